Context: an optimization exercise on an open-source flow, tuned for small area. The choices shown serve that exercise and are no tape-out recipe.
Where RTL was checked, it was by simulation tests only, not by an equivalence proof against the original.
Runs are listed by start time; runs that overlapped did not see each other's results, and the first one shown may already differ from the original design.
Some runs may be left out. An edit can pass the tests and still lose a function that they never use.
Function not checked in run 5: the RTL went through the layout flow alone.
No driver is modelled on the clock port, so clocking that relies on it looks cheaper here than on a real chip.
No activity file was given, so power comes from the tool's default toggle rates.

File: flow/run.sh
#!/bin/bash
# synth_recipe.tcl (not shown) runs the flow's synth.tcl, then flattens the netlist and writes it again
# the make line also repeats each setting of config.mk as NAME=value (left out here)
make -C /OpenROAD-flow-scripts/flow DESIGN_CONFIG=/design/flow/config.mk WORK_HOME=/design/flow/orfs CLKGATE_MAP_FILE= SYNTH_SCRIPT=/design/flow/synth_recipe.tcl finish
File: flow/config.mk
export PLATFORM = sky130hd
export DESIGN_NAME = main_proj
export DESIGN_NICKNAME = main_proj
export VERILOG_FILES = /design/flow/design.v
export SDC_FILE = /design/flow/constraint.sdc
export NUM_CORES = 4
export LEC_CHECK = 0
export CAP_MARGIN = 20
export CORE_MARGIN = 2
export CORE_UTILIZATION = 40
export SLEW_MARGIN = 20
File: flow/constraint.sdc
create_clock -name core_clock -period 8.0 [get_ports {clk}]
set_input_delay 1.6000 -clock core_clock [delete_from_list [all_inputs] [get_ports {clk}]]
set_output_delay 1.6000 -clock core_clock [all_outputs]
set_load 0.01 [all_outputs]
File: flow/design.v
`timescale 1ns / 1ps
module mode(clk_05hz,clk_2hz,sw0, sw1, outyl1, outyl2, train1, train2);
    input clk_05hz,clk_2hz,sw0, sw1;
    output reg outyl1, outyl2, train1, train2;
    always @ (clk_05hz,clk_2hz,sw0,sw1) begin
        if (sw0 == 1) begin
            if (sw1 == 1) begin
                outyl1 <= clk_05hz;
                outyl2 <= clk_05hz;
                train1 <= clk_2hz;
                train2 <= ~clk_2hz;
            end
            else begin
                outyl1 <= clk_05hz;
                outyl2 <= clk_05hz;
                train1 <= 1'b0;
                train2 <= 1'b0;
            end
        end
        else begin
            if (sw1 == 1) begin
                outyl1 <= 1'b0;
                outyl2 <= 1'b0;
                train1 <= clk_2hz;
                train2 <= ~clk_2hz;
            end
            else begin
                outyl1 <= 1'b0;
                outyl2 <= 1'b0;
                train1 <= 1'b0;
                train2 <= 1'b0;
            end
        end
    end
endmodule    
module count_time1(clk,en,G1,Y1,sw0,set,rst,seg,run);
input clk,en,sw0,set,rst,run;
input [7:0] G1,Y1;
output [7:0] seg;
reg [7:0] pre_count,count;
assign seg[7:0] =        count == 8'd100 ? 8'b1010_1010 :
                         count == 8'd88 ?  9'b1000_1000 :
                         count == 8'd30 ?  8'b0011_0000 :
                         count == 8'd29 ?  8'b0010_1001 :
                         count == 8'd28 ?  8'b0010_1000 :
                         count == 8'd27 ?  8'b0010_0111 :
                         count == 8'd26 ?  8'b0010_0110 :
                         count == 8'd25 ?  8'b0010_0101 :
                         count == 8'd24 ?  8'b0010_0100 :
                         count == 8'd23 ?  8'b0010_0011 :
                         count == 8'd22 ?   8'b0010_0010 :
                         count == 8'd21 ?   8'b0010_0001 :
                         count == 8'd20 ?  8'b0010_0000 :
                         count == 8'd19 ?  8'b0001_1001 :
                         count == 8'd18 ?  8'b0001_1000 :
                         count == 8'd17 ?  8'b0001_0111 :
                         count == 8'd16 ?  8'b0001_0110 :
                         count == 8'd15 ?  8'b0001_0101 :
                         count == 8'd14 ?  8'b0001_0100 :
                         count == 8'd13 ?  8'b0001_0011 :
                         count == 8'd12 ?  8'b0001_0010 :
                         count == 8'd11 ? 8'b0001_0001 :
                         count == 8'd10 ? 8'b0001_0000 :
                         count == 8'd9 ?  8'b0000_1001 :
                         count == 8'd8 ?  8'b0000_1000 :
                         count == 8'd7 ?  8'b0000_0111 :
                         count == 8'd6 ?  8'b0000_0110 :
                         count == 8'd5 ?  8'b0000_0101 :
                         count == 8'd4 ?  8'b0000_0100 :
                         count == 8'd3 ?  8'b0000_0011 :
                         count == 8'd2 ?  8'b0000_0010 :
                                         8'b0000_0001 ;
    always @(posedge clk) if (en) begin
    if(rst) begin
    pre_count<= 8'd7;
    count<= 8'd88;
    end
    else if(run) begin
    pre_count<= G1;
    count<=8'd88;
    end
    else if (sw0) begin
    pre_count <= G1;
      count <= 8'd100;
    end
    else if (set) begin
    pre_count <= G1;
      count <= G1;
    end
    else if (count > 1) begin
      if(count==8'd100|| count==8'd88) count<=G1;
      else
      count <= count - 1;
    end
    else begin
        case (pre_count)
        G1+Y1: begin
        count <= G1;
        pre_count<=G1;end
        G1: begin
        count <= Y1;
        pre_count <=Y1;end
        Y1: begin
        count <= G1+Y1;
        pre_count <=G1+Y1;
        end
        default:begin
        pre_count<= G1;
        count<= G1+1;
        end
      endcase
end
end
endmodule
module count_time2(clk,en,G1,Y1,sw0,set,rst,seg,run);
input clk,en,sw0,set,rst,run;
input [7:0] G1,Y1;
output [7:0] seg;
reg [7:0] pre_count,count;
assign seg[7:0] =        count == 8'd100 ? 8'b1010_1010 :
                         count == 8'd88 ?  9'b1000_1000 :
                         count == 8'd30 ?  8'b0011_0000 :
                         count == 8'd29 ?  8'b0010_1001 :
                         count == 8'd28 ?  8'b0010_1000 :
                         count == 8'd27 ?  8'b0010_0111 :
                         count == 8'd26 ?  8'b0010_0110 :
                         count == 8'd25 ?  8'b0010_0101 :
                         count == 8'd24 ?  8'b0010_0100 :
                         count == 8'd23 ?  8'b0010_0011 :
                         count == 8'd22 ?   8'b0010_0010 :
                         count == 8'd21 ?   8'b0010_0001 :
                         count == 8'd20 ?  8'b0010_0000 :
                         count == 8'd19 ?  8'b0001_1001 :
                         count == 8'd18 ?  8'b0001_1000 :
                         count == 8'd17 ?  8'b0001_0111 :
                         count == 8'd16 ?  8'b0001_0110 :
                         count == 8'd15 ?  8'b0001_0101 :
                         count == 8'd14 ?  8'b0001_0100 :
                         count == 8'd13 ?  8'b0001_0011 :
                         count == 8'd12 ?  8'b0001_0010 :
                         count == 8'd11 ? 8'b0001_0001 :
                         count == 8'd10 ? 8'b0001_0000 :
                         count == 8'd9 ?  8'b0000_1001 :
                         count == 8'd8 ?  8'b0000_1000 :
                         count == 8'd7 ?  8'b0000_0111 :
                         count == 8'd6 ?  8'b0000_0110 :
                         count == 8'd5 ?  8'b0000_0101 :
                         count == 8'd4 ?  8'b0000_0100 :
                         count == 8'd3 ?  8'b0000_0011 :
                         count == 8'd2 ?  8'b0000_0010 :
                                         8'b0000_0001 ;
  always @(posedge clk) if (en) begin
    if(rst) begin
    pre_count <= 8'd10;
        count <= 8'd88;
        end
    else if(run) begin
        pre_count <= G1+Y1;
        count <= 8'd88;
    end
    else if (sw0) begin
    pre_count <= G1+Y1;
      count <= 8'd100;
    end
    else if(set) begin
    pre_count <= G1+Y1;
    count <= G1+Y1;
    end
    else if (count > 1) begin
    if(count==8'd100|| count==8'd88) count<=G1+Y1;
    else
      count <= count - 1;
    end
    else begin
        case (pre_count)
        G1+Y1: begin
        count <= G1;
        pre_count<=G1;end
        G1: begin
        count <= Y1;
        pre_count <=Y1;end
        Y1: begin
        count <= G1+Y1;
        pre_count <=G1+Y1;
        end
        default:begin
        pre_count<= G1+Y1;
        count<= G1+Y1+1;
        end
      endcase
    end
  end
  endmodule
module FSM(traffic1,traffic2,clk,en,rst,set,run,sw0,G1,Y1);
input clk,en,set,sw0,rst,run;
input [7:0] G1,Y1;
output reg [2:0] traffic1,traffic2;
reg [2:0] state, next_state;
reg [7:0] counter;
  parameter 
        RED		= 3'b001,
        YELLOW	= 3'b101,
        GREEN	= 3'b100;
    parameter		 
        S0 = 3'd0,	 
        S1 = 3'd1,	 
        S2 = 3'd2,	 
        S3 = 3'd3,	 
        OFF =3'd4;
   always @(state) begin
        case (state)
            S0: begin
                    traffic1 = GREEN;
                    traffic2 = RED;
                end
            S1: begin
                    traffic1 = YELLOW;
                    traffic2 = RED;
                end
            S2: begin
                    traffic1 = RED;
                    traffic2 = GREEN;
                end
            S3: begin
                    traffic1 = RED;
                    traffic2 = YELLOW;
                end
            OFF:begin
                    traffic1 = 3'b000;
                    traffic2 = 3'b000;
                end
            default: begin 
                    traffic1 = 3'b000;
                    traffic2 = 3'b000;
                    end
        endcase
    end
    always @(posedge clk) if (en) begin
          if(rst) begin
                state<=OFF;
                counter<=8'd2;
                  end
          else if(run) begin
                state<=OFF;
                  end
          else if(set) begin
                state<=OFF;
                  end
          else if(sw0) begin
                state<=OFF;
                end
          else begin
                state <= next_state;
                end
    case (state)
        S0:if (counter < G1) begin
                    counter <= counter + 8'd1;
                end else begin
                    next_state <= S1;
                    counter <= 8'd1;
                    end
        S1:if (counter < Y1) begin
                    counter <= counter + 8'd1;
                end else begin
                    next_state <= S2;
                    counter <= 8'd1;
                end
        S2:   if (counter < G1) begin
                    counter <= counter + 8'd1;
                end else begin
                    next_state <= S3;
                    counter <= 8'd1;
                end
        S3:  if (counter < Y1) begin
                    counter <= counter + 8'd1;
                end else begin
                    next_state <= S0;
                    counter <= 8'd1;
                end
        OFF: begin
                    next_state<=S0;
                    counter<=8'd2;
                    end
    endcase
end
endmodule
module clk_divider_1hz(
   input clock_in,
   input rst,
output reg clock_out,
output tick);
reg[7:0] counter;
parameter DIVISOR = 8'd100;
assign tick = ~clock_out & (counter<DIVISOR/2);
always @(posedge clock_in)
begin
 if (rst) begin
  counter <= 8'd0;
  clock_out <= 1'b0;
 end else begin
 counter <= counter + 8'd1;
 if(counter>=(DIVISOR-1))
  counter <= 8'd0;
 clock_out <= (counter<DIVISOR/2)?1'b1:1'b0;
 end
end
endmodule
module clk_divider_05hz(
     input clock_in,
     input rst,
output reg clock_out);
reg[7:0] counter;
parameter DIVISOR = 8'd200;
always @(posedge clock_in)
begin
 if (rst) begin
  counter <= 8'd0;
  clock_out <= 1'b0;
 end else begin
 counter <= counter + 8'd1;
 if(counter>=(DIVISOR-1))
  counter <= 8'd0;
 clock_out <= (counter<DIVISOR/2)?1'b1:1'b0;
 end
end
endmodule
module clk_divider_2hz(
     input clock_in,
     input rst,
output reg clock_out);
reg[7:0] counter;
parameter DIVISOR = 8'd50;
always @(posedge clock_in)
begin
 if (rst) begin
  counter <= 8'd0;
  clock_out <= 1'b0;
 end else begin
 counter <= counter + 8'd1;
 if(counter>=(DIVISOR-1))
  counter <= 8'd0;
 clock_out <= (counter<DIVISOR/2)?1'b1:1'b0;
 end
end
endmodule  
module main_proj ( 
input clk,sw0,sw1,bgreen1,bgreen2,byellow1,byellow2,set,rst,run,
output [7:0] seg1,
output [7:0] seg2,
output [2:0] traffic1,traffic2,
output outyl1,outyl2,
output train1,train2);
wire clk_1hz,clk_2hz,clk_05hz,tick_1hz;
wire en_1hz = rst | tick_1hz;
reg [7:0] Y_to_R_delay;
reg [7:0] G_to_Y_delay;
    clk_divider_05hz divider05(clk,rst,clk_05hz);
    clk_divider_1hz divider1(clk,rst,clk_1hz,tick_1hz);
    clk_divider_2hz divider2(clk,rst,clk_2hz);
    count_time1 c2(.clk(clk),.en(en_1hz),.G1(G_to_Y_delay),.Y1(Y_to_R_delay),.sw0(sw0),.set(set),.seg(seg1),.rst(rst),.run(run));
    count_time2 c1(.clk(clk),.en(en_1hz),.G1(G_to_Y_delay),.Y1(Y_to_R_delay),.sw0(sw0),.set(set),.seg(seg2),.rst(rst),.run(run));
    mode m1(.clk_2hz(clk_2hz),.clk_05hz(clk_05hz),.sw0(sw0), .sw1(sw1), .outyl1(outyl1), .outyl2(outyl2), .train1(train1), .train2(train2));
    FSM f1(.traffic1(traffic1),.traffic2(traffic2),.clk(clk),.en(en_1hz),.rst(rst),.run(run),.set(set),.sw0(sw0),.G1(G_to_Y_delay),.Y1(Y_to_R_delay));
    always @(posedge clk)
    if (en_1hz) begin
    if(rst) begin 
    Y_to_R_delay<=8'd3;
    G_to_Y_delay<=8'd7;
    end
    else if(set) begin
    if(byellow1) Y_to_R_delay<=Y_to_R_delay+8'd1;
    else if(byellow2) Y_to_R_delay<=Y_to_R_delay-8'd1;
    else if(bgreen1) G_to_Y_delay<=G_to_Y_delay+8'd1;
    else if(bgreen2) G_to_Y_delay<=G_to_Y_delay-8'd1;
    end
    end
endmodule
==> flow_summary.ini, run 1 <==
[worst_setup_path]
crit_fanout = 10
cp-start-kind = register
r2r_setup_slack_ps = 3230
critPathKind = reg -> out
arrival_ps = 3280
end_kind = output pin
required_ps = 6400

[synth]
synth_warnings = 8
synth.area.top_cells = edfxtp_1 24%, ha_1 7.4%, dfxtp_1 7.0%
synth_top_area_share_pct = 23.7
synthFlopType = edfxtp_1
synth_edf_count = 61
synth_cell_types = 79
synth-seq-cells = 88
syn_inst = 902
syn_area_um2 = 7730
synth.avg_cell_area_um2 = 8.57
synth_area_leader_cell = edfxtp_1
synthArstFlopShare_pct = 0
ys_seq_area_share_pct = 30.7

[die]
dieArea_um2 = 20500
core_area_um2 = 18800
rows = 50
die_x_um = 143
start_util_pct = 41.0
ios = 36
fp.dieH_um = 143

[clocking]
cts_hold_buffers = 0
htreeDepth = 3
tritoncts = built
cts_made_buffers = 9
clk_pin_slew_ps = 60
worstSkewPairLatency_ps = 350
cts.sinks = 88
clockBufferDepth = 2
root_buffer = clkbuf_16
cts_setup_buffers = 0
cts_resized = 0

[outcome]
outcome = finished clean

[layout]
fill_cells = 1848
fin_cells = 1163
final_area_um2 = 8510
area_growth_pct = 10.1
final_nets = 957
layout-drive-gt1-share_pct = 4.98
n_antenna_cell = 0

[detailed_routing]
drtPass1Iterations = 6
drt_iter0_markers = 693
wire_per_inst_um = 18.6
remaining_drc_errors = 0
ant_nets = 0
vias = 6800
viasPerCell = 5.85
drt-total-wl_um = 21600

[grt]
grt_usage_pct = 21.7
grt_overflow = 0
grt_max_degree = 47
grt_pass1_vias = 6372
grt_pass1_wl_um = 34400
antenna_found_initial = 0

[sta]
period_minus_slack_ps = 4880
slew_headroom_pct = 33.9
period_share_pct = 61.1
rsz0062_at_grt = false
hold_viol_final = 0
drv_slew = 0
fmaxAchievable_ghz = 0.205
max_slew.worst_pin.slew_ps = 990
finClkSkew_ps = 11.0
tns_ps = 0
finalSetupViolCount = 0

[power]
p_total_mw = 1.68
power_density_nw_per_um2 = 197
ir_drop_v = 0.000112
p_leak_nw = 3.26

[placement]
dp_hpwl_um = 15600
post-place-cells = 1147
io_buffers = 31
dpl_cell_area_um2 = 8180
gp_congestion = 0.918

[flow_run]
maxCapViolations = 0

[hold_path]
hold_class = reg -> reg
## cell families after synthesis
kind of cell    count (synthesis)  share of synthesized area [%]
xor+xnor                      116                           14.9
flops                          88                           30.7
other cells                     1                         0.0485
mux                             5                          0.680
buf+inv                       112                           5.94
simple gates                  288                           18.2
compound gates                243                           21.3
fa+ha+maj                      49                           8.22
## synthesized netlist by cell type, drive strengths merged, types with 4 or more instances
| cell type | count |
|---|---|
| nand3 | 30 |
| nand2b | 11 |
| nor3 | 32 |
| a31oi | 14 |
| or3 | 15 |
| nor2b | 6 |
| o21ai | 52 |
| xor2 | 59 |
| nand2 | 44 |
| inv | 51 |
| a221oi | 17 |
| and2 | 7 |
| buf | 13 |
| xnor2 | 48 |
| and3 | 9 |
| a211oi | 7 |
| or2 | 4 |
| o21a | 7 |
| o32ai | 6 |
| edfxtp | 61 |
| a2111oi | 4 |
| ha | 46 |
| o21bai | 6 |
| nor2 | 100 |
| a22oi | 5 |
| o22ai | 18 |
| nor4 | 13 |
| clkbuf | 48 |
| dfxtp | 27 |
| a221o | 7 |
| xnor3 | 8 |
| or4 | 4 |
| o311ai | 5 |
| a21oi | 50 |
| a21o | 8 |
| o211ai | 10 |
## final cells by class
cell class                 count  area [µm²]  area share (%)
tap                          260         325            3.82
clock inverter                 3        23.8           0.279
timing repair buffer          40         373            4.38
multi-input combinational    708        4920            57.8
inverter                      51         191            2.25
clock buffer                  13         304            3.57
sequential                    88        2370            27.9
## power by group
group	leakage, nW	internal, mW	total (mW)	switching (mW)
clock network	0.163	0.270	0.453	0.183
registers	0.829	0.536	0.610	0.0740
logic	2.27	0.267	0.612	0.346
## final timing paths
| path | startpoint | to | cells past startpoint |
|---|---|---|---|
| setup / recovery | c2.count[0] | seg1[1] | 11 |
| hold / removal | divider1.counter[0] | divider1.counter[0] | 1 |
| setup reg to reg | Y_to_R_delay[0] | c1.pre_count[3] | 9 |
| hold reg to reg | divider1.counter[0] | divider1.counter[0] | 1 |
## flip-flops by register name, indices dropped and copies added (netlist names)
signal and flops:
G_to_Y_delay 8, Y_to_R_delay 8, c1.count 8, c1.pre_count 8
c2.count 8, c2.pre_count 8, divider05.clock_out 1, divider05.counter 8
divider1.clock_out 1, divider1.counter 8, divider2.clock_out 1, divider2.counter 8
f1.counter 8, f1.next_state 2, f1.state 3
## layer usage
layer | global-route usage (%) | vias up | part of all wire [%]
met5 | 0 | - | 0
met4 | 9.74 | 0 | 3.4
met3 | 3.02 | 53 | 5.9
met2 | 33.6 | 250 | 45
met1 | 30.0 | 3223 | 46
li1 | - | 3274 | -
## per-stage QoR
step / util, % / setup WS [ps] / hold WS [ps]
3_3_place_gp: 43.5 / 3340 / 434
2_1_floorplan: - / 4210 / 405
3_5_place_dp: 43.5 / 3310 / 437
4_1_cts: 45.2 / 3130 / 452
6_report: 45.2 / 3120 / 446
5_1_grt: 45.2 / 2870 / 474
## critical path: stages (launching register included)
cell	delay (ps)
edfxtp_1	400
inv_1	130
ha_1	320
nor2_1	480
o21ai_0	230
nor2_1	160
a22oi_1	110
nor2_1	180
mux2_2	170
nor2_1	40
a31oi_1	160
clkdlybuf4s50_1	550
## placed cells by master (no fill, tap or decap), drive strengths merged, types with 4 or more instances in the layout
cell type / n
nor2b: 6
a21oi: 50
nand3: 30
a221oi: 17
clkdlybuf4s50: 30
edfxtp: 61
nor3: 32
or3: 15
xnor2: 48
and3: 9
nor4: 13
o22ai: 18
xor2: 59
a21o: 8
o21bai: 6
nand2b: 11
xnor3: 8
ha: 46
a2111oi: 4
or4: 4
or2: 4
o211ai: 10
nand2: 44
and2: 7
o21ai: 52
a221o: 7
buf: 10
a22oi: 5
nor2: 100
o311ai: 5
conb: 7
o32ai: 6
a31oi: 14
clkbuf: 13
dfxtp: 27
o21a: 7
a211oi: 7
inv: 54
==> run 2: changes to the inputs <==
==> flow/design.v (replaced) <==
`timescale 1ns / 1ps
module main_proj (
input clk,sw0,sw1,bgreen1,bgreen2,byellow1,byellow2,set,rst,run,
output [7:0] seg1,
output [7:0] seg2,
output [2:0] traffic1,traffic2,
output outyl1,outyl2,
output train1,train2);
reg [4:0] m25;
reg [2:0] ph;
wire m_nz = |m25;
wire m_last = m25[4] & m25[3];           
always @(posedge clk) begin
  if (rst) begin
    m25 <= 5'd0;
    ph  <= 3'd0;
  end else begin
    m25 <= m_last ? 5'd0 : m25 + 5'd1;
    if (m_last) ph <= ph + 3'd1;
  end
end
wire tick    = ~m_nz & ~ph[1] & ~ph[0];         
wire clk_2hz = ph[0] ^ m_nz;                    
wire clk_05hz = ph[2] ^ (ph[1] | ph[0] | m_nz);  
wire en = rst | tick;
assign outyl1 = sw0 & clk_05hz;
assign outyl2 = sw0 & clk_05hz;
assign train1 = sw1 & clk_2hz;
assign train2 = sw1 & ~clk_2hz;
reg [7:0] G, Y;
wire yinc = byellow1;
wire ydec = ~byellow1 & byellow2;
wire ginc = ~byellow1 & ~byellow2 & bgreen1;
wire gdec = ~byellow1 & ~byellow2 & ~bgreen1 & bgreen2;
always @(posedge clk) if (en) begin
  if (rst) begin
    Y <= 8'd3;
    G <= 8'd7;
  end else if (set) begin
    if (yinc) Y <= Y + 8'd1;
    else if (ydec) Y <= Y - 8'd1;
    else if (ginc) G <= G + 8'd1;
    else if (gdec) G <= G - 8'd1;
  end
end
wire [7:0] S  = G + Y;
wire [7:0] G1 = G + 8'd1;
wire [7:0] S1 = S + 8'd1;
wire g0 = (G == 8'd0), g1 = (G == 8'd1), g255 = (G == 8'd255);
wire y0 = (Y == 8'd0), y1 = (Y == 8'd1), y255 = (Y == 8'd255);
wire [7:0] D = G - Y;
wire geqy  = (D == 8'd0);
wire geqy1 = (D == 8'd1);       
wire yeqg1 = (D == 8'd255);     
localparam TG = 3'd0, TY = 3'd1, TS = 3'd2, TM = 3'd3, TP = 3'd4;
reg [7:0] c1, c2;
reg [2:0] t1, t2;
wire c1_big = |c1[7:1];
wire c2_big = |c2[7:1];
wire c1_100 = (c1 == 8'd100), c1_88 = (c1 == 8'd88);
wire c2_100 = (c2 == 8'd100), c2_88 = (c2 == 8'd88);
wire set_step = set;
wire [2:0] t1_set = (set_step & ginc) ? TM : (set_step & gdec) ? TP : TG;
wire [2:0] t2_set = (set_step & (yinc | ginc)) ? TM : (set_step & (ydec | gdec)) ? TP : TS;
reg [1:0] r1, r2;
always @* begin
  case (t1)
    TG: r1 = y0 ? 2'd0 : 2'd1;
    TY: r1 = g0 ? 2'd0 : geqy ? 2'd1 : 2'd2;
    TS: r1 = 2'd0;
    TM: r1 = y255 ? 2'd0 : geqy1 ? 2'd2 : 2'd3;
    default: r1 = y1 ? 2'd0 : yeqg1 ? 2'd2 : 2'd3;
  endcase
  case (t2)
    TS: r2 = 2'd0;
    TG: r2 = y0 ? 2'd0 : 2'd1;
    TY: r2 = g0 ? 2'd0 : geqy ? 2'd1 : 2'd2;
    TM: r2 = y1 ? 2'd1 : g1 ? 2'd2 : 2'd3;
    default: r2 = y255 ? 2'd1 : g255 ? 2'd2 : 2'd3;
  endcase
end
always @(posedge clk) if (en) begin
  if (rst) begin
    t1 <= TG; c1 <= 8'd88;
  end else if (run) begin
    t1 <= t1_set; c1 <= 8'd88;
  end else if (sw0) begin
    t1 <= t1_set; c1 <= 8'd100;
  end else if (set) begin
    t1 <= t1_set; c1 <= G;
  end else if (c1_big) begin
    if (c1_100 | c1_88) c1 <= G;
    else c1 <= c1 - 8'd1;
  end else begin
    case (r1)
      2'd0: begin t1 <= TG; c1 <= G; end
      2'd1: begin t1 <= TY; c1 <= Y; end
      2'd2: begin t1 <= TS; c1 <= S; end
      default: begin t1 <= TG; c1 <= G1; end
    endcase
  end
end
always @(posedge clk) if (en) begin
  if (rst) begin
    t2 <= TS; c2 <= 8'd88;
  end else if (run) begin
    t2 <= t2_set; c2 <= 8'd88;
  end else if (sw0) begin
    t2 <= t2_set; c2 <= 8'd100;
  end else if (set) begin
    t2 <= t2_set; c2 <= S;
  end else if (c2_big) begin
    if (c2_100 | c2_88) c2 <= S;
    else c2 <= c2 - 8'd1;
  end else begin
    case (r2)
      2'd0: begin t2 <= TG; c2 <= G; end
      2'd1: begin t2 <= TY; c2 <= Y; end
      2'd2: begin t2 <= TS; c2 <= S; end
      default: begin t2 <= TS; c2 <= S1; end
    endcase
  end
end
function [7:0] disp(input [7:0] c);
  reg [4:0] v;
  begin
    v = c[4:0];
    if (c == 8'd100) disp = 8'hAA;
    else if (c == 8'd88) disp = 8'h88;
    else if (c[7:5] != 3'd0 || v == 5'd31 || v < 5'd2) disp = 8'h01;
    else if (v >= 5'd30) disp = {4'd3, 4'd0};
    else if (v >= 5'd20) disp = {4'd2, v[3:0] - 4'd4};
    else if (v >= 5'd10) disp = {4'd1, v[3:0] - 4'd10};
    else disp = {4'd0, v[3:0]};
  end
endfunction
assign seg1 = disp(c1);
assign seg2 = disp(c2);
reg st_on;
reg [1:0] st, ns;
reg [7:0] fc;
wire [7:0] tgt = st[0] ? Y : G;
wire lt = fc < tgt;
always @(posedge clk) if (en) begin
  st_on <= ~(rst | run | set | sw0);
  st <= ns;
  if (~st_on) begin
    ns <= 2'd0;
    fc <= 8'd2;
  end else if (lt) begin
    fc <= fc + 8'd1;
  end else begin
    ns <= st + 2'd1;
    fc <= 8'd1;
  end
end
assign traffic1 = {st_on & ~st[1], 1'b0, st_on & (st[1] | st[0])};
assign traffic2 = {st_on & st[1], 1'b0, st_on & (~st[1] | st[0])};
endmodule
==> run 2 against run 1 <==
Effect of this change: still clean; via count shrank 16%; non-clock buffer count shrank 4; critical path depth shrank 7; combinational power shrank 14%; critical path type is now in -> out; largest cell class unchanged.
==> flow_summary.ini, run 2 <==
[synth]
synth_compound_area_share_pct = 21.3
synthFlopType = edfxtp_1
synth_most_common_cell = nor2_1
synth.avg_cell_area_um2 = 8.40
synth_top_area_share_pct = 24.5
synthTopCellsByCount = 80 x nor2_1, 62 x ha_1, 61 x nand2_1, 51 x edfxtp_1, 42 x a21oi_1
ys_seq_area_share_pct = 27.0
synth-seq-cells = 59
synth_warnings = 1
synth_edf_count = 51
syn_inst = 745
synthArstFlopShare_pct = 0
synth_top_family_by_area = simple AND/OR/NAND/NOR gates
synth_cell_types = 86
synth_xor_area_share_pct = 7.27
syn_area_um2 = 6260
synthMuxAreaShare_pct = 3.08
synth.area.top_cells = edfxtp_1 24%, ha_1 12%, nor2_1 4.8%
synth-simple-area-share_pct = 22.1
synth_area_leader_cell = edfxtp_1
synth_adder_area_share_pct = 13.0

[detailed_routing]
drtPass1Iterations = 5
vias = 5743
wire_per_inst_um = 18.3
ant_nets = 0
remaining_drc_errors = 0
viasPerCell = 5.90
drt_iter0_markers = 587
drt-total-wl_um = 17800

[clocking]
clockBufferDepth = 2
cts_made_buffers = 9
htreeDepth = 3
tritoncts = built
cts_resized = 0
cts_setup_buffers = 0
clk_pin_slew_ps = 50
cts.sinks = 59
cts_hold_buffers = 0
worstSkewPairLatency_ps = 350
root_buffer = clkbuf_16

[grt]
grt_pass1_vias = 5455
grt_max_degree = 30
antenna_found_initial = 0
grt_overflow = 0
grt_pass1_wl_um = 28700
grt_usage_pct = 21.9

[layout]
final_cell_mix = 80 x nor2_1, 62 x ha_1, 61 x nand2_1
area_growth_pct = 11.9
n_antenna_cell = 0
final_nets = 831
layout-drive-gt1-share_pct = 6.56
utilization_pct = 45.9
final_common_cell = nor2_1

[sta]
rsz0062_at_grt = false
finClkSkew_ps = 6.59
drv_slew = 0
max_slew.worst_pin.slew_ps = 1020
finalSetupViolCount = 0
slew_headroom_pct = 31.3
period_minus_slack_ps = 4930
tns_ps = 0
hold_viol_final = 0
period_share_pct = 61.6
fmaxAchievable_ghz = 0.203

[power]
power_density_nw_per_um2 = 200
ir_drop_v = 0.000114
p_leak_nw = 2.70

[die]
fp.dieH_um = 129
dieArea_um2 = 16700
core_area_um2 = 15300
die_x_um = 129
start_util_pct = 41.0
rows = 45
ios = 36

[placement]
dp_hpwl_um = 13500
io_buffers = 31
gp_congestion = 0.970

[worst_setup_path]
critPathKind = in -> out
r2r-start = Y[3]
end_kind = output pin
r2r_setup_slack_ps = 3910
r2r_cells = 10
crit_fanout = 10
arrival_ps = 3330
cp-startpoint = sw0
timing.rr.end = c2[0]
cp-start-kind = input pin
crit_path_end = outyl2
required_ps = 6400

[flow_run]
maxCapViolations = 0

[outcome]
outcome = finished clean

[hold_path]
hold_class = reg -> reg
## run 2: cell count changes after synthesis, moves of 14 or more
cell,change
clkbuf_1,-31
dfxtp_1,-19
ha_1,+16
mux2i_1,+14
nand2_1,+18
nor2_1,-19
xnor2_1,-15
xor2_1,-39
## run 2: critical path, cell delays in order
cell	delay [ps]
clkdlybuf4s50_1	670
inv_1	220
nor2_1	250
clkdlybuf4s50_1	580
## run 2: how the worst min path moves through the flow
stage,end,startpoint,depth (start not counted)
after floorplan,st[0],ns[0],0
after global placement,st[1],ns[1],0
after detailed placement,st[0],ns[0],0
after CTS,st[0],ns[0],0
after global routing,st[0],ns[0],0
final,st[0],ns[0],0
## run 2: area by class of cell
type,instances,area (µm²)
clock buffers,11,253
clock inverters,5,85.1
fillers,1488,8250
inverters,44,165
multi-input cells,607,4200
flip-flops and latches,59,1690
well taps,211,264
repair buffers,36,348
## run 2: through the flow
stage	setup WS (ps)	hold slack [ps]	instance area (µm²)	cells	power (mW)
global placement	3120	401	6670	957	0.952
global route	3050	434	7000	973	1.48
detailed placement	3090	410	6670	957	0.962
floorplan	4010	400	6270	748	0.824
CTS	3090	424	7000	973	1.40
finish	3070	420	7000	973	1.40
## run 2: power by group
| part | leakage [nW] | internal (mW) | switching [mW] |
|---|---|---|---|
| Clock | 0.162 | 0.290 | 0.144 |
| Combinational | 1.95 | 0.209 | 0.319 |
| Sequential | 0.586 | 0.378 | 0.0620 |
| Total | 2.70 | 0.877 | 0.525 |
## run 2: logic make-up (layout without fill, tap and decap cells)
| logic type | after synthesis | count (layout) |
|---|---|---|
| muxes | 19 | 19 |
| adders and majority gates | 64 | 64 |
| DFF | 59 | 59 |
| and+or+nand+nor | 276 | 276 |
| AOI/OAI and AO/OA | 192 | 192 |
| other | 1 | 4 |
| xor gates and xnor gates | 52 | 52 |
| buffers and inverters | 82 | 96 |
## run 2: per-layer routing
metal	vias to the layer above	track usage, %	share of wire, %
met5	-	0	0
met4	0	9.72	2.7
met3	39	4.09	6.2
met2	212	34.3	46
met1	2751	29.4	46
li1	2741	-	-
==> run 3: changes to the inputs <==
--- a/flow/config.mk
+++ b/flow/config.mk
@@ -8,4 +8,5 @@
 export CAP_MARGIN = 20
 export CORE_MARGIN = 2
 export CORE_UTILIZATION = 40
+export CTS_BUF_LIST = sky130_fd_sc_hd__clkbuf_4
 export SLEW_MARGIN = 20
==> run 3 against run 2 <==
Effect of this change: sequential power about the same; utilization decreased by 1.1 points; global-route usage shrank 0.063 points; power decreased by 13%; sequential share of layout area is 0.57 points higher; clock power is 43% lower; clock-buffer cell count fell by 2; die area unchanged; critical path type unchanged; largest power group unchanged; highest routed layer unchanged.
==> flow_summary.ini, run 3 <==
[synth]
synth.area.top_cells = edfxtp_1 24%, ha_1 12%, nor2_1 4.8%
synth_cell_types = 86
synth_most_common_cell = nor2_1
synthArstFlopShare_pct = 0
synth_warnings = 1
synth_top_area_share_pct = 24.5
synthFlopType = edfxtp_1
syn_inst = 745
syn_area_um2 = 6260
ys_seq_area_share_pct = 27.0
synth-seq-cells = 59
synth_area_leader_cell = edfxtp_1
synth_edf_count = 51
synthTopCellsByCount = 80 x nor2_1, 62 x ha_1, 61 x nand2_1, 51 x edfxtp_1, 42 x a21oi_1
synth.avg_cell_area_um2 = 8.40

[grt]
grt_pass1_vias = 5437
antenna_found_initial = 0
grt_pass1_wl_um = 28500
grt_max_degree = 30
grt_overflow = 0
grt_usage_pct = 21.8

[worst_setup_path]
path_delay_family = buffers and inverters
required_ps = 6400
crit_top_cell = clkdlybuf4s50_1
slowest_stage = clkdlybuf4s50_1
critPathBufInv = 3
critPathKind = in -> out
crit_fanout = 10
end_kind = output pin
cp-start-kind = input pin
path_cells = clkdlybuf4s50_1, inv_1, nor2_1, clkdlybuf4s50_1
arrival_ps = 3330
crit_path_max_incr_delay_ps = 670

[sta]
layout_setup_ws_ps = 3070
drv_slew = 0
hold_viol_final = 0
finClkSkew_ps = 16.5
slew_headroom_pct = 40.3
period_minus_slack_ps = 4930
finalSetupViolCount = 0
tns_ps = 0
fmaxAchievable_ghz = 0.203
max_slew.worst_pin.slew_ps = 893
rsz0062_at_grt = false
period_share_pct = 61.6

[clocking]
cts_setup_buffers = 0
clockBufferDepth = 2
root_buffer = clkbuf_4
cts_made_buffers = 9
htreeDepth = 3
cts_hold_buffers = 0
cts.sinks = 59
clk_pin_slew_ps = 110
cts_resized = 0
worstSkewPairLatency_ps = 450
tritoncts = built

[layout]
layout-drive-gt1-share_pct = 6.42
area_growth_pct = 9.27
final_common_cell = nor2_1
n_antenna_cell = 0
final_nets = 832
final_cell_mix = 80 x nor2_1, 62 x ha_1, 61 x nand2_1

[power]
ir_drop_v = 0.000123
p_leak_nw = 2.63
p_total_mw = 1.22
power_density_nw_per_um2 = 178

[die]
core_area_um2 = 15300
start_util_pct = 41.0
dieArea_um2 = 16700
fp.dieH_um = 129
rows = 45
die_x_um = 129
ios = 36

[detailed_routing]
viasPerCell = 5.88
wire_per_inst_um = 18.3
vias = 5728
ant_nets = 0
drtPass1Iterations = 6
drt-total-wl_um = 17800
remaining_drc_errors = 0
drt_iter0_markers = 572

[hold_path]
hold_class = reg -> reg

[placement]
gp_congestion = 0.970
dp_hpwl_um = 13500
dp_worst_setup_slack_ps = 3090
io_buffers = 31

[flow_run]
maxCapViolations = 0

[outcome]
outcome = finished clean
run 3: kinds of logic (layout without fill, tap and decap cells):
kind of cell               Yosys count  count (layout)  share of synthesized area (%)
muxes                               19              19                           3.08
and+or+nand+nor                    276             276                           22.1
adders and majority gates           64              64                           13.0
buffers and inverters               82              97                           6.11
DFF                                 59              59                           27.0
xor gates and xnor gates            52              52                           7.27
AOI/OAI and AO/OA                  192             192                           21.3
other                                1               4                         0.0599
run 3: worst register-to-register path, delay by kind of cell, from the launching register on:
family                   cells  cell delay [ps]
flip-flops                   1              540
buffers and inverters        2              600
adder cells (fa/ha/maj)      1              630
AO/OA/AOI/OAI                7             1470
AND/OR/NAND/NOR              2              620
run 3: final cells by class:
cell class / count / area (µm²)
fill: 1515 / 8420
multi-input combinational: 607 / 4200
sequential: 59 / 1690
timing repair buffer: 37 / 363
tap: 211 / 264
inverter: 44 / 165
clock inverter: 7 / 92.6
clock buffer: 9 / 67.6
run 3: per-layer routing:
metal  global-route usage, %  vias to the layer above  part of all wire, %
li1                        -                     2742                    -
met1                    29.4                     2757                   46
met2                    34.5                      194                   46
met3                    4.71                       35                  5.9
met4                    7.86                        0                  2.7
met5                       0                        -                    0
run 3: through the flow:
step / hold WS (ps) / std cells / cell area, µm² / util [%]
detailed placement: 410 / 957 / 6670 / 43.7
CTS: 437 / 973 / 6830 / 44.7
finish: 438 / 974 / 6840 / 44.8
global placement: 401 / 957 / 6670 / 43.7
floorplan: 400 / 748 / 6270 / -
global route: 449 / 974 / 6840 / 44.8
run 3: final timing paths:
path,cells after the start,start,slack (ps),to
worst max register to register,12,Y[3],3880,c2[2]
worst max-delay path,4,sw0,3070,outyl2
worst min register to register,0,ns[0],440,st[0]
worst min-delay path,0,ns[0],440,st[0]
run 3: where the power goes:
part	switching, mW	internal, mW	leakage [nW]	total, mW
Sequential	0.0618	0.377	0.586	0.438
Clock	0.123	0.125	0.0812	0.248
Combinational	0.319	0.210	1.96	0.529
Total	0.503	0.712	2.63	1.22
==> run 4: changes to the inputs <==
--- a/flow/config.mk
+++ b/flow/config.mk
@@ -8,5 +8,6 @@
 export CAP_MARGIN = 20
 export CORE_MARGIN = 2
 export CORE_UTILIZATION = 40
-export CTS_BUF_LIST = sky130_fd_sc_hd__clkbuf_4
+export CTS_BUF_LIST = sky130_fd_sc_hd__clkbuf_2 sky130_fd_sc_hd__clkbuf_4
+export CTS_CLUSTER_SIZE = 30
 export SLEW_MARGIN = 20
==> run 4 against run 3 <==
Effect of this change: via count unchanged; non-clock buffer count unchanged; sequential power about the same; routed wire length unchanged; critical path type unchanged; critical endpoint unchanged; largest power group unchanged.
==> flow_summary.ini, run 4 <==
[synth]
syn_inst = 745
synth_warnings = 1
synth_area_leader_cell = edfxtp_1
synth.area.top_cells = edfxtp_1 24%, ha_1 12%, nor2_1 4.8%
syn_area_um2 = 6260
synth.avg_cell_area_um2 = 8.40
synth-seq-cells = 59
synthTopCellsByCount = 80 x nor2_1, 62 x ha_1, 61 x nand2_1, 51 x edfxtp_1, 42 x a21oi_1
ys_seq_area_share_pct = 27.0
synth_top_area_share_pct = 24.5
synth_most_common_cell = nor2_1
synth_edf_count = 51
synth_cell_types = 86
synthFlopType = edfxtp_1
synthArstFlopShare_pct = 0

[sta]
tns_ps = 0
max_slew.worst_pin.slew_ps = 893
finalSetupViolCount = 0
period_minus_slack_ps = 4930
rsz0062_at_grt = false
period_share_pct = 61.6
drv_slew = 0
fin_hold_ws_ps = 438
fmaxAchievable_ghz = 0.203
hold_viol_final = 0
slew_headroom_pct = 40.3
finClkSkew_ps = 16.5

[clocking]
clockBufferDepth = 2
cts_made_buffers = 9
tritoncts = built
cts_hold_buffers = 0
root_buffer = clkbuf_4
htreeDepth = 3
cts_resized = 0
clk_pin_slew_ps = 110
cts.sinks = 59
worstSkewPairLatency_ps = 450
cts_setup_buffers = 0

[detailed_routing]
wire_per_inst_um = 18.3
remaining_drc_errors = 0
ant_nets = 0
drt_iter0_markers = 572
viasPerCell = 5.88
vias = 5728
drtPass1Iterations = 6
drt-total-wl_um = 17800

[layout]
final_cell_mix = 80 x nor2_1, 62 x ha_1, 61 x nand2_1
fin_cells = 974
final_nets = 832
area_growth_pct = 9.27
final_common_cell = nor2_1
layout-drive-gt1-share_pct = 6.42
n_antenna_cell = 0
final_area_um2 = 6840

[worst_setup_path]
crit_fanout = 10
end_kind = output pin
arrival_ps = 3330
critPathKind = in -> out
required_ps = 6400
cp-start-kind = input pin

[die]
fp.dieH_um = 129
ios = 36
dieArea_um2 = 16700
start_util_pct = 41.0
rows = 45
die_x_um = 129
core_area_um2 = 15300

[placement]
dpl_cell_area_um2 = 6670
gp_congestion = 0.970
io_buffers = 31
dp_hpwl_um = 13500
post-place-cells = 957

[power]
p_leak_nw = 2.63
p_switching_mw = 0.503
clkPwrFrac_pct = 20.4
p_int_mw = 0.712
share_comb_of_total_power_pct = 43.5
p_total_mw = 1.22
ir_drop_v = 0.000123
switching_share_pct = 41.4
power_density_nw_per_um2 = 178
pwr-share-seq_pct = 36.1

[hold_path]
hold_class = reg -> reg

[grt]
grt_max_degree = 30
grt_usage_pct = 21.8
use_met3_pct = 4.71
grt_pass1_vias = 5437
grtUsageMet2_pct = 34.5
grt_pass1_wl_um = 28500
busiest_layer = met2
grt_overflow = 0
antenna_found_initial = 0
met1_usage_pct = 29.4

[flow_run]
maxCapViolations = 0

[outcome]
outcome = finished clean
==> run 4: cell counts in the layout (fill, tap and decap cells not counted) <==
No cell type changed its count.
==> run 4: logic make-up (layout without fill, tap and decap cells) <==
| logic type | count (synthesis) | after routing | synth area share (%) |
|---|---|---|---|
| AOI/OAI and AO/OA | 192 | 192 | 21.3 |
| and+or+nand+nor | 276 | 276 | 22.1 |
| adders and majority gates | 64 | 64 | 13.0 |
| muxes | 19 | 19 | 3.08 |
| other | 1 | 4 | 0.0599 |
| buffers and inverters | 82 | 97 | 6.11 |
| DFF | 59 | 59 | 27.0 |
| xor gates and xnor gates | 52 | 52 | 7.27 |
==> run 4: routing by layer <==
metal | up-vias | part of all wire [%]
met5 | - | 0
met4 | 0 | 2.7
li1 | 2742 | -
met2 | 194 | 46
met3 | 35 | 5.9
met1 | 2757 | 46
==> run 4: power by group through the flow <==
| stage | combinational [mW] | clock, mW | sequential [mW] |
|---|---|---|---|
| after floorplan | 0.411 | 0 | 0.413 |
| after global placement | 0.508 | 0 | 0.444 |
| after detailed placement | 0.515 | 0 | 0.446 |
| after CTS | 0.519 | 0.255 | 0.439 |
| after global routing | 0.581 | 0.265 | 0.446 |
| final | 0.529 | 0.248 | 0.438 |
==> run 4: path summary, 6_finish.rpt <==
check             slack (ps)      to  cells after the start   from
setup / recovery        3070  outyl2                      4    sw0
hold / removal           440   st[0]                      0  ns[0]
setup reg to reg        3880   c2[2]                     12   Y[3]
hold reg to reg          440   st[0]                      0  ns[0]
==> run 4: worst max-delay path: stages <==
cell and delay, ps:
clkdlybuf4s50_1 670, inv_1 220, nor2_1 250, clkdlybuf4s50_1 580
==> run 4: layout make-up <==
cell class                      count  area [µm²]
Fill cell                        1515        8420
Multi-Input combinational cell    607        4200
Sequential cell                    59        1690
Timing Repair Buffer               37         363
Tap cell                          211         264
Inverter                           44         165
Clock inverter                      7        92.6
Clock buffer                        9        67.6
==> run 4: per-stage QoR <==
step	setup slack, ps	util, %
global placement	3120	43.7
CTS	3100	44.7
global route	3040	44.8
finish	3070	44.8
floorplan	4010	-
detailed placement	3090	43.7
==> run 5: changes to the inputs <==
--- a/flow/design.v
+++ b/flow/design.v
@@ -32,19 +32,20 @@
 wire ydec = ~byellow1 & byellow2;
 wire ginc = ~byellow1 & ~byellow2 & bgreen1;
 wire gdec = ~byellow1 & ~byellow2 & ~bgreen1 & bgreen2;
+wire ysel = set & (byellow1 | byellow2);
+wire dn = set & ~byellow1 & (byellow2 | ~bgreen1);
+wire [7:0] op = ysel ? Y : G;
+wire [7:0] G1 = op + {{7{dn}}, 1'b1};
 always @(posedge clk) if (en) begin
   if (rst) begin
     Y <= 8'd3;
     G <= 8'd7;
   end else if (set) begin
-    if (yinc) Y <= Y + 8'd1;
-    else if (ydec) Y <= Y - 8'd1;
-    else if (ginc) G <= G + 8'd1;
-    else if (gdec) G <= G - 8'd1;
+    if (ysel) Y <= G1;
+    else if (bgreen1 | bgreen2) G <= G1;
   end
 end
 wire [7:0] S  = G + Y;
-wire [7:0] G1 = G + 8'd1;
 wire [7:0] S1 = S + 8'd1;
 wire g0 = (G == 8'd0), g1 = (G == 8'd1), g255 = (G == 8'd255);
 wire y0 = (Y == 8'd0), y1 = (Y == 8'd1), y255 = (Y == 8'd255);
==> flow/flow/run.sh (new file) <==
#!/bin/bash
# Own layout flow: the standard synthesis, then its combinational logic re-mapped by ABC with
# an area script (registers untouched, proven equal), then the standard layout steps with
# small port buffers and a clock tree without dummy loads.
set -euo pipefail
here=$(pwd)
YOSYS=$(command -v yosys || echo "$FLOW_HOME/../tools/install/yosys/bin/yosys")
R=$here/orfs/results/$FLOW_PLATFORM/main_proj/base
LIB=$FLOW_HOME/platforms/$FLOW_PLATFORM/lib/sky130_fd_sc_hd__tt_025C_1v80.lib

bash standard.sh synth > $here/1_standard_synth.log 2>&1

cp $R/1_2_yosys.v $here/1_2_yosys_standard.v
export RESYN_LIB=$LIB RESYN_IN=$here/1_2_yosys_standard.v RESYN_OUT=$here/1_2_yosys_resyn.v RESYN_ABC=$here/flow/abc.scr
if "$YOSYS" -c $here/flow/resyn.tcl > $here/2_resyn.log 2>&1 && \
   "$YOSYS" -c $here/flow/eqv.tcl > $here/3_resyn_equiv.log 2>&1; then
  cp $here/1_2_yosys_resyn.v $R/1_2_yosys.v
  echo "using re-mapped netlist" > $here/resyn_choice.txt
else
  echo "using standard netlist" > $here/resyn_choice.txt
fi
rm -f $R/1_synth.odb $R/1_synth.sdc
touch $R/1_2_yosys.v

bash standard.sh finish \
  "BUFFER_PORTS_ARGS=-buffer_cell sky130_fd_sc_hd__buf_1" \
  "CTS_ARGS=-sink_clustering_enable -repair_clock_nets -dont_use_dummy_load -buf_list sky130_fd_sc_hd__clkbuf_4" \
  > $here/4_standard_finish.log 2>&1
==> flow/flow/abc.scr (new file) <==
strash
balance -l; resub -K 6 -l; rewrite -l; resub -K 6 -N 2 -l; refactor -l; resub -K 8 -l; balance -l; resub -K 8 -N 2 -l; rewrite -l; resub -K 10 -l; rewrite -z -l; resub -K 10 -N 2 -l; balance -l; resub -K 12 -l; refactor -z -l; resub -K 12 -N 2 -l; rewrite -z -l; balance -l
dch -f
amap
strash
balance -l; resub -K 6 -l; rewrite -l; resub -K 6 -N 2 -l; refactor -l; resub -K 8 -l; balance -l; resub -K 8 -N 2 -l; rewrite -l; resub -K 10 -l; rewrite -z -l; resub -K 10 -N 2 -l; balance -l; resub -K 12 -l; refactor -z -l; resub -K 12 -N 2 -l; rewrite -z -l; balance -l
dch -f
amap
strash
dch -f
amap
topo
==> flow/flow/eqv.tcl (new file) <==
# Prove the re-mapped netlist equal to the standard one (registers paired by name).
yosys -import
set lib $::env(RESYN_LIB)
read_liberty -ignore_miss_func $lib
read_verilog $::env(RESYN_IN)
yosys rename main_proj gold
read_verilog $::env(RESYN_OUT)
yosys rename main_proj gate
flatten gold gate
yosys rename -hide gold/w:_* gate/w:_* gold/c:_* gate/c:_*
opt_clean
equiv_make gold gate eq
hierarchy -top eq
equiv_simple -seq 2
equiv_induct
equiv_status -assert
==> flow/flow/resyn.tcl (new file) <==
# Re-map the combinational logic of the standard synthesis netlist with an area-oriented ABC
# script. Every register instance (name, cell type, connections) is kept as it is.
yosys -import
set lib $::env(RESYN_LIB)
set in $::env(RESYN_IN)
set out $::env(RESYN_OUT)
set scr $::env(RESYN_ABC)
read_liberty -ignore_miss_func $lib
read_verilog $in
hierarchy -top main_proj
set ffs [exec grep -oE {sky130_fd_sc_hd__(e?dfxtp|dfxbp|dfrtp|dfstp|dfrbp|dfsbp|dfbbp|sdf|sedf|dl)\w*} $in]
foreach f [lsort -unique $ffs] {
  setattr -mod -set keep_hierarchy 1 $f
}
flatten
opt_clean -purge
abc -liberty $lib -dont_use sky130_fd_sc_hd__probe_p_8 -dont_use sky130_fd_sc_hd__probec_p_8 -dont_use *lpflow* -script $scr main_proj
opt_clean -purge
hilomap -singleton -hicell sky130_fd_sc_hd__conb_1 HI -locell sky130_fd_sc_hd__conb_1 LO main_proj
splitnets main_proj
opt_clean -purge
select main_proj
write_verilog -noattr -nohex -nodec -selected $out
==> flow/standard.sh (new file) <==
#!/bin/bash
# synth_recipe.tcl (not shown) runs the flow's synth.tcl, then flattens the netlist and writes it again
# the make line also repeats each setting of config.mk as NAME=value (left out here)
make -C /OpenROAD-flow-scripts/flow DESIGN_CONFIG=/design/flow/config.mk WORK_HOME=/design/flow/orfs CLKGATE_MAP_FILE= SYNTH_SCRIPT=/design/flow/synth_recipe.tcl "${@:-finish}"
--- a/flow/config.mk
+++ b/flow/config.mk
@@ -8,6 +8,4 @@
 export CAP_MARGIN = 20
 export CORE_MARGIN = 2
 export CORE_UTILIZATION = 40
-export CTS_BUF_LIST = sky130_fd_sc_hd__clkbuf_2 sky130_fd_sc_hd__clkbuf_4
-export CTS_CLUSTER_SIZE = 30
 export SLEW_MARGIN = 20
removed: flow/run.sh
==> run 5 against run 4 <==
Effect of this change: non-clock buffer count fell by 1; sequential power shrank 4.8%; clock-buffer cell count stayed put; utilization shrank 0.12 points; power shrank 21%; area after synthesis is 29% lower; final cell count shrank 19%.
==> flow_summary.ini, run 5 <==
[outcome]
outcome = finished clean

[detailed_routing]
wl_met1_um = 6470
vias = 4750
drtPass1Iterations = 5
wire_per_inst_um = 18.1
wl_met3_um = 856
viasPerCell = 6.03
drt_iter0_markers = 533
remaining_drc_errors = 0
routed.top_layer = met4
drt-total-wl_um = 14300
ant_nets = 0
wl_met2_um = 6490

[placement]
post-place-cells = 779
dpl_cell_area_um2 = 4760
gp_congestion = 1.05
dp_worst_setup_slack_ps = 1900
dp_hpwl_um = 11100
io_buffers = 31

[sta]
period_share_pct = 73.5
rsz0062_at_grt = false
max_slew.worst_pin.slew_ps = 970
hold_viol_final = 0
slew_headroom_pct = 35.0
fmaxAchievable_ghz = 0.170
tns_ps = 0
drv_slew = 0
finClkSkew_ps = 42.4
period_minus_slack_ps = 5880
layout_setup_ws_ps = 2120
finalSetupViolCount = 0

[die]
start_util_pct = 40.9
dieArea_um2 = 11900
ios = 36
core_area_um2 = 10800
fp.dieH_um = 109
die_x_um = 109
rows = 38

[hold_path]
hp-start = ns[1]
hold_class = reg -> reg
hold_path_end = st[1]
min_delay_path_depth = 0

[worst_setup_path]
r2r_setup_slack_ps = 2190
r2r_cells = 28
cp-start-kind = input pin
critPathKind = in -> reg
r2r-start = G[2]
timing.rr.end = c2[5]
required_ps = 8250
end_kind = register
arrival_ps = 6130
crit_fanout = 13

[clocking]
cts.sinks = 59
root_buffer = clkbuf_4
worstSkewPairLatency_ps = 440
cts_setup_buffers = 0
cts_resized = 0
cts_hold_buffers = 0
clk_pin_slew_ps = 120
htreeDepth = 3
clockBufferDepth = 2
cts_made_buffers = 9
tritoncts = built

[grt]
grt_usage_pct = 25.5
grt_max_degree = 28
grt_pass1_vias = 4417
grt_pass1_wl_um = 23100
grt_overflow = 0
antenna_found_initial = 0

[flow_run]
maxCapViolations = 0

[layout]
fin_cells = 788
fill_cells = 1131
final_area_um2 = 4830
layout-drive-gt1-share_pct = 2.16
area_growth_pct = 9.23
final_common_cell = nor2_1
final_cell_mix = 124 x nor2_1, 83 x clkinv_1, 66 x nand2_1
n_antenna_cell = 0
final_nets = 660

[synth]
synth_warnings = 1
synth.avg_cell_area_um2 = 7.36
syn_inst = 600
syn_area_um2 = 4420

[power]
ir_drop_v = 0.0000801
power_density_nw_per_um2 = 199
p_leak_nw = 1.56
==> run 5: cell count changes in the layout (fill, tap and decap cells not counted), moves of 31 or more <==
cell | previous run | this run
buf_1 | 0 | 31
nor2_1 | 80 | 124
clkdlybuf4s50_1 | 31 | 0
xnor2_1 | 32 | 0
ha_1 | 62 | 0
inv_1 | 38 | 0
clkinv_1 | 5 | 83
==> run 5: per-stage QoR <==
stage               hold slack (ps)  util, %  power, mW
detailed placement              417     44.1      0.803
finish                          429     44.7      0.959
CTS                             426     44.7      0.951
global route                    430     44.7       1.02
global placement                402     44.1      0.800
floorplan                       400        -      0.682
==> run 5: per-layer routing <==
metal,GRT usage [%],vias to the layer above
met5,0,-
met4,12.2,0
met3,3.53,37
met2,40.3,187
met1,34.5,2188
li1,-,2338
==> run 5: where the power goes <==
part	internal, mW	switching [mW]	leakage, nW	total, mW
combinational	0.123	0.269	0.930	0.393
clock	0.0520	0.0973	0.0414	0.149
sequential	0.377	0.0403	0.586	0.417
total	0.552	0.407	1.56	0.959
==> run 5: area by class of cell <==
type                    count  area [µm²]  share of cell area [%]
multi-input cells         461        2430                    50.3
flip-flops and latches     59        1690                    35.1
inverters                  83         312                    6.46
well taps                 140         175                    3.63
repair buffers             36         154                    3.19
clock buffers               9        67.6                    1.40
==> run 5: critical path: stages <==
cell and delay [ps]:
buf_1 490, clkinv_1 490, nor2_1 540, clkinv_1 360, o22ai_1 350, nor2_1 70, a21oi_1 150, nand2_1 80
o21ai_0 130, o21ai_0 140, nand2_1 100, nand2_1 70, nand2_1 80, nand2_1 60, nand2_1 80, nand2_1 70
nor2_1 160, nand2_1 60, o21ai_0 120, a21oi_1 120, or2_0 240, a32oi_1 240, a21oi_1 60, a211oi_1 250
==> run 5: worst max path at each step <==
stage               startpoint  endpoint  slack [ps]  cells after the start
floorplan                  set     c1[7]        3260                     23
global placement           set     c1[7]        2100                     24
detailed placement         set     c1[7]        1900                     24
CTS                        set     c1[7]        2330                     24
global route               set     c1[7]        1570                     24
finish                     set     c1[7]        2120                     24
==> run 6: changes to the inputs <==
--- a/flow/design.v
+++ b/flow/design.v
@@ -80,6 +80,18 @@
     default: r2 = y255 ? 2'd1 : g255 ? 2'd2 : 2'd3;
   endcase
 end
+wire c1_case = ~run & ~sw0 & ~set & ~c1_big;
+wire c2_case = ~run & ~sw0 & ~set & ~c2_big;
+wire a1g = ~c1_case | (r1 != 2'd1);
+wire a1y = c1_case & (r1 == 2'd1 || r1 == 2'd2);
+wire a1c = c1_case & (r1 == 2'd3);
+wire d1 = ~run & ~sw0 & ~set & c1_big & ~(c1_100 | c1_88);
+wire [7:0] L1 = (d1 ? c1 : a1g ? G : 8'd0) + (d1 ? 8'hFF : a1y ? Y : 8'd0) + {7'd0, a1c};
+wire a2g = ~c2_case | (r2 != 2'd1);
+wire a2y = ~c2_case | (r2 != 2'd0);
+wire a2c = c2_case & (r2 == 2'd3);
+wire d2 = ~run & ~sw0 & ~set & c2_big & ~(c2_100 | c2_88);
+wire [7:0] L2 = (d2 ? c2 : a2g ? G : 8'd0) + (d2 ? 8'hFF : a2y ? Y : 8'd0) + {7'd0, a2c};
 always @(posedge clk) if (en) begin
   if (rst) begin
     t1 <= TG; c1 <= 8'd88;
@@ -88,16 +100,17 @@
   end else if (sw0) begin
     t1 <= t1_set; c1 <= 8'd100;
   end else if (set) begin
-    t1 <= t1_set; c1 <= G;
+    t1 <= t1_set; c1 <= L1;
   end else if (c1_big) begin
-    if (c1_100 | c1_88) c1 <= G;
-    else c1 <= c1 - 8'd1;
+    if (c1_100 | c1_88) c1 <= L1;
+    else c1 <= L1;
   end else begin
+    c1 <= L1;
     case (r1)
-      2'd0: begin t1 <= TG; c1 <= G; end
-      2'd1: begin t1 <= TY; c1 <= Y; end
-      2'd2: begin t1 <= TS; c1 <= S; end
-      default: begin t1 <= TG; c1 <= G1; end
+      2'd0: t1 <= TG;
+      2'd1: t1 <= TY;
+      2'd2: t1 <= TS;
+      default: t1 <= TG;
     endcase
   end
 end
@@ -109,16 +122,17 @@
   end else if (sw0) begin
     t2 <= t2_set; c2 <= 8'd100;
   end else if (set) begin
-    t2 <= t2_set; c2 <= S;
+    t2 <= t2_set; c2 <= L2;
   end else if (c2_big) begin
-    if (c2_100 | c2_88) c2 <= S;
-    else c2 <= c2 - 8'd1;
+    if (c2_100 | c2_88) c2 <= L2;
+    else c2 <= L2;
   end else begin
+    c2 <= L2;
     case (r2)
-      2'd0: begin t2 <= TG; c2 <= G; end
-      2'd1: begin t2 <= TY; c2 <= Y; end
-      2'd2: begin t2 <= TS; c2 <= S; end
-      default: begin t2 <= TS; c2 <= S1; end
+      2'd0: t2 <= TG;
+      2'd1: t2 <= TY;
+      2'd2: t2 <= TS;
+      default: t2 <= TS;
     endcase
   end
 end
==> run 6 against run 5 <==
Effect of this change: sequential share of layout area up 1.9 points; synthesized cell count decreased by 6.3%; routed wire length shrank 14%; clock skew decreased by 10 ps; register-to-register slack worse by 820 ps; clock-buffer cell count unchanged.
==> flow_summary.ini, run 6 <==
[die]
ios = 36
start_util_pct = 40.8
die_x_um = 106
core_area_um2 = 10200
rows = 37
dieArea_um2 = 11300
fp.dieH_um = 106

[synth]
synth.avg_cell_area_um2 = 7.43
synth_warnings = 1
syn_area_um2 = 4180
syn_inst = 562

[grt]
grt_max_degree = 28
grt_usage_pct = 23.0
grt_pass1_vias = 3970
antenna_found_initial = 0
grt_pass1_wl_um = 20200
grt_overflow = 0

[power]
switching_share_pct = 38.5
power_density_nw_per_um2 = 185
clkPwrFrac_pct = 18.4
share_comb_of_total_power_pct = 32.9
p_total_mw = 0.846
p_int_mw = 0.521
pwr-share-seq_pct = 48.7
p_switching_mw = 0.325
p_leak_nw = 1.50
ir_drop_v = 0.0000789

[clocking]
root_buffer = clkbuf_4
cts_resized = 0
cts_hold_buffers = 0
htreeDepth = 3
worstSkewPairLatency_ps = 430
clockBufferDepth = 2
tritoncts = built
clk_pin_slew_ps = 110
cts_setup_buffers = 0
cts.sinks = 59
cts_made_buffers = 9

[layout]
final_cell_mix = 118 x nor2_1, 70 x clkinv_1, 51 x edfxtp_1
layout-drive-gt1-share_pct = 1.97
area_growth_pct = 9.70
n_antenna_cell = 0
utilization_pct = 44.8
final_nets = 620
final_common_cell = nor2_1

[placement]
gp_congestion = 0.928
dp_hpwl_um = 9560
io_buffers = 31

[sta]
max_slew.worst_pin.slew_ps = 942
finClkSkew_ps = 32.3
fmaxAchievable_ghz = 0.151
drv_slew = 0
period_share_pct = 82.9
tns_ps = 0
slew_headroom_pct = 36.5
rsz0062_at_grt = false
finalSetupViolCount = 0
period_minus_slack_ps = 6630
hold_viol_final = 0

[worst_setup_path]
end_kind = register
slowest_stage = o21ai_0
crit_path_max_incr_delay_ps = 770
crit_top_cell = nand2_1
cp-start-kind = register
r2r_setup_slack_ps = 1370
cp-startpoint = G[1]
required_ps = 8140
arrival_ps = 6770
crit_path_end = c2[7]
critPathKind = reg -> reg
timing.rr.end = c2[7]
r2r-start = G[1]
crit_fanout = 10
r2r_cells = 36

[detailed_routing]
vias = 4293
drtPass1Iterations = 5
ant_nets = 0
drt_iter0_markers = 500
drt-total-wl_um = 12400
remaining_drc_errors = 0
wire_per_inst_um = 16.6
viasPerCell = 5.77

[outcome]
outcome = finished clean

[hold_path]
hold_class = reg -> reg

[flow_run]
maxCapViolations = 0
run 6: worst max-delay path, delay by kind of cell (launching register included):
kind | cells | cell delay, ps
flops | 1 | 460
simple gates | 20 | 2320
compound gates | 15 | 3400
buf+inv | 1 | 180
run 6: through the flow:
step	cell area [µm²]	setup slack [ps]	std cells	hold WS, ps
2_1_floorplan	4190	2550	565	400
3_3_place_gp	4490	1380	734	404
3_5_place_dp	4490	1470	734	417
4_1_cts	4560	1550	743	400
5_1_grt	4580	733	744	418
6_report	4580	1370	744	395
run 6: layout make-up:
cell class,instances,area (µm²)
clock buffers,9,67.6
fillers,1062,5650
inverters,70,263
multi-input cells,436,2230
flip-flops and latches,59,1690
well taps,136,170
repair buffers,34,156
run 6: how the worst min path moves through the flow:
stage,startpoint,end,slack [ps],cells past startpoint
final,ns[1],st[1],400,0
after global routing,ns[1],st[1],420,0
after detailed placement,ns[1],st[1],420,0
after CTS,ns[1],st[1],400,0
after floorplan,ns[0],st[0],400,0
after global placement,ns[1],st[1],400,0
run 6: power by group through the flow:
stage               Combinational, mW  Clock (mW)  Sequential, mW
finish                          0.278       0.156           0.412
CTS                             0.273       0.158           0.411
global placement                0.268           0           0.417
global route                    0.315       0.169           0.417
floorplan                       0.205           0           0.403
detailed placement              0.272           0           0.418
run 6: per-layer routing:
metal | vias up | track usage (%) | routed length, µm
li1 | 2133 | - | -
met1 | 1966 | 32.5 | 5900
met2 | 159 | 34.6 | 5370
met3 | 35 | 4.41 | 712
met4 | 0 | 9.40 | 368
met5 | - | 0 | 0
==> run 7: changes to the inputs <==
==> flow/design.v (replaced) <==
`timescale 1ns / 1ps
module main_proj (
input clk,sw0,sw1,bgreen1,bgreen2,byellow1,byellow2,set,rst,run,
output [7:0] seg1,
output [7:0] seg2,
output [2:0] traffic1,traffic2,
output outyl1,outyl2,
output train1,train2);
reg [4:0] m25;
reg [2:0] ph;
wire m_nz = |m25;
wire m_last = m25[4] & m25[3];           
always @(posedge clk) begin
  if (rst) begin
    m25 <= 5'd0;
    ph  <= 3'd0;
  end else begin
    m25 <= m_last ? 5'd0 : m25 + 5'd1;
    if (m_last) ph <= ph + 3'd1;
  end
end
wire tick     = ~m_nz & ~ph[1] & ~ph[0];          
wire clk_2hz  = ph[0] ^ m_nz;                     
wire clk_05hz = ph[2] ^ (ph[1] | ph[0] | m_nz);   
wire en = rst | tick;
assign outyl1 = sw0 & clk_05hz;
assign outyl2 = sw0 & clk_05hz;
assign train1 = sw1 & clk_2hz;
assign train2 = sw1 & ~clk_2hz;
reg [7:0] G, Y;
wire yinc = byellow1;
wire ydec = ~byellow1 & byellow2;
wire ginc = ~byellow1 & ~byellow2 & bgreen1;
wire gdec = ~byellow1 & ~byellow2 & ~bgreen1 & bgreen2;
wire step = en & ~rst & set;
wire yi = step & (yinc | ydec), yd = step & ydec;
wire gi = step & (ginc | gdec), gd = step & gdec;
always @(posedge clk) begin
  if (rst) begin
    Y <= 8'd3;
    G <= 8'd7;
  end else begin
    Y <= Y + {{7{yd}}, yi};
    G <= G + {{7{gd}}, gi};
  end
end
wire gz = ~|G[7:1], yz = ~|Y[7:1];
wire g0 = gz & ~G[0], g1 = gz & G[0], g255 = &G;
wire y0 = yz & ~Y[0], y1 = yz & Y[0], y255 = &Y;
wire geqy = (G == Y);
localparam TG = 2'd0, TY = 2'd1, TS = 2'd2, TD = 2'd3;
reg [7:0] c1, c2;
reg [1:0] t1, t2;
wire c1_big = |c1[7:1];
wire c2_big = |c2[7:1];
wire c1_100 = (c1 == 8'd100), c1_88 = (c1 == 8'd88);
wire c2_100 = (c2 == 8'd100), c2_88 = (c2 == 8'd88);
wire [1:0] t1_set = ~set ? TG :
                    ginc ? (y255 ? TS : geqy ? TY : TD) :
                    gdec ? (y1   ? TS : geqy ? TY : TD) : TG;
wire [1:0] t2_set = ~set ? TS :
                    yinc ? (y0 ? TG : g1   ? TY : TD) :
                    ydec ? (y0 ? TG : g255 ? TY : TD) :
                    ginc ? (y1   ? TG : g0 ? TY : TD) :
                    gdec ? (y255 ? TG : g0 ? TY : TD) : TS;
function [1:0] res(input [1:0] t, input y0, input g0, input geqy);
  case (t)
    TG: res = y0 ? 2'd0 : 2'd1;
    TY: res = g0 ? 2'd0 : geqy ? 2'd1 : 2'd2;
    TS: res = 2'd0;
    default: res = 2'd3;
  endcase
endfunction
wire [1:0] r1 = res(t1, y0, g0, geqy);
wire [1:0] r2 = res(t2, y0, g0, geqy);
wire ctl  = ~rst & ~run & ~sw0 & ~set;
wire k1   = en & (rst | run);                  
wire h1   = en & ~rst & ~run & sw0;            
wire dec1 = en & ctl & c1_big & ~(c1_100 | c1_88);
wire cs1  = en & ctl & ~c1_big;                
wire dec2 = en & ctl & c2_big & ~(c2_100 | c2_88);
wire cs2  = en & ctl & ~c2_big;
wire ld1  = en & ~rst & ~run & ~sw0 & (set | c1_big);
wire ld2  = en & ~rst & ~run & ~sw0 & (set | c2_big);
wire a1c  = ~en | dec1;                        
wire a1g  = (ld1 & ~dec1) | (cs1 & (r1 != 2'd1));
wire a1y  = cs1 & (r1 == 2'd1 || r1 == 2'd2);
wire a1i  = cs1 & (r1 == 2'd3);
wire [7:0] L1 = (a1c ? c1 : a1g ? G : 8'd0) + (dec1 ? 8'hFF : a1y ? Y : 8'd0) + {7'd0, a1i};
wire a2c  = ~en | dec2;
wire a2g  = (ld2 & ~dec2) | (cs2 & (r2 != 2'd1));
wire a2y  = (ld2 & ~dec2) | (cs2 & (r2 != 2'd0));
wire a2i  = cs2 & (r2 == 2'd3);
wire [7:0] L2 = (a2c ? c2 : a2g ? G : 8'd0) + (dec2 ? 8'hFF : a2y ? Y : 8'd0) + {7'd0, a2i};
always @(posedge clk) begin
  c1 <= k1 ? 8'd88 : h1 ? 8'd100 : L1;
  c2 <= k1 ? 8'd88 : h1 ? 8'd100 : L2;
end
always @(posedge clk) if (en) begin
  if (rst) begin
    t1 <= TG; t2 <= TS;
  end else if (run | sw0 | set) begin
    t1 <= t1_set; t2 <= t2_set;
  end else begin
    if (~c1_big)
      case (r1)
        2'd1: t1 <= TY;
        2'd2: t1 <= TS;
        default: t1 <= TG;
      endcase
    if (~c2_big)
      case (r2)
        2'd0: t2 <= TG;
        2'd1: t2 <= TY;
        default: t2 <= TS;
      endcase
  end
end
function [7:0] disp(input [7:0] c);
  reg [4:0] v;
  begin
    v = c[4:0];
    if (c == 8'd100) disp = 8'hAA;
    else if (c == 8'd88) disp = 8'h88;
    else if (c[7:5] != 3'd0 || v == 5'd31 || v < 5'd2) disp = 8'h01;
    else if (v >= 5'd30) disp = {4'd3, 4'd0};
    else if (v >= 5'd20) disp = {4'd2, v[3:0] - 4'd4};
    else if (v >= 5'd10) disp = {4'd1, v[3:0] - 4'd10};
    else disp = {4'd0, v[3:0]};
  end
endfunction
assign seg1 = disp(c1);
assign seg2 = disp(c2);
reg st_on;
reg [1:0] st, ns;
reg [7:0] fc;
wire [7:0] tgt = st[0] ? Y : G;
wire lt = fc < tgt;
always @(posedge clk) if (en) begin
  st_on <= ~(rst | run | set | sw0);
  st <= ns;
  if (~st_on) ns <= 2'd0;
  else if (~lt) ns <= st + 2'd1;
end
wire f_ld = en & ~(st_on & lt);
always @(posedge clk)
  fc <= f_ld ? {~st_on, st_on} : fc + {7'd0, en & st_on & lt};
assign traffic1 = {st_on & ~st[1], 1'b0, st_on & (st[1] | st[0])};
assign traffic2 = {st_on & st[1], 1'b0, st_on & (~st[1] | st[0])};
endmodule
==> run 7 against run 6 <==
Effect of this change: synthesized cell count down 1.1%; utilization down 0.19 points; sequential power down 18%; largest power group unchanged; setup slack better by 880 ps; power down 18%.
==> flow_summary.ini, run 7 <==
[clocking]
clockBufferDepth = 2
cts_made_buffers = 9
worstSkewPairLatency_ps = 410
tritoncts = built
cts.sinks = 57
cts_resized = 0
cts_hold_buffers = 0
cts_setup_buffers = 0
htreeDepth = 3
root_buffer = clkbuf_4
clk_pin_slew_ps = 110

[die]
dieArea_um2 = 10100
ios = 36
core_area_um2 = 9150
rows = 35
die_x_um = 101
fp.dieH_um = 101
start_util_pct = 40.7

[sta]
slew_headroom_pct = 43.8
rsz0062_at_grt = false
period_minus_slack_ps = 5750
drv_slew = 0
hold_viol_final = 0
tns_ps = 0
period_share_pct = 71.9
finClkSkew_ps = 33.9
fmaxAchievable_ghz = 0.174
finalSetupViolCount = 0
max_slew.worst_pin.slew_ps = 837

[worst_setup_path]
cp-start-kind = input pin
end_kind = register
required_ps = 8280
crit_fanout = 13
critPathKind = in -> reg
arrival_ps = 6040

[detailed_routing]
drt_iter0_markers = 230
vias = 4120
wire_per_inst_um = 15.1
drtPass1Iterations = 6
viasPerCell = 5.78
ant_nets = 0
remaining_drc_errors = 0
drt-total-wl_um = 10800

[flow_run]
maxCapViolations = 0

[layout]
layout-drive-gt1-share_pct = 1.99
final_nets = 614
area_growth_pct = 9.57
final_cell_mix = 112 x nor2_1, 77 x clkinv_1, 61 x o21ai_0
final_common_cell = nor2_1
n_antenna_cell = 0
utilization_pct = 44.6

[synth]
synth_warnings = 1
syn_area_um2 = 3730
syn_inst = 556
synth.avg_cell_area_um2 = 6.70

[placement]
gp_congestion = 0.938
dp_hpwl_um = 8100
io_buffers = 31

[grt]
grt_max_degree = 15
grt_pass1_vias = 3620
grt_pass1_wl_um = 17200
grt_usage_pct = 21.7
grt_overflow = 0
antenna_found_initial = 0

[power]
power_density_nw_per_um2 = 169
ir_drop_v = 0.000108
p_leak_nw = 1.43

[outcome]
outcome = finished clean

[hold_path]
hold_class = reg -> reg
==> run 7: final cells by class <==
class / instances / area (µm²)
fill: 950 / 5070
clock buffer: 9 / 67.6
sequential: 57 / 1230
timing repair buffer: 34 / 139
multi-input combinational: 425 / 2220
tap: 111 / 139
inverter: 77 / 289
==> run 7: through the flow <==
stage / instances / area (µm²) / total power, mW / hold slack, ps / setup WS (ps)
2_1_floorplan: 559 / 3740 / 0.484 / 400 / 2780
3_3_place_gp: 704 / 4020 / 0.539 / 406 / 2140
3_5_place_dp: 704 / 4020 / 0.541 / 412 / 1940
4_1_cts: 713 / 4080 / 0.695 / 434 / 2310
5_1_grt: 713 / 4080 / 0.734 / 461 / 1840
6_report: 713 / 4080 / 0.690 / 428 / 2250
==> run 7: power breakdown <==
| group | total (mW) | internal, mW | leakage [nW] | switching (mW) |
|---|---|---|---|---|
| clock network | 0.152 | 0.0522 | 0.0414 | 0.0996 |
| registers | 0.339 | 0.316 | 0.486 | 0.0229 |
| logic | 0.200 | 0.0694 | 0.902 | 0.130 |
==> run 7: path summary, 6_finish.rpt <==
path,from,endpoint,slack (ps),cells after the start
setup / recovery,rst,c1[7],2250,20
hold / removal,ns[0],st[0],430,0
setup reg to reg,Y[5],c1[7],3460,19
hold reg to reg,ns[0],st[0],430,0
==> run 7: metal layers <==
| layer | global-route usage (%) | vias up | wire length, µm |
|---|---|---|---|
| met2 | 34.7 | 139 | 4970 |
| met5 | 0 | - | 0 |
| met4 | 8.96 | 0 | 303 |
| li1 | - | 2098 | - |
| met3 | 4.85 | 29 | 599 |
| met1 | 28.4 | 1854 | 4920 |
==> run 7: critical path, stage by stage <==
cell and delay (ps):
buf_1 70, buf_4 180, or2_0 270, nor2_1 260
clkinv_1 180, nor2_1 330, clkinv_1 240, nor4_1 710
nor2_1 280, o22a_1 250, nor2_1 140, a21oi_1 70
and2_0 160, nor2_1 180, o22ai_1 130, a21o_1 230
a21oi_1 180, nor2_1 90, o21a_1 210, o31a_1 280
==> run 8: changes to the inputs <==
==> flow/flow/run.sh (replaced) <==
#!/bin/bash
# Own layout flow: the standard synthesis; then its combinational logic re-mapped by ABC with
# a few area scripts (registers untouched), each proven equal to the standard netlist, and the
# smallest kept; then the standard layout steps, with small port buffers and a clock tree
# without dummy loads.
set -euo pipefail
here=$(pwd)
YOSYS=$(command -v yosys || echo "$FLOW_HOME/../tools/install/yosys/bin/yosys")
R=$here/orfs/results/$FLOW_PLATFORM/main_proj/base
LIB=$FLOW_HOME/platforms/$FLOW_PLATFORM/lib/sky130_fd_sc_hd__tt_025C_1v80.lib

bash standard.sh synth > $here/1_standard_synth.log 2>&1
cp $R/1_2_yosys.v $here/1_2_yosys_standard.v
export RESYN_LIB=$LIB RESYN_IN=$here/1_2_yosys_standard.v

for c in a b c; do
  ( export RESYN_OUT=$here/1_2_yosys_resyn_$c.v RESYN_ABC=$here/flow/abc_$c.scr RESYN_AREA=$here/area_$c.txt
    if "$YOSYS" -c $here/flow/resyn.tcl > $here/2_resyn_$c.log 2>&1 && \
       "$YOSYS" -c $here/flow/eqv.tcl > $here/3_resyn_equiv_$c.log 2>&1 && \
       "$YOSYS" -c $here/flow/area.tcl > $here/3_area_$c.log 2>&1; then
      echo ok > $here/resyn_ok_$c
    fi ) &
done
wait

best=""; bestarea=""
for c in a b c; do
  [[ -f $here/resyn_ok_$c ]] || continue
  a=$(grep -oE "Chip area for module '.main_proj': [0-9.]+" $here/area_$c.txt | awk '{print $NF}')
  [[ -n "$a" ]] || continue
  if [[ -z "$bestarea" ]] || awk -v x="$a" -v y="$bestarea" 'BEGIN{exit !(x<y)}'; then best=$c; bestarea=$a; fi
done
if [[ -n "$best" ]]; then
  cp $here/1_2_yosys_resyn_$best.v $R/1_2_yosys.v
  echo "using re-mapped netlist $best ($bestarea um2)" > $here/resyn_choice.txt
else
  echo "using standard netlist" > $here/resyn_choice.txt
fi
rm -f $R/1_synth.odb $R/1_synth.sdc
touch $R/1_2_yosys.v

bash standard.sh finish \
  "BUFFER_PORTS_ARGS=-buffer_cell sky130_fd_sc_hd__buf_1" \
  "CTS_ARGS=-sink_clustering_enable -repair_clock_nets -dont_use_dummy_load -buf_list sky130_fd_sc_hd__clkbuf_4" \
  > $here/4_standard_finish.log 2>&1
==> flow/flow/abc_a.scr (new file) <==
strash
balance -l; resub -K 6 -l; rewrite -l; resub -K 6 -N 2 -l; refactor -l; resub -K 8 -l; balance -l; resub -K 8 -N 2 -l; rewrite -l; resub -K 10 -l; rewrite -z -l; resub -K 10 -N 2 -l; balance -l; resub -K 12 -l; refactor -z -l; resub -K 12 -N 2 -l; rewrite -z -l; balance -l
dch -f
amap
strash
balance -l; resub -K 6 -l; rewrite -l; resub -K 6 -N 2 -l; refactor -l; resub -K 8 -l; balance -l; resub -K 8 -N 2 -l; rewrite -l; resub -K 10 -l; rewrite -z -l; resub -K 10 -N 2 -l; balance -l; resub -K 12 -l; refactor -z -l; resub -K 12 -N 2 -l; rewrite -z -l; balance -l
dch -f
amap
strash
dch -f
amap
topo
==> flow/flow/abc_b.scr (new file) <==
strash; &get -n; &deepsyn -T 60; &put; dch -f; amap; strash; dch -f; amap; topo
==> flow/flow/abc_c.scr (new file) <==
strash; &get -n; &deepsyn -T 60 -S 7; &put; dch -f; amap; strash; dch -f; amap; topo
==> flow/flow/area.tcl (new file) <==
# Standard-cell area of a netlist.
yosys -import
read_liberty -lib $::env(RESYN_LIB)
read_verilog $::env(RESYN_OUT)
hierarchy -top main_proj
tee -o $::env(RESYN_AREA) stat -liberty $::env(RESYN_LIB)
--- a/flow/config.mk
+++ b/flow/config.mk
@@ -5,7 +5,8 @@
 export SDC_FILE = /design/flow/constraint.sdc
 export NUM_CORES = 4
 export LEC_CHECK = 0
-export CAP_MARGIN = 20
+export CAP_MARGIN = 0
 export CORE_MARGIN = 2
 export CORE_UTILIZATION = 40
-export SLEW_MARGIN = 20
+export GPL_TIMING_DRIVEN = 0
+export SLEW_MARGIN = 0
removed: flow/flow/abc.scr
==> run 8 against run 7 <==
Effect of this change: worst hold slack got worse by 6.5 ps; non-clock buffer count decreased by 3; register-to-register slack worse by 340 ps; final cell count fell by 4.2%; cell area decreased by 4.0%; utilization increased by 0.31 points; combinational power fell by 5%; global-route usage is 0.13 points higher; area after synthesis is 3.7% lower; die area fell by 3.6%; flip-flop and latch count did not move; sequential share of layout area up 1.3 points; critical endpoint is now c2[7]; largest power group unchanged.
==> flow_summary.ini, run 8 <==
[clocking]
cts_resized = 0
cts_setup_buffers = 0
cts_made_buffers = 9
clk_pin_slew_ps = 110
cts.sinks = 57
htreeDepth = 3
root_buffer = clkbuf_4
worstSkewPairLatency_ps = 410
cts_hold_buffers = 0
tritoncts = built
clockBufferDepth = 2

[placement]
dp_hpwl_um = 7960
io_buffers = 31
gp_congestion = 0.956
post-place-cells = 674

[die]
dieArea_um2 = 9740
start_util_pct = 41.1
fp.dieH_um = 98.7
die_x_um = 98.7
ios = 36
core_area_um2 = 8720
rows = 34

[worst_setup_path]
cp-start-kind = input pin
critPathKind = in -> reg
crit_top_cell = nor2_1
end_kind = register
crit_path_max_incr_delay_ps = 430
r2r_setup_slack_ps = 3120
r2r_cells = 25
required_ps = 8330
r2r-start = m25[0]
crit_fanout = 19
slowest_stage = nor4_1
cp-startpoint = rst
arrival_ps = 6340

[layout]
final_nets = 587
fill_cells = 922
final_common_cell = nor2_1
fin_cells = 683
layout-drive-gt1-share_pct = 1.57
area_growth_pct = 9.21
final_cell_mix = 112 x nor2_1, 66 x clkinv_1, 60 x o21ai_0
n_antenna_cell = 0

[synth]
synth_warnings = 1
syn_inst = 532
syn_area_um2 = 3590
synth.avg_cell_area_um2 = 6.74

[sta]
drv_slew = 0
slew_headroom_pct = 25.7
tns_ps = 0
period_minus_slack_ps = 6020
fmaxAchievable_ghz = 0.166
finalSetupViolCount = 0
fin_hold_ws_ps = 421
finClkSkew_ps = 34.1
rsz0062_at_grt = false
hold_viol_final = 0
max_slew.worst_pin.slew_ps = 1100
period_share_pct = 75.2

[grt]
busiest_layer = met2
grtUsageMet2_pct = 32.2
grt_overflow = 0
grt_pass1_wl_um = 17100
grt_max_degree = 20
grt_usage_pct = 21.9
grt_pass1_vias = 3580
antenna_found_initial = 0
use_met3_pct = 3.90
met1_usage_pct = 31.5

[power]
pwr-share-seq_pct = 50.8
share_comb_of_total_power_pct = 27.7
p_switching_mw = 0.249
ir_drop_v = 0.0000642
switching_share_pct = 36.4
power_density_nw_per_um2 = 175
p_int_mw = 0.435
p_leak_nw = 1.32
clkPwrFrac_pct = 21.5

[hold_path]
min_delay_path_depth = 0
hp-start = ns[0]
hold_class = reg -> reg

[flow_run]
maxCapViolations = 0

[detailed_routing]
ant_nets = 0
vias = 3975
drt-total-wl_um = 10400
wire_per_inst_um = 15.2
drtPass1Iterations = 6
drt_iter0_markers = 309
viasPerCell = 5.82
remaining_drc_errors = 0

[outcome]
outcome = finished clean
## run 8: final cells by class
class | instances | area, µm² | share of cell area (%)
multi-input cells | 412 | 2120 | 54.1
flip-flops and latches | 57 | 1230 | 31.4
inverters | 66 | 248 | 6.32
well taps | 108 | 135 | 3.45
repair buffers | 31 | 116 | 2.97
clock buffers | 9 | 67.6 | 1.72
## run 8: final timing paths
kind	end
max	c2[7]
min	st[0]
max reg2reg	c2[7]
min reg2reg	st[0]
## run 8: worst max-delay path, delay by kind of cell
kind | cells | cell delay, ps
buf+inv | 4 | 1040
simple gates | 15 | 2440
compound gates | 7 | 1260
## run 8: power groups by stage
stage          clock [mW]  combinational (mW)  sequential (mW)
6_report            0.147               0.190            0.347
5_1_grt             0.165               0.214            0.351
4_1_cts             0.152               0.187            0.346
3_5_place_dp            0               0.187            0.353
3_3_place_gp            0               0.184            0.352
2_1_floorplan           0               0.139            0.343
## run 8: routing by layer
layer	routed length, µm	share of wire [%]
met3	783	7.5
met2	4390	42
met1	4970	48
met5	0	0
met4	266	2.6
## run 8: stage by stage
stage          total power [mW]  cell area (µm²)  setup WS (ps)  utilization (%)
3_5_place_dp              0.539             3850           1770             44.1
2_1_floorplan             0.482             3600           3200                -
3_3_place_gp              0.536             3850           1820             44.1
4_1_cts                   0.686             3920           2160             44.9
6_report                  0.684             3920           1980             44.9
5_1_grt                   0.729             3920           1520             44.9
==> run 9: changes to the inputs <==
==> flow/config.mk (replaced) <==
export PLATFORM = sky130hd
export DESIGN_NAME = main_proj
export DESIGN_NICKNAME = main_proj
export VERILOG_FILES = /design/flow/design.v
export SDC_FILE = /design/flow/constraint.sdc
export NUM_CORES = 4
export LEC_CHECK = 0
export CAP_MARGIN = 20
export CORE_MARGIN = 2
export CORE_UTILIZATION = 40
export SLEW_MARGIN = 20
==> run 9 against run 8 <==
Effect of this change: still clean on timing, DRC and antenna; die area unchanged; flip-flop and latch count is the same; sequential share of layout area decreased by 0.11 points; largest power group unchanged.
==> flow_summary.ini, run 9 <==
[worst_setup_path]
critPathBufInv = 4
crit_fanout = 19
path_delay_family = simple AND/OR/NAND/NOR gates
slowest_stage = nor2_1
critPathKind = in -> reg
arrival_ps = 6010
crit_path_max_incr_delay_ps = 380
cp-start-kind = input pin
end_kind = register
crit_top_cell = nor2_1
required_ps = 8330

[sta]
period_minus_slack_ps = 5670
tns_ps = 0
rsz0062_at_grt = false
max_slew.worst_pin.slew_ps = 921
layout_setup_ws_ps = 2330
fmaxAchievable_ghz = 0.176
finClkSkew_ps = 14.9
finalSetupViolCount = 0
fin_hold_ws_ps = 411
hold_viol_final = 0
period_share_pct = 70.9
drv_slew = 0
slew_headroom_pct = 37.8

[layout]
final_area_um2 = 3930
fin_cells = 684
layout-drive-gt1-share_pct = 1.91
area_growth_pct = 9.59
final_nets = 588
final_cell_mix = 112 x nor2_1, 66 x clkinv_1, 60 x o21ai_0
n_antenna_cell = 0
regArea_um2 = 1230
utilization_pct = 45.1
fill_cells = 912
multi_input_area_um2 = 2130
final_common_cell = nor2_1

[synth]
syn_inst = 532
synth_warnings = 1
synth.avg_cell_area_um2 = 6.74
syn_area_um2 = 3590

[power]
p_leak_nw = 1.33
power_density_nw_per_um2 = 176
p_total_mw = 0.691
ir_drop_v = 0.0000923

[detailed_routing]
drt_iter0_markers = 305
vias = 3976
wire_per_inst_um = 15.6
remaining_drc_errors = 0
viasPerCell = 5.81
drtPass1Iterations = 6
ant_nets = 0
drt-total-wl_um = 10600

[die]
dieArea_um2 = 9740
core_area_um2 = 8720
ios = 36
fp.dieH_um = 98.7
die_x_um = 98.7
rows = 34
start_util_pct = 41.1

[grt]
use_met3_pct = 4.54
grtUsageMet2_pct = 35.1
antenna_found_initial = 0
met1_usage_pct = 31.7
grt_pass1_vias = 3531
grt_pass1_wl_um = 17600
grt_usage_pct = 22.6
grt_overflow = 0
busiest_layer = met2
grt_max_degree = 20

[clocking]
cts.sinks = 57
clockBufferDepth = 2
worstSkewPairLatency_ps = 400
htreeDepth = 3
cts_made_buffers = 9
cts_resized = 0
cts_setup_buffers = 0
root_buffer = clkbuf_4
clk_pin_slew_ps = 100
cts_hold_buffers = 0
tritoncts = built

[outcome]
outcome = finished clean

[placement]
post-place-cells = 675
io_buffers = 31
gp_congestion = 0.936
dp_hpwl_um = 8140
dp_worst_setup_slack_ps = 2050
dpl_cell_area_um2 = 3860

[flow_run]
maxCapViolations = 0

[hold_path]
hold_class = reg -> reg
run 9: changes by cell type in the layout (fill, tap and decap cells not counted), sizes merged:
cell and delta:
buf +1
run 9: worst paths after layout:
path	slack (ps)	from	to	depth (start not counted)
hold / removal	410	ns[1]	st[1]	0
setup reg to reg	3240	m25[0]	c2[7]	25
setup / recovery	2330	rst	c2[7]	26
hold reg to reg	410	ns[1]	st[1]	0
run 9: power by group:
| part | switching (mW) | internal, mW |
|---|---|---|
| Clock | 0.102 | 0.0523 |
| Sequential | 0.0281 | 0.318 |
| Combinational | 0.126 | 0.0651 |
run 9: worst register-to-register path, cell delays in order (launching register included):
cell and delay, ps:
dfxtp_1 330, nor2_1 150, nand4_1 170, nor3_1 560, clkinv_1 430, nor2_1 350, o41ai_1 240, o21ai_0 400
nand2_1 80, o21ai_0 120, nor2_1 100, a21oi_1 180, nand2_1 90, o21ai_0 140, nor2_1 80, nor2_1 130
nor2_1 70, a21oi_1 150, nor2_1 80, a21oi_1 230, clkinv_1 110, o22ai_1 200, nor2_1 70, nor2_1 120
nor2_1 50, a21oi_1 100
run 9: final cells by class:
type                       count  area share (%)
inverter                      66            6.30
timing repair buffer          32            3.15
tap                          108            3.44
clock buffer                   9            1.72
sequential                    57            31.3
multi-input combinational    412            54.1
run 9: metal layers:
| metal | wire length (µm) | part of all wire [%] |
|---|---|---|
| met1 | 5060 | 48 |
| met2 | 4770 | 45 |
| met3 | 659 | 6.2 |
| met4 | 144 | 1.4 |
| met5 | 0 | 0 |
==> run 10: changes to the inputs <==
--- a/flow/flow/run.sh
+++ b/flow/flow/run.sh
@@ -1,6 +1,6 @@
 #!/bin/bash
 # Own layout flow: the standard synthesis; then its combinational logic re-mapped by ABC with
-# a few area scripts (registers untouched), each proven equal to the standard netlist, and the
+# a few area scripts (one plain, four deepsyn seeds) (registers untouched), each proven equal to the standard netlist, and the
 # smallest kept; then the standard layout steps, with small port buffers and a clock tree
 # without dummy loads.
 set -euo pipefail
@@ -13,7 +13,7 @@
 cp $R/1_2_yosys.v $here/1_2_yosys_standard.v
 export RESYN_LIB=$LIB RESYN_IN=$here/1_2_yosys_standard.v
 
-for c in a b c; do
+for c in a s1 s2 s3 s4; do
   ( export RESYN_OUT=$here/1_2_yosys_resyn_$c.v RESYN_ABC=$here/flow/abc_$c.scr RESYN_AREA=$here/area_$c.txt
     if "$YOSYS" -c $here/flow/resyn.tcl > $here/2_resyn_$c.log 2>&1 && \
        "$YOSYS" -c $here/flow/eqv.tcl > $here/3_resyn_equiv_$c.log 2>&1 && \
@@ -24,7 +24,7 @@
 wait
 
 best=""; bestarea=""
-for c in a b c; do
+for c in a s1 s2 s3 s4; do
   [[ -f $here/resyn_ok_$c ]] || continue
   a=$(grep -oE "Chip area for module '.main_proj': [0-9.]+" $here/area_$c.txt | awk '{print $NF}')
   [[ -n "$a" ]] || continue
==> flow/flow/abc_s1.scr (new file) <==
strash; &get -n; &deepsyn -T 90 -S 1; &put; dch -f; amap; strash; dch -f; amap; topo
==> flow/flow/abc_s2.scr (new file) <==
strash; &get -n; &deepsyn -T 90 -S 2; &put; dch -f; amap; strash; dch -f; amap; topo
==> flow/flow/abc_s3.scr (new file) <==
strash; &get -n; &deepsyn -T 90 -S 3; &put; dch -f; amap; strash; dch -f; amap; topo
==> flow/flow/abc_s4.scr (new file) <==
strash; &get -n; &deepsyn -T 90 -S 4; &put; dch -f; amap; strash; dch -f; amap; topo
--- a/flow/config.mk
+++ b/flow/config.mk
@@ -5,7 +5,8 @@
 export SDC_FILE = /design/flow/constraint.sdc
 export NUM_CORES = 4
 export LEC_CHECK = 0
-export CAP_MARGIN = 20
+export CAP_MARGIN = 0
 export CORE_MARGIN = 2
 export CORE_UTILIZATION = 40
-export SLEW_MARGIN = 20
+export GPL_TIMING_DRIVEN = 0
+export SLEW_MARGIN = 0
removed: flow/flow/abc_b.scr
removed: flow/flow/abc_c.scr
==> run 10 against run 9 <==
Effect of this change: sequential share of layout area increased by 0.44 points; still clean on timing, DRC and antenna; fmax shrank 19%; cell area down 1.4%; synthesized cell count is 1.3% lower; flip-flop and latch count unchanged; critical endpoint is now c1[7].
==> flow_summary.ini, run 10 <==
[worst_setup_path]
critPathKind = in -> reg
r2r_setup_slack_ps = 2430
required_ps = 8270
slowest_stage = nor3_1
crit_path_max_incr_delay_ps = 950
end_kind = register
cp-start-kind = input pin
crit_fanout = 19
arrival_ps = 7300
crit_top_cell = nor2_1

[layout]
final_cell_mix = 129 x nor2_1, 69 x clkinv_1, 51 x o21ai_0
area_growth_pct = 9.32
layout-drive-gt1-share_pct = 1.58
fin_cells = 676
final_common_cell = nor2_1
final_area_um2 = 3880
n_antenna_cell = 0
final_nets = 580

[clocking]
cts.sinks = 57
clockBufferDepth = 2
cts_resized = 0
clk_pin_slew_ps = 80
root_buffer = clkbuf_4
tritoncts = built
htreeDepth = 3
worstSkewPairLatency_ps = 420
cts_hold_buffers = 0
cts_made_buffers = 9
cts_setup_buffers = 0

[grt]
antenna_found_initial = 0
grt_pass1_vias = 3579
grt_max_degree = 20
grt_usage_pct = 22.1
grt_overflow = 0
grtUsageMet2_pct = 36.2
grt_pass1_wl_um = 17200
use_met3_pct = 4.51
met1_usage_pct = 28.7
busiest_layer = met2

[detailed_routing]
drt_iter0_markers = 209
ant_nets = 0
vias = 3891
viasPerCell = 5.76
drt-total-wl_um = 10400
wire_per_inst_um = 15.4
remaining_drc_errors = 0
drtPass1Iterations = 6

[placement]
gp_congestion = 0.916
post-place-cells = 667
io_buffers = 31
dp_hpwl_um = 7970
dpl_cell_area_um2 = 3810

[sta]
fmaxAchievable_ghz = 0.142
hold_viol_final = 0
max_slew.worst_pin.slew_ps = 1260
period_minus_slack_ps = 7030
finClkSkew_ps = 29.1
finalSetupViolCount = 0
period_share_pct = 87.8
slew_headroom_pct = 15.4
rsz0062_at_grt = false
tns_ps = 0
drv_slew = 0

[power]
pwr-share-seq_pct = 46.9
p_int_mw = 0.469
switching_share_pct = 40.0
share_comb_of_total_power_pct = 34.2
ir_drop_v = 0.0000894
p_leak_nw = 1.32
clkPwrFrac_pct = 18.9
p_switching_mw = 0.313
power_density_nw_per_um2 = 202

[die]
ios = 36
rows = 34
die_x_um = 98.2
fp.dieH_um = 98.2
core_area_um2 = 8680
start_util_pct = 40.9
dieArea_um2 = 9630

[synth]
syn_area_um2 = 3550
synth_warnings = 1
synth.avg_cell_area_um2 = 6.75
syn_inst = 525

[hold_path]
hold_class = reg -> reg

[outcome]
outcome = finished clean

[flow_run]
maxCapViolations = 0
## run 10: cell count changes in the layout (fill, tap and decap cells not counted), sizes merged, moves of 4 or more
cell / delta
a21oi: +4
nand2: -19
nor2: +17
o21ai: -9
o22ai: +4
or2: -4
## run 10: final timing paths
| kind | startpoint | end | cells past startpoint |
|---|---|---|---|
| worst max-delay path | rst | c1[7] | 26 |
| worst min-delay path | ns[1] | st[1] | 0 |
| worst max register to register | c1[2] | c1[7] | 26 |
| worst min register to register | ns[1] | st[1] | 0 |
## run 10: power groups by stage
stage / clock (mW) / sequential (mW) / combinational, mW
6_report: 0.148 / 0.366 / 0.267
5_1_grt: 0.161 / 0.372 / 0.302
4_1_cts: 0.151 / 0.366 / 0.266
3_5_place_dp: 0 / 0.372 / 0.264
3_3_place_gp: 0 / 0.372 / 0.262
2_1_floorplan: 0 / 0.358 / 0.195
## run 10: layer usage
layer,wire (µm),up-vias
met1,4640,1740
met2,4750,148
met5,0,-
met3,746,29
li1,-,1974
met4,263,0
## run 10: area by class of cell
class | count | area [µm²]
clock buffers | 9 | 67.6
fillers | 940 | 4800
inverters | 69 | 259
multi-input cells | 402 | 2070
flip-flops and latches | 57 | 1230
well taps | 108 | 135
repair buffers | 31 | 116
## run 10: critical path, delay by kind of cell
kind            cells  cell delay [ps]
compound gates      8             1250
buf+inv             3              670
simple gates       15             3760
## run 10: stage by stage
step	power [mW]	hold WS, ps	util (%)	setup slack, ps
floorplan	0.554	400	-	2310
global placement	0.634	403	43.9	632
detailed placement	0.637	407	43.9	588
CTS	0.783	429	44.7	942
global route	0.835	438	44.7	51.9
finish	0.782	426	44.7	972
==> run 11: changes to the inputs <==
--- a/flow/design.v
+++ b/flow/design.v
@@ -48,7 +48,7 @@
 wire g0 = gz & ~G[0], g1 = gz & G[0], g255 = &G;
 wire y0 = yz & ~Y[0], y1 = yz & Y[0], y255 = &Y;
 wire geqy = (G == Y);
-localparam TG = 2'd0, TY = 2'd1, TS = 2'd2, TD = 2'd3;
+localparam TG = 2'd0, TY = 2'd2, TS = 2'd1, TD = 2'd3;
 reg [7:0] c1, c2;
 reg [1:0] t1, t2;
 wire c1_big = |c1[7:1];
==> run 11 against run 10 <==
Effect of this change: first-iteration DRC count rose by 1.9%; via count barely moved; fmax fell by 1.9%; cell area rose by 0.32%; combinational power fell by 26%; clock power rose by 4%; global-route usage fell by 0.15 points; area after synthesis rose by 0.28%; largest power group unchanged.
==> flow_summary.ini, run 11 <==
[sta]
hold_viol_final = 0
max_slew.worst_pin.slew_ps = 1220
drv_slew = 0
period_share_pct = 89.6
finalSetupViolCount = 0
fin_hold_ws_ps = 433
finClkSkew_ps = 20.6
tns_ps = 0
fmaxAchievable_ghz = 0.140
slew_headroom_pct = 18.1
period_minus_slack_ps = 7170
rsz0062_at_grt = false

[worst_setup_path]
cp-start-kind = input pin
slowest_stage = nor2_1
required_ps = 8300
critPathKind = in -> reg
r2r_setup_slack_ps = 1850
crit_path_max_incr_delay_ps = 530
r2r-start = m25[0]
crit_top_cell = nand2_1
crit_fanout = 18
r2r_cells = 31
end_kind = register
arrival_ps = 7470
timing.rr.end = c2[7]

[outcome]
outcome = finished clean

[clocking]
cts_setup_buffers = 0
root_buffer = clkbuf_4
cts.sinks = 57
cts_resized = 0
cts_hold_buffers = 0
clockBufferDepth = 2
cts_made_buffers = 9
worstSkewPairLatency_ps = 420
clk_pin_slew_ps = 80
htreeDepth = 3
tritoncts = built

[power]
p_int_mw = 0.436
pwr-share-seq_pct = 49.1
clkPwrFrac_pct = 22.3
ir_drop_v = 0.0000457
share_comb_of_total_power_pct = 28.5
switching_share_pct = 36.8
p_switching_mw = 0.254
p_total_mw = 0.690
p_leak_nw = 1.29
power_density_nw_per_um2 = 178

[die]
ios = 36
rows = 34
fp.dieH_um = 98.3
core_area_um2 = 8680
dieArea_um2 = 9660
die_x_um = 98.3
start_util_pct = 41.0

[layout]
fill_cells = 940
layout-drive-gt1-share_pct = 1.60
final_cell_mix = 99 x nor2_1, 75 x clkinv_1, 52 x nand2_1
final_common_cell = nor2_1
final_nets = 576
area_growth_pct = 9.36

[grt]
grt_overflow = 0
grt_pass1_vias = 3647
grt_max_degree = 19
grt_pass1_wl_um = 17100
antenna_found_initial = 0
grt_usage_pct = 21.9

[hold_path]
hold_class = reg -> reg
hold_path_end = st[0]
min_delay_path_depth = 0
hp-start = ns[0]

[detailed_routing]
vias = 3894
remaining_drc_errors = 0
ant_nets = 0
drtPass1Iterations = 5
wire_per_inst_um = 15.2
drt-total-wl_um = 10200
drt_iter0_markers = 213
viasPerCell = 5.79

[flow_run]
maxCapViolations = 0

[synth]
syn_inst = 521
synth_warnings = 1
synth.avg_cell_area_um2 = 6.83
syn_area_um2 = 3560

[placement]
dp_hpwl_um = 7740
gp_congestion = 0.930
io_buffers = 31
==> run 11: per-stage QoR <==
step	instance area, µm²	worst slack, ps	util (%)	std cells
floorplan	3570	2310	-	524
global placement	3820	670	44.0	663
detailed placement	3820	568	44.0	663
CTS	3890	952	44.8	672
global route	3890	122	44.8	672
finish	3890	834	44.8	673
==> run 11: power groups by stage <==
| stage | Clock [mW] | Sequential, mW | Combinational [mW] |
|---|---|---|---|
| detailed placement | 0 | 0.345 | 0.194 |
| global placement | 0 | 0.345 | 0.191 |
| global route | 0.171 | 0.343 | 0.225 |
| CTS | 0.155 | 0.339 | 0.195 |
| finish | 0.154 | 0.339 | 0.197 |
| floorplan | 0 | 0.339 | 0.146 |
==> run 11: worst max path at each step <==
stage / start / to / slack [ps] / depth (start not counted)
finish: rst / c2[7] / 830 / 32
floorplan: rst / c2[7] / 2310 / 31
CTS: rst / c2[7] / 950 / 32
global route: rst / c2[7] / 120 / 34
global placement: rst / c2[7] / 670 / 32
detailed placement: rst / c2[7] / 570 / 32
==> run 11: per-layer routing <==
layer  share of wire [%]  up-vias  GRT usage, %
met1                  46     1746          29.3
li1                    -     1967             -
met2                  43      147          33.4
met3                 6.8       34          5.30
met5                   0        -             0
met4                 3.4        0          10.3
==> run 11: layout make-up <==
| type | instances | area [µm²] | area share (%) |
|---|---|---|---|
| clock buffers | 9 | 67.6 | 1.74 |
| diodes | 1 | 2.50 | 0.0644 |
| repair buffers | 31 | 116 | 2.99 |
| flip-flops and latches | 57 | 1230 | 31.7 |
| multi-input cells | 392 | 2050 | 52.8 |
| inverters | 75 | 282 | 7.24 |
| well taps | 108 | 135 | 3.47 |
==> run 11: worst max-delay path, delay by kind of cell <==
kind            cells  cell delay [ps]
xor+xnor            1               90
buf+inv             4              890
simple gates       16             2800
compound gates     11             2080
==> run 12: changes to the inputs <==
--- a/flow/flow/run.sh
+++ b/flow/flow/run.sh
@@ -1,8 +1,8 @@
 #!/bin/bash
 # Own layout flow: the standard synthesis; then its combinational logic re-mapped by ABC with
 # a few area scripts (one plain, four deepsyn seeds) (registers untouched), each proven equal to the standard netlist, and the
-# smallest kept; then the standard layout steps, with small port buffers and a clock tree
-# without dummy loads.
+# smallest kept; then the standard layout steps, with small port buffers, one tie cell for the constant
+# outputs, and a clock tree without dummy loads whose buffers are downsized where slew allows.
 set -euo pipefail
 here=$(pwd)
 YOSYS=$(command -v yosys || echo "$FLOW_HOME/../tools/install/yosys/bin/yosys")
@@ -42,4 +42,6 @@
 bash standard.sh finish \
   "BUFFER_PORTS_ARGS=-buffer_cell sky130_fd_sc_hd__buf_1" \
   "CTS_ARGS=-sink_clustering_enable -repair_clock_nets -dont_use_dummy_load -buf_list sky130_fd_sc_hd__clkbuf_4" \
+  "POST_CTS_TCL=$here/flow/clkdown.tcl" \
+  "SKIP_REPAIR_TIE_FANOUT=1" \
   > $here/4_standard_finish.log 2>&1
==> flow/flow/clkdown.tcl (new file) <==
# Run after CTS: downsize clock-tree buffers one at a time (clkbuf_4 -> clkbuf_2 -> clkbuf_1)
# where the largest flip-flop clock-pin slew, as estimated from placement, stays at most 120 ps.
set_propagated_clock [all_clocks]
proc clk_max_slew {} {
  estimate_parasitics -placement
  set mx 0
  foreach p [get_pins -hierarchical */CLK] {
    set s [get_property $p slew_max]
    if {$s > $mx} { set mx $s }
  }
  return $mx
}
set limit 0.120
puts "clock slew before downsizing: [clk_max_slew]"
foreach inst [get_cells clkbuf_*] {
  set m [get_property $inst ref_name]
  foreach small {sky130_fd_sc_hd__clkbuf_2 sky130_fd_sc_hd__clkbuf_1} {
    replace_cell $inst $small
    if {[clk_max_slew] > $limit} {
      replace_cell $inst $m
      break
    }
    puts "[get_property $inst name]: $m -> $small"
    set m $small
  }
}
puts "clock slew after downsizing: [clk_max_slew]"
estimate_parasitics -placement
==> run 12 against run 11 <==
Effect of this change: still clean; power decreased by 0.11%; non-clock buffer count unchanged; flip-flop and latch count unchanged; critical path depth unchanged; global-route usage increased by 0.48 points; worst hold slack improved by 3.3 ps; routed wire length increased by 1.8%; cell area decreased by 0.23%; combinational power about the same; sequential share of layout area increased by 0.071 points; register-to-register slack got worse by 70 ps; first-iteration DRC count decreased by 14%.
==> flow_summary.ini, run 12 <==
[sta]
slew_headroom_pct = 15.8
finalSetupViolCount = 0
max_slew.worst_pin.slew_ps = 1260
finClkSkew_ps = 44.8
hold_viol_final = 0
rsz0062_at_grt = false
tns_ps = 0
drv_slew = 0
layout_setup_ws_ps = 1010
period_minus_slack_ps = 6990
fmaxAchievable_ghz = 0.143
period_share_pct = 87.4

[detailed_routing]
ant_nets = 0
vias = 3869
remaining_drc_errors = 0
drtPass1Iterations = 5
wire_per_inst_um = 15.5
drt-total-wl_um = 10400
drt_iter0_markers = 183
viasPerCell = 5.77

[die]
rows = 34
fp.dieH_um = 98.3
start_util_pct = 41.0
dieArea_um2 = 9660
ios = 36
core_area_um2 = 8680
die_x_um = 98.3

[synth]
synth.avg_cell_area_um2 = 6.83
synth_warnings = 1
syn_area_um2 = 3560
syn_inst = 521

[grt]
grt_pass1_wl_um = 17400
antenna_found_initial = 0
grt_max_degree = 19
grt_overflow = 0
grt_usage_pct = 22.4
grt_pass1_vias = 3641

[clocking]
clk_pin_slew_ps = 100
cts.sinks = 57
worstSkewPairLatency_ps = 440
tritoncts = built

[power]
p_total_mw = 0.690
ir_drop_v = 0.0000491
power_density_nw_per_um2 = 178
p_switching_mw = 0.253
pwr-share-seq_pct = 49.2
share_comb_of_total_power_pct = 28.7
switching_share_pct = 36.7
clkPwrFrac_pct = 22.1
p_int_mw = 0.436
p_leak_nw = 1.28

[layout]
area_growth_pct = 9.11
final_cell_mix = 98 x nor2_1, 75 x clkinv_1, 52 x nand2_1
final_area_um2 = 3880
final_common_cell = nor2_1
fin_cells = 670
final_nets = 573
layout-drive-gt1-share_pct = 1.78

[placement]
gp_congestion = 0.885
io_buffers = 31
dpl_cell_area_um2 = 3810
dp_hpwl_um = 7910
dp_worst_setup_slack_ps = 524
post-place-cells = 660

[worst_setup_path]
required_ps = 8320
slowest_stage = nor2_2
crit_top_cell = nand2_1
cp-start-kind = input pin
end_kind = register
crit_fanout = 18
critPathKind = in -> reg
arrival_ps = 7310
crit_path_max_incr_delay_ps = 420

[flow_run]
maxCapViolations = 0

[outcome]
outcome = finished clean

[hold_path]
hold_class = reg -> reg
[run 12: final cells by class]
class,count,area (µm²)
Inverter,75,282
Timing Repair Buffer,31,116
Tap cell,108,135
Fill cell,925,4800
Antenna cell,1,2.50
Clock buffer,9,67.6
Sequential cell,57,1230
Multi-Input combinational cell,389,2050
[run 12: final timing paths]
path / to / cells after the start / slack (ps) / from
hold reg to reg: st[0] / 0 / 440 / ns[0]
setup reg to reg: c2[7] / 31 / 1780 / m25[0]
setup / recovery: c2[7] / 32 / 1010 / rst
hold / removal: st[0] / 0 / 440 / ns[0]
[run 12: critical path: cells and delay by family]
family / cells / cell delay [ps]
xor gates and xnor gates: 1 / 90
AOI/OAI and AO/OA: 11 / 2090
and+or+nand+nor: 16 / 2660
buffers and inverters: 4 / 850
[run 12: power groups by stage]
stage	clock network, mW	registers (mW)	logic [mW]
floorplan	0	0.339	0.146
global placement	0	0.345	0.191
detailed placement	0	0.346	0.195
global route	0.166	0.344	0.228
finish	0.153	0.339	0.198
[run 12: through the flow]
step / hold slack, ps / util, %
after global placement: 401 / 43.9
after floorplan: 400 / -
after global routing: 466 / 44.7
after detailed placement: 419 / 43.9
final: 436 / 44.7
[run 12: metal layers]
| layer | wire length, µm | GRT usage, % | up-vias | share of wire, % |
|---|---|---|---|---|
| met5 | 0 | 0 | - | 0 |
| met4 | 326 | 10.9 | 0 | 3.1 |
| met3 | 582 | 4.87 | 26 | 5.6 |
| met2 | 4610 | 34.2 | 107 | 44 |
| met1 | 4870 | 30.2 | 1762 | 47 |
| li1 | - | - | 1974 | - |
==> run 13: changes to the inputs <==
--- a/flow/config.mk
+++ b/flow/config.mk
@@ -7,6 +7,6 @@
 export LEC_CHECK = 0
 export CAP_MARGIN = 0
 export CORE_MARGIN = 2
-export CORE_UTILIZATION = 40
+export CORE_UTILIZATION = 55
 export GPL_TIMING_DRIVEN = 0
 export SLEW_MARGIN = 0
==> run 13 against run 12 <==
Effect of this change: sequential share of layout area grew 0.41 points; still clean on timing, DRC and antenna; utilization is 16 points higher; setup slack gained 220 ps; critical path type unchanged; register-to-register slack better by 50 ps; largest power group unchanged.
==> flow_summary.ini, run 13 <==
[outcome]
outcome = finished clean

[placement]
io_buffers = 31
post-place-cells = 629
dp_worst_setup_slack_ps = 721
gp_congestion = 0.933
dp_hpwl_um = 7320
dpl_cell_area_um2 = 3770

[synth]
syn_area_um2 = 3560
synth.avg_cell_area_um2 = 6.83
syn_inst = 521
synth_warnings = 1

[detailed_routing]
wire_per_inst_um = 15.3
drtPass1Iterations = 5
remaining_drc_errors = 0
drt-total-wl_um = 9760
viasPerCell = 6.05
drt_iter0_markers = 387
vias = 3859
ant_nets = 0

[power]
power_density_nw_per_um2 = 177
p_leak_nw = 1.28
clkPwrFrac_pct = 21.0
p_int_mw = 0.429
p_total_mw = 0.678
share_comb_of_total_power_pct = 28.9
ir_drop_v = 0.0000988
p_switching_mw = 0.248
pwr-share-seq_pct = 50.0
switching_share_pct = 36.7

[die]
fp.dieH_um = 84.4
die_x_um = 84.4
start_util_pct = 56.3
core_area_um2 = 6310
dieArea_um2 = 7120
rows = 29
ios = 36

[grt]
grt_pass1_vias = 3376
grt_pass1_wl_um = 16100
grtUsageMet2_pct = 41.1
antenna_found_initial = 0
grt_overflow = 0
busiest_layer = met2
grt_usage_pct = 28.3
met1_usage_pct = 39.8
use_met3_pct = 6.98
grt_max_degree = 19

[worst_setup_path]
crit_path_max_incr_delay_ps = 510
crit_fanout = 18
crit_top_cell = nand2_1
cp-start-kind = input pin
critPathKind = in -> reg
arrival_ps = 7370
end_kind = register
required_ps = 8600
r2r_setup_slack_ps = 1830
r2r_cells = 33
slowest_stage = nor2_1

[layout]
final_nets = 573
layout-drive-gt1-share_pct = 1.43
n_antenna_cell = 0
fin_cells = 638
final_cell_mix = 99 x nor2_1, 75 x clkinv_1, 52 x nand2_1
final_common_cell = nor2_1
final_area_um2 = 3830
area_growth_pct = 7.71
utilization_pct = 60.7

[sta]
layout_setup_ws_ps = 1220
hold_viol_final = 0
fin_hold_ws_ps = 439
period_minus_slack_ps = 6780
slew_headroom_pct = 18.0
finalSetupViolCount = 0
rsz0062_at_grt = false
max_slew.worst_pin.slew_ps = 1230
finClkSkew_ps = 61.1
fmaxAchievable_ghz = 0.148
tns_ps = 0
period_share_pct = 84.7
drv_slew = 0

[clocking]
tritoncts = built
cts.sinks = 57
clk_pin_slew_ps = 100
worstSkewPairLatency_ps = 710

[flow_run]
maxCapViolations = 0

[hold_path]
min_delay_path_depth = 0
hold_class = reg -> reg
run 13: worst paths after layout:
kind                             start  endpoint
worst max register to register  m25[0]     c2[7]
worst max-delay path               rst     c2[7]
worst min register to register   ns[1]     st[1]
worst min-delay path             ns[1]     st[1]
run 13: routing by layer:
layer  share of wire, %  vias up  routed length, µm
met4                3.6        0                352
met3                7.1       26                697
met2                 42      145               4090
met5                  0        -                  0
met1                 47     1720               4620
li1                   -     1968                  -
run 13: critical path: cells and delay by family:
kind	cells	cell delay [ps]
AND/OR/NAND/NOR	18	2930
AO/OA/AOI/OAI	11	1890
buffers and inverters	4	850
XOR/XNOR	1	90
run 13: cell type report:
class | instances | area [µm²]
tap | 77 | 96.3
multi-input combinational | 389 | 2040
timing repair buffer | 31 | 116
inverter | 75 | 282
clock buffer | 9 | 61.3
fill | 612 | 2480
sequential | 57 | 1230
run 13: power by group through the flow:
stage	Clock (mW)	Combinational, mW	Sequential [mW]
floorplan	0	0.146	0.339
global placement	0	0.189	0.345
detailed placement	0	0.194	0.345
global route	0.156	0.221	0.343
finish	0.142	0.196	0.339
==> run 14: changes to the inputs <==
--- a/flow/design.v
+++ b/flow/design.v
@@ -48,7 +48,7 @@
 wire g0 = gz & ~G[0], g1 = gz & G[0], g255 = &G;
 wire y0 = yz & ~Y[0], y1 = yz & Y[0], y255 = &Y;
 wire geqy = (G == Y);
-localparam TG = 2'd0, TY = 2'd2, TS = 2'd1, TD = 2'd3;
+localparam TG = 2'd0, TY = 2'd1, TS = 2'd2, TD = 2'd3;
 reg [7:0] c1, c2;
 reg [1:0] t1, t2;
 wire c1_big = |c1[7:1];
--- a/flow/flow/run.sh
+++ b/flow/flow/run.sh
@@ -2,7 +2,7 @@
 # Own layout flow: the standard synthesis; then its combinational logic re-mapped by ABC with
 # a few area scripts (one plain, four deepsyn seeds) (registers untouched), each proven equal to the standard netlist, and the
 # smallest kept; then the standard layout steps, with small port buffers, one tie cell for the constant
-# outputs, and a clock tree without dummy loads whose buffers are downsized where slew allows.
+# outputs, and a clock tree without dummy loads.
 set -euo pipefail
 here=$(pwd)
 YOSYS=$(command -v yosys || echo "$FLOW_HOME/../tools/install/yosys/bin/yosys")
@@ -42,6 +42,5 @@
 bash standard.sh finish \
   "BUFFER_PORTS_ARGS=-buffer_cell sky130_fd_sc_hd__buf_1" \
   "CTS_ARGS=-sink_clustering_enable -repair_clock_nets -dont_use_dummy_load -buf_list sky130_fd_sc_hd__clkbuf_4" \
-  "POST_CTS_TCL=$here/flow/clkdown.tcl" \
   "SKIP_REPAIR_TIE_FANOUT=1" \
   > $here/4_standard_finish.log 2>&1
--- a/flow/config.mk
+++ b/flow/config.mk
@@ -7,6 +7,6 @@
 export LEC_CHECK = 0
 export CAP_MARGIN = 0
 export CORE_MARGIN = 2
-export CORE_UTILIZATION = 55
+export CORE_UTILIZATION = 40
 export GPL_TIMING_DRIVEN = 0
 export SLEW_MARGIN = 0
removed: flow/flow/clkdown.tcl
==> run 14 against run 13 <==
Effect of this change: non-clock buffer count stayed put; largest power group unchanged; routed wire length is 6.2% higher; critical path depth is 8 lower; global-route usage is 6.3 points lower; via count is 0.73% higher; final cell count is 5.5% higher; first-iteration DRC count is 28% lower; critical path type unchanged.
==> flow_summary.ini, run 14 <==
[placement]
dp_worst_setup_slack_ps = 581
dpl_cell_area_um2 = 3800
post-place-cells = 664
io_buffers = 31
gp_congestion = 0.935
dp_hpwl_um = 7970

[detailed_routing]
vias = 3887
drt-total-wl_um = 10400
drtPass1Iterations = 5
drt_iter0_markers = 279
wire_per_inst_um = 15.4
remaining_drc_errors = 0
viasPerCell = 5.78
ant_nets = 0

[grt]
grt_pass1_wl_um = 17100
grt_usage_pct = 22.0
grt_max_degree = 20
grt_pass1_vias = 3573
grt_overflow = 0
antenna_found_initial = 0

[layout]
area_growth_pct = 9.00
fill_cells = 941
fin_cells = 673
n_antenna_cell = 0
final_area_um2 = 3860
layout-drive-gt1-share_pct = 1.59
utilization_pct = 44.5
final_cell_mix = 129 x nor2_1, 69 x clkinv_1, 51 x o21ai_0
final_nets = 577
final_common_cell = nor2_1

[outcome]
outcome = finished clean

[sta]
drv_slew = 0
layout_setup_ws_ps = 900
fin_hold_ws_ps = 426
rsz0062_at_grt = false
hold_viol_final = 0
finalSetupViolCount = 0
fmaxAchievable_ghz = 0.141
finClkSkew_ps = 27.9
slew_headroom_pct = 14.7
period_minus_slack_ps = 7100
max_slew.worst_pin.slew_ps = 1280
tns_ps = 0
period_share_pct = 88.8

[synth]
syn_inst = 525
syn_area_um2 = 3550
synth_warnings = 1
synth.avg_cell_area_um2 = 6.75

[clocking]
cts_resized = 0
cts.sinks = 57
root_buffer = clkbuf_4
clockBufferDepth = 2
cts_setup_buffers = 0
clk_pin_slew_ps = 80
cts_hold_buffers = 0
cts_made_buffers = 9
htreeDepth = 3
worstSkewPairLatency_ps = 410
tritoncts = built

[die]
ios = 36
core_area_um2 = 8680
fp.dieH_um = 98.2
dieArea_um2 = 9630
die_x_um = 98.2
start_util_pct = 40.9
rows = 34

[worst_setup_path]
arrival_ps = 7380
required_ps = 8280
end_kind = register
critPathKind = in -> reg
crit_fanout = 19
cp-start-kind = input pin

[power]
p_total_mw = 0.785
p_leak_nw = 1.31
ir_drop_v = 0.0000925
power_density_nw_per_um2 = 203

[hold_path]
hold_class = reg -> reg

[flow_run]
maxCapViolations = 0
-- run 14: where the power goes --
group | switching, mW | internal [mW]
Sequential | 0.0402 | 0.326
Clock | 0.0980 | 0.0522
Combinational | 0.178 | 0.0903
Total | 0.316 | 0.469
-- run 14: final timing paths --
| path | start | end | slack [ps] | depth (start not counted) |
|---|---|---|---|---|
| max | rst | c1[7] | 900 | 26 |
| min | ns[1] | st[1] | 430 | 0 |
| max reg2reg | c1[4] | c1[7] | 2360 | 26 |
| min reg2reg | ns[1] | st[1] | 430 | 0 |
-- run 14: cell type report --
class | count | area (µm²) | share of cell area [%]
Tap cell | 108 | 135 | 3.50
Timing Repair Buffer | 31 | 116 | 3.01
Inverter | 69 | 259 | 6.70
Multi-Input combinational cell | 399 | 2060 | 53.2
Sequential cell | 57 | 1230 | 31.9
Clock buffer | 9 | 67.6 | 1.75
-- run 14: critical path, stage by stage --
cell and delay, ps:
buf_1 410, nor2_1 330, clkinv_1 110, nor2_1 230, clkinv_1 160, nor2_1 360, o21ai_0 250, nor3_1 1000
nor2_1 280, o22ai_1 310, and2_0 190, nor2_1 60, nor3_1 220, nor2_1 80, nor2b_1 150, nor2_1 90
nand2_1 70, o21ai_0 110, nor3_1 200, a21oi_1 80, and2_0 200, or3_1 400, a21oi_1 210, a21oi_1 80
o211ai_1 100, o21ai_0 100
-- run 14: routing by layer --
metal	vias up	routed length (µm)	track usage (%)
met5	-	0	0
met4	0	233	7.90
met3	23	676	3.58
met2	145	4740	36.2
met1	1750	4720	29.1
li1	1969	-	-
==> run 15: changes to the inputs <==
--- a/flow/flow/run.sh
+++ b/flow/flow/run.sh
@@ -42,5 +42,6 @@
 bash standard.sh finish \
   "BUFFER_PORTS_ARGS=-buffer_cell sky130_fd_sc_hd__buf_1" \
   "CTS_ARGS=-sink_clustering_enable -repair_clock_nets -dont_use_dummy_load -buf_list sky130_fd_sc_hd__clkbuf_4" \
+  "POST_CTS_TCL=$here/flow/clkdown.tcl" \
   "SKIP_REPAIR_TIE_FANOUT=1" \
   > $here/4_standard_finish.log 2>&1
==> flow/flow/clkdown.tcl (new file) <==
# Run after CTS: downsize leaf clock buffers (not the root) from clkbuf_4 to clkbuf_2 where the
# largest flip-flop clock-pin slew, as estimated from placement, stays at most 105 ps.
set_propagated_clock [all_clocks]
proc clk_max_slew {} {
  estimate_parasitics -placement
  set mx 0
  foreach p [get_pins -hierarchical */CLK] {
    set s [get_property $p slew_max]
    if {$s > $mx} { set mx $s }
  }
  return $mx
}
set limit 0.105
puts "clock slew before downsizing: [clk_max_slew]"
foreach inst [get_cells clkbuf_*_f_clk] {
  set m [get_property $inst ref_name]
  if {$m ne "sky130_fd_sc_hd__clkbuf_4"} continue
  replace_cell $inst sky130_fd_sc_hd__clkbuf_2
  if {[clk_max_slew] > $limit} {
    replace_cell $inst $m
  } else {
    puts "[get_property $inst name]: $m -> sky130_fd_sc_hd__clkbuf_2"
  }
}
puts "clock slew after downsizing: [clk_max_slew]"
estimate_parasitics -placement
==> run 15 against run 14 <==
Effect of this change: clock-buffer cell count unchanged; combinational power about the same; clock skew unchanged; die area unchanged; final cell count unchanged; sequential power about the same; critical path type unchanged; critical endpoint unchanged.
==> flow_summary.ini, run 15 <==
[die]
die_x_um = 98.2
ios = 36
start_util_pct = 40.9
fp.dieH_um = 98.2
core_area_um2 = 8680
dieArea_um2 = 9630
rows = 34

[power]
clkPwrFrac_pct = 19.1
pwr-share-seq_pct = 46.7
ir_drop_v = 0.0000925
p_leak_nw = 1.31
p_int_mw = 0.469
share_comb_of_total_power_pct = 34.1
switching_share_pct = 40.2
p_switching_mw = 0.316
power_density_nw_per_um2 = 203

[layout]
final_nets = 577
n_antenna_cell = 0
area_growth_pct = 9.00
final_common_cell = nor2_1
final_cell_mix = 129 x nor2_1, 69 x clkinv_1, 51 x o21ai_0
fill_cells = 941
layout-drive-gt1-share_pct = 1.59
regArea_um2 = 1230
multi_input_area_um2 = 2060

[worst_setup_path]
end_kind = register
critPathKind = in -> reg
r2r_cells = 26
r2r_setup_slack_ps = 2360
required_ps = 8280
crit_fanout = 19
cp-start-kind = input pin
arrival_ps = 7380

[sta]
slew_headroom_pct = 14.7
finClkSkew_ps = 27.9
period_minus_slack_ps = 7100
rsz0062_at_grt = false
finalSetupViolCount = 0
drv_slew = 0
fin_hold_ws_ps = 426
hold_viol_final = 0
fmaxAchievable_ghz = 0.141
layout_setup_ws_ps = 900
max_slew.worst_pin.slew_ps = 1280
period_share_pct = 88.8
tns_ps = 0

[clocking]
worstSkewPairLatency_ps = 410
cts.sinks = 57
tritoncts = built
clk_pin_slew_ps = 80

[detailed_routing]
viasPerCell = 5.78
vias = 3887
ant_nets = 0
drtPass1Iterations = 5
drt-total-wl_um = 10400
wire_per_inst_um = 15.4
drt_iter0_markers = 279
remaining_drc_errors = 0

[grt]
antenna_found_initial = 0
grt_max_degree = 20
grt_pass1_wl_um = 17100
grt_pass1_vias = 3573
grt_overflow = 0
grt_usage_pct = 22.0

[placement]
gp_congestion = 0.935
dp_hpwl_um = 7970
io_buffers = 31
dp_worst_setup_slack_ps = 581

[synth]
syn_area_um2 = 3550
synth.avg_cell_area_um2 = 6.75
syn_inst = 525
synth_warnings = 1

[hold_path]
hold_class = reg -> reg
min_delay_path_depth = 0

[flow_run]
maxCapViolations = 0

[outcome]
outcome = finished clean
-- run 15: routing by layer --
metal	wire length [µm]	track usage, %	up-vias	part of all wire, %
li1	-	-	1969	-
met1	4720	29.1	1750	46
met4	233	7.90	0	2.2
met5	0	0	-	0
met2	4740	36.2	145	46
met3	676	3.58	23	6.5
-- run 15: final cells by class --
class	count	share of cell area [%]
Timing Repair Buffer	31	3.01
Multi-Input combinational cell	399	53.2
Clock buffer	9	1.75
Inverter	69	6.70
Tap cell	108	3.50
Sequential cell	57	31.9
-- run 15: power by group through the flow --
stage	Combinational, mW	Clock [mW]	Sequential [mW]
global placement	0.263	0	0.372
finish	0.268	0.150	0.367
global route	0.302	0.163	0.370
detailed placement	0.266	0	0.371
floorplan	0.195	0	0.358
-- run 15: final timing paths --
kind | end | from
hold / removal | st[1] | ns[1]
setup / recovery | c1[7] | rst
setup reg to reg | c1[7] | c1[4]
hold reg to reg | st[1] | ns[1]
-- run 15: per-stage QoR --
| step | area (µm²) | util [%] | instances | power [mW] |
|---|---|---|---|---|
| finish | 3860 | 44.5 | 673 | 0.785 |
| global route | 3860 | 44.5 | 673 | 0.835 |
| detailed placement | 3800 | 43.8 | 664 | 0.637 |
| global placement | 3800 | 43.8 | 664 | 0.634 |
| floorplan | 3550 | - | 525 | 0.554 |
-- run 15: worst max-delay path, stage by stage --
cell and delay, ps:
buf_1 410, nor2_1 330, clkinv_1 110, nor2_1 230
clkinv_1 160, nor2_1 360, o21ai_0 250, nor3_1 1000
nor2_1 280, o22ai_1 310, and2_0 190, nor2_1 60
nor3_1 220, nor2_1 80, nor2b_1 150, nor2_1 90
nand2_1 70, o21ai_0 110, nor3_1 200, a21oi_1 80
and2_0 200, or3_1 400, a21oi_1 210, a21oi_1 80
o211ai_1 100, o21ai_0 100
==> run 16: changes to the inputs <==
--- a/flow/flow/run.sh
+++ b/flow/flow/run.sh
@@ -1,8 +1,13 @@
 #!/bin/bash
-# Own layout flow: the standard synthesis; then its combinational logic re-mapped by ABC with
-# a few area scripts (one plain, four deepsyn seeds) (registers untouched), each proven equal to the standard netlist, and the
-# smallest kept; then the standard layout steps, with small port buffers, one tie cell for the constant
-# outputs, and a clock tree without dummy loads.
+# Own layout flow.
+# 1. the standard synthesis (standard.sh synth), unchanged.
+# 2. Its combinational logic re-mapped by ABC with five area scripts (one plain, four deepsyn
+#    seeds); every register instance is kept as it is. Each result is proven equal to the
+#    standard netlist (Yosys equiv, registers paired by name) and the smallest is kept; if none
+#    passes, the standard netlist is used.
+# 3. The standard layout steps (standard.sh finish) with buf_1 port buffers, one tie cell for
+#    the constant outputs, and a clock tree without dummy loads.
+# Each tool's output goes to its own log file in this folder.
 set -euo pipefail
 here=$(pwd)
 YOSYS=$(command -v yosys || echo "$FLOW_HOME/../tools/install/yosys/bin/yosys")
@@ -42,6 +47,5 @@
 bash standard.sh finish \
   "BUFFER_PORTS_ARGS=-buffer_cell sky130_fd_sc_hd__buf_1" \
   "CTS_ARGS=-sink_clustering_enable -repair_clock_nets -dont_use_dummy_load -buf_list sky130_fd_sc_hd__clkbuf_4" \
-  "POST_CTS_TCL=$here/flow/clkdown.tcl" \
   "SKIP_REPAIR_TIE_FANOUT=1" \
   > $here/4_standard_finish.log 2>&1
removed: flow/flow/clkdown.tcl
==> run 16 against run 15 <==
Effect of this change: synthesized cell count unchanged; flip-flop and latch count stayed put; sequential power barely moved; area after synthesis did not move; final cell count is the same; still clean on timing, DRC and antenna; combinational power barely moved; largest power group unchanged; largest cell class unchanged; sequential share of layout area unchanged; utilization stayed put; die area unchanged; highest routed layer unchanged; register-to-register slack is essentially flat; non-clock buffer count unchanged; setup slack stayed put; critical endpoint unchanged.
==> flow_summary.ini, run 16 <==
[die]
core_area_um2 = 8680
ios = 36
start_util_pct = 40.9
rows = 34
dieArea_um2 = 9630
fp.dieH_um = 98.2
die_x_um = 98.2

[sta]
max_slew.worst_pin.slew_ps = 1280
fmaxAchievable_ghz = 0.141
fin_hold_ws_ps = 426
drv_slew = 0
finClkSkew_ps = 27.9
finalSetupViolCount = 0
tns_ps = 0
slew_headroom_pct = 14.7
period_minus_slack_ps = 7100
rsz0062_at_grt = false
period_share_pct = 88.8
hold_viol_final = 0

[clocking]
clockBufferDepth = 2
cts.sinks = 57
cts_setup_buffers = 0
worstSkewPairLatency_ps = 410
cts_hold_buffers = 0
root_buffer = clkbuf_4
cts_made_buffers = 9
cts_resized = 0
clk_pin_slew_ps = 80
htreeDepth = 3
tritoncts = built

[layout]
final_nets = 577
final_cell_mix = 129 x nor2_1, 69 x clkinv_1, 51 x o21ai_0
area_growth_pct = 9.00
n_antenna_cell = 0
fill_cells = 941
final_common_cell = nor2_1
layout-drive-gt1-share_pct = 1.59
utilization_pct = 44.5
multi_input_area_um2 = 2060
regArea_um2 = 1230
final_area_um2 = 3860

[detailed_routing]
vias = 3887
drt_iter0_markers = 279
remaining_drc_errors = 0
ant_nets = 0
viasPerCell = 5.78
drt-total-wl_um = 10400
drtPass1Iterations = 5
wire_per_inst_um = 15.4

[grt]
antenna_found_initial = 0
grt_usage_pct = 22.0
grt_overflow = 0
grt_pass1_wl_um = 17100
grt_max_degree = 20
grt_pass1_vias = 3573

[synth]
synth_warnings = 1
syn_inst = 525
syn_area_um2 = 3550
synth.avg_cell_area_um2 = 6.75

[placement]
io_buffers = 31
dp_hpwl_um = 7970
gp_congestion = 0.935
dpl_cell_area_um2 = 3800

[power]
ir_drop_v = 0.0000925
power_density_nw_per_um2 = 203
p_total_mw = 0.785
p_leak_nw = 1.31

[hold_path]
hold_class = reg -> reg

[worst_setup_path]
arrival_ps = 7380
crit_fanout = 19
critPathKind = in -> reg
cp-start-kind = input pin
required_ps = 8280
end_kind = register

[outcome]
outcome = finished clean

[flow_run]
maxCapViolations = 0
==> run 16: cell counts in the layout (fill, tap and decap cells not counted) <==
No cell type changed its count.
==> run 16: area by class of cell <==
cell class	count	area share, %
Sequential cell	57	31.9
Inverter	69	6.70
Tap cell	108	3.50
Multi-Input combinational cell	399	53.2
Timing Repair Buffer	31	3.01
Clock buffer	9	1.75
==> run 16: per-layer routing <==
| layer | wire length (µm) | vias to the layer above | GRT usage [%] |
|---|---|---|---|
| li1 | - | 1969 | - |
| met1 | 4720 | 1750 | 29.1 |
| met2 | 4740 | 145 | 36.2 |
| met3 | 676 | 23 | 3.58 |
| met4 | 233 | 0 | 7.90 |
| met5 | 0 | - | 0 |
==> run 16: power by group <==
part / switching, mW / total, mW / internal [mW]
clock network: 0.0980 / 0.150 / 0.0522
logic: 0.178 / 0.268 / 0.0903
registers: 0.0402 / 0.367 / 0.326
==> run 16: worst paths after layout <==
check,from,end,slack [ps],depth (start not counted)
worst min register to register,ns[1],st[1],430,0
worst max register to register,c1[4],c1[7],2360,26
worst min-delay path,ns[1],st[1],430,0
worst max-delay path,rst,c1[7],900,26
==> run 16: metrics by stage <==
stage	setup slack, ps	cells
finish	900	673
global route	289	673
CTS	973	673
detailed placement	581	664
global placement	595	664
floorplan	2310	525
==> run 16: critical path, cell delays in order <==
cell      delay [ps]
buf_1            410
nor2_1           330
clkinv_1         110
nor2_1           230
clkinv_1         160
nor2_1           360
o21ai_0          250
nor3_1          1000
nor2_1           280
o22ai_1          310
and2_0           190
nor2_1            60
nor3_1           220
nor2_1            80
nor2b_1          150
nor2_1            90
nand2_1           70
o21ai_0          110
nor3_1           200
a21oi_1           80
and2_0           200
or3_1            400
a21oi_1          210
a21oi_1           80
o211ai_1         100
o21ai_0          100
==> run 17: changes to the inputs <==
--- a/flow/design.v
+++ b/flow/design.v
@@ -13,15 +13,15 @@
 always @(posedge clk) begin
   if (rst) begin
     m25 <= 5'd0;
-    ph  <= 3'd0;
+    ph  <= 3'd7;
   end else begin
     m25 <= m_last ? 5'd0 : m25 + 5'd1;
-    if (m_last) ph <= ph + 3'd1;
+    if (~m_nz) ph <= ph + 3'd1;
   end
 end
-wire tick     = ~m_nz & ~ph[1] & ~ph[0];          
-wire clk_2hz  = ph[0] ^ m_nz;                     
-wire clk_05hz = ph[2] ^ (ph[1] | ph[0] | m_nz);   
+wire tick     = ~m_nz & ph[1] & ph[0];       
+wire clk_2hz  = ~ph[0];                      
+wire clk_05hz = ~ph[2];                      
 wire en = rst | tick;
 assign outyl1 = sw0 & clk_05hz;
 assign outyl2 = sw0 & clk_05hz;
==> run 17 against run 16 <==
Effect of this change: clock skew fell by 5.1 ps; setup slack better by 1200 ps; area after synthesis fell by 0.25%; sequential share of layout area rose by 0.072 points; first-iteration DRC count up 5.0%; clock power about the same; critical endpoint is now c2[7]; flip-flop and latch count stayed put; worst hold slack gained 5.6 ps.
==> flow_summary.ini, run 17 <==
[grt]
antenna_found_initial = 0
grt_overflow = 0
grt_max_degree = 19
grt_usage_pct = 21.1
grt_pass1_wl_um = 16500
grt_pass1_vias = 3410

[die]
die_x_um = 98.0
rows = 34
start_util_pct = 41.0
dieArea_um2 = 9610
core_area_um2 = 8640
ios = 36
fp.dieH_um = 98.0

[sta]
fmaxAchievable_ghz = 0.169
drv_slew = 0
period_share_pct = 73.8
hold_viol_final = 0
rsz0062_at_grt = false
tns_ps = 0
max_slew.worst_pin.slew_ps = 965
slew_headroom_pct = 35.4
finClkSkew_ps = 22.8
finalSetupViolCount = 0
period_minus_slack_ps = 5900

[power]
p_leak_nw = 1.24
clkPwrFrac_pct = 18.5
p_int_mw = 0.484
p_switching_mw = 0.319
share_comb_of_total_power_pct = 35.4
pwr-share-seq_pct = 46.2
power_density_nw_per_um2 = 208
p_total_mw = 0.804
ir_drop_v = 0.0000834
switching_share_pct = 39.7

[detailed_routing]
ant_nets = 0
wire_per_inst_um = 15.0
drt_iter0_markers = 293
remaining_drc_errors = 0
vias = 3835
drtPass1Iterations = 5
viasPerCell = 5.72
drt-total-wl_um = 10100

[layout]
layout-drive-gt1-share_pct = 1.60
final_nets = 574
final_cell_mix = 107 x nor2_1, 80 x clkinv_1, 59 x o21ai_0
area_growth_pct = 9.02
final_common_cell = nor2_1
fill_cells = 903
n_antenna_cell = 0

[flow_run]
maxCapViolations = 0

[synth]
synth.avg_cell_area_um2 = 6.78
synth_warnings = 1
syn_inst = 522
syn_area_um2 = 3540

[worst_setup_path]
crit_fanout = 18
r2r_setup_slack_ps = 2790
end_kind = register
timing.rr.end = c2[7]
critPathKind = in -> reg
r2r-start = G[0]
required_ps = 8350
r2r_cells = 28
arrival_ps = 6250
cp-start-kind = input pin

[clocking]
cts_hold_buffers = 0
cts.sinks = 57
cts_setup_buffers = 0
cts_made_buffers = 9
clk_pin_slew_ps = 100
clockBufferDepth = 2
root_buffer = clkbuf_4
worstSkewPairLatency_ps = 410
cts_resized = 0
tritoncts = built
htreeDepth = 3

[hold_path]
min_delay_path_depth = 0
hold_path_end = st[1]
hp-start = ns[1]
hold_class = reg -> reg

[placement]
dp_hpwl_um = 7620
io_buffers = 31
gp_congestion = 0.918

[outcome]
outcome = finished clean
## run 17: changes by cell type in the layout (fill, tap and decap cells not counted), sizes merged, moves of 4 or more
cell | before | now
a211oi | 10 | 15
clkinv | 69 | 80
nor2 | 129 | 107
nor4 | 2 | 6
o21ai | 51 | 59
o221ai | 3 | 10
## run 17: cell type report
class                      count  area [µm²]  area share, %
inverter                      80         300           7.79
clock buffer                   9        67.6           1.75
tap                          108         135           3.50
timing repair buffer          31         116           3.02
multi-input combinational    385        2010           52.0
sequential                    57        1230           31.9
## run 17: worst max path at each step
stage,startpoint,to,slack [ps],cells past startpoint
2_1_floorplan,rst,c2[7],2920,26
3_3_place_gp,rst,c2[7],1770,26
3_5_place_dp,rst,c2[7],1730,26
4_1_cts,rst,c2[7],2120,26
5_1_grt,rst,c2[7],1430,26
6_report,rst,c2[7],2100,26
## run 17: critical path, stage by stage
cell and delay, ps:
buf_1 350, nor2_1 270, clkinv_1 100, nor2_1 190, nand2_1 170, nor3_1 580
clkinv_1 270, o22ai_1 320, o21ai_0 170, nor2_1 160, a21oi_1 70, nor2b_1 160
a21oi_1 180, nor2_1 80, a21oi_1 170, nor2_1 90, a21oi_1 150, and2_0 170
nor2_1 70, o21ai_0 200, nor2_1 90, a21oi_1 150, nor2b_1 190, nand2b_1 140
nor2_1 50, a21oi_1 100
## run 17: through the flow
| stage | hold slack [ps] | utilization [%] | setup slack, ps | std cells | instance area (µm²) |
|---|---|---|---|---|---|
| 6_report | 431 | 44.7 | 2100 | 670 | 3860 |
| 2_1_floorplan | 400 | - | 2920 | 522 | 3540 |
| 3_3_place_gp | 405 | 43.9 | 1770 | 661 | 3790 |
| 4_1_cts | 436 | 44.7 | 2120 | 670 | 3860 |
| 5_1_grt | 437 | 44.7 | 1430 | 670 | 3860 |
| 3_5_place_dp | 420 | 43.9 | 1730 | 661 | 3790 |
## run 17: routing by layer
layer | up-vias | track usage, % | share of wire [%]
met5 | - | 0 | 0
met4 | 0 | 6.62 | 1.6
met3 | 15 | 4.94 | 6.5
met2 | 129 | 34.7 | 46
met1 | 1725 | 27.6 | 46
li1 | 1966 | - | -
## run 17: power by group through the flow
| stage | Clock [mW] | Sequential [mW] | Combinational [mW] |
|---|---|---|---|
| finish | 0.148 | 0.371 | 0.285 |
| detailed placement | 0 | 0.376 | 0.279 |
| global route | 0.164 | 0.376 | 0.324 |
| global placement | 0 | 0.376 | 0.275 |
| floorplan | 0 | 0.366 | 0.215 |
| CTS | 0.153 | 0.370 | 0.281 |
==> run 18: changes to the inputs <==
--- a/flow/design.v
+++ b/flow/design.v
@@ -9,13 +9,12 @@
 reg [4:0] m25;
 reg [2:0] ph;
 wire m_nz = |m25;
-wire m_last = m25[4] & m25[3];           
 always @(posedge clk) begin
   if (rst) begin
     m25 <= 5'd0;
     ph  <= 3'd7;
   end else begin
-    m25 <= m_last ? 5'd0 : m25 + 5'd1;
+    m25 <= m_nz ? m25 - 5'd1 : 5'd24;
     if (~m_nz) ph <= ph + 3'd1;
   end
 end
==> run 18 against run 17 <==
Effect of this change: still clean; worst hold slack better by 1.4 ps; global-route usage is 1.2 points higher; via count is 3.7% higher; critical path type unchanged; largest cell class unchanged; highest routed layer unchanged.
==> flow_summary.ini, run 18 <==
[sta]
max_slew.worst_pin.slew_ps = 1140
rsz0062_at_grt = false
fmaxAchievable_ghz = 0.154
finalSetupViolCount = 0
period_minus_slack_ps = 6480
tns_ps = 0
slew_headroom_pct = 24.0
drv_slew = 0
finClkSkew_ps = 19.3
hold_viol_final = 0
period_share_pct = 81.0

[power]
p_leak_nw = 1.25
ir_drop_v = 0.000111
power_density_nw_per_um2 = 303

[clocking]
cts.sinks = 57
cts_made_buffers = 9
htreeDepth = 3
cts_setup_buffers = 0
cts_resized = 0
clk_pin_slew_ps = 90
root_buffer = clkbuf_4
cts_hold_buffers = 0
clockBufferDepth = 2
worstSkewPairLatency_ps = 410
tritoncts = built

[layout]
n_antenna_cell = 0
area_growth_pct = 9.01
fin_cells = 671
layout-drive-gt1-share_pct = 1.60
final_cell_mix = 110 x nor2_1, 76 x clkinv_1, 59 x o21ai_0
fill_cells = 929
final_nets = 575
final_common_cell = nor2_1

[worst_setup_path]
timing.rr.end = c1[7]
r2r-start = m25[1]
path_delay_family = simple AND/OR/NAND/NOR gates
cp-start-kind = input pin
required_ps = 8330
r2r_cells = 34
critPathBufInv = 3
slowest_stage = nor3_1
critPathKind = in -> reg
arrival_ps = 6820
r2r_setup_slack_ps = 2250
crit_path_max_incr_delay_ps = 490
crit_fanout = 15
crit_top_cell = nor2_1
end_kind = register

[die]
ios = 36
core_area_um2 = 8640
dieArea_um2 = 9620
rows = 34
die_x_um = 98.1
fp.dieH_um = 98.1
start_util_pct = 41.0

[detailed_routing]
drtPass1Iterations = 5
ant_nets = 0
drt-total-wl_um = 10500
remaining_drc_errors = 0
vias = 3978
drt_iter0_markers = 318
wire_per_inst_um = 15.6
viasPerCell = 5.93

[grt]
grt_usage_pct = 22.4
antenna_found_initial = 0
grt_pass1_vias = 3546
grt_pass1_wl_um = 17300
grt_max_degree = 17
grt_overflow = 0

[flow_run]
maxCapViolations = 0

[hold_path]
min_delay_path_depth = 0
hold_class = reg -> reg
hp-start = ns[0]
hold_path_end = st[0]

[synth]
synth.avg_cell_area_um2 = 6.77
syn_inst = 523
synth_warnings = 1
syn_area_um2 = 3540

[placement]
io_buffers = 31
post-place-cells = 662
gp_congestion = 0.980
dp_hpwl_um = 7940

[outcome]
outcome = finished clean
==> run 18: report_power, final <==
group          switching, mW  internal [mW]
clock                 0.0971         0.0521
sequential            0.0701          0.380
combinational          0.380          0.188
==> run 18: worst reg2reg max path, delay by kind of cell, from the launching register on <==
family	cells	cell delay, ps
flops	1	330
compound gates	13	1860
buf+inv	3	370
simple gates	18	3030
==> run 18: worst max path at each step <==
stage                     startpoint  slack (ps)  cells after the start     to
after CTS                        rst        1620                     28  c2[7]
after global placement           rst        1200                     28  c2[7]
after floorplan                  rst        2640                     27  c2[7]
after detailed placement         rst        1220                     28  c2[7]
final                            rst        1520                     28  c2[7]
after global routing             rst         820                     28  c2[7]
==> run 18: stage by stage <==
step           area (µm²)  hold slack (ps)  util [%]  setup WS, ps  power [mW]
2_1_floorplan        3540              400         -          2640       0.861
3_3_place_gp         3790              401      43.9          1200        1.01
3_5_place_dp         3790              412      43.9          1220        1.02
4_1_cts              3860              438      44.7          1620        1.17
5_1_grt              3860              436      44.7           821        1.28
6_report             3860              433      44.7          1520        1.17
==> run 18: routing by layer <==
metal	share of wire [%]	GRT usage [%]	wire, µm	up-vias
met5	0	0	0	-
met3	6.6	5.94	691	21
met1	47	29.9	4930	1828
met2	44	35.1	4660	149
li1	-	-	-	1980
met4	1.9	7.80	200	0
==> run 18: final cells by class <==
cell class,instances,area (µm²),area share (%)
clock buffer,9,67.6,1.75
timing repair buffer,31,116,3.02
tap,108,135,3.50
multi-input combinational,390,2020,52.4
sequential,57,1230,31.9
inverter,76,285,7.39
==> run 19: changes to the inputs <==
--- a/flow/design.v
+++ b/flow/design.v
@@ -9,12 +9,13 @@
 reg [4:0] m25;
 reg [2:0] ph;
 wire m_nz = |m25;
+wire m_last = m25[4] & m25[3];           
 always @(posedge clk) begin
   if (rst) begin
     m25 <= 5'd0;
     ph  <= 3'd7;
   end else begin
-    m25 <= m_nz ? m25 - 5'd1 : 5'd24;
+    m25 <= m_last ? 5'd0 : m25 + 5'd1;
     if (~m_nz) ph <= ph + 3'd1;
   end
 end
--- a/flow/flow/run.sh
+++ b/flow/flow/run.sh
@@ -1,7 +1,7 @@
 #!/bin/bash
 # Own layout flow.
 # 1. the standard synthesis (standard.sh synth), unchanged.
-# 2. Its combinational logic re-mapped by ABC with five area scripts (one plain, four deepsyn
+# 2. Its combinational logic re-mapped by ABC with nine area scripts (one plain, eight deepsyn
 #    seeds); every register instance is kept as it is. Each result is proven equal to the
 #    standard netlist (Yosys equiv, registers paired by name) and the smallest is kept; if none
 #    passes, the standard netlist is used.
@@ -18,18 +18,23 @@
 cp $R/1_2_yosys.v $here/1_2_yosys_standard.v
 export RESYN_LIB=$LIB RESYN_IN=$here/1_2_yosys_standard.v
 
-for c in a s1 s2 s3 s4; do
+resyn_one() {
+  local c=$1
   ( export RESYN_OUT=$here/1_2_yosys_resyn_$c.v RESYN_ABC=$here/flow/abc_$c.scr RESYN_AREA=$here/area_$c.txt
     if "$YOSYS" -c $here/flow/resyn.tcl > $here/2_resyn_$c.log 2>&1 && \
        "$YOSYS" -c $here/flow/eqv.tcl > $here/3_resyn_equiv_$c.log 2>&1 && \
        "$YOSYS" -c $here/flow/area.tcl > $here/3_area_$c.log 2>&1; then
       echo ok > $here/resyn_ok_$c
-    fi ) &
-done
+    fi )
+}
+# two waves of four, so each deepsyn run has a core of its own
+for c in s1 s2 s3 s4; do resyn_one $c & done
+wait
+for c in s5 s6 s7 s8 a; do resyn_one $c & done
 wait
 
 best=""; bestarea=""
-for c in a s1 s2 s3 s4; do
+for c in a s1 s2 s3 s4 s5 s6 s7 s8; do
   [[ -f $here/resyn_ok_$c ]] || continue
   a=$(grep -oE "Chip area for module '.main_proj': [0-9.]+" $here/area_$c.txt | awk '{print $NF}')
   [[ -n "$a" ]] || continue
==> flow/flow/abc_s5.scr (new file) <==
strash; &get -n; &deepsyn -T 90 -S 5; &put; dch -f; amap; strash; dch -f; amap; topo
==> flow/flow/abc_s6.scr (new file) <==
strash; &get -n; &deepsyn -T 90 -S 6; &put; dch -f; amap; strash; dch -f; amap; topo
==> flow/flow/abc_s7.scr (new file) <==
strash; &get -n; &deepsyn -T 90 -S 7; &put; dch -f; amap; strash; dch -f; amap; topo
==> flow/flow/abc_s8.scr (new file) <==
strash; &get -n; &deepsyn -T 90 -S 8; &put; dch -f; amap; strash; dch -f; amap; topo
==> run 19 against run 18 <==
Effect of this change: utilization down 0.12 points; fmax up 3.6%; clock power up 3%; area after synthesis down 0.28%; register-to-register slack better by 410 ps; critical path type unchanged; highest routed layer unchanged.
==> flow_summary.ini, run 19 <==
[clocking]
worstSkewPairLatency_ps = 430
cts_setup_buffers = 0
htreeDepth = 3
clockBufferDepth = 2
clk_pin_slew_ps = 100
cts.sinks = 57
cts_resized = 0
cts_hold_buffers = 0
cts_made_buffers = 9
root_buffer = clkbuf_4
tritoncts = built

[synth]
syn_area_um2 = 3530
synth.avg_cell_area_um2 = 6.81
syn_inst = 518
synth_warnings = 1

[worst_setup_path]
critPathKind = in -> reg
arrival_ps = 6620
timing.rr.end = c2[7]
cp-startpoint = rst
required_ps = 8360
r2r_cells = 28
end_kind = register
r2r-start = c2[2]
crit_fanout = 16
r2r_setup_slack_ps = 2660
cp-start-kind = input pin

[detailed_routing]
ant_nets = 0
remaining_drc_errors = 0
viasPerCell = 5.77
drtPass1Iterations = 5
drt-total-wl_um = 10400
wire_per_inst_um = 15.6
drt_iter0_markers = 339
vias = 3844

[sta]
rsz0062_at_grt = false
finClkSkew_ps = 23.0
fmaxAchievable_ghz = 0.160
period_minus_slack_ps = 6260
tns_ps = 0
period_share_pct = 78.2
hold_viol_final = 0
max_slew.worst_pin.slew_ps = 923
slew_headroom_pct = 38.3
drv_slew = 0
finalSetupViolCount = 0

[layout]
fill_cells = 923
final_cell_mix = 114 x nor2_1, 70 x clkinv_1, 48 x dfxtp_1, 48 x o21ai_0, 41 x nand2_1
n_antenna_cell = 0
multi_input_area_um2 = 2040
area_growth_pct = 9.04
final_nets = 570
final_common_cell = nor2_1
fin_cells = 666
layout-drive-gt1-share_pct = 1.61
regArea_um2 = 1230

[die]
dieArea_um2 = 9590
start_util_pct = 40.9
rows = 34
die_x_um = 97.9
core_area_um2 = 8640
fp.dieH_um = 97.9
ios = 36

[placement]
post-place-cells = 657
dp_hpwl_um = 7900
gp_congestion = 0.967
io_buffers = 31

[hold_path]
hp-start = ns[1]
hold_class = reg -> reg
hold_path_end = st[1]
min_delay_path_depth = 0

[grt]
grt_pass1_wl_um = 17600
grt_overflow = 0
antenna_found_initial = 0
grt_pass1_vias = 3608
grt_max_degree = 17
grt_usage_pct = 22.8

[power]
p_leak_nw = 1.29
ir_drop_v = 0.0000676
power_density_nw_per_um2 = 211

[outcome]
outcome = finished clean

[flow_run]
maxCapViolations = 0
[run 19: worst max-delay path by stage]
stage	slack [ps]	end
after floorplan	2790	c1[7]
after global placement	1400	c1[7]
after detailed placement	1350	c1[7]
after CTS	1750	c1[7]
after global routing	1110	c1[7]
final	1740	c1[7]
[run 19: worst max-delay path: stages]
cell,delay (ps)
buf_1,330
nor2_1,300
clkinv_1,140
nor3_1,660
clkinv_1,280
nor2_1,140
o21ai_0,110
or3_1,430
o21ai_0,760
o22ai_1,180
nor2_1,180
a21oi_1,80
a21oi_1,210
nor2b_1,100
o21a_1,180
nor2_1,170
nor2_1,80
o21a_1,210
o21a_1,190
nor2_1,120
nor2_1,60
a21oi_1,100
[run 19: power breakdown]
| part | leakage (nW) | internal, mW | switching [mW] |
|---|---|---|---|
| clock | 0.0414 | 0.0521 | 0.102 |
| sequential | 0.485 | 0.332 | 0.0382 |
| combinational | 0.766 | 0.0993 | 0.188 |
[run 19: cell type report]
type,instances,share of cell area (%)
Timing Repair Buffer,31,3.02
Clock buffer,9,1.76
Inverter,70,6.83
Multi-Input combinational cell,391,52.9
Tap cell,108,3.51
Sequential cell,57,32.0
[run 19: through the flow]
| stage | power, mW | hold WS (ps) | cell area, µm² | utilization [%] | worst slack (ps) |
|---|---|---|---|---|---|
| finish | 0.811 | 412 | 3850 | 44.6 | 1740 |
| detailed placement | 0.659 | 427 | 3780 | 43.8 | 1350 |
| global placement | 0.652 | 402 | 3780 | 43.8 | 1400 |
| CTS | 0.811 | 414 | 3850 | 44.6 | 1750 |
| global route | 0.877 | 421 | 3850 | 44.6 | 1110 |
| floorplan | 0.580 | 400 | 3530 | - | 2790 |
[run 19: routing by layer]
metal  share of wire (%)  wire length [µm]  global-route usage, %
met4                 2.0               206                   8.12
met3                 5.9               608                   4.80
met5                   0                 0                      0
met1                  46              4800                   30.7
met2                  46              4770                   36.3

port drivers added, routing unchanged:
No port has a modelled driver above. Below, the same layouts with a new extraction and two added sets of constraints.
Step 1: set_driving_cell puts a clkbuf_16 on clk and a buf_2 on each other input, an assumption about the parent block.
Step 2 times the ports against the registers' clock, not the clock port: input delays grow and output delays shrink by t, the midpoint of the rising clock arrivals with the driver on.
Slacks: ideal ports / drivers / drivers and shift; pairs: ideal ports / drivers.
| run | t (ns) | setup slack, ns | worst setup path after step 2 | latest minus earliest clock arrival (ns) | cell pins on the clock port's net |
|---|---|---|---|---|---|
| run 1 | 0.386 | 3.116 / 3.077 / 3.233 | register to register | 0.011 / 0.011 | 1 |
| run 2 | 0.384 | 3.073 / 3.038 / 3.038 | input to output | 0.007 / 0.007 | 1 |
| run 3 | 0.478 | 3.075 / 3.040 / 3.040 | input to output | 0.016 / 0.017 | 1 |
| run 4 | 0.478 | 3.075 / 3.040 / 3.040 | input to output | 0.016 / 0.017 | 1 |
| run 5 | 0.447 | 2.121 / 2.126 / 1.679 | input to register | 0.042 / 0.042 | 1 |
| run 6 | 0.445 | 1.368 / 1.368 / 1.253 | input to register | 0.032 / 0.032 | 1 |
| run 7 | 0.427 | 2.247 / 2.259 / 1.832 | input to register | 0.034 / 0.034 | 1 |
| run 8 | 0.422 | 1.983 / 1.991 / 1.569 | input to register | 0.034 / 0.034 | 1 |
| run 9 | 0.423 | 2.326 / 2.334 / 1.910 | input to register | 0.014 / 0.015 | 1 |
| run 10 | 0.430 | 0.972 / 0.983 / 0.553 | input to register | 0.029 / 0.029 | 1 |
| run 11 | 0.444 | 0.834 / 0.844 / 0.400 | input to register | 0.020 / 0.021 | 1 |
| run 12 | 0.449 | 1.006 / 1.018 / 0.569 | input to register | 0.045 / 0.045 | 1 |
| run 13 | 0.714 | 1.224 / 1.234 / 0.520 | input to register | 0.061 / 0.061 | 1 |
| run 14 | 0.429 | 0.900 / 0.912 / 0.483 | input to register | 0.028 / 0.028 | 1 |
| run 15 | 0.429 | 0.900 / 0.912 / 0.483 | input to register | 0.028 / 0.028 | 1 |
| run 16 | 0.429 | 0.900 / 0.912 / 0.483 | input to register | 0.028 / 0.028 | 1 |
| run 17 | 0.428 | 2.098 / 2.105 / 1.677 | input to register | 0.023 / 0.023 | 1 |
| run 18 | 0.427 | 1.517 / 1.529 / 1.101 | input to register | 0.019 / 0.019 | 1 |
| run 19 | 0.448 | 1.741 / 1.752 / 1.305 | input to register | 0.023 / 0.023 | 1 |
After both steps every run listed still meets setup and hold. The setup slack of run 13, which loses most, moves by +0.010 ns with the drivers and by -0.704 ns with both steps.
